Background: an optimization exercise with open tools, aiming at small area. Do not read the settings as production practice. Where RTL was checked, it was by simulation tests only, not by an equivalence proof against the original. The runs stand in the order in which they began. Some may have run side by side, so a run need not build on the results above it, and the first need not be the original design. The series may have gaps, and a smaller design here may also do less where the tests do not look. For runs 2, 3, 7 to 11 and 13, only the layout was checked, not whether the RTL still works. The flow treats the clock pin as an ideal source, which a real chip does not have.

==> flow/design.v <==
module System_top #(
    parameter  DATA_WIDTH='d8 ,
                DATA_DEPTH='d16,
                PRESCALE_WIDTH='d5,
                NUM_STAGES='d2,
                RATIO_WD='d4
) (
    input wire REF_CLK,
    input wire RST,
    input wire RX_IN,
    output wire TX_OUT
);
localparam [3:0] S_IDLE = 4'd0,    
                 S_WA   = 4'd1,    
                 S_WD   = 4'd2,    
                 S_WR   = 4'd3,    
                 S_RA   = 4'd4,    
                 S_RD   = 4'd5,    
                 S_CA   = 4'd6,    
                 S_CAW  = 4'd7,    
                 S_CB   = 4'd8,    
                 S_CBW  = 4'd9,    
                 S_DF   = 4'd10,   
                 S_AL   = 4'd11,   
                 S_AI   = 4'd12,   
                 S_AS   = 4'd13,   
                 S_TX   = 4'd14;   
reg  [3:0]  state;
reg  [3:0]  slot_cnt;    
reg         clr;         
reg         rx_act;      
reg  [3:0]  cyc;         
reg  [3:0]  bitn;        
reg  [15:0] P;
reg  [3:0]  func;
reg         par;         
reg         second;      
reg         pe, pt;      
reg  [3:0]  r3;          
reg  [15:0] ring0, ring1, ring2, ring3, ring4, ring5, ring6, ring7;
wire [7:0]  T = {ring7[0], ring6[0], ring5[0], ring4[0],
                 ring3[0], ring2[0], ring1[0], ring0[0]};
wire        is2 = (slot_cnt == 4'd2);
wire        is3 = (slot_cnt == 4'd3);
wire [7:0]  rv  = is2 ? 8'h1D : (is3 ? 8'h08 : 8'h00);
wire [3:0]  waddr = (state == S_CAW) ? 4'd0 : ((state == S_CBW) ? 4'd1 : P[3:0]);
wire        wr    = ((state == S_WR) | (state == S_CAW) | (state == S_CBW)) & (slot_cnt == waddr);
wire [7:0]  rin   = clr ? rv : (wr ? P[15:8] : T);
always @(posedge REF_CLK) begin
    ring0 <= {rin[0], ring0[15:1]};
    ring1 <= {rin[1], ring1[15:1]};
    ring2 <= {rin[2], ring2[15:1]};
    ring3 <= {rin[3], ring3[15:1]};
    ring4 <= {rin[4], ring4[15:1]};
    ring5 <= {rin[5], ring5[15:1]};
    ring6 <= {rin[6], ring6[15:1]};
    ring7 <= {rin[7], ring7[15:1]};
end
always @(posedge REF_CLK or negedge RST) begin
    if (!RST) begin
        slot_cnt <= 4'd0;
        clr      <= 1'b1;
    end else begin
        slot_cnt <= slot_cnt + 4'd1;
        if (slot_cnt == 4'd15)
            clr <= 1'b0;
    end
end
always @(posedge REF_CLK) begin
    if (is2) begin
        pe <= T[0];
        pt <= T[1];
    end
    if (is3)
        r3 <= T[3:0];
end
wire        f_mul = (func == 4'd2);
wire        f_div = (func == 4'd3);
wire        f_sub = (func != 4'd0);
wire [7:0]  ax    = f_mul ? P[15:8] : (f_div ? P[14:7] : P[7:0]);
wire [7:0]  ay    = f_mul ? (P[0] ? T : 8'h00) : (f_sub ? ~T : T);
wire        acin  = ~f_mul & f_sub;
wire [8:0]  asum  = {1'b0, ax} + {1'b0, ay} + {8'h00, acin};
wire [7:0]  s     = asum[7:0];
wire        c     = asum[8];
wire        ge    = P[15] | c;                  
wire        eq    = (s == 8'h00);               
wire        gt    = c & ~eq;                    
reg  [15:0] single;
always @(*) begin
    case (func)
        4'd0:    single = {7'b0, c, s};
        4'd1:    single = {{8{~c}}, s};
        4'd4:    single = {8'h00, P[7:0] & T};
        4'd5:    single = {8'h00, P[7:0] | T};
        4'd6:    single = {8'h00, ~(P[7:0] & T)};
        4'd7:    single = {8'h00, ~(P[7:0] | T)};
        4'd9:    single = {15'b0, eq};
        4'd10:   single = {14'b0, gt, 1'b0};
        4'd11:   single = {14'b0, gt, gt};
        4'd12:   single = {9'b0, P[7:1]};
        4'd13:   single = {8'h00, P[6:0], 1'b0};
        4'd14:   single = {9'b0, T[7:1]};
        4'd15:   single = {8'h00, T[6:0], 1'b0};
        default: single = 16'h0000;
    endcase
end
wire        last  = (bitn == 4'd7);
wire [15:0] step  = f_mul ? {c, s, P[7:1]}
                          : {(ge ? s : P[14:7]) & {8{~last}}, P[6:0], ge};
wire        rx_en  = (state <= S_DF);
wire        tx     = (state == S_TX);
wire [3:0]  tc     = tx ? ((r3[3:1] == 3'b000) ? 4'd0 : r3 - 4'd1) : 4'd7;
wire        bend   = (cyc == tc);               
wire        rx_smp = rx_act & (cyc == 4'd4);    
wire        rx_dat = rx_smp & (bitn != 4'd0) & ~bitn[3] | rx_smp & (bitn == 4'd8);
wire        rx_end = rx_smp & ((bitn == 4'd10) | (bitn == 4'd9) & ~pe);
wire        tx_dat = tx & bend & (bitn != 4'd0) & (bitn <= 4'd8);
wire        tx_end = tx & bend & ((bitn == 4'd10) | (bitn == 4'd9) & ~pe);
wire [7:0]  rxb    = P[15:8];                   
wire        rd_hit  = (state == S_RD) & (slot_cnt == P[11:8]);
wire        ai_step = (state == S_AI) & (slot_cnt == {3'b000, ~f_mul});
wire        go_tx   = rd_hit | ai_step & last | (state == S_AS) & (slot_cnt == 4'd1);
assign TX_OUT = ~tx | ((bitn == 4'd0) ? 1'b0 :
                       (bitn <= 4'd8) ? P[0] :
                       ((bitn == 4'd9) & pe) ? par : 1'b1);
always @(posedge REF_CLK or negedge RST) begin
    if (!RST) begin
        state  <= S_IDLE;
        rx_act <= 1'b0;
    end else begin
        if (!rx_act) begin
            if (rx_en & ~RX_IN)
                rx_act <= 1'b1;
        end else if (rx_end)
            rx_act <= 1'b0;
        case (state)
            S_IDLE: if (rx_end) begin
                        if (rxb == 8'hAA)      state <= S_WA;
                        else if (rxb == 8'hBB) state <= S_RA;
                        else if (rxb == 8'hCC) state <= S_CA;
                        else if (rxb == 8'hDD) state <= S_DF;
                    end
            S_WA:   if (rx_end) state <= S_WD;
            S_WD:   if (rx_end) state <= S_WR;
            S_WR:   if (wr) state <= S_IDLE;
            S_RA:   if (rx_end) state <= S_RD;
            S_RD:   if (slot_cnt == P[11:8]) state <= S_TX;
            S_CA:   if (rx_end) state <= S_CAW;
            S_CAW:  if (wr) state <= S_CB;
            S_CB:   if (rx_end) state <= S_CBW;
            S_CBW:  if (wr) state <= S_DF;
            S_DF:   if (rx_end) state <= S_AL;
            S_AL:   if (slot_cnt == {3'b000, f_mul})
                        state <= (f_mul | f_div) ? S_AI : S_AS;
            S_AI:   if (ai_step & last) state <= S_TX;
            S_AS:   if (slot_cnt == 4'd1) state <= S_TX;
            S_TX:   if (tx_end & ~second) state <= S_IDLE;
            default: state <= S_IDLE;
        endcase
    end
end
always @(posedge REF_CLK) begin
    if (go_tx | tx_end) begin
        cyc  <= 4'd0;
        bitn <= 4'd0;
    end else if (rx_act | tx) begin
        if (bend) begin
            cyc  <= 4'd0;
            bitn <= bitn + 4'd1;
        end else
            cyc  <= cyc + 4'd1;
    end else if (ai_step)
        bitn <= bitn + 4'd1;
    else if (state != S_AI) begin
        cyc  <= 4'd1;       
        bitn <= 4'd0;
    end
    if (rx_dat | tx_dat)
        P <= {RX_IN, P[15:1]};
    case (state)
        S_RD: if (slot_cnt == P[11:8]) P[7:0] <= T;
        S_AL: if (slot_cnt == {3'b000, f_mul}) P <= {8'h00, T};
        S_AI: if (ai_step) P <= step;
        S_AS: if (slot_cnt == 4'd1) P <= single;
        default: ;
    endcase
    if (state == S_DF)
        func <= P[11:8];
    if (tx & bend & (bitn == 4'd0))
        par <= pt;
    else if (tx_dat)
        par <= par ^ P[0];
    if (state == S_RD)
        second <= 1'b0;
    else if (state == S_AL)
        second <= 1'b1;
    else if (tx_end)
        second <= 1'b0;
end
endmodule
==> flow/run.sh <==
#!/bin/bash
# synth_recipe.tcl (not shown) runs the flow's synth.tcl, then flattens the netlist and writes it again
# the make line also repeats each setting of config.mk as NAME=value (left out here)
make -C /OpenROAD-flow-scripts/flow DESIGN_CONFIG=/design/flow/config.mk WORK_HOME=/design/flow/orfs CLKGATE_MAP_FILE= SYNTH_SCRIPT=/design/flow/synth_recipe.tcl finish
==> flow/config.mk <==
export PLATFORM = sky130hd
export DESIGN_NAME = System_top
export DESIGN_NICKNAME = System_top
export VERILOG_FILES = /design/flow/design.v
export SDC_FILE = /design/flow/constraint.sdc
export NUM_CORES = 4
export LEC_CHECK = 0
export CAP_MARGIN = 20
export CORE_MARGIN = 2
export CORE_UTILIZATION = 40
export SLEW_MARGIN = 20
==> flow/constraint.sdc <==
create_clock -name core_clock -period 32.0 [get_ports {REF_CLK}]
set_input_delay 6.4000 -clock core_clock [delete_from_list [all_inputs] [get_ports {REF_CLK}]]
set_output_delay 6.4000 -clock core_clock [all_outputs]
set_load 0.01 [all_outputs]
==> results of run 1 <==
-- routing by layer --
layer / global-route usage, % / vias to the layer above
met4: 5.84 / 0
li1: - / 2762
met2: 28.9 / 204
met5: 0 / -
met1: 25.9 / 2816
met3: 5.13 / 19
-- worst paths after layout --
| check | start | endpoint | slack (ns) | cells after the start |
|---|---|---|---|---|
| max in group asynchronous | RST | clr | 25.37 | 1 |
| min in group asynchronous | RST | slot_cnt[0] | 6.29 | 1 |
| worst min-delay path | ring7[2] | ring7[1] | 0.32 | 0 |
| worst min register to register | ring7[2] | ring7[1] | 0.32 | 0 |
| worst max-delay path | state[3] | TX_OUT | 23.02 | 4 |
| worst max register to register | func[1] | P[10] | 26.64 | 14 |
-- logic make-up after synthesis --
kind of cell             count (synthesis)
AO/OA/AOI/OAI                          199
buffers and inverters                   72
multiplexers                            47
adder cells (fa/ha/maj)                 24
XOR/XNOR                                27
flip-flops                             174
AND/OR/NAND/NOR                        241
-- cell usage in the layout (no fill, tap or decap), drive strengths merged, types with 4 or more instances in the layout --
master | synthesis | layout
dfxtp | 153 | 153
or3 | 6 | 6
buf | 13 | 6
a21o | 5 | 5
a211oi | 13 | 13
nand4b | 8 | 8
o211ai | 12 | 12
clkbuf | 36 | 17
nand2b | 13 | 13
or2 | 6 | 6
nor3 | 15 | 15
nand4 | 5 | 5
clkinv | 1 | 7
mux2i | 35 | 35
nand3 | 12 | 12
maj3 | 5 | 5
nor2b | 9 | 9
a21oi | 69 | 69
o31ai | 5 | 5
o221ai | 8 | 8
mux2 | 9 | 9
o22ai | 5 | 5
nand2 | 55 | 55
xor2 | 4 | 4
o21ai | 42 | 42
nor2 | 84 | 84
a31oi | 6 | 6
ha | 17 | 17
and2 | 8 | 8
xnor2 | 23 | 23
a221oi | 5 | 5
dfrtp | 9 | 9
edfxtp | 11 | 11
inv | 22 | 28
-- flip-flops by register name, summed over array words and instances (netlist names) --
| signal | flops |
|---|---|
| rx_act | 1 |
| ring2 | 16 |
| par | 1 |
| pt | 1 |
| bitn | 4 |
| func | 4 |
| second | 1 |
| ring7 | 16 |
| slot_cnt | 4 |
| r3 | 4 |
| ring0 | 16 |
| clr | 1 |
| cyc | 4 |
| ring6 | 16 |
| state | 4 |
| P | 16 |
| ring5 | 16 |
| ring3 | 16 |
| pe | 1 |
| ring1 | 16 |
| ring4 | 16 |
-- stage by stage --
stage          utilization (%)  hold slack, ns  setup slack, ns  cells
6_report                  45.4           0.322            23.02   1005
3_3_place_gp              42.0           0.310            23.52    973
5_1_grt                   45.4           0.333            22.78   1005
2_1_floorplan                -           0.310            24.42    784
3_5_place_dp              42.0           0.312            23.48    973
4_1_cts                   45.4           0.328            23.01   1005
-- worst register-to-register path: cells and delay by family (launching register included) --
kind	cells	cell delay, ns
AOI/OAI and AO/OA	7	2.33
buffers and inverters	2	0.56
DFF	1	0.96
adders and majority gates	2	0.74
and+or+nand+nor	3	0.66
-- area by class of cell --
| type | instances | area share [%] |
|---|---|---|
| repair buffers | 9 | 0.911 |
| flip-flops and latches | 174 | 44.2 |
| inverters | 23 | 1.05 |
| well taps | 229 | 3.48 |
| clock buffers | 17 | 5.16 |
| multi-input cells | 538 | 42.8 |
| clock inverters | 15 | 2.43 |
==> run summary, run 1 <==
final setup vio count: 0
Synth area leaders: dfxtp_1 41%, mux2i_1 4.7%, a21oi_1 4.6%
Routed Antenna Nets: 0
WL met1: 8220 µm
Post-CTS Setup Bufs: 0
Nets: 785
Total Routing Usage GR: 18.8%
# DRC: 0
# diodes: 0
critical path's largest stage delay: 0.64 ns
metal3 WL: 1250 µm
min cycle time layout: 8.98 ns
Post-Synth XOR/XNOR Area: 3.17%
Synth Register Bits: 174
top-count cell post-synth: dfxtp_1
Yosys cell types: 71
Largest delay share family, worst path: simple AND/OR/NAND/NOR gates
Starting DRT DRC Count: 534
post-synth top area share: 41.1%
worst hold-check path type: flop to flop
RSZ-0062 raised after global routing: no
Avg Inst Size Synth: 9.50 µm²
drt pass-1 iters: 5
max cap viols: 0
Synth async-reset ratio: 5.75%
CTS tree: yes
I/O pin count: 4
CTS Sinks: 174
placed cell areas: 7620 µm²
CTS Buf Count: 17
FILL cells: 1723
Final Skew: 0.0117 ns
FF/Latch Area: 3640 µm²
area of the multi-input gates: 3520 µm²
Critical Path Source Type: flop
Buf/Inv on CP: 1
EDFF count, synth: 11
starting density of the core: 41.0%
global-route wire length before repair: 29200 µm
critical path class: flop to primary output
post-synthesis simple-gate area fraction: 16.2%
Post-synth top flop: dfxtp_1
total number of vias: 5801
Chip Width: 140 µm
DP Wirelength: 12500 µm
top cells by count, synth: 153 x dfxtp_1, 84 x nor2_1, 69 x a21oi_1
Mapped Cells: 784
Skew-Pair Late Insertion Delay: 0.43 ns
Synth Area in Compound Gates: 16.9%
fin crit share: 28.1%
clock-pin slew on the worst setup and hold paths: 0.08 ns
Mapped Area: 7450 µm²
CP Capture Type: primary output
arrival time of data at the critical path endpoint: 2.58 ns
Vias/cell: 5.77
Critical-path top delay cell: dfrtp_1
routability cong.: 0.915
Pins Over Slew Limit: 0
CP Max Fanout: 17
DR top layer: met4
CTS root buffer: clkbuf_16
final WL: 18100 µm
largest net degree at the start of global routing: 39
area growth from synthesis to layout: 10.7%
YS warnings: 1
total global routing overflow: 0
Port Buffers: 3
run status: finished clean
setup tns final: 0 ns
hold buffer count at cts: 0
FP Rows: 49
CTS resizes: 0
clk buf depth: 2
synthesized net count: 806
crit-path cells: nand2_1 > nor3b_1 > o21ai_0 > clkdlybuf4s50_1
total core area: 18100 µm²
drt wl/cell: 18.0 µm
area share of fa/ha/maj cells after synthesis: 4.07%
Die Ht: 140 µm
main combinational cell family by area after synthesis: compound AO/OA/AOI/OAI gates
number of global-route vias before repair: 5408
proportion of layout cells with a drive suffix above 1: 7.99%
initial antenna violation count: 0
Die ar.: 19700 µm²
mux share of post-synthesis cell area: 6.97%
Final Hold Vio Count: 0
WL met2: 8330 µm
Worst-Margin Slew: 0.922 ns
CTS H-tree lvls: 4
CP required: 25.60 ns
post-synth top area cell: dfxtp_1
FMAX: 111 MHz
sequential fraction of the synthesis area: 48.9%
Slew HR: 38.5%
post-route cell area: 8240 µm²
Power of run 1 is not shown: the default activity estimate is doubtful for this run.
==> run 2: changes to the inputs <==
--- a/flow/design.v
+++ b/flow/design.v
@@ -23,7 +23,8 @@
                  S_DF   = 4'd10,   
                  S_AL   = 4'd11,   
-                 S_AI   = 4'd12,   
-                 S_AS   = 4'd13,   
-                 S_TX   = 4'd14;   
+                 S_AIM  = 4'd12,   
+                 S_AID  = 4'd13,   
+                 S_AS   = 4'd14,   
+                 S_TX   = 4'd15;   
 reg  [3:0]  state;
 reg  [3:0]  slot_cnt;    
@@ -33,5 +34,4 @@
 reg  [3:0]  bitn;        
 reg  [15:0] P;
-reg  [3:0]  func;
 reg         par;         
 reg         second;      
@@ -43,5 +43,5 @@
 wire        is2 = (slot_cnt == 4'd2);
 wire        is3 = (slot_cnt == 4'd3);
-wire [7:0]  rv  = is2 ? 8'h1D : (is3 ? 8'h08 : 8'h00);
+wire [7:0]  rv  = {3'b000, is2, is2 | is3, is2, 1'b0, is2};
 wire [3:0]  waddr = (state == S_CAW) ? 4'd0 : ((state == S_CBW) ? 4'd1 : P[3:0]);
 wire        wr    = ((state == S_WR) | (state == S_CAW) | (state == S_CBW)) & (slot_cnt == waddr);
@@ -75,10 +75,13 @@
         r3 <= T[3:0];
 end
-wire        f_mul = (func == 4'd2);
-wire        f_div = (func == 4'd3);
-wire        f_sub = (func != 4'd0);
-wire [7:0]  ax    = f_mul ? P[15:8] : (f_div ? P[14:7] : P[7:0]);
-wire [7:0]  ay    = f_mul ? (P[0] ? T : 8'h00) : (f_sub ? ~T : T);
-wire        acin  = ~f_mul & f_sub;
+wire [3:0]  fn    = P[11:8];                    
+wire        fmul  = (fn == 4'd2);
+wire        fdiv  = (fn == 4'd3);
+wire        aim   = (state == S_AIM);
+wire        aid   = (state == S_AID);
+wire        sub   = aid | (fn != 4'd0);
+wire [7:0]  ax    = aim ? P[15:8] : (aid ? P[14:7] : P[7:0]);
+wire [7:0]  ay    = aim ? (P[0] ? T : 8'h00) : (sub ? ~T : T);
+wire        acin  = ~aim & sub;
 wire [8:0]  asum  = {1'b0, ax} + {1'b0, ay} + {8'h00, acin};
 wire [7:0]  s     = asum[7:0];
@@ -89,5 +92,5 @@
 reg  [15:0] single;
 always @(*) begin
-    case (func)
+    case (fn)
         4'd0:    single = {7'b0, c, s};
         4'd1:    single = {{8{~c}}, s};
@@ -107,19 +110,17 @@
 end
 wire        last  = (bitn == 4'd7);
-wire [15:0] step  = f_mul ? {c, s, P[7:1]}
-                          : {(ge ? s : P[14:7]) & {8{~last}}, P[6:0], ge};
-wire        rx_en  = (state <= S_DF);
-wire        tx     = (state == S_TX);
-wire [3:0]  tc     = tx ? ((r3[3:1] == 3'b000) ? 4'd0 : r3 - 4'd1) : 4'd7;
-wire        bend   = (cyc == tc);               
-wire        rx_smp = rx_act & (cyc == 4'd4);    
-wire        rx_dat = rx_smp & (bitn != 4'd0) & ~bitn[3] | rx_smp & (bitn == 4'd8);
-wire        rx_end = rx_smp & ((bitn == 4'd10) | (bitn == 4'd9) & ~pe);
-wire        tx_dat = tx & bend & (bitn != 4'd0) & (bitn <= 4'd8);
-wire        tx_end = tx & bend & ((bitn == 4'd10) | (bitn == 4'd9) & ~pe);
-wire [7:0]  rxb    = P[15:8];                   
+wire        rx_en   = (state <= S_DF);
+wire        tx      = (state == S_TX);
+wire        bend    = (cyc[3:1] == 3'b000);     
+wire        rx_smp  = rx_act & (cyc == 4'd4);   
+wire        rx_dat  = rx_smp & (bitn != 4'd0) & ~bitn[3] | rx_smp & (bitn == 4'd8);
+wire        rx_end  = rx_smp & ((bitn == 4'd10) | (bitn == 4'd9) & ~pe);
+wire        tx_dat  = tx & bend & (bitn != 4'd0) & (bitn <= 4'd8);
+wire        tx_end  = tx & bend & ((bitn == 4'd10) | (bitn == 4'd9) & ~pe);
+wire [7:0]  rxb     = P[15:8];                  
 wire        rd_hit  = (state == S_RD) & (slot_cnt == P[11:8]);
-wire        ai_step = (state == S_AI) & (slot_cnt == {3'b000, ~f_mul});
-wire        go_tx   = rd_hit | ai_step & last | (state == S_AS) & (slot_cnt == 4'd1);
+wire        al_hit  = (state == S_AL) & (slot_cnt == {3'b000, fmul});
+wire        ai_step = aim & (slot_cnt == 4'd0) | aid & (slot_cnt == 4'd1);
+wire        go_tx   = rd_hit | ai_step & last | (state == S_AS);
 assign TX_OUT = ~tx | ((bitn == 4'd0) ? 1'b0 :
                        (bitn <= 4'd8) ? P[0] :
@@ -146,5 +147,5 @@
             S_WR:   if (wr) state <= S_IDLE;
             S_RA:   if (rx_end) state <= S_RD;
-            S_RD:   if (slot_cnt == P[11:8]) state <= S_TX;
+            S_RD:   if (rd_hit) state <= S_TX;
             S_CA:   if (rx_end) state <= S_CAW;
             S_CAW:  if (wr) state <= S_CB;
@@ -152,8 +153,8 @@
             S_CBW:  if (wr) state <= S_DF;
             S_DF:   if (rx_end) state <= S_AL;
-            S_AL:   if (slot_cnt == {3'b000, f_mul})
-                        state <= (f_mul | f_div) ? S_AI : S_AS;
-            S_AI:   if (ai_step & last) state <= S_TX;
-            S_AS:   if (slot_cnt == 4'd1) state <= S_TX;
+            S_AL:   if (al_hit) state <= fmul ? S_AIM : (fdiv ? S_AID : S_AS);
+            S_AIM,
+            S_AID:  if (ai_step & last) state <= S_TX;
+            S_AS:   state <= S_TX;
             S_TX:   if (tx_end & ~second) state <= S_IDLE;
             default: state <= S_IDLE;
@@ -163,29 +164,32 @@
 always @(posedge REF_CLK) begin
     if (go_tx | tx_end) begin
-        cyc  <= 4'd0;
+        cyc  <= r3;
         bitn <= 4'd0;
     end else if (rx_act | tx) begin
         if (bend) begin
-            cyc  <= 4'd0;
+            cyc  <= tx ? r3 : 4'd8;
             bitn <= bitn + 4'd1;
         end else
-            cyc  <= cyc + 4'd1;
+            cyc  <= cyc - 4'd1;
     end else if (ai_step)
         bitn <= bitn + 4'd1;
-    else if (state != S_AI) begin
-        cyc  <= 4'd1;       
+    else if (!aim & !aid) begin
+        cyc  <= 4'd7;       
         bitn <= 4'd0;
     end
     if (rx_dat | tx_dat)
         P <= {RX_IN, P[15:1]};
-    case (state)
-        S_RD: if (slot_cnt == P[11:8]) P[7:0] <= T;
-        S_AL: if (slot_cnt == {3'b000, f_mul}) P <= {8'h00, T};
-        S_AI: if (ai_step) P <= step;
-        S_AS: if (slot_cnt == 4'd1) P <= single;
-        default: ;
-    endcase
-    if (state == S_DF)
-        func <= P[11:8];
+    if (rd_hit)
+        P[7:0] <= T;
+    if (al_hit) begin
+        P[7:0] <= T;
+        if (fmul | fdiv)
+            P[15:8] <= 8'h00;
+    end
+    if (ai_step)
+        P <= aim ? {c, s, P[7:1]}
+                 : {(ge ? s : P[14:7]) & {8{~last}}, P[6:0], ge};
+    if (state == S_AS)
+        P <= single;
     if (tx & bend & (bitn == 4'd0))
         par <= pt;
==> run 2 against run 1 <==
Effect of this change: highest routed layer unchanged; area after synthesis fell by 3.8%; count of clock-buffer cells in the layout rose by 3; still clean; worst hold slack improved by 0.0016 ns; via count fell by 13%; die area fell by 3.7%; cell count fell by 11%.
==> run summary, run 2 <==
Routed Antenna Nets: 0 (unchanged)
CTS Sinks: 170 (-2.3%)
CP Capture Type: primary output
r2r setup slk: 27.08 ns (+0.44 ns)
Vias/cell: 5.61 (-2.7%)
area of the multi-input gates: 3230 µm² (-8.4%)
Chip Width: 138 µm (-1.9%)
CTS H-tree lvls: 4 (unchanged)
starting density of the core: 41.1% (+0.11 points)
Pins Over Slew Limit: 0 (unchanged)
CTS Buf Count: 17 (unchanged)
CTS resizes: 0 (unchanged)
clk buf depth: 2 (unchanged)
Port Buffers: 3 (unchanged)
Total Routing Usage GR: 18.6% (-0.24 points)
Post-CTS Setup Bufs: 0 (unchanged)
YS warnings: 1 (unchanged)
Synth Register Bits: 170 (-2.3%)
setup tns final: 0 ns (unchanged)
total global routing overflow: 0 (unchanged)
# DRC: 0 (unchanged)
area growth from synthesis to layout: 9.79%
Synth area leaders: dfxtp_1 39%, edfxtp_1 8.0%, mux2i_1 6.0%
FMAX: 116 MHz (+4.4%)
run status: finished clean
worst reg2reg startpoint: state[1]
largest net degree at the start of global routing: 40 (+2.6%)
arrival time of data at the critical path endpoint: 2.20 ns (-0.38 ns)
CP required: 25.60 ns (about the same)
initial antenna violation count: 0 (unchanged)
Mapped Area: 7170 µm² (-3.8%)
proportion of layout cells with a drive suffix above 1: 10.8% (+2.9 points)
Die ar.: 19000 µm² (-3.7%)
drt pass-1 iters: 5 (unchanged)
FILL cells: 1605 (-6.8%)
global-route wire length before repair: 26700 µm (-8.5%)
hold_sp: ring7[3]
fin crit share: 26.9% (-1.2 points)
CTS tree: yes
post-synth top area share: 39.4% (-1.7 points)
hold buffer count at cts: 0 (unchanged)
EDFF count, synth: 19 (+8)
min cycle time layout: 8.61 ns (-0.378 ns)
CTS root buffer: clkbuf_16
top-count cell post-synth: dfxtp_1
Final Skew: 0.0263 ns (+0.0147 ns)
Hold Path Cell Cnt: 0 (unchanged)
Yosys cell types: 90 (+27%)
I/O pin count: 4 (unchanged)
Skew-Pair Late Insertion Delay: 0.43 ns (about the same)
post-synth top area cell: dfxtp_1
max cap viols: 0 (unchanged)
RSZ-0062 raised after global routing: no
Starting DRT DRC Count: 456 (-15%)
Avg Inst Size Synth: 10.6 µm² (+12%)
Placed Cells incl. Taps: 866 (-11%)
total number of vias: 5041 (-13%)
Worst R2R End: P[0]
Post-synth top flop: dfxtp_1
DP Wirelength: 11200 µm (-9.8%)
critical path class: flop to primary output
worst hold-check path type: flop to flop
drt wl/cell: 18.5 µm (+2.8%)
Nets: 682 (-13%)
Post-Layout Cell Count: 898 (-11%)
Mapped Cells: 673 (-14%)
Worst-Margin Slew: 0.829 ns (-0.0933 ns)
synthesized net count: 695 (-14%)
commonest non-fill, non-tap cells in the layout: 141 x dfxtp_1, 56 x o21ai_0, 50 x nand2_1
sequential fraction of the synthesis area: 50.9% (+1.9 points)
total core area: 17400 µm² (-4.0%)
Synth async-reset ratio: 5.88% (+0.14 points)
final WL: 16600 µm (-8.2%)
number of global-route vias before repair: 4865 (-10%)
Critical Path Source Type: flop
Setup WS pre-CTS: 23.83 ns (+0.358 ns)
top cells by count, synth: 141 x dfxtp_1, 56 x o21ai_0, 50 x nand2_1
Final Hold Vio Count: 0 (unchanged)
Setup WS post-layout: 23.40 ns (+0.378 ns)
FP Rows: 48 (-2.0%)
CP Max Fanout: 25 (+8)
clock-pin slew on the worst setup and hold paths: 0.07 ns (about the same)
routability cong.: 0.894 (-2.3%)
Slew HR: 44.6% (+6.1 points)
FF/Latch Area: 3640 µm² (unchanged)
# diodes: 0 (unchanged)
Die Ht: 138 µm (-1.9%)
WHS Endpoint: ring7[2]
most common cell after layout, fill and taps aside: dfxtp_1
cells on worst reg2reg path: 15 (+1)
final setup vio count: 0 (unchanged)
[run 2: changes by cell type in the layout (fill, tap and decap cells not counted), moves of 8 or more]
cell      previous run  this run
o21ai_0             37        56
dfxtp_1            153       141
nor2_1              84        31
xnor2_1             23        13
mux2i_1             35        43
a21oi_1             69        22
a211oi_1            13         3
edfxtp_1            11        19
[run 2: critical path, stage by stage (launching register included)]
cell and delay [ns]:
dfrtp_1 0.79, and4_1 0.39, o21ai_0 0.12, clkdlybuf4s50_1 0.49
[run 2: area by class of cell]
class	count	area share (%)
Clock buffer	20	5.82
Clock inverter	12	1.27
Inverter	22	1.05
Multi-Input combinational cell	440	41.0
Sequential cell	170	46.3
Tap cell	225	3.58
Timing Repair Buffer	9	0.954
[run 2: how the worst max path moves through the flow]
stage	start	to
after global placement	state[1]	TX_OUT
final	state[1]	TX_OUT
after global routing	state[1]	TX_OUT
after detailed placement	state[1]	TX_OUT
after floorplan	bitn[0]	TX_OUT
after CTS	state[1]	TX_OUT
[run 2: per-stage QoR]
stage / hold WS, ns / utilization, % / area, µm²
floorplan: 0.310 / - / 7170
global placement: 0.311 / 42.0 / 7310
detailed placement: 0.312 / 42.0 / 7310
CTS: 0.323 / 45.2 / 7870
global route: 0.325 / 45.2 / 7870
finish: 0.324 / 45.2 / 7870
[run 2: logic make-up after synthesis]
group           share of synthesized area (%)
flops                                    50.9
simple gates                             12.7
compound gates                           16.1
buf+inv                                  4.12
mux                                      8.83
fa+ha+maj                                4.50
xor+xnor                                 2.93
[run 2: metal layers]
layer | GRT usage, % | share of wire, %
met5 | 0 | 0
met1 | 24.3 | 44
met4 | 7.99 | 2.5
met2 | 29.5 | 47
met3 | 4.17 | 5.8
Power of run 2 is not shown: the default activity estimate is doubtful for this run.
==> run 3: changes to the inputs <==
--- a/flow/config.mk
+++ b/flow/config.mk
@@ -6,6 +6,8 @@
 export NUM_CORES = 4
 export LEC_CHECK = 0
+export ABC_AREA = 1
 export CAP_MARGIN = 20
 export CORE_MARGIN = 2
-export CORE_UTILIZATION = 40
+export CORE_UTILIZATION = 60
+export CTS_BUF_LIST = sky130_fd_sc_hd__clkbuf_8
 export SLEW_MARGIN = 20
==> run 3 against run 2 <==
Effect of this change: still clean; first-iteration DRC count rose by 81%; non-clock buffer count fell by 6; global-route usage rose by 11 points; wire length rose by 7.5%; area after synthesis fell by 2.1%; design area fell by 4.2%; utilization rose by 21 points.
==> run summary, run 3 <==
run status: finished clean
Skew-Pair Late Insertion Delay: 0.47 ns (+0.04 ns)
Synth Register Bits: 170 (unchanged)
CP Capture Type: primary output
CTS root buffer: clkbuf_8
drt wl/cell: 17.7 µm (-4.1%)
commonest non-fill, non-tap cells in the layout: 162 x nand2_1, 141 x dfxtp_1, 112 x inv_1
arrival time of data at the critical path endpoint: 2.28 ns (+0.08 ns)
hold slack: 0.331 ns (+0.00748 ns)
Nets: 873 (+28%)
clk buf depth: 2 (unchanged)
DP Wirelength: 12700 µm (+13%)
Chip Width: 112 µm (-19%)
Avg Inst Size Synth: 8.28 µm² (-22%)
Setup WS pre-CTS: 23.85 ns (+0.0190 ns)
sequential fraction of the synthesis area: 51.9% (+1.1 points)
global-route wire length before repair: 29000 µm (+8.6%)
Slew HR: 42.3% (-2.3 points)
fin crit share: 27.1% (+0.22 points)
top cells by count, synth: 162 x nand2_1, 141 x dfxtp_1, 112 x inv_1
number of global-route vias before repair: 5563 (+14%)
total number of vias: 5917 (+17%)
post-synth top area share: 40.2% (+0.84 points)
final WL: 17900 µm (+7.5%)
CTS Buf Count: 17 (unchanged)
Worst-Margin Slew: 0.863 ns (+0.0343 ns)
critical path class: flop to primary output
Final Skew: 0.0156 ns (-0.0108 ns)
min cycle time layout: 8.68 ns (+0.0705 ns)
hold buffer count at cts: 0 (unchanged)
total core area: 11400 µm² (-34%)
# DRC: 0 (unchanged)
most common cell after layout, fill and taps aside: nand2_1
Critical Path Source Type: flop
final setup vio count: 0 (unchanged)
setup tns final: 0 ns (unchanged)
Die Ht: 112 µm (-19%)
starting density of the core: 61.5% (+20 points)
CP Max Fanout: 5 (-80%)
initial antenna violation count: 0 (unchanged)
I/O pin count: 4 (unchanged)
Yosys cell types: 47 (-48%)
Final Hold Vio Count: 0 (unchanged)
Vias/cell: 5.88 (+4.7%)
Synth async-reset ratio: 5.88% (unchanged)
largest net degree at the start of global routing: 28 (-30%)
Pins Over Slew Limit: 0 (unchanged)
post-synth top area cell: dfxtp_1
CTS H-tree lvls: 4 (unchanged)
max cap viols: 0 (unchanged)
Port Buffers: 3 (unchanged)
Die ar.: 12600 µm² (-34%)
cells on worst reg2reg path: 20 (+5)
Synth area leaders: dfxtp_1 40%, nand2_1 8.7%, edfxtp_1 8.1%
Post-CTS Setup Bufs: 0 (unchanged)
Setup WS post-layout: 23.32 ns (-0.0705 ns)
area growth from synthesis to layout: 7.36%
Routed Antenna Nets: 0 (unchanged)
routability cong.: 0.961 (+7.4%)
CTS tree: yes
proportion of layout cells with a drive suffix above 1: 6.25% (-4.6 points)
Starting DRT DRC Count: 824 (+81%)
CP required: 25.60 ns (about the same)
Total Routing Usage GR: 29.4% (+11 points)
YS warnings: 1 (unchanged)
top-count cell post-synth: nand2_1
Post-synth top flop: dfxtp_1
Hold Path Cell Cnt: 0 (unchanged)
EDFF count, synth: 19 (unchanged)
clock-pin slew on the worst setup and hold paths: 0.10 ns (+0.03 ns)
synthesized net count: 870 (+25%)
# diodes: 0 (unchanged)
CTS resizes: 0 (unchanged)
RSZ-0062 raised after global routing: no
total global routing overflow: 0 (unchanged)
FP Rows: 39 (-19%)
Mapped Cells: 848 (+26%)
FMAX: 115 MHz (-0.81%)
drt pass-1 iters: 5 (unchanged)
Mapped Area: 7020 µm² (-2.1%)
worst hold-check path type: flop to flop
CTS Sinks: 170 (unchanged)
==> run 3: kinds of logic (layout without fill, tap and decap cells) <==
kind of cell / count (synthesis) / count (layout) / synth area share, %
buf+inv: 134 / 150 / 7.68
compound gates: 194 / 194 / 15.2
simple gates: 322 / 322 / 20.5
flops: 170 / 170 / 51.9
fa+ha+maj: 19 / 19 / 3.60
xor+xnor: 9 / 9 / 1.12
==> run 3: worst paths after layout <==
check | from | end | slack (ns)
max reg2reg | state[0] | P[8] | 27.59
min reg2reg | ring0[12] | ring0[11] | 0.33
min in group asynchronous | RST | state[2] | 6.26
max | bitn[0] | TX_OUT | 23.32
max in group asynchronous | RST | clr | 25.36
min | ring0[12] | ring0[11] | 0.33
==> run 3: layout make-up <==
cell class	instances	area, µm²
fillers	966	3880
flip-flops and latches	170	3640
multi-input cells	544	2830
inverters	115	437
clock buffers	17	234
well taps	143	179
clock inverters	15	176
repair buffers	3	30.0
==> run 3: critical path, cell delays in order (launching register included) <==
cell and delay, ns:
dfxtp_1 0.41, inv_1 0.10, ha_1 0.24, nand2_1 0.09
nand2_1 0.10, inv_1 0.08, o21ai_0 0.07, o21ai_0 0.16
clkdlybuf4s50_1 0.55
==> run 3: through the flow <==
stage                     utilization [%]  instances  area [µm²]
final                                66.0       1007        7530
after global routing                 66.0       1007        7530
after CTS                            66.0       1007        7530
after detailed placement             62.4        975        7120
after global placement               62.4        975        7120
after floorplan                         -        848        7020
==> run 3: layer usage <==
| layer | vias to the layer above | global-route usage (%) | share of wire, % |
|---|---|---|---|
| li1 | 2815 | - | - |
| met2 | 300 | 45.1 | 45 |
| met3 | 51 | 6.64 | 8.7 |
| met5 | - | 0 | 0 |
| met1 | 2751 | 39.9 | 42 |
| met4 | 0 | 14.1 | 3.7 |
Power of run 3 is not shown: the default activity estimate is doubtful for this run.
==> run 4: changes to the inputs <==
--- a/flow/design.v
+++ b/flow/design.v
@@ -34,5 +34,7 @@
 reg  [3:0]  bitn;        
 reg  [15:0] P;
-reg         par;         
+reg         cy;          
+reg         sg;          
+reg         hb;          
 reg         second;      
 reg         pe, pt;      
@@ -80,38 +82,38 @@
 wire        aim   = (state == S_AIM);
 wire        aid   = (state == S_AID);
-wire        sub   = aid | (fn != 4'd0);
-wire [7:0]  ax    = aim ? P[15:8] : (aid ? P[14:7] : P[7:0]);
-wire [7:0]  ay    = aim ? (P[0] ? T : 8'h00) : (sub ? ~T : T);
-wire        acin  = ~aim & sub;
-wire [8:0]  asum  = {1'b0, ax} + {1'b0, ay} + {8'h00, acin};
-wire [7:0]  s     = asum[7:0];
-wire        c     = asum[8];
-wire        ge    = P[15] | c;                  
-wire        eq    = (s == 8'h00);               
-wire        gt    = c & ~eq;                    
-reg  [15:0] single;
-always @(*) begin
-    case (fn)
-        4'd0:    single = {7'b0, c, s};
-        4'd1:    single = {{8{~c}}, s};
-        4'd4:    single = {8'h00, P[7:0] & T};
-        4'd5:    single = {8'h00, P[7:0] | T};
-        4'd6:    single = {8'h00, ~(P[7:0] & T)};
-        4'd7:    single = {8'h00, ~(P[7:0] | T)};
-        4'd9:    single = {15'b0, eq};
-        4'd10:   single = {14'b0, gt, 1'b0};
-        4'd11:   single = {14'b0, gt, gt};
-        4'd12:   single = {9'b0, P[7:1]};
-        4'd13:   single = {8'h00, P[6:0], 1'b0};
-        4'd14:   single = {9'b0, T[7:1]};
-        4'd15:   single = {8'h00, T[6:0], 1'b0};
-        default: single = 16'h0000;
-    endcase
-end
-wire        last  = (bitn == 4'd7);
+wire        as    = (state == S_AS);
+wire        f_cmp = (fn[3:2] == 2'b10);         
+wire        f_sub = (fn == 4'd1) | f_cmp;       
+wire        f_lg  = (fn[3:2] == 2'b01);         
+wire        f_sl  = (fn[3:2] == 2'b11) &  fn[0];    
+wire        f_sr  = (fn[3:2] == 2'b11) & ~fn[0];    
+wire        f_ld1 = fmul | (fn[3:1] == 3'b111);     
+wire        Tb    = T[cyc[2:0]];                
+wire        x     = as ? P[0] : P[8];
+wire        yb    = aim ? (P[0] & Tb) :
+                    aid ? (Tb ^ ~sg) :
+                    ((f_sl ? x : Tb) ^ f_sub);
+wire        fs    = x ^ yb ^ cy;
+wire        fc    = (x & yb) | (x & cy) | (yb & cy);
+wire        lgb   = fn[1] ^ (fn[0] ? (x | Tb) : (x & Tb));
+wire        ins   = (aim | aid) ? fs :
+                    f_lg ? lgb :
+                    (f_sr | (fn == 4'd8)) ? 1'b0 : fs;
+wire        ser   = ~cyc[3] & (aim ? (slot_cnt == 4'd0) : (slot_cnt == 4'd1));
+wire        as_st = as & ser;                   
+wire        as_end = as_st & (f_sr | (cyc[2:0] == 3'b111));
+wire        hi_st = (aim | aid) & ser;          
+wire        m_post = aim & (cyc == 4'd8);       
+wire        d_pre  = aid & (cyc == 4'd15);      
+wire        d_post = aid & (cyc == 4'd8);       
+wire        s8     = hb ^ ~sg ^ cy;             
+wire        last   = (bitn == 4'd7);
+wire        nz    = sg | ins;                   
+wire        gt    = fc & nz;                    
+wire [7:0]  hiv   = (fn == 4'd1) ? {8{~fc}} : {7'b0, (fn == 4'd0) & fc};
 wire        rx_en   = (state <= S_DF);
 wire        tx      = (state == S_TX);
-wire        bend    = (cyc[3:1] == 3'b000);     
-wire        rx_smp  = rx_act & (cyc == 4'd4);   
+wire        bend    = (cyc[3:1] == 3'b111);     
+wire        rx_smp  = rx_act & (cyc == 4'd11);  
 wire        rx_dat  = rx_smp & (bitn != 4'd0) & ~bitn[3] | rx_smp & (bitn == 4'd8);
 wire        rx_end  = rx_smp & ((bitn == 4'd10) | (bitn == 4'd9) & ~pe);
@@ -120,10 +122,11 @@
 wire [7:0]  rxb     = P[15:8];                  
 wire        rd_hit  = (state == S_RD) & (slot_cnt == P[11:8]);
-wire        al_hit  = (state == S_AL) & (slot_cnt == {3'b000, fmul});
-wire        ai_step = aim & (slot_cnt == 4'd0) | aid & (slot_cnt == 4'd1);
-wire        go_tx   = rd_hit | ai_step & last | (state == S_AS);
+wire        al_hit  = (state == S_AL) & (slot_cnt == {3'b000, f_ld1});
+wire        m_done  = m_post & last;
+wire        d_done  = d_post & last;
+wire        go_tx   = rd_hit | m_done | d_done | as_end;
 assign TX_OUT = ~tx | ((bitn == 4'd0) ? 1'b0 :
                        (bitn <= 4'd8) ? P[0] :
-                       ((bitn == 4'd9) & pe) ? par : 1'b1);
+                       ((bitn == 4'd9) & pe) ? cy : 1'b1);
 always @(posedge REF_CLK or negedge RST) begin
     if (!RST) begin
@@ -147,5 +150,4 @@
             S_WR:   if (wr) state <= S_IDLE;
             S_RA:   if (rx_end) state <= S_RD;
-            S_RD:   if (rd_hit) state <= S_TX;
             S_CA:   if (rx_end) state <= S_CAW;
             S_CAW:  if (wr) state <= S_CB;
@@ -154,9 +156,6 @@
             S_DF:   if (rx_end) state <= S_AL;
             S_AL:   if (al_hit) state <= fmul ? S_AIM : (fdiv ? S_AID : S_AS);
-            S_AIM,
-            S_AID:  if (ai_step & last) state <= S_TX;
-            S_AS:   state <= S_TX;
             S_TX:   if (tx_end & ~second) state <= S_IDLE;
-            default: state <= S_IDLE;
+            default: if (go_tx) state <= S_TX;      
         endcase
     end
@@ -164,16 +163,24 @@
 always @(posedge REF_CLK) begin
     if (go_tx | tx_end) begin
-        cyc  <= r3;
+        cyc  <= ~r3;
         bitn <= 4'd0;
     end else if (rx_act | tx) begin
         if (bend) begin
-            cyc  <= tx ? r3 : 4'd8;
+            cyc  <= tx ? ~r3 : 4'd7;
             bitn <= bitn + 4'd1;
         end else
-            cyc  <= cyc - 4'd1;
-    end else if (ai_step)
-        bitn <= bitn + 4'd1;
-    else if (!aim & !aid) begin
-        cyc  <= 4'd7;       
+            cyc  <= cyc + 4'd1;
+    end else if (al_hit) begin
+        cyc  <= {4{fdiv}};
+        bitn <= 4'd0;
+    end else if (aim | aid | as) begin
+        if (ser | d_pre)
+            cyc  <= cyc + 4'd1;
+        if (m_post | d_post) begin
+            cyc  <= {4{aid}};
+            bitn <= bitn + 4'd1;
+        end
+    end else begin
+        cyc  <= 4'd8;       
         bitn <= 4'd0;
     end
@@ -187,13 +194,43 @@
             P[15:8] <= 8'h00;
     end
-    if (ai_step)
-        P <= aim ? {c, s, P[7:1]}
-                 : {(ge ? s : P[14:7]) & {8{~last}}, P[6:0], ge};
-    if (state == S_AS)
-        P <= single;
+    if (hi_st)
+        P[15:8] <= {ins, P[15:9]};
+    if (m_post)
+        P <= {cy, P[15:1]};
+    if (d_pre)
+        P <= {P[14:0], 1'b0};
+    if (d_post) begin
+        P[0] <= ~s8;
+        if (last)
+            P[15:8] <= 8'h00;
+    end
+    if (as_st) begin
+        P[7:0] <= {ins, P[7:1]};
+        if (as_end) begin
+            P[15:8] <= hiv;
+            if (f_cmp)
+                P[7:0] <= {6'b0, fn[1] & gt, fn[0] & (fn[1] ? gt : ~nz)};
+        end
+    end
     if (tx & bend & (bitn == 4'd0))
-        par <= pt;
+        cy <= pt;
     else if (tx_dat)
-        par <= par ^ P[0];
+        cy <= cy ^ P[0];
+    else if (al_hit)
+        cy <= f_sub;
+    else if (as_st | hi_st)
+        cy <= fc;
+    else if (m_post)
+        cy <= 1'b0;
+    else if (d_pre)
+        cy <= ~sg;
+    if (al_hit)
+        sg <= 1'b0;
+    else if (as_st)
+        sg <= nz;
+    else if (d_post)
+        sg <= s8;
+    if (d_pre)
+        hb <= P[15];
     if (state == S_RD)
         second <= 1'b0;
==> run 4 against run 3 <==
Effect of this change: utilization increased by 0.91 points; largest cell class unchanged; wire length decreased by 21%; still clean on timing, DRC and antenna; maximum frequency about the same.
==> run summary, run 4 <==
Post-synth top flop: dfxtp_1
critical path's largest stage delay: 0.48 ns (-0.07 ns)
worst hold-check path type: flop to flop
setup tns final: 0 ns (unchanged)
I/O pin count: 4 (unchanged)
Die ar.: 11300 µm² (-10%)
FP Rows: 37 (-5.1%)
Pins Over Slew Limit: 0 (unchanged)
starting density of the core: 61.2% (-0.29 points)
Worst-Margin Slew: 0.791 ns (-0.0718 ns)
DP Wirelength: 10300 µm (-19%)
Starting DRT DRC Count: 518 (-37%)
CP Max Fanout: 5 (unchanged)
Synth Register Bits: 172 (+1.2%)
sequential fraction of the synthesis area: 59.0% (+7.1 points)
CTS root buffer: clkbuf_8
Die Ht: 106 µm (-5.4%)
Mapped Cells: 684 (-19%)
final setup vio count: 0 (unchanged)
Post-CTS Setup Bufs: 0 (unchanged)
max cap viols: 0 (unchanged)
area of the multi-input gates: 2200 µm² (-22%)
run status: finished clean
Skew-Pair Late Insertion Delay: 0.46 ns (about the same)
Largest delay share family, worst path: buffers and inverters
Chip Width: 106 µm (-5.4%)
Yosys cell types: 45 (-4.3%)
clock-pin slew on the worst setup and hold paths: 0.09 ns (about the same)
Nets: 714 (-18%)
fin crit share: 27.1% (about the same)
# diodes: 0 (unchanged)
Synth async-reset ratio: 5.81% (-0.068 points)
post-route cell area: 6840 µm² (-9.2%)
Total Routing Usage GR: 26.9% (-2.5 points)
Synth area leaders: dfxtp_1 45%, edfxtp_1 9.6%, nand2_1 8.2%
top-count cell post-synth: dfxtp_1
crit-path cells: inv_1 > ha_1 > nand2_1 > nand2_1 > o311ai_0 > nand2_1 > clkdlybuf4s50_1
Port Buffers: 3 (unchanged)
CTS Sinks: 172 (+1.2%)
top cells by count, synth: 142 x dfxtp_1, 136 x nand2_1, 72 x inv_1
total global routing overflow: 0 (unchanged)
initial antenna violation count: 0 (unchanged)
global-route wire length before repair: 22800 µm (-21%)
Avg Inst Size Synth: 9.15 µm² (+11%)
CTS tree: yes
final WL: 14100 µm (-21%)
largest net degree at the start of global routing: 26 (-7.1%)
arrival time of data at the critical path endpoint: 2.28 ns (about the same)
EDFF count, synth: 20 (+1)
Slew HR: 46.8% (+4.6 points)
clk buf depth: 2 (unchanged)
placed cell areas: 6430 µm² (-9.8%)
post-synth top area share: 45.4% (+5.2 points)
FMAX: 115 MHz (about the same)
Mapped Area: 6260 µm² (-11%)
crit-path most repeated cell: nand2_1
Critical Path Source Type: flop
Critical-path top delay cell: clkdlybuf4s50_1
routability cong.: 0.977 (+1.7%)
total core area: 10200 µm² (-10%)
CP Capture Type: primary output
critical path class: flop to primary output
RSZ-0062 raised after global routing: no
drt pass-1 iters: 5 (unchanged)
min cycle time layout: 8.68 ns (+0.00260 ns)
CP required: 25.60 ns (about the same)
CTS Buf Count: 17 (unchanged)
number of global-route vias before repair: 4363 (-22%)
Routed Antenna Nets: 0 (unchanged)
drt wl/cell: 16.6 µm (-6.4%)
Final Skew: 0.0116 ns (-0.00396 ns)
synthesized net count: 699 (-20%)
hold buffer count at cts: 0 (unchanged)
post-synth top area cell: dfxtp_1
Final Hold Vio Count: 0 (unchanged)
area growth from synthesis to layout: 9.36%
FILL cells: 793 (-18%)
CTS H-tree lvls: 4 (unchanged)
Buf/Inv on CP: 2 (-1)
YS warnings: 1 (unchanged)
Vias/cell: 5.56 (-5.3%)
CTS resizes: 0 (unchanged)
proportion of layout cells with a drive suffix above 1: 10.5% (+4.3 points)
total number of vias: 4719 (-20%)
# DRC: 0 (unchanged)
FF/Latch Area: 3690 µm² (+1.4%)
most common cell after layout, fill and taps aside: dfxtp_1
commonest non-fill, non-tap cells in the layout: 142 x dfxtp_1, 136 x nand2_1, 73 x inv_1
==> run 4: kinds of logic after synthesis <==
family / count (synthesis) / share of synthesized area, %
buf+inv: 93 / 5.80
compound gates: 108 / 9.98
flops: 172 / 59.0
xor+xnor: 14 / 1.96
fa+ha+maj: 12 / 2.52
simple gates: 285 / 20.7
==> run 4: layout make-up <==
cell class,instances,area share (%)
Timing Repair Buffer,4,0.548
Clock inverter,13,2.29
Multi-Input combinational cell,419,32.2
Sequential cell,172,54.0
Inverter,85,4.72
Tap cell,136,2.49
Clock buffer,19,3.82
==> run 4: worst register-to-register path, delay by kind of cell (launching register included) <==
kind                       cells  cell delay (ns)
buffers and inverters          2             0.33
AOI/OAI and AO/OA              2             0.32
adders and majority gates      1             0.51
and+or+nand+nor                8             0.90
xor gates and xnor gates       1             0.15
DFF                            1             0.60
==> run 4: path summary, 6_finish.rpt <==
| path | from | to | slack [ns] | cells past startpoint |
|---|---|---|---|---|
| setup / recovery | bitn[1] | TX_OUT | 23.32 | 7 |
| setup reg to reg | P[8] | P[0] | 28.95 | 14 |
| hold reg to reg | ring5[14] | ring5[13] | 0.32 | 0 |
| hold / removal | ring5[14] | ring5[13] | 0.32 | 0 |
| max in group asynchronous | RST | clr | 25.39 | 1 |
| min in group asynchronous | RST | slot_cnt[0] | 6.26 | 1 |
==> run 4: per-layer routing <==
metal  part of all wire (%)  routed length, µm  track usage (%)  vias up
met5                      0                  0                0        -
met2                     43               6100             39.1      228
li1                       -                  -                -     2261
met4                    2.9                412             11.3        0
met3                    9.3               1300             8.03       45
met1                     45               6260             37.5     2185
==> run 4: stage by stage <==
stage | hold WS, ns | utilization, % | setup WS (ns) | instances
floorplan | 0.310 | - | 24.38 | 684
global placement | 0.310 | 62.8 | 23.89 | 816
detailed placement | 0.312 | 62.8 | 23.83 | 816
CTS | 0.325 | 66.9 | 23.32 | 848
global route | 0.333 | 66.9 | 23.16 | 848
finish | 0.324 | 66.9 | 23.32 | 848
Power of run 4 is not shown: the default activity estimate is doubtful for this run.
==> run 5: changes to the inputs <==
--- a/flow/config.mk
+++ b/flow/config.mk
@@ -6,5 +6,4 @@
 export NUM_CORES = 4
 export LEC_CHECK = 0
-export ABC_AREA = 1
 export CAP_MARGIN = 20
 export CORE_MARGIN = 2
==> run 5 against run 4 <==
Effect of this change: flip-flop and latch count is the same; still clean; critical path depth shrank 4; critical path type unchanged; worst hold slack lost 0.0021 ns; synthesized cell count shrank 16%; utilization shrank 1.5 points; count of clock-buffer cells in the layout grew 1; global-route usage grew 0.22 points; design area shrank 1.8%; via count shrank 6.8%; cell count shrank 16%; clock skew shrank 0.0018 ns.
==> run summary, run 5 <==
Worst R2R End: P[1]
# diodes: 0 (unchanged)
Chip Width: 107 µm (+0.41%)
total global routing overflow: 0 (unchanged)
worst reg2reg startpoint: cyc[0]
Mapped Area: 6310 µm² (+0.86%)
top cells by count, synth: 142 x dfxtp_1, 28 x nand2_1, 28 x nor2_1
Synth async-reset ratio: 5.81% (unchanged)
Vias/cell: 6.19 (+11%)
Nets: 578 (-19%)
global-route wire length before repair: 22900 µm (+0.30%)
commonest non-fill, non-tap cells in the layout: 142 x dfxtp_1, 28 x nand2_1, 28 x nor2_1
top-count cell post-synth: dfxtp_1
most common cell after layout, fill and taps aside: dfxtp_1
Skew-Pair Late Insertion Delay: 0.46 ns (about the same)
drt pass-1 iters: 5 (unchanged)
Post-synth top flop: dfxtp_1
setup tns final: 0 ns (unchanged)
CP Capture Type: primary output
Mapped Cells: 576 (-16%)
run status: finished clean
CP required: 25.60 ns (about the same)
Die ar.: 11400 µm² (+0.83%)
r2r setup slk: 28.38 ns (-0.57 ns)
hold_sp: ring7[8]
clock-pin slew on the worst setup and hold paths: 0.09 ns (about the same)
post-synth top area share: 45.0% (-0.39 points)
hold buffer count at cts: 0 (unchanged)
Avg Inst Size Synth: 11.0 µm² (+20%)
total core area: 10300 µm² (+0.45%)
largest net degree at the start of global routing: 28 (+7.7%)
Final Skew: 0.00983 ns (-0.00177 ns)
Starting DRT DRC Count: 475 (-8.3%)
drt wl/cell: 20.2 µm (+22%)
clk buf depth: 2 (unchanged)
CTS resizes: 0 (unchanged)
Yosys cell types: 67 (+49%)
Total Routing Usage GR: 27.1% (+0.22 points)
worst hold-check path type: flop to flop
CTS Buf Count: 17 (unchanged)
CTS Sinks: 172 (unchanged)
Pins Over Slew Limit: 0 (unchanged)
FMAX: 113 MHz (-1.7%)
CP Max Fanout: 27 (+22)
Routed Antenna Nets: 0 (unchanged)
critical path class: flop to primary output
final setup vio count: 0 (unchanged)
Synth area leaders: dfxtp_1 45%, edfxtp_1 9.5%, dfrtp_1 3.6%
CTS root buffer: clkbuf_8
FP Rows: 37 (unchanged)
synthesized net count: 591 (-15%)
Final Hold Vio Count: 0 (unchanged)
min cycle time layout: 8.83 ns (+0.151 ns)
initial antenna violation count: 0 (unchanged)
cells on worst reg2reg path: 10 (-4)
YS warnings: 1 (unchanged)
max cap viols: 0 (unchanged)
Synth Register Bits: 172 (unchanged)
Worst-Margin Slew: 0.946 ns (+0.155 ns)
area growth from synthesis to layout: 6.50%
# DRC: 0 (unchanged)
Slew HR: 36.5% (-10 points)
fin crit share: 27.6% (+0.47 points)
proportion of layout cells with a drive suffix above 1: 7.30% (-3.2 points)
routability cong.: 0.969 (-0.83%)
EDFF count, synth: 20 (unchanged)
WHS Endpoint: ring7[7]
RSZ-0062 raised after global routing: no
DP Wirelength: 10100 µm (-2.7%)
arrival time of data at the critical path endpoint: 2.43 ns (+0.15 ns)
Post-CTS Setup Bufs: 0 (unchanged)
Critical Path Source Type: flop
post-synth top area cell: dfxtp_1
FILL cells: 839 (+5.8%)
total number of vias: 4400 (-6.8%)
Die Ht: 107 µm (+0.41%)
final WL: 14400 µm (+2.2%)
sequential fraction of the synthesis area: 58.5% (-0.50 points)
Port Buffers: 3 (unchanged)
CTS H-tree lvls: 4 (unchanged)
number of global-route vias before repair: 4218 (-3.3%)
I/O pin count: 4 (unchanged)
starting density of the core: 61.4% (+0.25 points)
Hold Path Cell Cnt: 0 (unchanged)
CTS tree: yes
## run 5: cell types whose count changed in the layout (fill, tap and decap cells not counted), sizes merged, moves of 6 or more
cell and delta:
or3 +10, nand2b +8, nor2 -43, xnor2 +12, inv -61, nand3 -26
mux2i +20, nor2b +6, nand2 -117, o21ai -23
## run 5: layout make-up
cell class                 count  area [µm²]  share of cell area (%)
sequential                   172        3690                    55.0
inverter                      21        78.8                    1.17
timing repair buffer           3        30.0                   0.447
multi-input combinational    348        2390                    35.6
tap                          136         170                    2.53
clock buffer                  20         275                    4.09
clock inverter                11        81.3                    1.21
## run 5: how the worst max path moves through the flow
stage | endpoint | start | slack, ns
2_1_floorplan | TX_OUT | bitn[0] | 24.42
3_3_place_gp | TX_OUT | state[1] | 23.75
3_5_place_dp | TX_OUT | state[1] | 23.69
4_1_cts | TX_OUT | state[0] | 23.18
5_1_grt | TX_OUT | state[0] | 23.01
6_report | TX_OUT | state[1] | 23.17
## run 5: cells by family after synthesis
family	Yosys count	synth area share (%)
XOR/XNOR	21	2.91
AO/OA/AOI/OAI	137	14.3
flip-flops	172	58.5
buffers and inverters	56	3.57
adder cells (fa/ha/maj)	12	2.50
AND/OR/NAND/NOR	152	13.6
multiplexers	26	4.66
## run 5: metrics by stage
stage	hold slack (ns)	setup slack (ns)	instance area, µm²	util [%]	std cells
floorplan	0.310	24.42	6310	-	576
global placement	0.311	23.75	6370	61.9	680
detailed placement	0.312	23.69	6370	61.9	680
CTS	0.323	23.18	6720	65.4	711
global route	0.335	23.01	6720	65.4	711
finish	0.322	23.17	6720	65.4	711
## run 5: metal layers
metal | vias up | share of wire (%) | track usage [%]
li1 | 2054 | - | -
met1 | 2103 | 45 | 37.8
met2 | 197 | 44 | 39.4
met3 | 46 | 7.4 | 6.57
met4 | 0 | 3.3 | 13.9
met5 | - | 0 | 0
## run 5: critical path, stage by stage (launching register included)
cell,delay [ns]
dfrtp_1,0.82
and4_1,0.49
o21ai_0,0.16
clkdlybuf4s50_1,0.51
Power of run 5 is not shown: the default activity estimate is doubtful for this run.
==> run 6: changes to the inputs <==
==> flow/flow/run.sh (new file) <==
#!/bin/bash
# Standard ORFS flow; CTS with small clock buffers in small clusters and no dummy loads.
export CTS_ARGS="-sink_clustering_enable -repair_clock_nets -buf_list sky130_fd_sc_hd__clkbuf_4 -sink_clustering_size 6 -sink_clustering_max_diameter 40 -dont_use_dummy_load"
bash standard.sh > standard.log 2>&1
==> flow/standard.sh (new file) <==
#!/bin/bash
# synth_recipe.tcl (not shown) runs the flow's synth.tcl, then flattens the netlist and writes it again
# the make line also repeats each setting of config.mk as NAME=value (left out here)
make -C /OpenROAD-flow-scripts/flow DESIGN_CONFIG=/design/flow/config.mk WORK_HOME=/design/flow/orfs CLKGATE_MAP_FILE= SYNTH_SCRIPT=/design/flow/synth_recipe.tcl "${@:-finish}"
removed: flow/run.sh
==> run 6 against run 5 <==
Effect of this change: still clean; global-route usage shrank 0.50 points; synthesized cell count is the same; area after synthesis is the same; critical path depth is the same; utilization shrank 2.2 points; critical path type unchanged; count of clock-buffer cells in the layout shrank 3; sequential share of layout area grew 1.9 points; flip-flop and latch count is the same; design area shrank 3.4%; worst setup slack lost 0.046 ns.
==> run summary, run 6 <==
Synth async-reset ratio: 5.81% (unchanged)
total global routing overflow: 0 (unchanged)
final WL: 14300 µm (-0.76%)
initial antenna violation count: 0 (unchanged)
CTS resizes: 0 (unchanged)
area growth from synthesis to layout: 2.87%
Nets: 578 (unchanged)
total core area: 10300 µm² (unchanged)
# diodes: 0 (unchanged)
run status: finished clean
EDFF count, synth: 20 (unchanged)
global-route wire length before repair: 22500 µm (-1.5%)
clk buf depth: 2 (unchanged)
post-synth top area share: 45.0% (unchanged)
setup tns final: 0 ns (unchanged)
post-synth top area cell: dfxtp_1
Die Ht: 107 µm (unchanged)
routability cong.: 0.969 (unchanged)
Final Hold Vio Count: 0 (unchanged)
top cells by count, synth: 142 x dfxtp_1, 28 x nand2_1, 28 x nor2_1
Final Skew: 0.0332 ns (+0.0233 ns)
min cycle time layout: 8.87 ns (+0.0460 ns)
YS warnings: 1 (unchanged)
critical path's largest stage delay: 0.81 ns (about the same)
Die ar.: 11400 µm² (unchanged)
top-count cell post-synth: dfxtp_1
CTS tree: yes
Slew HR: 37.7% (+1.2 points)
Starting DRT DRC Count: 538 (+13%)
hold buffer count at cts: 0 (unchanged)
Post-synth top flop: dfxtp_1
CP required: 25.60 ns (about the same)
Critical-path top delay cell: dfrtp_1
Mapped Cells: 576 (unchanged)
drt pass-1 iters: 6 (+1)
max cap viols: 0 (unchanged)
starting density of the core: 61.4% (unchanged)
critical path class: flop to primary output
Total Routing Usage GR: 26.6% (-0.50 points)
number of global-route vias before repair: 4214 (-0.095%)
I/O pin count: 4 (unchanged)
CTS Buf Count: 17 (unchanged)
Synth area leaders: dfxtp_1 45%, edfxtp_1 9.5%, dfrtp_1 3.6%
Hold Path Cell Cnt: 0 (unchanged)
drt wl/cell: 20.5 µm (+1.2%)
Critical Path Source Type: flop
CP Capture Type: primary output
Worst-Margin Slew: 0.929 ns (-0.0173 ns)
cells on worst reg2reg path: 10 (unchanged)
crit-path cells: and4_1 > o21ai_0 > clkdlybuf4s50_1
DP Wirelength: 10100 µm (unchanged)
CP Max Fanout: 27 (unchanged)
synthesized net count: 591 (unchanged)
Port Buffers: 3 (unchanged)
most common cell after layout, fill and taps aside: dfxtp_1
Vias/cell: 6.25 (+1.0%)
total number of vias: 4358 (-0.95%)
Skew-Pair Late Insertion Delay: 0.53 ns (+0.07 ns)
arrival time of data at the critical path endpoint: 2.47 ns (+0.04 ns)
FMAX: 113 MHz (-0.52%)
CTS Sinks: 172 (unchanged)
final setup vio count: 0 (unchanged)
Mapped Area: 6310 µm² (unchanged)
largest net degree at the start of global routing: 28 (unchanged)
Pins Over Slew Limit: 0 (unchanged)
CTS root buffer: clkbuf_4
clock-pin slew on the worst setup and hold paths: 0.12 ns (+0.03 ns)
Chip Width: 107 µm (unchanged)
Routed Antenna Nets: 0 (unchanged)
Yosys cell types: 67 (unchanged)
Synth Register Bits: 172 (unchanged)
FP Rows: 37 (unchanged)
CTS H-tree lvls: 4 (unchanged)
commonest non-fill, non-tap cells in the layout: 142 x dfxtp_1, 28 x nand2_1, 28 x nor2_1
Post-CTS Setup Bufs: 0 (unchanged)
Avg Inst Size Synth: 11.0 µm² (unchanged)
worst hold-check path type: flop to flop
RSZ-0062 raised after global routing: no
sequential fraction of the synthesis area: 58.5% (unchanged)
proportion of layout cells with a drive suffix above 1: 5.17% (-2.1 points)
fin crit share: 27.7% (+0.14 points)
# DRC: 0 (unchanged)
[run 6: cells by family after synthesis]
| logic type | Yosys count | synth area share, % |
|---|---|---|
| multiplexers | 26 | 4.66 |
| AND/OR/NAND/NOR | 152 | 13.6 |
| buffers and inverters | 56 | 3.57 |
| adder cells (fa/ha/maj) | 12 | 2.50 |
| flip-flops | 172 | 58.5 |
| XOR/XNOR | 21 | 2.91 |
| AO/OA/AOI/OAI | 137 | 14.3 |
[run 6: final timing paths]
check                         start       end  slack [ns]
setup / recovery           state[0]    TX_OUT       23.13
setup reg to reg             cyc[0]      P[1]       28.37
hold / removal             ring7[8]  ring7[7]        0.29
max in group asynchronous       RST       clr       25.49
hold reg to reg            ring7[8]  ring7[7]        0.29
min in group asynchronous       RST    rx_act        6.18
[run 6: through the flow]
step,utilization (%),area (µm²),hold slack [ns],setup WS [ns],cells
global placement,61.9,6370,0.311,23.75,680
global route,63.2,6490,0.310,22.91,697
finish,63.2,6490,0.293,23.13,697
CTS,63.2,6490,0.293,23.09,697
floorplan,-,6310,0.310,24.42,576
detailed placement,61.9,6370,0.312,23.69,680
[run 6: area by class of cell]
class | instances | area (µm²)
fillers | 858 | 3780
well taps | 136 | 170
repair buffers | 3 | 30.0
flip-flops and latches | 172 | 3690
inverters | 21 | 78.8
multi-input cells | 348 | 2390
clock buffers | 17 | 128
[run 6: worst max-delay path, delay by kind of cell, from the launching register on]
| kind | cells | cell delay [ns] |
|---|---|---|
| AOI/OAI and AO/OA | 1 | 0.15 |
| DFF | 1 | 0.81 |
| and+or+nand+nor | 1 | 0.49 |
| buffers and inverters | 1 | 0.51 |
[run 6: layer usage]
layer  wire (µm)  up-vias  GRT usage [%]  share of wire [%]
li1            -     2040              -                  -
met1        6400     2067           36.5                 45
met5           0        -              0                  0
met4         482        0           14.7                3.4
met2        6320      207           38.7                 44
met3        1080       44           6.75                7.6
Power of run 6 is not shown: the default activity estimate is doubtful for this run.
==> run 7: changes to the inputs <==
--- a/flow/design.v
+++ b/flow/design.v
@@ -90,5 +90,5 @@
 wire        f_ld1 = fmul | (fn[3:1] == 3'b111);     
 wire        Tb    = T[cyc[2:0]];                
-wire        x     = as ? P[0] : P[8];
+wire        x     = as ? P[0] : (aid ? hb : P[8]);
 wire        yb    = aim ? (P[0] & Tb) :
                     aid ? (Tb ^ ~sg) :
@@ -101,10 +101,10 @@
                     (f_sr | (fn == 4'd8)) ? 1'b0 : fs;
 wire        ser   = ~cyc[3] & (aim ? (slot_cnt == 4'd0) : (slot_cnt == 4'd1));
+wire        post  = (aim | aid) & cyc[3];       
 wire        as_st = as & ser;                   
 wire        as_end = as_st & (f_sr | (cyc[2:0] == 3'b111));
 wire        hi_st = (aim | aid) & ser;          
-wire        m_post = aim & (cyc == 4'd8);       
-wire        d_pre  = aid & (cyc == 4'd15);      
-wire        d_post = aid & (cyc == 4'd8);       
+wire        m_post = aim & post;                
+wire        d_post = aid & post;                
 wire        s8     = hb ^ ~sg ^ cy;             
 wire        last   = (bitn == 4'd7);
@@ -172,11 +172,11 @@
             cyc  <= cyc + 4'd1;
     end else if (al_hit) begin
-        cyc  <= {4{fdiv}};
+        cyc  <= 4'd0;
         bitn <= 4'd0;
     end else if (aim | aid | as) begin
-        if (ser | d_pre)
+        if (ser)
             cyc  <= cyc + 4'd1;
-        if (m_post | d_post) begin
-            cyc  <= {4{aid}};
+        if (post) begin
+            cyc  <= 4'd0;
             bitn <= bitn + 4'd1;
         end
@@ -198,8 +198,6 @@
     if (m_post)
         P <= {cy, P[15:1]};
-    if (d_pre)
-        P <= {P[14:0], 1'b0};
     if (d_post) begin
-        P[0] <= ~s8;
+        P[7:0] <= {P[6:0], ~s8};
         if (last)
             P[15:8] <= 8'h00;
@@ -218,11 +216,11 @@
         cy <= cy ^ P[0];
     else if (al_hit)
-        cy <= f_sub;
+        cy <= f_sub | fdiv;
     else if (as_st | hi_st)
         cy <= fc;
     else if (m_post)
         cy <= 1'b0;
-    else if (d_pre)
-        cy <= ~sg;
+    else if (d_post)
+        cy <= ~s8;
     if (al_hit)
         sg <= 1'b0;
@@ -231,6 +229,10 @@
     else if (d_post)
         sg <= s8;
-    if (d_pre)
-        hb <= P[15];
+    if (al_hit)
+        hb <= T[7];
+    else if (aid & ser)
+        hb <= P[8];
+    else if (d_post)
+        hb <= P[6];
     if (state == S_RD)
         second <= 1'b0;
==> flow/flow/run.sh (replaced) <==
#!/bin/bash
# Standard ORFS flow with CTS told not to add dummy loads.
export CTS_ARGS="-sink_clustering_enable -repair_clock_nets -buf_list sky130_fd_sc_hd__clkbuf_8 -dont_use_dummy_load"
bash standard.sh > standard.log 2>&1
==> run 7 against run 6 <==
Effect of this change: worst setup slack gained 0.20 ns; design area grew 0.77%; die area down 1.4%; utilization increased by 1.1 points; still clean; first-iteration DRC count increased by 3.0%; area after synthesis fell by 1.5%.
==> run summary, run 7 <==
Nets: 558 (-3.5%)
Pins Over Slew Limit: 0 (unchanged)
Yosys cell types: 77 (+15%)
CP required: 25.60 ns (about the same)
max cap viols: 0 (unchanged)
EDFF count, synth: 20 (unchanged)
CTS tree: yes
Port Buffers: 3 (unchanged)
crit-path cells: and4_1 > o21ai_0 > clkdlybuf4s50_1
area share of fa/ha/maj cells after synthesis: 2.33% (-0.16 points)
CTS Buf Count: 17 (unchanged)
clock-pin slew on the worst setup and hold paths: 0.09 ns (-0.03 ns)
final setup vio count: 0 (unchanged)
number of global-route vias before repair: 4017 (-4.7%)
run status: finished clean
worst reg2reg startpoint: state[2]
CTS resizes: 0 (unchanged)
drt wl/cell: 20.3 µm (-0.73%)
synthesized net count: 558 (-5.6%)
fin crit share: 27.1% (-0.64 points)
main combinational cell family by area after synthesis: simple AND/OR/NAND/NOR gates
Die Ht: 106 µm (-0.72%)
# DRC: 0 (unchanged)
Critical-path top delay cell: dfrtp_1
Starting DRT DRC Count: 554 (+3.0%)
most common cell after layout, fill and taps aside: dfxtp_1
top-count cell post-synth: dfxtp_1
Die ar.: 11200 µm² (-1.4%)
CTS Sinks: 172 (unchanged)
FMAX: 115 MHz (+2.4%)
post-synth top area share: 45.7% (+0.68 points)
final WL: 13800 µm (-3.4%)
hold buffer count at cts: 0 (unchanged)
crit path launch: state[1]
Slew HR: 49.6% (+12 points)
Final Hold Vio Count: 0 (unchanged)
Skew-Pair Late Insertion Delay: 0.45 ns (-0.08 ns)
YS warnings: 1 (unchanged)
post-synth top area cell: dfxtp_1
hold slack: 0.309 ns (+0.0164 ns)
end-of-flow core utilization: 64.3% (+1.1 points)
CP Capture Type: primary output
Total Routing Usage GR: 26.2% (-0.47 points)
mux share of post-synthesis cell area: 4.73% (+0.070 points)
Vias/cell: 6.26 (+0.16%)
Largest delay share family, worst path: flip-flops
global-route wire length before repair: 22000 µm (-2.4%)
Routed Antenna Nets: 0 (unchanged)
Worst-Margin Slew: 0.756 ns (-0.173 ns)
critical path class: flop to primary output
post-synthesis simple-gate area fraction: 13.9% (+0.29 points)
total global routing overflow: 0 (unchanged)
largest net degree at the start of global routing: 42 (+50%)
I/O pin count: 4 (unchanged)
CP Max Fanout: 28 (+3.7%)
Mapped Area: 6220 µm² (-1.5%)
FP Rows: 37 (unchanged)
total number of vias: 4246 (-2.6%)
Synth async-reset ratio: 5.81% (unchanged)
# diodes: 0 (unchanged)
setup tns final: 0 ns (unchanged)
Post-Synth XOR/XNOR Area: 2.39% (-0.52 points)
hold_sp: ring4[8]
starting density of the core: 61.1% (-0.36 points)
Final Skew: 0.0227 ns (-0.0105 ns)
Critical Path Source Type: flop
Post-CTS Setup Bufs: 0 (unchanged)
Synth Register Bits: 172 (unchanged)
clk buf depth: 2 (unchanged)
Avg Inst Size Synth: 11.4 µm² (+4.3%)
initial antenna violation count: 1 (+1)
critical path's largest stage delay: 0.82 ns (about the same)
top cells by count, synth: 142 x dfxtp_1, 32 x nor2_1, 30 x nand2_1
Synth Area in Compound Gates: 13.8% (-0.49 points)
DP Wirelength: 9660 µm (-4.0%)
CTS H-tree lvls: 4 (unchanged)
post-route cell area: 6540 µm² (+0.77%)
area of the multi-input gates: 2310 µm² (-3.6%)
min cycle time layout: 8.67 ns (-0.205 ns)
drt pass-1 iters: 8 (+2)
Synth area leaders: dfxtp_1 46%, edfxtp_1 9.7%, dfrtp_1 3.6%
FF/Latch Area: 3690 µm² (unchanged)
commonest non-fill, non-tap cells in the layout: 142 x dfxtp_1, 32 x nor2_1, 30 x nand2_1
CTS root buffer: clkbuf_8
area growth from synthesis to layout: 5.23%
Chip Width: 106 µm (-0.72%)
sequential fraction of the synthesis area: 59.4% (+0.88 points)
Buf/Inv on CP: 1 (unchanged)
Post-synth top flop: dfxtp_1
placed cell areas: 6310 µm² (-0.88%)
proportion of layout cells with a drive suffix above 1: 7.38% (+2.2 points)
total core area: 10200 µm² (-0.90%)
worst hold-check path type: flop to flop
RSZ-0062 raised after global routing: no
arrival time of data at the critical path endpoint: 2.27 ns (-0.20 ns)
routability cong.: 0.899 (-7.2%)
FILL cells: 814 (-5.1%)
Mapped Cells: 544 (-5.6%)
==> run 7: logic make-up after synthesis <==
logic type / after synthesis
DFF: 172
and+or+nand+nor: 152
AOI/OAI and AO/OA: 117
buffers and inverters: 49
muxes: 26
xor gates and xnor gates: 17
adders and majority gates: 11
==> run 7: layout make-up <==
class	instances	area share, %
tap	136	2.60
sequential	172	56.5
timing repair buffer	5	0.688
multi-input combinational	323	35.2
clock buffer	17	3.58
inverter	25	1.43
==> run 7: per-stage QoR <==
step	setup slack [ns]	instances
after floorplan	24.40	544
after CTS	23.32	678
after global routing	23.17	678
after global placement	23.88	661
final	23.33	678
after detailed placement	23.80	661
==> run 7: path summary, 6_finish.rpt <==
| check | to | slack, ns | depth (start not counted) |
|---|---|---|---|
| max | TX_OUT | 23.33 | 3 |
| min | ring4[7] | 0.31 | 0 |
| max reg2reg | P[0] | 28.04 | 11 |
| min reg2reg | ring4[7] | 0.31 | 0 |
| max in group asynchronous | clr | 25.37 | 1 |
| min in group asynchronous | slot_cnt[2] | 6.26 | 1 |
==> run 7: routing by layer <==
layer	GRT usage [%]	share of wire, %
met2	38.3	45
met5	0	0
met4	11.6	3.3
met1	36.0	44
met3	7.79	8.1
Power of run 7 is not shown: the default activity estimate is doubtful for this run.
==> run 8: changes to the inputs <==
--- a/flow/design.v
+++ b/flow/design.v
@@ -64,6 +64,7 @@
         clr      <= 1'b1;
     end else begin
-        slot_cnt <= slot_cnt + 4'd1;
-        if (slot_cnt == 4'd15)
+        slot_cnt <= {slot_cnt[2:0],
+                     slot_cnt[3] ^ slot_cnt[2] ^ (slot_cnt[2:0] == 3'b000)};
+        if (slot_cnt == 4'd8)
             clr <= 1'b0;
     end
==> run 8 against run 7 <==
Effect of this change: still clean; die area increased by 3.2%; highest routed layer unchanged; first-iteration DRC count decreased by 10%; sequential share of layout area decreased by 1.4 points.
==> run summary, run 8 <==
run status: finished clean
synthesized net count: 614 (+10%)
critical path class: flop to primary output
CTS root buffer: clkbuf_8
hold buffer count at cts: 0 (unchanged)
final setup vio count: 0 (unchanged)
top-count cell post-synth: dfxtp_1
Post-Synth XOR/XNOR Area: 2.59% (+0.19 points)
worst hold-check path type: flop to flop
final WL: 14200 µm (+2.7%)
Pins Over Slew Limit: 0 (unchanged)
FMAX: 113 MHz (-2.3%)
post-synthesis simple-gate area fraction: 16.1% (+2.3 points)
Die Ht: 108 µm (+1.6%)
YS warnings: 1 (unchanged)
# DRC: 0 (unchanged)
CP required: 25.60 ns (about the same)
drt pass-1 iters: 5 (-3)
clk buf depth: 2 (unchanged)
Routed Antenna Nets: 0 (unchanged)
Port Buffers: 3 (unchanged)
total global routing overflow: 0 (unchanged)
post-synth top area cell: dfxtp_1
max cap viols: 0 (unchanged)
CTS tree: yes
Worst-Margin Slew: 0.932 ns (+0.177 ns)
CTS Sinks: 172 (unchanged)
DP Wirelength: 9910 µm (+2.6%)
most common cell after layout, fill and taps aside: dfxtp_1
area of the multi-input gates: 2500 µm² (+8.4%)
Yosys cell types: 76 (-1.3%)
Mapped Area: 6430 µm² (+3.4%)
Nets: 602 (+7.9%)
total core area: 10400 µm² (+1.8%)
initial antenna violation count: 0 (-1)
Synth Register Bits: 172 (unchanged)
Die ar.: 11600 µm² (+3.2%)
drt wl/cell: 19.6 µm (-3.9%)
starting density of the core: 62.0% (+0.94 points)
Total Routing Usage GR: 26.4% (+0.25 points)
CTS resizes: 0 (unchanged)
Avg Inst Size Synth: 10.7 µm² (-6.6%)
fin crit share: 27.7% (+0.62 points)
main combinational cell family by area after synthesis: simple AND/OR/NAND/NOR gates
FF/Latch Area: 3690 µm² (unchanged)
Synth area leaders: dfxtp_1 44%, edfxtp_1 9.3%, dfrtp_1 3.5%
RSZ-0062 raised after global routing: no
# diodes: 0 (unchanged)
FP Rows: 37 (unchanged)
global-route wire length before repair: 22600 µm (+2.9%)
total number of vias: 4439 (+4.5%)
sequential fraction of the synthesis area: 57.5% (-1.9 points)
area share of fa/ha/maj cells after synthesis: 1.87% (-0.47 points)
CP Capture Type: primary output
Post-CTS Setup Bufs: 0 (unchanged)
Final Skew: 0.0270 ns (+0.00431 ns)
I/O pin count: 4 (unchanged)
CTS H-tree lvls: 4 (unchanged)
FILL cells: 843 (+3.6%)
Chip Width: 108 µm (+1.6%)
routability cong.: 0.928 (+3.3%)
largest net degree at the start of global routing: 38 (-9.5%)
Starting DRT DRC Count: 498 (-10%)
clock-pin slew on the worst setup and hold paths: 0.08 ns (about the same)
Synth async-reset ratio: 5.81% (unchanged)
commonest non-fill, non-tap cells in the layout: 142 x dfxtp_1, 44 x nand2_1, 44 x nor2_1
Mapped Cells: 602 (+11%)
top cells by count, synth: 142 x dfxtp_1, 44 x nand2_1, 44 x nor2_1
area growth from synthesis to layout: 4.32%
min cycle time layout: 8.87 ns (+0.200 ns)
Vias/cell: 6.13 (-2.1%)
setup tns final: 0 ns (unchanged)
Final Hold Vio Count: 0 (unchanged)
number of global-route vias before repair: 4207 (+4.7%)
Skew-Pair Late Insertion Delay: 0.44 ns (about the same)
Slew HR: 37.9% (-12 points)
Post-synth top flop: dfxtp_1
CTS Buf Count: 17 (unchanged)
post-synth top area share: 44.2% (-1.5 points)
Critical Path Source Type: flop
end-of-flow core utilization: 64.7% (+0.42 points)
proportion of layout cells with a drive suffix above 1: 6.63% (-0.75 points)
EDFF count, synth: 20 (unchanged)
CP Max Fanout: 33 (+18%)
arrival time of data at the critical path endpoint: 2.47 ns (+0.20 ns)
Synth Area in Compound Gates: 14.1% (+0.39 points)
mux share of post-synthesis cell area: 4.15% (-0.58 points)
==> run 8: final timing paths <==
kind / slack (ns) / start / endpoint / cells past startpoint
setup / recovery: 23.13 / state[1] / TX_OUT / 3
min in group asynchronous: 6.30 / RST / slot_cnt[2] / 1
hold / removal: 0.32 / ring5[8] / ring5[7] / 0
max in group asynchronous: 25.33 / RST / rx_act / 1
hold reg to reg: 0.32 / ring5[8] / ring5[7] / 0
setup reg to reg: 27.65 / state[2] / P[7] / 12
==> run 8: cells by family (layout without fill, tap and decap cells) <==
logic type                 Yosys count  after routing
xor gates and xnor gates            19             19
AOI/OAI and AO/OA                  136            136
muxes                               24             24
buffers and inverters               53             39
adders and majority gates            9              9
and+or+nand+nor                    189            189
DFF                                172            172
==> run 8: layer usage <==
| layer | GRT usage (%) | share of wire (%) | vias to the layer above |
|---|---|---|---|
| met2 | 38.8 | 45 | 173 |
| met3 | 5.87 | 6.3 | 33 |
| met5 | 0 | 0 | - |
| met1 | 36.9 | 46 | 2117 |
| li1 | - | - | 2116 |
| met4 | 12.9 | 3.2 | 0 |
==> run 8: stage by stage <==
stage               hold WS, ns  cells  worst slack (ns)  instance area [µm²]
floorplan                 0.310    602             24.42                 6430
global placement          0.310    707             23.70                 6470
detailed placement        0.312    707             23.62                 6470
CTS                       0.314    724             23.15                 6710
global route              0.317    724             22.99                 6710
finish                    0.315    724             23.13                 6710
==> run 8: critical path, stage by stage (launching register included) <==
cell and delay, ns:
dfrtp_1 0.95, and4_1 0.47, o21ai_0 0.13, clkdlybuf4s50_1 0.49
==> run 8: final cells by class <==
| class | instances | area share (%) |
|---|---|---|
| Sequential cell | 172 | 55.1 |
| Multi-Input combinational cell | 377 | 37.3 |
| Clock buffer | 17 | 3.49 |
| Tap cell | 136 | 2.54 |
| Inverter | 17 | 0.951 |
| Timing Repair Buffer | 5 | 0.672 |
Power of run 8 is not shown: the default activity estimate is doubtful for this run.
==> run 9: changes to the inputs <==
--- a/flow/design.v
+++ b/flow/design.v
@@ -11,20 +11,20 @@
     output wire TX_OUT
 );
-localparam [3:0] S_IDLE = 4'd0,    
-                 S_WA   = 4'd1,    
-                 S_WD   = 4'd2,    
-                 S_WR   = 4'd3,    
+localparam [3:0] S_IDLE = 4'd5,    
+                 S_WA   = 4'd7,    
+                 S_WD   = 4'd0,    
+                 S_WR   = 4'd11,    
                  S_RA   = 4'd4,    
-                 S_RD   = 4'd5,    
-                 S_CA   = 4'd6,    
-                 S_CAW  = 4'd7,    
-                 S_CB   = 4'd8,    
-                 S_CBW  = 4'd9,    
-                 S_DF   = 4'd10,   
-                 S_AL   = 4'd11,   
-                 S_AIM  = 4'd12,   
-                 S_AID  = 4'd13,   
+                 S_RD   = 4'd10,    
+                 S_CA   = 4'd8,    
+                 S_CAW  = 4'd13,    
+                 S_CB   = 4'd12,    
+                 S_CBW  = 4'd1,    
+                 S_DF   = 4'd9,   
+                 S_AL   = 4'd15,   
+                 S_AIM  = 4'd2,   
+                 S_AID  = 4'd6,   
                  S_AS   = 4'd14,   
-                 S_TX   = 4'd15;   
+                 S_TX   = 4'd3;   
 reg  [3:0]  state;
 reg  [3:0]  slot_cnt;    
@@ -113,5 +113,7 @@
 wire        gt    = fc & nz;                    
 wire [7:0]  hiv   = (fn == 4'd1) ? {8{~fc}} : {7'b0, (fn == 4'd0) & fc};
-wire        rx_en   = (state <= S_DF);
+wire        rx_en   = (state == S_IDLE) | (state == S_WA) | (state == S_WD) | (state == S_WR) |
+                      (state == S_RA) | (state == S_CA) | (state == S_CAW) | (state == S_CB) |
+                      (state == S_CBW) | (state == S_DF);
 wire        tx      = (state == S_TX);
 wire        bend    = (cyc[3:1] == 3'b111);     
==> run 9 against run 8 <==
Effect of this change: critical path depth unchanged; worst hold slack worse by 0.011 ns; clock skew up 0.013 ns; flip-flop and latch count unchanged; via count down 5.7%; worst setup slack better by 0.20 ns; maximum frequency up 2.3%; first-iteration DRC count down 14%; utilization down 0.16 points; still clean on timing, DRC and antenna; wire length down 5.0%; critical path type unchanged; design area down 1.6%; non-clock buffer count down 2.
==> run summary, run 9 <==
run status: finished clean
Hold Path Cell Cnt: 0 (unchanged)
initial antenna violation count: 1 (+1)
Chip Width: 106 µm (-1.0%)
number of global-route vias before repair: 4127 (-1.9%)
starting density of the core: 61.5% (-0.50 points)
Slew HR: 40.5% (+2.6 points)
total number of vias: 4185 (-5.7%)
post-synth top area cell: dfxtp_1
synthesized net count: 575 (-6.4%)
max cap viols: 0 (unchanged)
hold slack: 0.304 ns (-0.0110 ns)
CP required: 25.60 ns (about the same)
min cycle time layout: 8.67 ns (-0.203 ns)
YS warnings: 1 (unchanged)
CTS H-tree lvls: 4 (unchanged)
Die ar.: 11300 µm² (-2.1%)
Routed Antenna Nets: 0 (unchanged)
Synth area leaders: dfxtp_1 45%, edfxtp_1 9.5%, dfrtp_1 2.8%
CP Capture Type: primary output
top cells by count, synth: 142 x dfxtp_1, 42 x nand2_1, 33 x o21ai_0
CTS Buf Count: 17 (unchanged)
drt wl/cell: 19.4 µm (-0.74%)
Post-synth top flop: dfxtp_1
post-synth top area share: 45.2% (+0.97 points)
Synth async-reset ratio: 5.81% (unchanged)
area growth from synthesis to layout: 4.91%
EDFF count, synth: 20 (unchanged)
cells on worst reg2reg path: 12 (unchanged)
DP Wirelength: 9510 µm (-4.1%)
Mapped Area: 6290 µm² (-2.1%)
Port Buffers: 3 (unchanged)
fin crit share: 27.1% (-0.64 points)
final setup vio count: 0 (unchanged)
end-of-flow core utilization: 64.5% (-0.16 points)
FP Rows: 37 (unchanged)
largest net degree at the start of global routing: 32 (-16%)
Starting DRT DRC Count: 428 (-14%)
top-count cell post-synth: dfxtp_1
RSZ-0062 raised after global routing: no
CTS root buffer: clkbuf_8
arrival time of data at the critical path endpoint: 2.27 ns (-0.20 ns)
CTS resizes: 0 (unchanged)
critical path class: flop to primary output
Critical Path Source Type: flop
global-route wire length before repair: 21900 µm (-3.4%)
hold buffer count at cts: 0 (unchanged)
setup tns final: 0 ns (unchanged)
Avg Inst Size Synth: 11.2 µm² (+4.6%)
Nets: 570 (-5.3%)
CTS Sinks: 172 (unchanged)
total core area: 10200 µm² (-1.3%)
# DRC: 0 (unchanged)
worst hold-check path type: flop to flop
clock-pin slew on the worst setup and hold paths: 0.07 ns (about the same)
Post-CTS Setup Bufs: 0 (unchanged)
Vias/cell: 6.04 (-1.5%)
Mapped Cells: 563 (-6.5%)
final WL: 13500 µm (-5.0%)
sequential fraction of the synthesis area: 58.8% (+1.3 points)
Yosys cell types: 82 (+7.9%)
total global routing overflow: 0 (unchanged)
Total Routing Usage GR: 25.7% (-0.70 points)
Skew-Pair Late Insertion Delay: 0.44 ns (about the same)
Synth Register Bits: 172 (unchanged)
Pins Over Slew Limit: 0 (unchanged)
Worst-Margin Slew: 0.882 ns (-0.0505 ns)
most common cell after layout, fill and taps aside: dfxtp_1
clk buf depth: 2 (unchanged)
routability cong.: 0.939 (+1.1%)
CP Max Fanout: 31 (-6.1%)
commonest non-fill, non-tap cells in the layout: 142 x dfxtp_1, 42 x nand2_1, 33 x o21ai_0
I/O pin count: 4 (unchanged)
Final Skew: 0.0399 ns (+0.0129 ns)
proportion of layout cells with a drive suffix above 1: 9.71% (+3.1 points)
CTS tree: yes
Final Hold Vio Count: 0 (unchanged)
Die Ht: 106 µm (-1.0%)
drt pass-1 iters: 5 (unchanged)
FMAX: 115 MHz (+2.3%)
[run 9: cell count changes after synthesis, moves of 5 or more]
cell      before  now
a211oi_1       7    2
nor3b_1        7    1
nor3_1         5   11
clkbuf_1      15   10
o211ai_1       4    9
nor2_1        44   31
[run 9: final timing paths]
check                         endpoint  startpoint  slack [ns]
max reg2reg                       P[0]    state[3]       27.85
max                             TX_OUT    state[2]       23.33
max in group asynchronous     state[2]         RST       25.33
min in group asynchronous  slot_cnt[1]         RST        6.28
min                           ring3[2]    ring3[3]        0.30
min reg2reg                   ring3[2]    ring3[3]        0.30
[run 9: stage by stage]
step	area, µm²	cells	setup slack, ns
after global placement	6360	675	23.79
final	6600	693	23.33
after floorplan	6290	563	24.37
after global routing	6600	692	23.23
after detailed placement	6360	675	23.77
after CTS	6600	692	23.30
[run 9: cell type report]
| class | instances | area, µm² |
|---|---|---|
| multi-input combinational | 345 | 2390 |
| antenna | 1 | 2.50 |
| timing repair buffer | 3 | 30.0 |
| clock buffer | 17 | 234 |
| fill | 800 | 3630 |
| sequential | 172 | 3700 |
| tap | 136 | 170 |
| inverter | 19 | 71.3 |
[run 9: worst max-delay path: stages (launching register included)]
cell and delay [ns]:
dfstp_2 0.85, and4bb_2 0.35, o21ai_0 0.09, clkdlybuf4s50_1 0.56
[run 9: cell families (layout without fill, tap and decap cells)]
family,count (synthesis),after routing,share of synthesized area [%]
other cells,0,1,0
xor+xnor,19,19,2.65
mux,27,27,5.43
compound gates,121,121,13.2
fa+ha+maj,10,10,2.07
flops,172,172,58.8
simple gates,168,168,14.7
buf+inv,46,39,3.18
[run 9: routing by layer]
layer	vias up	global-route usage, %	routed length, µm
li1	1994	-	-
met1	2000	34.7	6100
met2	161	39.7	6140
met3	30	6.01	830
met4	0	11.5	378
met5	-	0	0
Power of run 9 is not shown: the default activity estimate is doubtful for this run.
==> run 10: changes to the inputs <==
--- a/flow/design.v
+++ b/flow/design.v
@@ -11,20 +11,20 @@
     output wire TX_OUT
 );
-localparam [3:0] S_IDLE = 4'd5,    
-                 S_WA   = 4'd7,    
-                 S_WD   = 4'd0,    
-                 S_WR   = 4'd11,    
-                 S_RA   = 4'd4,    
-                 S_RD   = 4'd10,    
-                 S_CA   = 4'd8,    
+localparam [3:0] S_IDLE = 4'd3,    
+                 S_WA   = 4'd8,    
+                 S_WD   = 4'd2,    
+                 S_WR   = 4'd10,    
+                 S_RA   = 4'd9,    
+                 S_RD   = 4'd15,    
+                 S_CA   = 4'd11,    
                  S_CAW  = 4'd13,    
-                 S_CB   = 4'd12,    
-                 S_CBW  = 4'd1,    
-                 S_DF   = 4'd9,   
-                 S_AL   = 4'd15,   
-                 S_AIM  = 4'd2,   
+                 S_CB   = 4'd1,    
+                 S_CBW  = 4'd12,    
+                 S_DF   = 4'd0,   
+                 S_AL   = 4'd4,   
+                 S_AIM  = 4'd7,   
                  S_AID  = 4'd6,   
-                 S_AS   = 4'd14,   
-                 S_TX   = 4'd3;   
+                 S_AS   = 4'd5,   
+                 S_TX   = 4'd14;   
 reg  [3:0]  state;
 reg  [3:0]  slot_cnt;    
==> run 10 against run 9 <==
Effect of this change: worst setup slack got worse by 0.027 ns; sequential share of layout area is 0.46 points higher; critical path depth unchanged; non-clock buffer count stayed put.
==> run summary, run 10 <==
EDFF count, synth: 20 (unchanged)
# DRC: 0 (unchanged)
Chip Width: 106 µm (-0.35%)
commonest non-fill, non-tap cells in the layout: 142 x dfxtp_1, 35 x nor2_1, 34 x a21oi_1
largest net degree at the start of global routing: 32 (unchanged)
most common cell after layout, fill and taps aside: dfxtp_1
critical path class: flop to primary output
Synth async-reset ratio: 5.81% (unchanged)
total global routing overflow: 0 (unchanged)
CTS Sinks: 172 (unchanged)
proportion of layout cells with a drive suffix above 1: 6.88% (-2.8 points)
Avg Inst Size Synth: 11.2 µm² (+0.15%)
hold slack: 0.312 ns (+0.00788 ns)
worst hold-check path type: flop to flop
Placed Cells incl. Taps: 671 (-0.59%)
arrival time of data at the critical path endpoint: 2.29 ns (+0.02 ns)
top-count cell post-synth: dfxtp_1
Yosys cell types: 77 (-6.1%)
Die Ht: 106 µm (-0.35%)
Starting DRT DRC Count: 475 (+11%)
number of global-route vias before repair: 3880 (-6.0%)
FF/Latch Area: 3700 µm² (unchanged)
sequential fraction of the synthesis area: 59.2% (+0.44 points)
DP Wirelength: 9310 µm (-2.0%)
Routed Antenna Nets: 0 (unchanged)
Synth Register Bits: 172 (unchanged)
RSZ-0062 raised after global routing: no
end-of-flow core utilization: 64.0% (-0.53 points)
Mapped Area: 6240 µm² (-0.74%)
Critical Path Source Type: flop
CP Capture Type: primary output
Slew HR: 42.8% (+2.3 points)
final setup vio count: 0 (unchanged)
area growth from synthesis to layout: 4.83% (about the same)
top cells by count, synth: 142 x dfxtp_1, 35 x nor2_1, 34 x a21oi_1
synthesized net count: 570 (-0.87%)
initial antenna violation count: 0 (-1)
CP required: 25.60 ns (about the same)
FILL cells: 805 (+0.63%)
setup tns final: 0 ns (unchanged)
global-route wire length before repair: 21100 µm (-3.6%)
drt pass-1 iters: 5 (unchanged)
min cycle time layout: 8.69 ns (+0.0271 ns)
CTS resizes: 0 (unchanged)
post-synth top area share: 45.5% (+0.33 points)
total number of vias: 4137 (-1.1%)
drt wl/cell: 19.3 µm (-0.42%)
Worst-Margin Slew: 0.856 ns (-0.0259 ns)
Final Skew: 0.0225 ns (-0.0174 ns)
post-synth top area cell: dfxtp_1
Post-CTS Setup Bufs: 0 (unchanged)
Port Buffers: 3 (unchanged)
Synth area leaders: dfxtp_1 46%, edfxtp_1 9.6%, dfrtp_1 2.8%
CTS Buf Count: 17 (unchanged)
CP Max Fanout: 31 (unchanged)
# diodes: 0 (-1)
Post-Layout Cell Count: 688 (-0.72%)
clk buf depth: 2 (unchanged)
Pins Over Slew Limit: 0 (unchanged)
FMAX: 115 MHz (-0.31%)
CTS H-tree lvls: 4 (unchanged)
run status: finished clean
starting density of the core: 61.0% (-0.45 points)
Skew-Pair Late Insertion Delay: 0.44 ns (about the same)
Die ar.: 11200 µm² (-0.70%)
hold buffer count at cts: 0 (unchanged)
YS warnings: 1 (unchanged)
Final Hold Vio Count: 0 (unchanged)
total core area: 10200 µm² (unchanged)
Mapped Cells: 558 (-0.89%)
max cap viols: 0 (unchanged)
Total Routing Usage GR: 25.3% (-0.44 points)
fin crit share: 27.2% (+0.085 points)
routability cong.: 0.932 (-0.73%)
area of the multi-input gates: 2350 µm² (-1.7%)
r2r setup slk: 28.27 ns (+0.42 ns)
final WL: 13300 µm (-1.1%)
I/O pin count: 4 (unchanged)
Post-synth top flop: dfxtp_1
CTS root buffer: clkbuf_8
clock-pin slew on the worst setup and hold paths: 0.07 ns (about the same)
Nets: 566 (-0.70%)
FP Rows: 37 (unchanged)
Vias/cell: 6.01 (-0.43%)
CTS tree: yes
run 10: layer usage:
layer | GRT usage (%) | wire (µm) | vias up
met2 | 38.2 | 6110 | 161
met3 | 6.81 | 869 | 43
met5 | 0 | 0 | -
met1 | 33.7 | 5840 | 1957
li1 | - | - | 1976
met4 | 12.4 | 476 | 0
run 10: cells by family after synthesis:
group	synth area share, %
compound gates	13.5
xor+xnor	3.03
fa+ha+maj	1.92
buf+inv	3.09
flops	59.2
mux	4.35
simple gates	14.9
run 10: layout make-up:
| type | instances | area share (%) |
|---|---|---|
| sequential | 172 | 56.5 |
| timing repair buffer | 3 | 0.459 |
| clock buffer | 17 | 3.57 |
| inverter | 16 | 0.917 |
| tap | 136 | 2.60 |
| multi-input combinational | 344 | 36.0 |
run 10: path summary, 6_finish.rpt:
path | startpoint | end | depth (start not counted)
max in group asynchronous | RST | state[0] | 1
setup reg to reg | cyc[0] | P[0] | 11
hold / removal | ring1[1] | ring1[0] | 0
setup / recovery | state[0] | TX_OUT | 3
hold reg to reg | ring1[1] | ring1[0] | 0
min in group asynchronous | RST | slot_cnt[1] | 1
run 10: per-stage QoR:
stage               cell area [µm²]  worst slack [ns]
finish                         6550             23.31
global route                   6550             23.19
CTS                            6550             23.29
detailed placement             6310             23.77
global placement               6310             23.80
floorplan                      6240             24.27
run 10: critical path, stage by stage (launching register included):
cell             delay (ns)
dfstp_2                0.86
and4b_1                0.35
o21ai_0                0.11
clkdlybuf4s50_1        0.55
Power of run 10 is not shown: the default activity estimate is doubtful for this run.
==> run 11: changes to the inputs <==
--- a/flow/design.v
+++ b/flow/design.v
@@ -11,20 +11,20 @@
     output wire TX_OUT
 );
-localparam [3:0] S_IDLE = 4'd3,    
-                 S_WA   = 4'd8,    
+localparam [3:0] S_IDLE = 4'd0,    
+                 S_WA   = 4'd1,    
                  S_WD   = 4'd2,    
-                 S_WR   = 4'd10,    
-                 S_RA   = 4'd9,    
-                 S_RD   = 4'd15,    
-                 S_CA   = 4'd11,    
-                 S_CAW  = 4'd13,    
-                 S_CB   = 4'd1,    
-                 S_CBW  = 4'd12,    
-                 S_DF   = 4'd0,   
-                 S_AL   = 4'd4,   
-                 S_AIM  = 4'd7,   
-                 S_AID  = 4'd6,   
-                 S_AS   = 4'd5,   
-                 S_TX   = 4'd14;   
+                 S_WR   = 4'd3,    
+                 S_RA   = 4'd4,    
+                 S_RD   = 4'd5,    
+                 S_CA   = 4'd6,    
+                 S_CAW  = 4'd7,    
+                 S_CB   = 4'd8,    
+                 S_CBW  = 4'd9,    
+                 S_DF   = 4'd10,   
+                 S_AL   = 4'd11,   
+                 S_AIM  = 4'd12,   
+                 S_AID  = 4'd13,   
+                 S_AS   = 4'd14,   
+                 S_TX   = 4'd15;   
 reg  [3:0]  state;
 reg  [3:0]  slot_cnt;    
@@ -64,7 +64,6 @@
         clr      <= 1'b1;
     end else begin
-        slot_cnt <= {slot_cnt[2:0],
-                     slot_cnt[3] ^ slot_cnt[2] ^ (slot_cnt[2:0] == 3'b000)};
-        if (slot_cnt == 4'd8)
+        slot_cnt <= slot_cnt + 4'd1;
+        if (slot_cnt == 4'd15)
             clr <= 1'b0;
     end
@@ -113,7 +112,5 @@
 wire        gt    = fc & nz;                    
 wire [7:0]  hiv   = (fn == 4'd1) ? {8{~fc}} : {7'b0, (fn == 4'd0) & fc};
-wire        rx_en   = (state == S_IDLE) | (state == S_WA) | (state == S_WD) | (state == S_WR) |
-                      (state == S_RA) | (state == S_CA) | (state == S_CAW) | (state == S_CB) |
-                      (state == S_CBW) | (state == S_DF);
+wire        rx_en   = (state <= S_DF);
 wire        tx      = (state == S_TX);
 wire        bend    = (cyc[3:1] == 3'b111);     
==> flow/flow/run.sh (replaced) <==
#!/bin/bash
# Standard ORFS flow with CTS told not to add dummy loads.
export CTS_ARGS="-sink_clustering_enable -repair_clock_nets -buf_list {sky130_fd_sc_hd__clkbuf_4 sky130_fd_sc_hd__clkbuf_8} -dont_use_dummy_load"
bash standard.sh > standard.log 2>&1
==> run 11 against run 10 <==
Effect of this change: maximum frequency grew 0.27%; via count grew 2.6%; count of clock-buffer cells in the layout is the same; area after synthesis shrank 0.42%; design area is essentially flat; critical path type unchanged; cell count shrank 1.5%; largest cell class unchanged; critical path depth is the same; highest routed layer unchanged; first-iteration DRC count grew 17%; wire length grew 3.7%; synthesized cell count shrank 2.5%; clock skew is essentially flat; worst hold slack lost 0.0030 ns.
==> run summary, run 11 <==
met2 usage: 38.3% (+0.14 points)
CTS root buffer: clkbuf_8
top cells by count, synth: 142 x dfxtp_1, 32 x nor2_1, 30 x nand2_1
RSZ-0062 raised after global routing: no
CTS resizes: 0 (unchanged)
main combinational cell family by area after synthesis: simple AND/OR/NAND/NOR gates
proportion of layout cells with a drive suffix above 1: 7.38% (+0.50 points)
fin crit share: 27.1% (-0.073 points)
min cycle time layout: 8.67 ns (-0.0234 ns)
post-synth top area share: 45.7% (+0.19 points)
layer with the highest usage: met2
DP Wirelength: 9660 µm (+3.7%)
arrival time of data at the critical path endpoint: 2.27 ns (-0.02 ns)
sequential fraction of the synthesis area: 59.4% (+0.21 points)
Synth area leaders: dfxtp_1 46%, edfxtp_1 9.7%, dfrtp_1 3.6%
Die ar.: 11200 µm² (-0.40%)
Nets: 558 (-1.4%)
mux share of post-synthesis cell area: 4.73% (+0.38 points)
Avg Inst Size Synth: 11.4 µm² (+2.1%)
top-count cell post-synth: dfxtp_1
global-route wire length before repair: 22000 µm (+4.4%)
crit-path cells: and4_1 > o21ai_0 > clkdlybuf4s50_1
# diodes: 0 (unchanged)
Synth Register Bits: 172 (unchanged)
FMAX: 115 MHz (+0.27%)
post-synth top area cell: dfxtp_1
YS warnings: 1 (unchanged)
Pins Over Slew Limit: 0 (unchanged)
met1 usage: 36.0% (+2.2 points)
starting density of the core: 61.1% (about the same)
Synth async-reset ratio: 5.81% (unchanged)
FP Rows: 37 (unchanged)
run status: finished clean
number of global-route vias before repair: 4017 (+3.5%)
Synth Area in Compound Gates: 13.8% (+0.22 points)
Slew HR: 49.6% (+6.8 points)
post-synthesis simple-gate area fraction: 13.9% (-1.0 points)
FILL cells: 814 (+1.1%)
area share of fa/ha/maj cells after synthesis: 2.33% (+0.41 points)
Port Buffers: 3 (unchanged)
Buf/Inv on CP: 1 (unchanged)
CP Max Fanout: 28 (-9.7%)
Setup WS pre-CTS: 23.80 ns (+0.0292 ns)
met3 Track Usage GR: 7.79% (+0.99 points)
Routed Antenna Nets: 0 (unchanged)
r2r setup slk: 28.04 ns (-0.23 ns)
CTS Sinks: 172 (unchanged)
CTS tree: yes
Critical-path top delay cell: dfrtp_1
Skew-Pair Late Insertion Delay: 0.45 ns (about the same)
Worst-Margin Slew: 0.756 ns (-0.100 ns)
worst hold-check path type: flop to flop
drt pass-1 iters: 8 (+3)
Post-Synth XOR/XNOR Area: 2.39% (-0.63 points)
Critical Path Source Type: flop
CP required: 25.60 ns (about the same)
Setup WS post-layout: 23.33 ns (+0.0234 ns)
CTS Buf Count: 17 (unchanged)
CTS H-tree lvls: 4 (unchanged)
Post-synth top flop: dfxtp_1
total core area: 10200 µm² (-0.45%)
commonest non-fill, non-tap cells in the layout: 142 x dfxtp_1, 32 x nor2_1, 30 x nand2_1
final WL: 13800 µm (+3.7%)
Yosys cell types: 77 (unchanged)
Largest delay share family, worst path: flip-flops
I/O pin count: 4 (unchanged)
clk buf depth: 2 (unchanged)
largest net degree at the start of global routing: 42 (+31%)
routability cong.: 0.899 (-3.6%)
critical path class: flop to primary output
Vias/cell: 6.26 (+4.1%)
critical path's largest stage delay: 0.82 ns (-0.04 ns)
hold buffer count at cts: 0 (unchanged)
total number of vias: 4246 (+2.6%)
most common cell after layout, fill and taps aside: dfxtp_1
setup tns final: 0 ns (unchanged)
initial antenna violation count: 1 (+1)
Total Routing Usage GR: 26.2% (+0.89 points)
post-route cell area: 6540 µm² (about the same)
Final Skew: 0.0227 ns (+0.000201 ns)
EDFF count, synth: 20 (unchanged)
CP Capture Type: primary output
synthesized net count: 558 (-2.1%)
clock-pin slew on the worst setup and hold paths: 0.09 ns (+0.02 ns)
drt wl/cell: 20.3 µm (+5.2%)
Die Ht: 106 µm (-0.20%)
final setup vio count: 0 (unchanged)
area growth from synthesis to layout: 5.23%
max cap viols: 0 (unchanged)
Post-CTS Setup Bufs: 0 (unchanged)
placed cell areas: 6310 µm² (about the same)
Final Hold Vio Count: 0 (unchanged)
end-of-flow core utilization: 64.3% (+0.27 points)
Starting DRT DRC Count: 554 (+17%)
Chip Width: 106 µm (-0.20%)
Mapped Area: 6220 µm² (-0.42%)
Mapped Cells: 544 (-2.5%)
# DRC: 0 (unchanged)
total global routing overflow: 0 (unchanged)
[run 11: final cells by class]
class	count	area [µm²]	area share [%]
Inverter	25	93.8	1.43
Tap cell	136	170	2.60
Sequential cell	172	3690	56.5
Multi-Input combinational cell	323	2310	35.2
Clock buffer	17	234	3.58
Timing Repair Buffer	5	45.0	0.688
[run 11: worst register-to-register path: stages (launching register included)]
cell	delay [ns]
dfrtp_1	0.78
and2_1	0.37
a21oi_1	0.11
a221oi_1	0.50
a31o_2	0.23
a21oi_1	0.07
a21oi_1	0.20
fa_1	0.50
a32oi_1	0.24
o2111ai_1	0.19
a32o_1	0.25
a211o_1	0.29
[run 11: cell families (layout without fill, tap and decap cells)]
kind of cell,count (synthesis),after routing
DFF,172,172
and+or+nand+nor,152,152
AOI/OAI and AO/OA,117,117
buffers and inverters,49,47
muxes,26,26
xor gates and xnor gates,17,17
adders and majority gates,11,11
[run 11: worst paths after layout]
path / startpoint / end / depth (start not counted)
min: ring4[8] / ring4[7] / 0
max in group asynchronous: RST / clr / 1
min reg2reg: ring4[8] / ring4[7] / 0
max: state[1] / TX_OUT / 3
max reg2reg: state[2] / P[0] / 11
min in group asynchronous: RST / slot_cnt[2] / 1
[run 11: layer usage]
metal | vias to the layer above | wire (µm)
li1 | 1973 | -
met1 | 2021 | 6050
met2 | 209 | 6160
met3 | 43 | 1120
met4 | 0 | 460
met5 | - | 0
[run 11: through the flow]
stage	hold WS (ns)	std cells
finish	0.309	678
global route	0.311	678
CTS	0.309	678
detailed placement	0.312	661
global placement	0.310	661
floorplan	0.310	544
Power of run 11 is not shown: the default activity estimate is doubtful for this run.
==> run 12: changes to the inputs <==
--- a/flow/design.v
+++ b/flow/design.v
@@ -11,20 +11,20 @@
     output wire TX_OUT
 );
-localparam [3:0] S_IDLE = 4'd0,    
-                 S_WA   = 4'd1,    
-                 S_WD   = 4'd2,    
-                 S_WR   = 4'd3,    
-                 S_RA   = 4'd4,    
-                 S_RD   = 4'd5,    
-                 S_CA   = 4'd6,    
-                 S_CAW  = 4'd7,    
+localparam [3:0] S_IDLE = 4'd4,    
+                 S_WA   = 4'd7,    
+                 S_WD   = 4'd3,    
+                 S_WR   = 4'd15,    
+                 S_RA   = 4'd10,    
+                 S_RD   = 4'd6,    
+                 S_CA   = 4'd12,    
+                 S_CAW  = 4'd11,    
                  S_CB   = 4'd8,    
                  S_CBW  = 4'd9,    
-                 S_DF   = 4'd10,   
-                 S_AL   = 4'd11,   
-                 S_AIM  = 4'd12,   
-                 S_AID  = 4'd13,   
-                 S_AS   = 4'd14,   
-                 S_TX   = 4'd15;   
+                 S_DF   = 4'd2,   
+                 S_AL   = 4'd14,   
+                 S_AIM  = 4'd13,   
+                 S_AID  = 4'd5,   
+                 S_AS   = 4'd0,   
+                 S_TX   = 4'd1;   
 reg  [3:0]  state;
 reg  [3:0]  slot_cnt;    
@@ -64,6 +64,7 @@
         clr      <= 1'b1;
     end else begin
-        slot_cnt <= slot_cnt + 4'd1;
-        if (slot_cnt == 4'd15)
+        slot_cnt <= {slot_cnt[2:0],
+                     slot_cnt[3] ^ slot_cnt[2] ^ (slot_cnt[2:0] == 3'b000)};
+        if (slot_cnt == 4'd8)
             clr <= 1'b0;
     end
@@ -112,5 +113,7 @@
 wire        gt    = fc & nz;                    
 wire [7:0]  hiv   = (fn == 4'd1) ? {8{~fc}} : {7'b0, (fn == 4'd0) & fc};
-wire        rx_en   = (state <= S_DF);
+wire        rx_en   = (state == S_IDLE) | (state == S_WA) | (state == S_WD) | (state == S_WR) |
+                      (state == S_RA) | (state == S_CA) | (state == S_CAW) | (state == S_CB) |
+                      (state == S_CBW) | (state == S_DF);
 wire        tx      = (state == S_TX);
 wire        bend    = (cyc[3:1] == 3'b111);     
==> flow/flow/run.sh (replaced) <==
#!/bin/bash
# Standard ORFS flow with CTS told not to add dummy loads.
export CTS_ARGS="-sink_clustering_enable -repair_clock_nets -buf_list sky130_fd_sc_hd__clkbuf_8 -dont_use_dummy_load"
bash standard.sh > standard.log 2>&1
==> run 12 against run 11 <==
Effect of this change: synthesized cell count down 3.3%; critical path depth unchanged; design area down 3.3%; clock skew up 0.0069 ns; first-iteration DRC count down 37%; cell count down 3.2%; via count down 7.4%; wire length down 10%; largest cell class unchanged.
==> run summary, run 12 <==
run status: finished clean
Yosys cell types: 71 (-7.8%)
Critical Path Source Type: flop
worst reg2reg startpoint: state[3]
Synth Area in Compound Gates: 12.3% (-1.5 points)
hold_sp: ring1[14]
Final Hold Vio Count: 0 (unchanged)
Synth async-reset ratio: 5.81% (unchanged)
crit path launch: state[3]
post-synth top area share: 47.4% (+1.7 points)
CTS Sinks: 172 (unchanged)
Placed Cells incl. Taps: 639 (-3.3%)
WL met1: 5390 µm (-11%)
setup tns final: 0 ns (unchanged)
# DRC: 0 (unchanged)
Mapped Cells: 526 (-3.3%)
CTS resizes: 0 (unchanged)
Mapped Area: 6000 µm² (-3.5%)
top cells by count, synth: 142 x dfxtp_1, 34 x nor2_1, 32 x nand2_1
Die Ht: 104 µm (-1.7%)
critical path class: flop to primary output
Worst-Margin Slew: 0.940 ns (+0.185 ns)
largest net degree at the start of global routing: 32 (-24%)
Synth Register Bits: 172 (unchanged)
CTS tree: yes
DR top layer: met5
top-count cell post-synth: dfxtp_1
area growth from synthesis to layout: 5.46%
CP Max Fanout: 31 (+11%)
Starting DRT DRC Count: 350 (-37%)
CP required: 25.60 ns (about the same)
min cycle time layout: 9.04 ns (+0.368 ns)
final setup vio count: 0 (unchanged)
Chip Width: 104 µm (-1.7%)
max cap viols: 0 (unchanged)
drt wl/cell: 18.8 µm (-7.3%)
CTS H-tree lvls: 4 (unchanged)
Port Buffers: 3 (unchanged)
YS warnings: 1 (unchanged)
Post-Synth XOR/XNOR Area: 2.77% (+0.38 points)
global-route wire length before repair: 20100 µm (-8.8%)
total core area: 9730 µm² (-4.5%)
Vias/cell: 6.00 (-4.3%)
Die ar.: 10800 µm² (-3.4%)
post-synth top area cell: dfxtp_1
FMAX: 111 MHz (-4.1%)
Avg Inst Size Synth: 11.4 µm² (-0.22%)
clock-pin slew on the worst setup and hold paths: 0.08 ns (about the same)
sequential fraction of the synthesis area: 61.6% (+2.2 points)
starting density of the core: 61.7% (+0.61 points)
clk buf depth: 2 (unchanged)
Skew-Pair Late Insertion Delay: 0.43 ns (-0.02 ns)
# diodes: 0 (unchanged)
FP Rows: 36 (-2.7%)
CTS root buffer: clkbuf_8
synthesized net count: 538 (-3.6%)
number of global-route vias before repair: 3786 (-5.8%)
hold buffer count at cts: 0 (unchanged)
WL met2: 5570 µm (-9.7%)
hold slack: 0.306 ns (-0.00310 ns)
most common cell after layout, fill and taps aside: dfxtp_1
routability cong.: 0.893 (-0.67%)
metal3 WL: 959 µm (-14%)
placed cell areas: 6090 µm² (-3.4%)
total global routing overflow: 0 (unchanged)
Synth area leaders: dfxtp_1 47%, edfxtp_1 10%, dfrtp_1 3.3%
Slew HR: 37.3% (-12 points)
EDFF count, synth: 20 (unchanged)
final WL: 12400 µm (-10%)
CTS Buf Count: 17 (unchanged)
arrival time of data at the critical path endpoint: 2.64 ns (+0.37 ns)
commonest non-fill, non-tap cells in the layout: 142 x dfxtp_1, 34 x nor2_1, 32 x nand2_1
I/O pin count: 4 (unchanged)
Total Routing Usage GR: 24.1% (-2.0 points)
main combinational cell family by area after synthesis: simple AND/OR/NAND/NOR gates
drt pass-1 iters: 7 (-1)
initial antenna violation count: 1 (unchanged)
total number of vias: 3933 (-7.4%)
Nets: 537 (-3.8%)
CP Capture Type: primary output
DP Wirelength: 8620 µm (-11%)
Final Skew: 0.0296 ns (+0.00690 ns)
Post-CTS Setup Bufs: 0 (unchanged)
mux share of post-synthesis cell area: 4.67% (-0.057 points)
Routed Antenna Nets: 0 (unchanged)
area share of fa/ha/maj cells after synthesis: 2.00% (-0.33 points)
Post-synth top flop: dfxtp_1
Pins Over Slew Limit: 0 (unchanged)
Post-Layout Cell Count: 656 (-3.2%)
proportion of layout cells with a drive suffix above 1: 7.27% (-0.11 points)
post-synthesis simple-gate area fraction: 13.5% (-0.37 points)
RSZ-0062 raised after global routing: no
post-route cell area: 6330 µm² (-3.3%)
fin crit share: 28.2% (+1.2 points)
worst hold-check path type: flop to flop
## run 12: cell types whose count changed in the layout (fill, tap and decap cells not counted), moves of 5 or more
cell / before / now
xor2_1: 4 / 13
inv_1: 25 / 17
o21bai_1: 0 / 7
xnor2_1: 13 / 6
o2111ai_1: 6 / 0
a21oi_1: 25 / 30
nand2b_1: 2 / 7
## run 12: cells by family (layout without fill, tap and decap cells)
family | count (synthesis) | count (layout)
xor+xnor | 19 | 19
compound gates | 109 | 109
flops | 172 | 172
buf+inv | 43 | 40
simple gates | 150 | 150
fa+ha+maj | 9 | 9
mux | 24 | 24
## run 12: worst max-delay path, stage by stage, from the launching register on
cell and delay [ns]:
dfrtp_1 0.73, nor4b_2 0.76, o21ai_0 0.20, clkdlybuf4s50_1 0.52
## run 12: layer usage
layer,track usage (%),up-vias
li1,-,1860
met1,32.7,1862
met2,35.3,172
met3,6.20,37
met4,13.5,2
met5,0,-
## run 12: area by class of cell
cell class / count / area (µm²)
fillers: 753 / 3400
multi-input cells: 311 / 2120
flip-flops and latches: 172 / 3700
clock buffers: 17 / 234
well taps: 133 / 166
repair buffers: 5 / 45.0
inverters: 18 / 67.6
## run 12: path summary, 6_finish.rpt
| check | endpoint | slack [ns] | cells after the start |
|---|---|---|---|
| worst max-delay path | TX_OUT | 22.96 | 3 |
| worst min-delay path | ring1[13] | 0.31 | 0 |
| worst max register to register | P[0] | 28.01 | 13 |
| worst min register to register | ring1[13] | 0.31 | 0 |
| max in group asynchronous | state[2] | 25.33 | 1 |
| min in group asynchronous | slot_cnt[2] | 6.29 | 1 |
## run 12: metrics by stage
stage          util, %  setup WS [ns]
2_1_floorplan        -          24.40
3_3_place_gp      62.6          23.49
3_5_place_dp      62.6          23.45
4_1_cts           65.0          22.98
5_1_grt           65.0          22.76
6_report          65.0          22.96
Power of run 12 is not shown: the default activity estimate is doubtful for this run.
==> run 13: changes to the inputs <==
--- a/flow/design.v
+++ b/flow/design.v
@@ -12,19 +12,19 @@
 );
 localparam [3:0] S_IDLE = 4'd4,    
-                 S_WA   = 4'd7,    
-                 S_WD   = 4'd3,    
-                 S_WR   = 4'd15,    
-                 S_RA   = 4'd10,    
-                 S_RD   = 4'd6,    
-                 S_CA   = 4'd12,    
-                 S_CAW  = 4'd11,    
-                 S_CB   = 4'd8,    
-                 S_CBW  = 4'd9,    
-                 S_DF   = 4'd2,   
-                 S_AL   = 4'd14,   
-                 S_AIM  = 4'd13,   
-                 S_AID  = 4'd5,   
-                 S_AS   = 4'd0,   
-                 S_TX   = 4'd1;   
+                 S_WA   = 4'd11,    
+                 S_WD   = 4'd13,    
+                 S_WR   = 4'd8,    
+                 S_RA   = 4'd9,    
+                 S_RD   = 4'd10,    
+                 S_CA   = 4'd0,    
+                 S_CAW  = 4'd7,    
+                 S_CB   = 4'd6,    
+                 S_CBW  = 4'd3,    
+                 S_DF   = 4'd12,   
+                 S_AL   = 4'd5,   
+                 S_AIM  = 4'd14,   
+                 S_AID  = 4'd1,   
+                 S_AS   = 4'd2,   
+                 S_TX   = 4'd15;   
 reg  [3:0]  state;
 reg  [3:0]  slot_cnt;    
@@ -91,5 +91,8 @@
 wire        f_ld1 = fmul | (fn[3:1] == 3'b111);     
 wire        Tb    = T[cyc[2:0]];                
-wire        x     = as ? P[0] : (aid ? hb : P[8]);
+wire        first = (bitn == 4'd0);
+wire        last   = (bitn == 4'd7);
+wire        hi8   = P[8] & ~first;              
+wire        x     = as ? P[0] : (aid ? hb : hi8);
 wire        yb    = aim ? (P[0] & Tb) :
                     aid ? (Tb ^ ~sg) :
@@ -98,5 +101,6 @@
 wire        fc    = (x & yb) | (x & cy) | (yb & cy);
 wire        lgb   = fn[1] ^ (fn[0] ? (x | Tb) : (x & Tb));
-wire        ins   = (aim | aid) ? fs :
+wire        ins   = aim ? fs :
+                    aid ? fs & ~last :          
                     f_lg ? lgb :
                     (f_sr | (fn == 4'd8)) ? 1'b0 : fs;
@@ -109,5 +113,4 @@
 wire        d_post = aid & post;                
 wire        s8     = hb ^ ~sg ^ cy;             
-wire        last   = (bitn == 4'd7);
 wire        nz    = sg | ins;                   
 wire        gt    = fc & nz;                    
@@ -194,6 +197,4 @@
     if (al_hit) begin
         P[7:0] <= T;
-        if (fmul | fdiv)
-            P[15:8] <= 8'h00;
     end
     if (hi_st)
@@ -203,6 +204,4 @@
     if (d_post) begin
         P[7:0] <= {P[6:0], ~s8};
-        if (last)
-            P[15:8] <= 8'h00;
     end
     if (as_st) begin
@@ -235,5 +234,5 @@
         hb <= T[7];
     else if (aid & ser)
-        hb <= P[8];
+        hb <= hi8;
     else if (d_post)
         hb <= P[6];
--- a/flow/config.mk
+++ b/flow/config.mk
@@ -6,4 +6,5 @@
 export NUM_CORES = 4
 export LEC_CHECK = 0
+export ABC_AREA = 1
 export CAP_MARGIN = 20
 export CORE_MARGIN = 2
==> run 13 against run 12 <==
Effect of this change: still clean on timing, DRC and antenna; wire length rose by 3.5%; first-iteration DRC count rose by 22%; critical path depth rose by 4; count of clock-buffer cells in the layout did not move; worst hold slack improved by 0.0068 ns; utilization rose by 0.71 points; synthesized cell count rose by 23%; critical endpoint unchanged; largest cell class unchanged.
==> run summary, run 13 <==
run status: finished clean
global-route wire length before repair: 21600 µm (+7.7%)
cells on worst reg2reg path: 21 (+8)
Post-synth top flop: dfxtp_1
Hold Path Cell Cnt: 0 (unchanged)
Critical-path top delay cell: clkdlybuf4s50_1
proportion of layout cells with a drive suffix above 1: 7.50% (+0.24 points)
Die Ht: 104 µm (+0.40%)
FMAX: 114 MHz (+3.3%)
Post-CTS Setup Bufs: 0 (unchanged)
Skew-Pair Late Insertion Delay: 0.45 ns (+0.02 ns)
YS warnings: 1 (unchanged)
arrival time of data at the critical path endpoint: 2.35 ns (-0.29 ns)
worst hold-check path type: flop to flop
top cells by count, synth: 142 x dfxtp_1, 110 x nand2_1, 68 x nor2_1
FP Rows: 36 (unchanged)
Worst R2R End: P[0]
number of global-route vias before repair: 4251 (+12%)
starting density of the core: 61.9% (+0.23 points)
CP Max Fanout: 5 (-84%)
CP required: 25.60 ns (about the same)
top-count cell post-synth: dfxtp_1
most common cell after layout, fill and taps aside: dfxtp_1
final WL: 12800 µm (+3.5%)
Mapped Area: 6050 µm² (+0.83%)
CTS resizes: 0 (unchanged)
Starting DRT DRC Count: 426 (+22%)
CP Capture Type: primary output
post-synth top area cell: dfxtp_1
commonest non-fill, non-tap cells in the layout: 142 x dfxtp_1, 110 x nand2_1, 68 x nor2_1
setup tns final: 0 ns (unchanged)
CTS tree: yes
Synth Register Bits: 172 (unchanged)
post-synth top area share: 47.0% (-0.39 points)
Nets: 667 (+24%)
# DRC: 0 (unchanged)
Mapped Cells: 645 (+23%)
hold buffer count at cts: 0 (unchanged)
largest net degree at the start of global routing: 18 (-44%)
crit-path cells: inv_1 > ha_1 > a21oi_1 > inv_1 > o311ai_0 > nand2_1 > clkdlybuf4s50_1
r2r setup slk: 28.30 ns (+0.29 ns)
Synth area leaders: dfxtp_1 47%, edfxtp_1 9.9%, nand2_1 6.8%
area growth from synthesis to layout: 6.23%
Yosys cell types: 46 (-35%)
CTS Buf Count: 17 (unchanged)
CTS H-tree lvls: 4 (unchanged)
post-route cell area: 6430 µm² (+1.6%)
Avg Inst Size Synth: 9.38 µm² (-18%)
Critical Path Source Type: flop
hold_sp: ring2[7]
Final Hold Vio Count: 0 (unchanged)
I/O pin count: 4 (unchanged)
critical path class: flop to primary output
Vias/cell: 5.54 (-7.6%)
Worst-Margin Slew: 0.626 ns (-0.315 ns)
crit-path most repeated cell: inv_1
total global routing overflow: 0 (unchanged)
CTS Sinks: 172 (unchanged)
EDFF count, synth: 20 (unchanged)
clock-pin slew on the worst setup and hold paths: 0.08 ns (about the same)
Routed Antenna Nets: 0 (unchanged)
Port Buffers: 3 (unchanged)
fin crit share: 27.4% (-0.89 points)
clk buf depth: 2 (unchanged)
total number of vias: 4355 (+11%)
synthesized net count: 657 (+22%)
sequential fraction of the synthesis area: 61.1% (-0.51 points)
DP Wirelength: 9400 µm (+9.1%)
Total Routing Usage GR: 25.6% (+1.5 points)
Slew HR: 58.1% (+21 points)
drt pass-1 iters: 5 (-2)
min cycle time layout: 8.75 ns (-0.285 ns)
max cap viols: 0 (unchanged)
RSZ-0062 raised after global routing: no
# diodes: 0 (unchanged)
Final Skew: 0.0282 ns (-0.00142 ns)
total core area: 9770 µm² (+0.46%)
WHS Endpoint: ring2[6]
Pins Over Slew Limit: 0 (unchanged)
drt wl/cell: 16.3 µm (-14%)
CTS root buffer: clkbuf_8
final setup vio count: 0 (unchanged)
initial antenna violation count: 0 (-1)
Synth async-reset ratio: 5.81% (unchanged)
Chip Width: 104 µm (+0.40%)
Die ar.: 10900 µm² (+0.80%)
placed cell areas: 6190 µm² (+1.6%)
routability cong.: 0.975 (+9.2%)
worst reg2reg startpoint: state[0]
critical path's largest stage delay: 0.48 ns (-0.28 ns)
-- run 13: cell count changes after synthesis, sizes merged, moves of 7 or more --
cell,before,now
o21ai,25,58
nand2b,7,0
nand2,32,115
nor2b,7,0
buf,15,5
nand3,15,26
mux2i,19,0
nor2,34,75
inv,18,75
a21oi,31,39
-- run 13: per-layer routing --
layer  track usage (%)  wire [µm]  part of all wire [%]
met2              38.0       5610                    44
met3              5.70        964                   7.5
met5                 0          0                     0
met1              35.4       5770                    45
met4              13.1        451                   3.5
-- run 13: worst max path at each step --
| stage | start | cells past startpoint | slack, ns | endpoint |
|---|---|---|---|---|
| 4_1_cts | bitn[0] | 7 | 23.17 | TX_OUT |
| 6_report | bitn[0] | 7 | 23.25 | TX_OUT |
| 3_5_place_dp | bitn[0] | 7 | 23.65 | TX_OUT |
| 2_1_floorplan | bitn[0] | 6 | 24.29 | TX_OUT |
| 5_1_grt | bitn[0] | 7 | 23.08 | TX_OUT |
| 3_3_place_gp | bitn[0] | 7 | 23.69 | TX_OUT |
-- run 13: through the flow --
step           hold slack, ns  util, %  cells  setup slack, ns
2_1_floorplan           0.310        -    645            24.29
3_3_place_gp            0.310     63.4    769            23.69
3_5_place_dp            0.312     63.4    769            23.65
4_1_cts                 0.320     65.7    786            23.17
5_1_grt                 0.319     65.7    786            23.08
6_report                0.313     65.7    786            23.25
-- run 13: area by class of cell --
class                           instances  area [µm²]
Sequential cell                       172        3700
Fill cell                             808        3350
Multi-Input combinational cell        386        2020
Inverter                               75         282
Clock buffer                           17         234
Tap cell                              133         166
Timing Repair Buffer                    3        30.0
-- run 13: logic make-up (layout without fill, tap and decap cells) --
logic type / Yosys count / in the layout / share of synthesized area [%]
xor+xnor: 13 / 13 / 2.01
simple gates: 238 / 238 / 17.7
buf+inv: 87 / 95 / 5.54
flops: 172 / 172 / 61.1
fa+ha+maj: 9 / 9 / 1.99
compound gates: 126 / 126 / 11.7
-- run 13: worst max-delay path: cells and delay by family, from the launching register on --
| family | cells | cell delay (ns) |
|---|---|---|
| buffers and inverters | 3 | 0.68 |
| AOI/OAI and AO/OA | 2 | 0.51 |
| DFF | 1 | 0.40 |
| adders and majority gates | 1 | 0.24 |
| and+or+nand+nor | 1 | 0.08 |
Power of run 13 is not shown: the default activity estimate is doubtful for this run.
==> run 14: changes to the inputs <==
--- a/flow/design.v
+++ b/flow/design.v
@@ -11,20 +11,20 @@
     output wire TX_OUT
 );
-localparam [3:0] S_IDLE = 4'd4,    
-                 S_WA   = 4'd11,    
-                 S_WD   = 4'd13,    
-                 S_WR   = 4'd8,    
-                 S_RA   = 4'd9,    
-                 S_RD   = 4'd10,    
-                 S_CA   = 4'd0,    
-                 S_CAW  = 4'd7,    
-                 S_CB   = 4'd6,    
-                 S_CBW  = 4'd3,    
-                 S_DF   = 4'd12,   
-                 S_AL   = 4'd5,   
-                 S_AIM  = 4'd14,   
-                 S_AID  = 4'd1,   
-                 S_AS   = 4'd2,   
-                 S_TX   = 4'd15;   
+localparam [3:0] S_IDLE = 4'd15,    
+                 S_WA   = 4'd14,    
+                 S_WD   = 4'd10,    
+                 S_WR   = 4'd5,    
+                 S_RA   = 4'd13,    
+                 S_RD   = 4'd1,    
+                 S_CA   = 4'd11,    
+                 S_CAW  = 4'd6,    
+                 S_CB   = 4'd3,    
+                 S_CBW  = 4'd7,    
+                 S_DF   = 4'd9,   
+                 S_AL   = 4'd8,   
+                 S_AIM  = 4'd2,   
+                 S_AID  = 4'd0,   
+                 S_AS   = 4'd12,   
+                 S_TX   = 4'd4;   
 reg  [3:0]  state;
 reg  [3:0]  slot_cnt;    
@@ -122,8 +122,8 @@
 wire        bend    = (cyc[3:1] == 3'b111);     
 wire        rx_smp  = rx_act & (cyc == 4'd11);  
-wire        rx_dat  = rx_smp & (bitn != 4'd0) & ~bitn[3] | rx_smp & (bitn == 4'd8);
-wire        rx_end  = rx_smp & ((bitn == 4'd10) | (bitn == 4'd9) & ~pe);
-wire        tx_dat  = tx & bend & (bitn != 4'd0) & (bitn <= 4'd8);
-wire        tx_end  = tx & bend & ((bitn == 4'd10) | (bitn == 4'd9) & ~pe);
+wire        rx_dat  = rx_smp & bitn[3];
+wire        rx_end  = rx_smp & ((bitn == 4'd1) | (bitn == 4'd0) & ~pe);
+wire        tx_dat  = tx & bend & bitn[3];
+wire        tx_end  = tx & bend & ((bitn == 4'd1) | (bitn == 4'd0) & ~pe);
 wire [7:0]  rxb     = P[15:8];                  
 wire        rd_hit  = (state == S_RD) & (slot_cnt == P[11:8]);
@@ -132,7 +132,7 @@
 wire        d_done  = d_post & last;
 wire        go_tx   = rd_hit | m_done | d_done | as_end;
-assign TX_OUT = ~tx | ((bitn == 4'd0) ? 1'b0 :
-                       (bitn <= 4'd8) ? P[0] :
-                       ((bitn == 4'd9) & pe) ? cy : 1'b1);
+assign TX_OUT = ~tx | (bitn[3] ? P[0] :
+                       (bitn == 4'd7) ? 1'b0 :
+                       ((bitn == 4'd0) & pe) ? cy : 1'b1);
 always @(posedge REF_CLK or negedge RST) begin
     if (!RST) begin
@@ -170,5 +170,5 @@
     if (go_tx | tx_end) begin
         cyc  <= ~r3;
-        bitn <= 4'd0;
+        bitn <= 4'd7;
     end else if (rx_act | tx) begin
         if (bend) begin
@@ -189,5 +189,5 @@
     end else begin
         cyc  <= 4'd8;       
-        bitn <= 4'd0;
+        bitn <= 4'd7;
     end
     if (rx_dat | tx_dat)
@@ -213,5 +213,5 @@
         end
     end
-    if (tx & bend & (bitn == 4'd0))
+    if (tx & bend & (bitn == 4'd7))
         cy <= pt;
     else if (tx_dat)
==> run 14 against run 13 <==
Effect of this change: critical path type unchanged; via count down 1.7%; worst hold slack worse by 0.017 ns; non-clock buffer count unchanged; utilization down 0.47 points; still clean; synthesized cell count down 2.3%; design area down 1.6%.
==> run summary, run 14 <==
Post-CTS Setup Bufs: 0 (unchanged)
hold slack: 0.296 ns (-0.0174 ns)
most common cell after layout, fill and taps aside: dfxtp_1
clk buf depth: 2 (unchanged)
# DRC: 0 (unchanged)
hold buffer count at cts: 0 (unchanged)
Critical Path Source Type: flop
crit path launch: state[2]
Die ar.: 10700 µm² (-1.5%)
CTS resizes: 0 (unchanged)
total core area: 9680 µm² (-0.92%)
Critical-path top delay cell: dfstp_2
top cells by count, synth: 142 x dfxtp_1, 119 x nand2_1, 61 x o21ai_0
RSZ-0062 raised after global routing: no
# diodes: 0 (unchanged)
initial antenna violation count: 0 (unchanged)
CTS Sinks: 172 (unchanged)
Die Ht: 104 µm (-0.76%)
FF/Latch Area: 3700 µm² (+0.10%)
CP required: 25.60 ns (about the same)
Nets: 652 (-2.2%)
Total Routing Usage GR: 25.2% (-0.41 points)
post-route cell area: 6320 µm² (-1.6%)
placed cell areas: 6090 µm² (-1.7%)
DP Wirelength: 9370 µm (-0.38%)
EDFF count, synth: 20 (unchanged)
final setup vio count: 0 (unchanged)
Yosys cell types: 45 (-2.2%)
min cycle time layout: 8.58 ns (-0.172 ns)
FMAX: 117 MHz (+2.0%)
Final Hold Vio Count: 0 (unchanged)
Synth Register Bits: 172 (unchanged)
worst reg2reg startpoint: state[3]
CTS H-tree lvls: 4 (unchanged)
area growth from synthesis to layout: 6.16% (about the same)
fin crit share: 26.8% (-0.54 points)
final WL: 12800 µm (+0.20%)
FILL cells: 791 (-2.1%)
Synth async-reset ratio: 5.81% (unchanged)
routability cong.: 1.01 (+3.9%)
area of the multi-input gates: 1940 µm² (-3.8%)
Final Skew: 0.0337 ns (+0.00552 ns)
Routed Antenna Nets: 0 (unchanged)
CTS Buf Count: 17 (unchanged)
drt wl/cell: 16.6 µm (+2.0%)
Chip Width: 104 µm (-0.76%)
arrival time of data at the critical path endpoint: 2.18 ns (-0.17 ns)
run status: finished clean
largest net degree at the start of global routing: 19 (+1)
YS warnings: 1 (unchanged)
CP Capture Point: TX_OUT
number of global-route vias before repair: 4094 (-3.7%)
Slew HR: 59.9% (+1.7 points)
sequential fraction of the synthesis area: 62.1% (+1.0 points)
CTS root buffer: clkbuf_8
Post-synth top flop: dfxtp_1
Avg Inst Size Synth: 9.45 µm² (+0.77%)
CTS tree: yes
proportion of layout cells with a drive suffix above 1: 8.92% (+1.4 points)
Mapped Area: 5950 µm² (-1.6%)
CP Capture Type: primary output
Setup WS post-layout: 23.42 ns (+0.172 ns)
worst hold-check path type: flop to flop
Pins Over Slew Limit: 0 (unchanged)
setup tns final: 0 ns (unchanged)
critical path's largest stage delay: 0.61 ns (+0.13 ns)
Worst-Margin Slew: 0.600 ns (-0.0253 ns)
CP Max Fanout: 9 (+4)
commonest non-fill, non-tap cells in the layout: 142 x dfxtp_1, 119 x nand2_1, 61 x o21ai_0
total global routing overflow: 0 (unchanged)
total number of vias: 4281 (-1.7%)
FP Rows: 36 (unchanged)
critical path class: flop to primary output
Mapped Cells: 630 (-2.3%)
Starting DRT DRC Count: 323 (-24%)
Vias/cell: 5.55 (about the same)
post-synth top area share: 47.7% (+0.75 points)
clock-pin slew on the worst setup and hold paths: 0.09 ns (about the same)
synthesized net count: 641 (-2.4%)
Skew-Pair Late Insertion Delay: 0.45 ns (about the same)
drt pass-1 iters: 5 (unchanged)
max cap viols: 0 (unchanged)
crit-path cells: inv_2 > nor2_4 > nand2_1 > a31oi_1 > o21ai_0 > clkdlybuf4s50_1
I/O pin count: 4 (unchanged)
post-synth top area cell: dfxtp_1
Hold Path Cell Cnt: 0 (unchanged)
r2r setup slk: 28.51 ns (+0.21 ns)
global-route wire length before repair: 20900 µm (-3.4%)
Worst R2R End: P[1]
Synth area leaders: dfxtp_1 48%, edfxtp_1 10%, nand2_1 7.5%
top-count cell post-synth: dfxtp_1
Setup WS pre-CTS: 23.86 ns (+0.213 ns)
starting density of the core: 61.5% (-0.41 points)
Port Buffers: 3 (unchanged)
cells on worst reg2reg path: 22 (+4.8%)
## run 14: logic make-up after synthesis
kind of cell | count (synthesis) | share of synthesized area, %
AOI/OAI and AO/OA | 135 | 12.8
and+or+nand+nor | 229 | 16.7
DFF | 172 | 62.1
adders and majority gates | 8 | 1.81
buffers and inverters | 77 | 5.25
xor gates and xnor gates | 9 | 1.32
## run 14: layout make-up
| type | count | area share (%) |
|---|---|---|
| Sequential cell | 172 | 58.5 |
| Multi-Input combinational cell | 381 | 30.7 |
| Inverter | 66 | 3.94 |
| Clock buffer | 17 | 3.70 |
| Tap cell | 133 | 2.63 |
| Timing Repair Buffer | 3 | 0.475 |
## run 14: worst max-delay path, delay by kind of cell, from the launching register on
family / cells / cell delay, ns
compound gates: 2 / 0.28
buf+inv: 2 / 0.57
flops: 1 / 0.61
simple gates: 2 / 0.30
## run 14: through the flow
stage,util [%],instances
floorplan,-,630
global placement,62.9,755
detailed placement,62.9,755
CTS,65.3,772
global route,65.3,772
finish,65.3,772
## run 14: layer usage
layer | vias up | global-route usage (%) | routed length [µm]
met5 | - | 0 | 0
met4 | 0 | 10.4 | 310
met3 | 23 | 6.92 | 754
met2 | 131 | 39.6 | 6030
met1 | 2036 | 33.2 | 5720
li1 | 2091 | - | -
## run 14: worst min-delay path by stage
stage	start	end	slack [ns]
floorplan	ring0[1]	ring0[0]	0.31
global placement	ring5[7]	ring5[6]	0.31
detailed placement	ring0[3]	ring0[2]	0.31
CTS	ring5[13]	ring5[12]	0.30
global route	ring5[13]	ring5[12]	0.30
finish	ring5[13]	ring5[12]	0.30
Power of run 14 is not shown: the default activity estimate is doubtful for this run.
==> run 15: changes to the inputs <==
==> flow/flow/run.sh (replaced) <==
#!/bin/bash
# Standard ORFS flow, except: CTS builds the tree from clkbuf_4 without dummy
# loads, and before routing flow/fix_clk.tcl upsizes to clkbuf_8 the clock
# buffers whose flip-flops would see a slow clock edge.
set -e
export CTS_ARGS="-sink_clustering_enable -repair_clock_nets -buf_list sky130_fd_sc_hd__clkbuf_4 -dont_use_dummy_load"
bash standard.sh cts > standard_cts.log 2>&1
openroad -no_init -exit flow/fix_clk.tcl > fix_clk.log 2>&1
bash standard.sh finish > standard.log 2>&1
==> flow/flow/fix_clk.tcl (new file) <==
# Upsize clock buffers (clkbuf_4 -> clkbuf_8) whose loads would see a slow
# clock edge, then legalize the placement. Runs on the CTS result.
set R orfs/results/sky130hd/System_top/base
set P $::env(FLOW_HOME)/platforms/sky130hd
read_liberty $P/lib/sky130_fd_sc_hd__tt_025C_1v80.lib
read_db $R/4_cts.odb
read_sdc $R/4_cts.sdc
source $P/setRC.tcl
proc load_slew {inst} {
  set p [get_pins -of_objects $inst -filter "direction==output"]
  set mx 0
  foreach q [get_pins -of_objects [get_nets -of_objects $p] -filter "direction==input"] {
    set s [get_property $q slew_max]
    if {$s > $mx} { set mx $s }
  }
  return $mx
}
for {set it 0} {$it < 24} {incr it} {
  estimate_parasitics -placement
  set worst ""
  set wslew 0
  foreach inst [get_cells *] {
    if {[get_property $inst ref_name] != "sky130_fd_sc_hd__clkbuf_4"} { continue }
    set s [load_slew $inst]
    if {$s > $wslew} { set wslew $s; set worst $inst }
  }
  puts "iteration $it: worst [get_full_name $worst] $wslew"
  if {$wslew <= 0.105} { break }
  replace_cell $worst sky130_fd_sc_hd__clkbuf_8
}
detailed_placement
check_placement
estimate_parasitics -placement
foreach inst [get_cells *] {
  if {[string match *clkbuf* [get_property $inst ref_name]]} {
    puts "final [get_full_name $inst] [get_property $inst ref_name] [load_slew $inst]"
  }
}
write_db $R/4_cts.odb
==> run 15 against run 14 <==
Effect of this change: still clean; sequential share of layout area is 0.41 points higher; area after synthesis did not move; via count up 0.42%; flip-flop and latch count did not move; worst hold slack better by 0.0098 ns.
==> run summary, run 15 <==
FMAX: 116 MHz (-0.25%)
most common cell after layout, fill and taps aside: dfxtp_1
Pins Over Slew Limit: 0 (unchanged)
Yosys cell types: 45 (unchanged)
Critical Path Source Type: flop
CTS H-tree lvls: 4 (unchanged)
Final Skew: 0.0306 ns (-0.00302 ns)
I/O pin count: 4 (unchanged)
hold slack: 0.305 ns (+0.00981 ns)
Port Buffers: 3 (unchanged)
Buf/Inv on CP: 2 (unchanged)
drt pass-1 iters: 5 (unchanged)
Post-Layout Cell Count: 772 (unchanged)
worst reg2reg startpoint: state[3]
routability cong.: 1.01 (unchanged)
cells on worst reg2reg path: 22 (unchanged)
critical path class: flop to primary output
Largest delay share family, worst path: flip-flops
# diodes: 0 (unchanged)
EDFF count, synth: 20 (unchanged)
worst hold-check path type: flop to flop
Vias/cell: 5.57 (+0.42%)
commonest non-fill, non-tap cells in the layout: 142 x dfxtp_1, 119 x nand2_1, 61 x o21ai_0
DP Wirelength: 9370 µm (unchanged)
max cap viols: 0 (unchanged)
crit-path cells: inv_2 > nor2_4 > nand2_1 > a31oi_1 > o21ai_0 > clkdlybuf4s50_1
post-synth top area cell: dfxtp_1
Setup WS post-layout: 23.40 ns (-0.0216 ns)
CTS resizes: 0 (unchanged)
synthesized net count: 641 (unchanged)
Setup WS pre-CTS: 23.86 ns (unchanged)
Synth async-reset ratio: 5.81% (unchanged)
CP required: 25.60 ns (about the same)
arrival time of data at the critical path endpoint: 2.20 ns (+0.02 ns)
# DRC: 0 (unchanged)
proportion of layout cells with a drive suffix above 1: 8.92% (unchanged)
Die ar.: 10700 µm² (unchanged)
Avg Inst Size Synth: 9.45 µm² (unchanged)
CP Capture Type: primary output
number of global-route vias before repair: 4040 (-1.3%)
total core area: 9680 µm² (unchanged)
Post-CTS Setup Bufs: 0 (unchanged)
top-count cell post-synth: dfxtp_1
Routed Antenna Nets: 0 (unchanged)
fin crit share: 26.9% (+0.068 points)
Synth area leaders: dfxtp_1 48%, edfxtp_1 10%, nand2_1 7.5%
clock-pin slew on the worst setup and hold paths: 0.09 ns (about the same)
crit path launch: state[2]
Mapped Cells: 630 (unchanged)
total global routing overflow: 0 (unchanged)
final WL: 12600 µm (-1.5%)
Critical-path top delay cell: dfstp_2
Post-synth top flop: dfxtp_1
CP Depth: 6 (unchanged)
Skew-Pair Late Insertion Delay: 0.44 ns (about the same)
Mapped Area: 5950 µm² (unchanged)
setup tns final: 0 ns (unchanged)
Total Routing Usage GR: 24.9% (-0.33 points)
hold buffer count at cts: 0 (unchanged)
area growth from synthesis to layout: 5.42%
global-route wire length before repair: 20600 µm (-1.4%)
FILL cells: 806 (+1.9%)
CTS root buffer: clkbuf_4
CTS Sinks: 172 (unchanged)
CTS Buf Count: 17 (unchanged)
Chip Width: 104 µm (unchanged)
initial antenna violation count: 0 (unchanged)
top cells by count, synth: 142 x dfxtp_1, 119 x nand2_1, 61 x o21ai_0
starting density of the core: 61.5% (unchanged)
run status: finished clean
largest net degree at the start of global routing: 19 (unchanged)
FP Rows: 36 (unchanged)
clk buf depth: 2 (unchanged)
Worst R2R End: P[1]
final setup vio count: 0 (unchanged)
Nets: 652 (unchanged)
Final Hold Vio Count: 0 (unchanged)
total number of vias: 4299 (+0.42%)
critical path's largest stage delay: 0.62 ns (about the same)
Die Ht: 104 µm (unchanged)
r2r setup slk: 28.45 ns (-0.06 ns)
CTS tree: yes
Placed Cells incl. Taps: 755 (unchanged)
Worst-Margin Slew: 0.594 ns (-0.00684 ns)
post-synth top area share: 47.7% (unchanged)
YS warnings: 1 (unchanged)
CP Capture Point: TX_OUT
Starting DRT DRC Count: 366 (+13%)
RSZ-0062 raised after global routing: no
sequential fraction of the synthesis area: 62.1% (unchanged)
Synth Register Bits: 172 (unchanged)
drt wl/cell: 16.4 µm (-1.5%)
Slew HR: 60.3% (+0.46 points)
min cycle time layout: 8.60 ns (+0.0216 ns)
CP Max Fanout: 9 (unchanged)
## run 15: cell counts after synthesis
No cell type changed its count.
## run 15: cells by family after synthesis
group	after synthesis	share of synthesized area, %
AOI/OAI and AO/OA	135	12.8
xor gates and xnor gates	9	1.32
adders and majority gates	8	1.81
buffers and inverters	77	5.25
DFF	172	62.1
and+or+nand+nor	229	16.7
## run 15: per-layer routing
| layer | up-vias | GRT usage (%) | wire (µm) |
|---|---|---|---|
| met5 | - | 0 | 0 |
| met3 | 23 | 7.30 | 804 |
| met4 | 0 | 10.1 | 323 |
| li1 | 2095 | - | - |
| met1 | 2021 | 32.9 | 5570 |
| met2 | 160 | 38.7 | 5940 |
## run 15: per-stage QoR
stage	util, %	instance area (µm²)
global route	64.8	6280
floorplan	-	5950
finish	64.8	6280
CTS	64.2	6210
detailed placement	62.9	6090
global placement	62.9	6090
## run 15: how the worst min path moves through the flow
stage | slack [ns] | endpoint | startpoint | cells after the start
after floorplan | 0.31 | ring0[0] | ring0[1] | 0
after global placement | 0.31 | ring5[6] | ring5[7] | 0
after detailed placement | 0.31 | ring0[2] | ring0[3] | 0
after CTS | 0.28 | ring5[12] | ring5[13] | 0
after global routing | 0.31 | ring5[1] | ring5[2] | 0
final | 0.31 | ring7[10] | ring7[11] | 0
## run 15: worst reg2reg max path, cell delays in order (launching register included)
cell	delay, ns
dfstp_2	0.64
nand2_1	0.11
nor2_1	0.24
inv_2	0.11
nand3_1	0.10
nand2_1	0.07
inv_1	0.09
nand2_1	0.05
o21ai_0	0.09
nand2_1	0.08
nand2_1	0.06
o22ai_1	0.08
nand2_1	0.07
o31ai_1	0.08
fa_1	0.58
o21ai_0	0.10
a311oi_1	0.23
nor2_1	0.07
nand2_1	0.07
nand2_1	0.12
nand2_1	0.09
nand2_1	0.07
o21ai_1	0.17
## run 15: area by class of cell
cell class,count,area (µm²),share of cell area (%)
Timing Repair Buffer,3,30.0,0.478
Tap cell,133,166,2.65
Sequential cell,172,3700,58.9
Inverter,66,249,3.97
Multi-Input combinational cell,381,1940,30.9
Clock buffer,17,190,3.03
Power of run 15 is not shown: the default activity estimate is doubtful for this run.
==> run 16: changes to the inputs <==
--- a/flow/flow/fix_clk.tcl
+++ b/flow/flow/fix_clk.tcl
@@ -26,5 +26,5 @@
   }
   puts "iteration $it: worst [get_full_name $worst] $wslew"
-  if {$wslew <= 0.105} { break }
+  if {$wslew <= 0.115} { break }
   replace_cell $worst sky130_fd_sc_hd__clkbuf_8
 }
==> run 16 against run 15 <==
Effect of this change: still clean on timing, DRC and antenna; maximum frequency increased by 0.17%; global-route usage did not move; flip-flop and latch count did not move; wire length grew 0.29%; sequential share of layout area is 0.24 points higher; critical path depth unchanged; via count down 0.70%; worst hold slack lost 0.0042 ns; clock skew rose by 0.0017 ns; count of clock-buffer cells in the layout did not move; first-iteration DRC count is 8.2% lower.
==> run summary, run 16 <==
run status: finished clean
cells on worst reg2reg path: 23 (+4.5%)
Chip Width: 104 µm (unchanged)
# diodes: 0 (unchanged)
EDFF count, synth: 20 (unchanged)
worst hold-check path type: flop to flop
area of the multi-input gates: 1940 µm² (unchanged)
hold buffer count at cts: 0 (unchanged)
CP Max Fanout: 9 (unchanged)
arrival time of data at the critical path endpoint: 2.19 ns (about the same)
number of global-route vias before repair: 4040 (unchanged)
FP Rows: 36 (unchanged)
Mapped Cells: 630 (unchanged)
FILL cells: 807 (+0.12%)
FF/Latch Area: 3700 µm² (unchanged)
global-route wire length before repair: 20600 µm (unchanged)
min cycle time layout: 8.59 ns (-0.0142 ns)
Post-CTS Setup Bufs: 0 (unchanged)
total core area: 9680 µm² (unchanged)
clk buf depth: 2 (unchanged)
sequential fraction of the synthesis area: 62.1% (unchanged)
# DRC: 0 (unchanged)
final WL: 12700 µm (+0.29%)
total global routing overflow: 0 (unchanged)
post-synth top area cell: dfxtp_1
largest net degree at the start of global routing: 19 (unchanged)
Synth async-reset ratio: 5.81% (unchanged)
hold_sp: ring3[2]
Die ar.: 10700 µm² (unchanged)
YS warnings: 1 (unchanged)
total number of vias: 4269 (-0.70%)
Skew-Pair Late Insertion Delay: 0.43 ns (about the same)
DP Wirelength: 9370 µm (unchanged)
Post-synth top flop: dfxtp_1
CTS resizes: 0 (unchanged)
clock-pin slew on the worst setup and hold paths: 0.11 ns (+0.02 ns)
Synth Register Bits: 172 (unchanged)
Starting DRT DRC Count: 336 (-8.2%)
most common cell after layout, fill and taps aside: dfxtp_1
CTS tree: yes
drt wl/cell: 16.4 µm (+0.29%)
commonest non-fill, non-tap cells in the layout: 142 x dfxtp_1, 119 x nand2_1, 61 x o21ai_0
Worst-Margin Slew: 0.583 ns (-0.0104 ns)
critical path class: flop to primary output
Setup WS pre-CTS: 23.86 ns (unchanged)
Final Hold Vio Count: 0 (unchanged)
Placed Cells incl. Taps: 755 (unchanged)
setup tns final: 0 ns (unchanged)
Worst R2R End: P[0]
Critical Path Source Type: flop
final setup vio count: 0 (unchanged)
CP required: 25.60 ns (about the same)
Vias/cell: 5.53 (-0.70%)
Hold Path Cell Cnt: 0 (unchanged)
Port Buffers: 3 (unchanged)
top cells by count, synth: 142 x dfxtp_1, 119 x nand2_1, 61 x o21ai_0
top-count cell post-synth: dfxtp_1
synthesized net count: 641 (unchanged)
max cap viols: 0 (unchanged)
Final Skew: 0.0323 ns (+0.00169 ns)
Pins Over Slew Limit: 0 (unchanged)
post-synth top area share: 47.7% (unchanged)
area growth from synthesis to layout: 5.00%
Synth area leaders: dfxtp_1 48%, edfxtp_1 10%, nand2_1 7.5%
Total Routing Usage GR: 24.9% (unchanged)
drt pass-1 iters: 4 (-1)
I/O pin count: 4 (unchanged)
Yosys cell types: 45 (unchanged)
Slew HR: 61.0% (+0.70 points)
fin crit share: 26.8% (-0.044 points)
routability cong.: 1.01 (unchanged)
worst reg2reg startpoint: state[3]
Nets: 652 (unchanged)
starting density of the core: 61.5% (unchanged)
r2r setup slk: 28.47 ns (+0.02 ns)
CP Capture Type: primary output
FMAX: 116 MHz (+0.17%)
initial antenna violation count: 0 (unchanged)
Die Ht: 104 µm (unchanged)
CTS Sinks: 172 (unchanged)
CTS H-tree lvls: 4 (unchanged)
CTS Buf Count: 17 (unchanged)
Mapped Area: 5950 µm² (unchanged)
Routed Antenna Nets: 0 (unchanged)
RSZ-0062 raised after global routing: no
CTS root buffer: clkbuf_4
Avg Inst Size Synth: 9.45 µm² (unchanged)
WHS Endpoint: ring3[1]
Setup WS post-layout: 23.41 ns (+0.0142 ns)
proportion of layout cells with a drive suffix above 1: 8.92% (unchanged)
Post-Layout Cell Count: 772 (unchanged)
[run 16: cell counts after synthesis]
Identical to the previous run, type by type.
[run 16: layer usage]
metal,up-vias,share of wire [%],track usage [%],routed length [µm]
met3,21,6.1,7.30,775
met2,137,47,38.7,5910
met1,2009,45,32.9,5680
met5,-,0,0,0
met4,0,2.4,10.1,303
li1,2102,-,-,-
[run 16: layout make-up]
class                           instances  share of cell area [%]
Tap cell                              133                    2.66
Multi-Input combinational cell        381                    31.1
Timing Repair Buffer                    3                   0.480
Inverter                               66                    3.98
Sequential cell                       172                    59.2
Clock buffer                           17                    2.64
[run 16: logic make-up after synthesis]
kind of cell	synth area share (%)
and+or+nand+nor	16.7
DFF	62.1
adders and majority gates	1.81
xor gates and xnor gates	1.32
buffers and inverters	5.25
AOI/OAI and AO/OA	12.8
[run 16: worst max path at each step]
stage,start,endpoint,slack (ns),cells after the start
finish,state[2],TX_OUT,23.41,6
global route,state[2],TX_OUT,23.25,6
CTS,state[2],TX_OUT,23.28,6
detailed placement,state[2],TX_OUT,23.86,6
global placement,state[2],TX_OUT,23.91,6
floorplan,state[2],TX_OUT,24.38,6
[run 16: critical path: stages, from the launching register on]
cell and delay [ns]:
dfstp_2 0.62, inv_2 0.09, nor2_4 0.14, nand2_1 0.16, a31oi_1 0.19, o21ai_0 0.10
clkdlybuf4s50_1 0.48
[run 16: metrics by stage]
stage / instance area, µm² / utilization, % / hold WS (ns)
final: 6250 / 64.6 / 0.301
after CTS: 6210 / 64.2 / 0.279
after global routing: 6250 / 64.6 / 0.298
after floorplan: 5950 / - / 0.310
after global placement: 6090 / 62.9 / 0.310
after detailed placement: 6090 / 62.9 / 0.312
Power of run 16 is not shown: the default activity estimate is doubtful for this run.
==> run 17: changes to the inputs <==
==> flow/flow/run.sh (replaced) <==
#!/bin/bash
# ORFS flow with three changes:
#  - synthesis is the standard flow's, except that ABC maps the logic with flow/area.abc
#    (an area-oriented script; flip-flops are mapped before ABC, unchanged);
#  - CTS builds the tree from clkbuf_4 without dummy loads;
#  - before routing, flow/fix_clk.tcl upsizes to clkbuf_8 the clock buffers
#    whose flip-flops would see a slow clock edge.
set -e
W=$(pwd)
export MY_ABC_SCRIPT=$W/flow/area.abc
export CTS_ARGS="-sink_clustering_enable -repair_clock_nets -buf_list sky130_fd_sc_hd__clkbuf_4 -dont_use_dummy_load"
S="SYNTH_SCRIPT=$W/flow/mysynth.tcl"
bash standard.sh synth "$S" > standard_synth.log 2>&1
bash standard.sh cts "$S" > standard_cts.log 2>&1
openroad -no_init -exit flow/fix_clk.tcl > fix_clk.log 2>&1
bash standard.sh finish "$S" > standard.log 2>&1
==> flow/flow/area.abc (new file) <==
strash
&get -n
&fraig -x
&put
scorr
dc2
strash
&get -n
&dch -f
&nf -R 1000
&put
strash
&get -n
&dch -f
&nf -R 1000
&put
topo
dnsize
==> flow/flow/mysynth.tcl (new file) <==
# The standard flow's synthesis script, with ABC run on a script of our own (MY_ABC_SCRIPT)
proc synth {args} { yosys synth -nofsm -noshare {*}$args }
proc fix_abc_args {n1 n2 op} {
  upvar #0 abc_args a
  set i [lsearch -exact $a -script]
  if {$i >= 0 && [lindex $a [expr {$i + 1}]] ne $::env(MY_ABC_SCRIPT)} {
    set a [lreplace $a [expr {$i + 1}] [expr {$i + 1}] $::env(MY_ABC_SCRIPT)]
  }
}
trace add variable ::abc_args write fix_abc_args
source $::env(SCRIPTS_DIR)/synth.tcl
# left out here: clear keep_hierarchy, flatten, clean up, hide names made inside functions, write 1_2_yosys.v
==> run 17 against run 16 <==
Effect of this change: critical endpoint unchanged; critical path depth decreased by 2; highest routed layer unchanged; worst hold slack better by 0.0012 ns; flip-flop and latch count stayed put.
==> run summary, run 17 <==
Synth area leaders: dfxtp_1 51%, edfxtp_1 11%, o21ai_0 4.1%
run status: finished clean
EDFF count, synth: 20 (unchanged)
CTS H-tree lvls: 4 (unchanged)
Worst R2R End: P[0]
CP Capture Point: TX_OUT
post-synth top area share: 50.7% (+3.0 points)
post-synth top area cell: dfxtp_1
worst hold-check path type: flop to flop
CTS Buf Count: 17 (unchanged)
sequential fraction of the synthesis area: 66.0% (+3.9 points)
CP required: 25.60 ns (about the same)
FILL cells: 733 (-9.2%)
Critical Path Source Type: flop
clock-pin slew on the worst setup and hold paths: 0.10 ns (about the same)
CTS tree: yes
CP Max Fanout: 12 (+3)
Post-synth top flop: dfxtp_1
Mapped Cells: 491 (-22%)
global-route wire length before repair: 18100 µm (-12%)
Worst-Margin Slew: 0.884 ns (+0.301 ns)
total core area: 9150 µm² (-5.5%)
proportion of layout cells with a drive suffix above 1: 4.70% (-4.2 points)
Port Buffers: 3 (unchanged)
drt pass-1 iters: 6 (+2)
worst reg2reg startpoint: state[1]
area growth from synthesis to layout: 5.96%
Yosys cell types: 48 (+6.7%)
YS warnings: 1 (unchanged)
initial antenna violation count: 0 (unchanged)
final setup vio count: 0 (unchanged)
crit path launch: state[2]
Pins Over Slew Limit: 0 (unchanged)
Routed Antenna Nets: 0 (unchanged)
top cells by count, synth: 142 x dfxtp_1, 48 x nor2_1, 46 x o21ai_0
total number of vias: 3796 (-11%)
starting density of the core: 61.2% (-0.24 points)
drt wl/cell: 18.0 µm (+9.6%)
r2r setup slk: 27.64 ns (-0.83 ns)
CTS root buffer: clkbuf_4
Skew-Pair Late Insertion Delay: 0.42 ns (about the same)
Final Skew: 0.0377 ns (+0.00537 ns)
# diodes: 0 (unchanged)
placed cell areas: 5770 µm² (-5.1%)
Slew HR: 40.6% (-20 points)
synthesized net count: 502 (-22%)
Nets: 524 (-20%)
hold buffer count at cts: 0 (unchanged)
number of global-route vias before repair: 3465 (-14%)
routability cong.: 0.946 (-6.7%)
fin crit share: 26.9% (+0.073 points)
max cap viols: 0 (unchanged)
DP Wirelength: 7810 µm (-17%)
largest net degree at the start of global routing: 21 (+2)
most common cell after layout, fill and taps aside: dfxtp_1
Total Routing Usage GR: 23.7% (-1.2 points)
Vias/cell: 6.10 (+10%)
Synth async-reset ratio: 5.81% (unchanged)
Synth Register Bits: 172 (unchanged)
cells on worst reg2reg path: 14 (-39%)
top-count cell post-synth: dfxtp_1
setup tns final: 0 ns (unchanged)
clk buf depth: 2 (unchanged)
CTS resizes: 0 (unchanged)
CP Capture Type: primary output
CTS Sinks: 172 (unchanged)
Final Hold Vio Count: 0 (unchanged)
Die Ht: 101 µm (-2.9%)
min cycle time layout: 8.61 ns (+0.0232 ns)
RSZ-0062 raised after global routing: no
commonest non-fill, non-tap cells in the layout: 142 x dfxtp_1, 48 x nor2_1, 46 x o21ai_0
# DRC: 0 (unchanged)
Hold Path Cell Cnt: 0 (unchanged)
Avg Inst Size Synth: 11.4 µm² (+21%)
total global routing overflow: 0 (unchanged)
FP Rows: 35 (-2.8%)
Chip Width: 101 µm (-2.9%)
arrival time of data at the critical path endpoint: 2.21 ns (+0.02 ns)
critical path class: flop to primary output
I/O pin count: 4 (unchanged)
FMAX: 116 MHz (-0.27%)
Mapped Area: 5610 µm² (-5.9%)
Post-CTS Setup Bufs: 0 (unchanged)
Die ar.: 10100 µm² (-5.6%)
post-route cell area: 5940 µm² (-5.0%)
Starting DRT DRC Count: 420 (+25%)
final WL: 11200 µm (-12%)
## run 17: cell types whose count changed after synthesis, sizes merged, moves of 10 or more
cell	previous run	this run
nand2	122	35
mux2i	0	11
clkinv	1	11
inv	65	0
o21ai	77	46
nor2	61	48
nand3	30	20
## run 17: logic make-up (layout without fill, tap and decap cells)
group / count (synthesis) / after routing / share of synthesized area, %
flip-flops: 172 / 172 / 66.0
multiplexers: 18 / 18 / 3.77
AND/OR/NAND/NOR: 153 / 153 / 13.0
XOR/XNOR: 17 / 17 / 2.66
buffers and inverters: 11 / 31 / 0.737
adder cells (fa/ha/maj): 9 / 9 / 2.10
AO/OA/AOI/OAI: 111 / 111 / 11.7
## run 17: final cells by class
cell class	count	area, µm²	share of cell area [%]
Sequential cell	172	3700	62.3
Tap cell	111	139	2.34
Inverter	11	41.3	0.695
Multi-Input combinational cell	308	1860	31.4
Clock buffer	17	165	2.78
Timing Repair Buffer	3	30.0	0.506
## run 17: worst min path at each step
stage              start  slack (ns)        end
3_3_place_gp    ring1[9]        0.31   ring1[8]
2_1_floorplan   ring0[1]        0.31   ring0[0]
5_1_grt        ring6[13]        0.30  ring6[12]
6_report       ring6[13]        0.30  ring6[12]
3_5_place_dp    ring5[4]        0.31   ring5[3]
4_1_cts         ring3[5]        0.28   ring3[4]
## run 17: per-stage QoR
step / util, % / std cells / setup slack (ns) / hold slack, ns
2_1_floorplan: - / 491 / 24.42 / 0.310
5_1_grt: 64.9 / 622 / 23.24 / 0.300
3_3_place_gp: 63.1 / 605 / 23.88 / 0.310
4_1_cts: 64.5 / 622 / 23.28 / 0.280
3_5_place_dp: 63.1 / 605 / 23.80 / 0.312
6_report: 64.9 / 622 / 23.39 / 0.302
## run 17: worst max-delay path: stages (launching register included)
cell,delay (ns)
dfstp_2,0.64
nand2b_1,0.15
nor3_1,0.38
o21ai_0,0.15
clkdlybuf4s50_1,0.50
## run 17: layer usage
layer | vias up | GRT usage, % | share of wire (%)
li1 | 1797 | - | -
met1 | 1786 | 32.5 | 43
met2 | 191 | 35.2 | 46
met3 | 22 | 7.42 | 8.8
met4 | 0 | 9.59 | 2.2
met5 | - | 0 | 0
Power of run 17 is not shown: the default activity estimate is doubtful for this run.
==> run 18: changes to the inputs <==
==> flow/flow/area.abc (replaced) <==
strash
&get -n
&fraig -x
&put
scorr
dc2
strash
&get -n
&deepsyn -T 30
&put
strash
&get -n
&dch -f
&nf -R 1000
&put
topo
dnsize
--- a/flow/flow/fix_clk.tcl
+++ b/flow/flow/fix_clk.tcl
@@ -26,5 +26,5 @@
   }
   puts "iteration $it: worst [get_full_name $worst] $wslew"
-  if {$wslew <= 0.115} { break }
+  if {$wslew <= 0.110} { break }
   replace_cell $worst sky130_fd_sc_hd__clkbuf_8
 }
==> run 18 against run 17 <==
Effect of this change: maximum frequency increased by 0.28%; cell count decreased by 5.6%; still clean; first-iteration DRC count decreased by 29%; critical path type unchanged; critical endpoint unchanged.
==> run summary, run 18 <==
run status: finished clean
most common cell after layout, fill and taps aside: dfxtp_1
Nets: 492 (-6.1%)
synthesized net count: 468 (-6.8%)
final setup vio count: 0 (unchanged)
Port Buffers: 3 (unchanged)
fin crit share: 26.8% (-0.076 points)
hold_sp: ring4[13]
# diodes: 0 (unchanged)
worst reg2reg startpoint: state[1]
critical path class: flop to primary output
area growth from synthesis to layout: 6.47%
Die ar.: 9830 µm² (-3.0%)
total number of vias: 3544 (-6.6%)
WHS Endpoint: ring4[12]
Mapped Cells: 457 (-6.9%)
cells on worst reg2reg path: 13 (-1)
post-synth top area cell: dfxtp_1
RSZ-0062 raised after global routing: no
CP required: 25.60 ns (about the same)
sequential fraction of the synthesis area: 68.1% (+2.1 points)
Starting DRT DRC Count: 297 (-29%)
final WL: 11000 µm (-2.2%)
Final Skew: 0.0337 ns (-0.00404 ns)
FMAX: 116 MHz (+0.28%)
CTS Buf Count: 17 (unchanged)
hold buffer count at cts: 0 (unchanged)
# DRC: 0 (unchanged)
Synth area leaders: dfxtp_1 52%, edfxtp_1 11%, nand2_1 3.5%
Yosys cell types: 55 (+15%)
Vias/cell: 6.04 (-1.1%)
placed cell areas: 5610 µm² (-2.8%)
max cap viols: 0 (unchanged)
crit path launch: state[2]
Post-synth top flop: dfxtp_1
Worst-Margin Slew: 0.833 ns (-0.0518 ns)
starting density of the core: 62.0% (+0.75 points)
Pins Over Slew Limit: 0 (unchanged)
largest net degree at the start of global routing: 28 (+33%)
CP Max Fanout: 12 (unchanged)
worst hold-check path type: flop to flop
total global routing overflow: 0 (unchanged)
Total Routing Usage GR: 24.3% (+0.56 points)
clock-pin slew on the worst setup and hold paths: 0.10 ns (about the same)
CTS tree: yes
top cells by count, synth: 142 x dfxtp_1, 50 x nand2_1, 31 x nor2_1
drt wl/cell: 18.7 µm (+3.7%)
FP Rows: 34 (-2.9%)
number of global-route vias before repair: 3504 (+1.1%)
Setup WS pre-CTS: 23.84 ns (+0.0330 ns)
Final Hold Vio Count: 0 (unchanged)
Mapped Area: 5430 µm² (-3.1%)
min cycle time layout: 8.59 ns (-0.0243 ns)
arrival time of data at the critical path endpoint: 2.19 ns (-0.02 ns)
setup tns final: 0 ns (unchanged)
Routed Antenna Nets: 0 (unchanged)
Die Ht: 99.2 µm (-1.5%)
initial antenna violation count: 0 (unchanged)
Hold Path Cell Cnt: 0 (unchanged)
total core area: 8760 µm² (-4.3%)
commonest non-fill, non-tap cells in the layout: 142 x dfxtp_1, 50 x nand2_1, 31 x nor2_1
post-synth top area share: 52.3% (+1.6 points)
CTS resizes: 0 (unchanged)
Avg Inst Size Synth: 11.9 µm² (+4.1%)
EDFF count, synth: 20 (unchanged)
drt pass-1 iters: 5 (-1)
YS warnings: 1 (unchanged)
DP Wirelength: 7780 µm (-0.46%)
I/O pin count: 4 (unchanged)
proportion of layout cells with a drive suffix above 1: 5.22% (+0.52 points)
clk buf depth: 2 (unchanged)
routability cong.: 0.989 (+4.6%)
global-route wire length before repair: 18200 µm (+0.42%)
Synth Register Bits: 172 (unchanged)
Setup WS post-layout: 23.41 ns (+0.0243 ns)
Chip Width: 99.2 µm (-1.5%)
Worst R2R End: P[0]
Critical Path Source Type: flop
Slew HR: 43.1% (+2.5 points)
Post-CTS Setup Bufs: 0 (unchanged)
CTS Sinks: 172 (unchanged)
post-route cell area: 5780 µm² (-2.6%)
r2r setup slk: 27.97 ns (+0.33 ns)
CTS H-tree lvls: 4 (unchanged)
CP Capture Type: primary output
top-count cell post-synth: dfxtp_1
CTS root buffer: clkbuf_4
Skew-Pair Late Insertion Delay: 0.41 ns (about the same)
Synth async-reset ratio: 5.81% (unchanged)
## run 18: cell count changes after synthesis, moves of 4 or more
cell / previous run / this run
and3_1: 8 / 1
mux2i_1: 11 / 4
a31oi_1: 5 / 0
nand2_1: 35 / 50
nor2b_1: 2 / 9
nor3_1: 9 / 16
a22o_1: 0 / 4
o21ai_0: 46 / 16
nor2_1: 48 / 31
and2_0: 1 / 7
mux2_1: 5 / 1
a21oi_1: 28 / 13
## run 18: kinds of logic (layout without fill, tap and decap cells)
| kind of cell | count (synthesis) | count (layout) | share of synthesized area (%) |
|---|---|---|---|
| buf+inv | 13 | 35 | 0.898 |
| compound gates | 82 | 82 | 10.8 |
| fa+ha+maj | 8 | 8 | 1.98 |
| simple gates | 158 | 158 | 14.0 |
| mux | 6 | 6 | 1.36 |
| flops | 172 | 172 | 68.1 |
| xor+xnor | 18 | 18 | 2.90 |
## run 18: how the worst max path moves through the flow
stage                   to  slack [ns]  depth (start not counted)
finish              TX_OUT       23.41                          4
global route        TX_OUT       23.25                          4
CTS                 TX_OUT       23.25                          4
detailed placement  TX_OUT       23.84                          4
global placement    TX_OUT       23.91                          4
floorplan           TX_OUT       24.53                          3
## run 18: through the flow
| stage | cells | hold slack, ns | utilization (%) |
|---|---|---|---|
| 6_report | 587 | 0.313 | 66.0 |
| 2_1_floorplan | 457 | 0.310 | - |
| 4_1_cts | 587 | 0.281 | 65.5 |
| 3_5_place_dp | 570 | 0.312 | 64.0 |
| 3_3_place_gp | 570 | 0.310 | 64.0 |
| 5_1_grt | 587 | 0.315 | 66.0 |
## run 18: worst max-delay path, cell delays in order, from the launching register on
cell	delay (ns)
dfstp_2	0.64
nand2b_1	0.14
nor3_1	0.38
nand3_1	0.14
clkdlybuf4s50_1	0.51
## run 18: cell type report
cell class                 instances  area [µm²]
clock buffer                      17         171
fill                             666        2980
inverter                          13        48.8
multi-input combinational        272        1680
sequential                       172        3700
tap                              108         135
timing repair buffer               5        45.0
## run 18: layer usage
layer / routed length (µm) / up-vias / global-route usage (%) / share of wire, %
met4: 105 / 0 / 8.85 / 0.96
met1: 4900 / 1735 / 34.6 / 45
met3: 700 / 12 / 5.83 / 6.4
met2: 5240 / 136 / 36.7 / 48
met5: 0 / - / 0 / 0
li1: - / 1661 / - / -
Power of run 18 is not shown: the default activity estimate is doubtful for this run.
==> run 19: changes to the inputs <==
--- a/flow/design.v
+++ b/flow/design.v
@@ -11,20 +11,19 @@
     output wire TX_OUT
 );
-localparam [3:0] S_IDLE = 4'd15,    
-                 S_WA   = 4'd14,    
-                 S_WD   = 4'd10,    
-                 S_WR   = 4'd5,    
-                 S_RA   = 4'd13,    
-                 S_RD   = 4'd1,    
-                 S_CA   = 4'd11,    
-                 S_CAW  = 4'd6,    
-                 S_CB   = 4'd3,    
-                 S_CBW  = 4'd7,    
-                 S_DF   = 4'd9,   
-                 S_AL   = 4'd8,   
-                 S_AIM  = 4'd2,   
-                 S_AID  = 4'd0,   
-                 S_AS   = 4'd12,   
-                 S_TX   = 4'd4;   
+localparam [3:0] S_IDLE = 4'd4,    
+                 S_WA   = 4'd7,    
+                 S_WD   = 4'd3,    
+                 S_WR   = 4'd15,    
+                 S_RA   = 4'd10,    
+                 S_RD   = 4'd6,    
+                 S_CA   = 4'd12,    
+                 S_CB   = 4'd8,    
+                 S_DFB  = 4'd9,    
+                 S_DF   = 4'd2,   
+                 S_AL   = 4'd14,   
+                 S_AIM  = 4'd13,   
+                 S_AID  = 4'd5,   
+                 S_AS   = 4'd0,   
+                 S_TX   = 4'd1;   
 reg  [3:0]  state;
 reg  [3:0]  slot_cnt;    
@@ -46,6 +45,7 @@
 wire        is3 = (slot_cnt == 4'd3);
 wire [7:0]  rv  = {3'b000, is2, is2 | is3, is2, 1'b0, is2};
-wire [3:0]  waddr = (state == S_CAW) ? 4'd0 : ((state == S_CBW) ? 4'd1 : P[3:0]);
-wire        wr    = ((state == S_WR) | (state == S_CAW) | (state == S_CBW)) & (slot_cnt == waddr);
+wire [3:0]  waddr = (state == S_CB) ? 4'd0 : ((state == S_DFB) ? 4'd1 : P[3:0]);
+wire        wr    = ((state == S_WR) | ((state == S_CB) | (state == S_DFB)) & (bitn == 4'd7)) &
+                    (slot_cnt == waddr);
 wire [7:0]  rin   = clr ? rv : (wr ? P[15:8] : T);
 always @(posedge REF_CLK) begin
@@ -117,6 +117,6 @@
 wire [7:0]  hiv   = (fn == 4'd1) ? {8{~fc}} : {7'b0, (fn == 4'd0) & fc};
 wire        rx_en   = (state == S_IDLE) | (state == S_WA) | (state == S_WD) | (state == S_WR) |
-                      (state == S_RA) | (state == S_CA) | (state == S_CAW) | (state == S_CB) |
-                      (state == S_CBW) | (state == S_DF);
+                      (state == S_RA) | (state == S_CA) | (state == S_CB) | (state == S_DFB) |
+                      (state == S_DF);
 wire        tx      = (state == S_TX);
 wire        bend    = (cyc[3:1] == 3'b111);     
@@ -156,8 +156,7 @@
             S_WR:   if (wr) state <= S_IDLE;
             S_RA:   if (rx_end) state <= S_RD;
-            S_CA:   if (rx_end) state <= S_CAW;
-            S_CAW:  if (wr) state <= S_CB;
-            S_CB:   if (rx_end) state <= S_CBW;
-            S_CBW:  if (wr) state <= S_DF;
+            S_CA:   if (rx_end) state <= S_CB;
+            S_CB:   if (rx_end) state <= S_DFB;
+            S_DFB,
             S_DF:   if (rx_end) state <= S_AL;
             S_AL:   if (al_hit) state <= fmul ? S_AIM : (fdiv ? S_AID : S_AS);
--- a/flow/flow/area.abc
+++ b/flow/flow/area.abc
@@ -14,4 +14,9 @@
 &nf -R 1000
 &put
+strash
+&get -n
+&dch -f
+&nf -R 1000
+&put
 topo
 dnsize
==> run 19 against run 18 <==
Effect of this change: die area decreased by 0.75%; worst setup slack got worse by 0.12 ns; global-route usage decreased by 0.20 points; design area decreased by 0.89%; synthesized cell count increased by 4.2%; cell count increased by 2.9%; critical path depth decreased by 1; area after synthesis decreased by 0.78%; non-clock buffer count decreased by 2; via count increased by 1.2%; critical path type unchanged.
==> run summary, run 19 <==
commonest non-fill, non-tap cells in the layout: 142 x dfxtp_1, 67 x nand2_1, 35 x nor2_1, 35 x a21oi_1, 23 x o21ai_0
top-count cell post-synth: dfxtp_1
# diodes: 0 (unchanged)
Mapped Cells: 476 (+4.2%)
global-route wire length before repair: 17900 µm (-1.3%)
initial antenna violation count: 0 (unchanged)
Post-synth top flop: dfxtp_1
crit-path cells: nor3_1 > o211ai_1 > clkdlybuf4s50_1
Buf/Inv on CP: 1 (unchanged)
FP Rows: 34 (unchanged)
Slew HR: 31.9% (-11 points)
hold buffer count at cts: 0 (unchanged)
DP Wirelength: 7600 µm (-2.3%)
Yosys cell types: 46 (-16%)
clock-pin slew on the worst setup and hold paths: 0.09 ns (about the same)
post-synth top area cell: dfxtp_1
post-synth top area share: 52.7% (+0.41 points)
number of global-route vias before repair: 3434 (-2.0%)
# DRC: 0 (unchanged)
CTS Sinks: 172 (unchanged)
Synth Register Bits: 172 (unchanged)
met1 usage: 34.0% (-0.58 points)
CTS resizes: 0 (unchanged)
Vias/cell: 5.94 (-1.7%)
FILL cells: 678 (+1.8%)
EDFF count, synth: 20 (unchanged)
drt pass-1 iters: 5 (unchanged)
clk buf depth: 2 (unchanged)
sequential fraction of the synthesis area: 68.6% (+0.47 points)
CP required: 25.60 ns (about the same)
Avg Inst Size Synth: 11.3 µm² (-4.7%)
Routed Antenna Nets: 0 (unchanged)
critical path's largest stage delay: 0.63 ns (about the same)
CTS tree: yes
FF/Latch Area: 3700 µm² (-0.10%)
Pins Over Slew Limit: 0 (unchanged)
Port Buffers: 3 (unchanged)
CTS H-tree lvls: 4 (unchanged)
layer with the highest usage: met2
YS warnings: 1 (unchanged)
RSZ-0062 raised after global routing: no
critical path class: flop to primary output
Starting DRT DRC Count: 333 (+12%)
worst hold-check path type: flop to flop
met3 Track Usage GR: 4.26% (-1.6 points)
drt wl/cell: 18.4 µm (-1.3%)
CTS root buffer: clkbuf_4
total number of vias: 3585 (+1.2%)
Post-CTS Setup Bufs: 0 (unchanged)
Die ar.: 9760 µm² (-0.75%)
area of the multi-input gates: 1660 µm² (-1.6%)
FMAX: 115 MHz (-1.4%)
Synth async-reset ratio: 5.81% (unchanged)
synthesized net count: 487 (+4.1%)
Largest delay share family, worst path: simple AND/OR/NAND/NOR gates
final WL: 11100 µm (+1.6%)
run status: finished clean
Worst-Margin Slew: 1.02 ns (+0.189 ns)
arrival time of data at the critical path endpoint: 2.31 ns (+0.12 ns)
Synth area leaders: dfxtp_1 53%, edfxtp_1 11%, nand2_1 4.7%
Critical Path Source Type: flop
starting density of the core: 61.8% (-0.19 points)
Chip Width: 98.8 µm (-0.38%)
Die Ht: 98.8 µm (-0.38%)
total core area: 8720 µm² (-0.49%)
CP Capture Type: primary output
top cells by count, synth: 142 x dfxtp_1, 67 x nand2_1, 35 x a21oi_1, 35 x nor2_1, 23 x o21ai_0
I/O pin count: 4 (unchanged)
Final Skew: 0.0276 ns (-0.00609 ns)
fin crit share: 27.2% (+0.38 points)
min cycle time layout: 8.71 ns (+0.122 ns)
Skew-Pair Late Insertion Delay: 0.40 ns (about the same)
setup tns final: 0 ns (unchanged)
r2r setup slk: 28.53 ns (+0.56 ns)
max cap viols: 0 (unchanged)
CTS Buf Count: 17 (unchanged)
area growth from synthesis to layout: 6.36%
total global routing overflow: 0 (unchanged)
CP Max Fanout: 17 (+5)
Final Hold Vio Count: 0 (unchanged)
most common cell after layout, fill and taps aside: dfxtp_1
Mapped Area: 5390 µm² (-0.78%)
Critical-path top delay cell: nor3_1
largest net degree at the start of global routing: 22 (-21%)
routability cong.: 1.00 (+1.0%)
Total Routing Usage GR: 24.1% (-0.20 points)
met2 usage: 37.8% (+1.1 points)
Nets: 509 (+3.5%)
proportion of layout cells with a drive suffix above 1: 3.83% (-1.4 points)
final setup vio count: 0 (unchanged)
[run 19: final timing paths]
check / startpoint / endpoint / cells past startpoint
worst max-delay path: state[3] / TX_OUT / 3
max in group asynchronous: RST / state[2] / 1
worst min register to register: ring7[9] / ring7[8] / 0
worst max register to register: state[0] / P[0] / 14
min in group asynchronous: RST / slot_cnt[1] / 1
worst min-delay path: ring7[9] / ring7[8] / 0
[run 19: cell families after synthesis]
| group | count (synthesis) | share of synthesized area, % |
|---|---|---|
| and+or+nand+nor | 167 | 14.2 |
| DFF | 172 | 68.6 |
| AOI/OAI and AO/OA | 100 | 11.4 |
| xor gates and xnor gates | 16 | 2.60 |
| adders and majority gates | 8 | 2.00 |
| buffers and inverters | 10 | 0.696 |
| muxes | 3 | 0.580 |
[run 19: area by class of cell]
class	count	share of cell area, %
inverters	10	0.655
clock buffers	17	3.10
repair buffers	3	0.524
well taps	108	2.36
flip-flops and latches	172	64.5
multi-input cells	294	28.9
[run 19: per-stage QoR]
stage	hold slack, ns	std cells	setup slack [ns]	utilization, %	area, µm²
after global placement	0.310	587	23.87	63.7	5560
final	0.305	604	23.29	65.7	5730
after CTS	0.298	604	23.19	65.2	5680
after floorplan	0.310	476	24.50	-	5390
after global routing	0.301	604	23.17	65.7	5730
after detailed placement	0.312	587	23.78	63.7	5560
[run 19: layer usage]
| metal | routed length, µm | up-vias | share of wire (%) |
|---|---|---|---|
| met2 | 5230 | 154 | 47 |
| met4 | 153 | 0 | 1.4 |
| met1 | 5020 | 1695 | 45 |
| li1 | - | 1715 | - |
| met5 | 0 | - | 0 |
| met3 | 713 | 21 | 6.4 |
Power of run 19 is not shown: the default activity estimate is doubtful for this run.
==> run 20: changes to the inputs <==
--- a/flow/config.mk
+++ b/flow/config.mk
@@ -9,5 +9,5 @@
 export CAP_MARGIN = 20
 export CORE_MARGIN = 2
-export CORE_UTILIZATION = 60
+export CORE_UTILIZATION = 50
 export CTS_BUF_LIST = sky130_fd_sc_hd__clkbuf_8
 export SLEW_MARGIN = 20
==> run 20 against run 19 <==
Effect of this change: global-route usage is 3.2 points lower; wire length decreased by 2.0%; maximum frequency grew 0.95%; register-to-register slack got worse by 0.06 ns; via count decreased by 1.5%; worst setup slack gained 0.082 ns; sequential share of layout area shrank 0.34 points; die area increased by 19%; critical path depth is the same; utilization shrank 10 points; first-iteration DRC count is 4.8% higher; critical path type unchanged; critical endpoint unchanged.
==> run summary, run 20 <==
post-synth top area share: 52.7% (unchanged)
Die ar.: 11600 µm² (+19%)
met2 usage: 31.1% (-6.7 points)
EDFF count, synth: 20 (unchanged)
mux share of post-synthesis cell area: 0.580% (unchanged)
post-synth top area cell: dfxtp_1
CTS tree: yes
CTS resizes: 0 (unchanged)
arrival time of data at the critical path endpoint: 2.23 ns (-0.08 ns)
clk buf depth: 2 (unchanged)
Worst-Margin Slew: 0.889 ns (-0.132 ns)
Final Skew: 0.0351 ns (+0.00748 ns)
CTS H-tree lvls: 4 (unchanged)
most common cell after layout, fill and taps aside: dfxtp_1
Hold Path Cell Cnt: 0 (unchanged)
CP required: 25.60 ns (about the same)
sequential fraction of the synthesis area: 68.6% (unchanged)
initial antenna violation count: 0 (unchanged)
Nets: 510 (+0.20%)
met1 usage: 28.6% (-5.4 points)
main combinational cell family by area after synthesis: simple AND/OR/NAND/NOR gates
Post-Synth XOR/XNOR Area: 2.60% (unchanged)
WHS Endpoint: ring1[3]
Starting DRT DRC Count: 349 (+4.8%)
Skew-Pair Late Insertion Delay: 0.42 ns (+0.02 ns)
top-count cell post-synth: dfxtp_1
layer with the highest usage: met2
I/O pin count: 4 (unchanged)
synthesized net count: 487 (unchanged)
FMAX: 116 MHz (+0.95%)
CTS root buffer: clkbuf_4
RSZ-0062 raised after global routing: no
run status: finished clean
Synth Area in Compound Gates: 11.4% (unchanged)
met3 Track Usage GR: 5.39% (+1.1 points)
# diodes: 0 (unchanged)
r2r setup slk: 28.47 ns (-0.06 ns)
Die Ht: 108 µm (+9.2%)
FF/Latch Area: 3700 µm² (unchanged)
final WL: 10900 µm (-2.0%)
Vias/cell: 5.58 (-6.0%)
number of global-route vias before repair: 3476 (+1.2%)
Pins Over Slew Limit: 0 (unchanged)
Post-CTS Setup Bufs: 0 (unchanged)
routability cong.: 0.866 (-13%)
Synth Register Bits: 172 (unchanged)
worst hold-check path type: flop to flop
critical path class: flop to primary output
Synth area leaders: dfxtp_1 53%, edfxtp_1 11%, nand2_1 4.7%
total number of vias: 3531 (-1.5%)
top cells by count, synth: 142 x dfxtp_1, 67 x nand2_1, 35 x a21oi_1, 35 x nor2_1, 23 x o21ai_0
CP Capture Type: primary output
proportion of layout cells with a drive suffix above 1: 4.02% (+0.19 points)
clock-pin slew on the worst setup and hold paths: 0.11 ns (+0.02 ns)
area growth from synthesis to layout: 6.92%
# DRC: 0 (unchanged)
FP Rows: 37 (+8.8%)
hold_sp: ring1[4]
Yosys cell types: 46 (unchanged)
Final Hold Vio Count: 0 (unchanged)
CTS Sinks: 172 (unchanged)
drt pass-1 iters: 5 (unchanged)
YS warnings: 1 (unchanged)
starting density of the core: 51.7% (-10 points)
area share of fa/ha/maj cells after synthesis: 2.00% (unchanged)
FILL cells: 934 (+38%)
Slew HR: 40.3% (+8.4 points)
max cap viols: 0 (unchanged)
Routed Antenna Nets: 0 (unchanged)
Mapped Area: 5390 µm² (unchanged)
min cycle time layout: 8.63 ns (-0.0816 ns)
Avg Inst Size Synth: 11.3 µm² (unchanged)
total global routing overflow: 0 (unchanged)
CP Max Fanout: 17 (unchanged)
Port Buffers: 3 (unchanged)
Setup WS pre-CTS: 23.83 ns (+0.0452 ns)
Critical Path Source Type: flop
Post-synth top flop: dfxtp_1
Total Routing Usage GR: 20.9% (-3.2 points)
setup tns final: 0 ns (unchanged)
final setup vio count: 0 (unchanged)
global-route wire length before repair: 18000 µm (+0.57%)
DP Wirelength: 7640 µm (+0.54%)
Setup WS post-layout: 23.37 ns (+0.0816 ns)
Synth async-reset ratio: 5.81% (unchanged)
Chip Width: 108 µm (+9.2%)
cells on worst reg2reg path: 14 (unchanged)
post-synthesis simple-gate area fraction: 14.2% (unchanged)
hold slack: 0.291 ns (-0.0146 ns)
drt wl/cell: 17.2 µm (-6.5%)
hold buffer count at cts: 0 (unchanged)
worst reg2reg startpoint: state[0]
CTS Buf Count: 17 (unchanged)
area of the multi-input gates: 1660 µm² (unchanged)
total core area: 10400 µm² (+19%)
largest net degree at the start of global routing: 19 (-14%)
commonest non-fill, non-tap cells in the layout: 142 x dfxtp_1, 67 x nand2_1, 35 x nor2_1, 35 x a21oi_1, 23 x o21ai_0
fin crit share: 27.0% (-0.26 points)
Worst R2R End: P[0]
Mapped Cells: 476 (unchanged)
==> run 20: cell types whose count changed in the layout (fill, tap and decap cells not counted) <==
cell / delta
buf_4: +1
clkbuf_8: -2
clkbuf_4: +2
==> run 20: metrics by stage <==
step	utilization, %	std cells	area, µm²
CTS	55.0	633	5730
detailed placement	53.7	616	5600
global placement	53.7	616	5600
finish	55.3	633	5760
floorplan	-	476	5390
global route	55.3	633	5760
==> run 20: layout make-up <==
| class | count | area share [%] |
|---|---|---|
| inverter | 10 | 0.651 |
| sequential | 172 | 64.1 |
| multi-input combinational | 294 | 28.7 |
| tap | 136 | 2.95 |
| clock buffer | 17 | 2.87 |
| timing repair buffer | 4 | 0.651 |
==> run 20: metal layers <==
layer / vias to the layer above / part of all wire (%) / wire length, µm
li1: 1717 / - / -
met3: 13 / 4.0 / 433
met1: 1733 / 49 / 5320
met4: 0 / 1.7 / 182
met5: - / 0 / 0
met2: 68 / 46 / 4970
==> run 20: worst max-delay path by stage <==
stage | startpoint | endpoint | slack [ns]
detailed placement | state[3] | TX_OUT | 23.83
floorplan | state[1] | TX_OUT | 24.50
global placement | state[3] | TX_OUT | 23.88
global route | state[1] | TX_OUT | 23.14
finish | state[3] | TX_OUT | 23.37
CTS | state[3] | TX_OUT | 23.19
==> run 20: worst max-delay path: stages (launching register included) <==
cell,delay [ns]
dfrtp_1,0.58
nor3_1,0.55
o211ai_1,0.18
clkdlybuf4s50_1,0.52
==> run 20: kinds of logic (layout without fill, tap and decap cells) <==
| kind of cell | after synthesis | after routing |
|---|---|---|
| flops | 172 | 172 |
| fa+ha+maj | 8 | 8 |
| simple gates | 167 | 167 |
| compound gates | 100 | 100 |
| buf+inv | 10 | 31 |
| xor+xnor | 16 | 16 |
| mux | 3 | 3 |
Power of run 20 is not shown: the default activity estimate is doubtful for this run.
==> run 21: changes to the inputs <==
--- a/flow/config.mk
+++ b/flow/config.mk
@@ -9,5 +9,5 @@
 export CAP_MARGIN = 20
 export CORE_MARGIN = 2
-export CORE_UTILIZATION = 50
+export CORE_UTILIZATION = 70
 export CTS_BUF_LIST = sky130_fd_sc_hd__clkbuf_8
 export SLEW_MARGIN = 20
==> run 21 against run 20 <==
Effect of this change: clock skew decreased by 0.0094 ns; sequential share of layout area increased by 0.53 points; area after synthesis unchanged; wire length increased by 9.1%; maximum frequency about the same; worst hold slack improved by 0.022 ns; die area decreased by 28%; highest routed layer unchanged.
==> run summary, run 21 <==
run status: finished clean
Worst-Margin Slew: 1.16 ns (+0.269 ns)
most common cell after layout, fill and taps aside: dfxtp_1
Synth area leaders: dfxtp_1 53%, edfxtp_1 11%, nand2_1 4.7%
metal3 WL: 1160 µm (+170%)
Critical-path top delay cell: dfrtp_1
Critical Path Source Type: flop
post-route cell area: 5720 µm² (-0.83%)
Mapped Area: 5390 µm² (unchanged)
crit-path cells: nor3_1 > o211ai_1 > clkdlybuf4s50_1
synthesized net count: 487 (unchanged)
Pins Over Slew Limit: 0 (unchanged)
setup tns final: 0 ns (unchanged)
CTS Sinks: 172 (unchanged)
arrival time of data at the critical path endpoint: 2.23 ns (about the same)
clk buf depth: 2 (unchanged)
CP required: 25.60 ns (about the same)
total global routing overflow: 0 (unchanged)
FP Rows: 31 (-16%)
Die Ht: 91.8 µm (-15%)
FMAX: 116 MHz (about the same)
CP Max Fanout: 17 (unchanged)
YS warnings: 1 (unchanged)
total core area: 7370 µm² (-29%)
I/O pin count: 4 (unchanged)
RSZ-0062 raised after global routing: no
Skew-Pair Late Insertion Delay: 0.42 ns (about the same)
CTS Buf Count: 17 (unchanged)
WL met1: 4730 µm (-11%)
Slew HR: 22.8% (-17 points)
placed cell areas: 5540 µm² (-0.96%)
number of global-route vias before repair: 3615 (+4.0%)
routability cong.: 0.936 (+8.1%)
post-synth top area share: 52.7% (unchanged)
hold buffer count at cts: 0 (unchanged)
Yosys cell types: 46 (unchanged)
largest net degree at the start of global routing: 19 (unchanged)
CP Capture Type: primary output
# DRC: 0 (unchanged)
Final Skew: 0.0256 ns (-0.00944 ns)
CTS root buffer: clkbuf_4
clock-pin slew on the worst setup and hold paths: 0.09 ns (-0.02 ns)
sequential fraction of the synthesis area: 68.6% (unchanged)
Vias/cell: 6.44 (+16%)
Total Routing Usage GR: 30.0% (+9.1 points)
worst hold-check path type: flop to flop
global-route wire length before repair: 18800 µm (+4.3%)
Chip Width: 91.8 µm (-15%)
CTS H-tree lvls: 4 (unchanged)
initial antenna violation count: 0 (unchanged)
Post-CTS Setup Bufs: 0 (unchanged)
Final Hold Vio Count: 0 (unchanged)
# diodes: 0 (unchanged)
Routed Antenna Nets: 0 (unchanged)
DR top layer: met4
Starting DRT DRC Count: 487 (+40%)
commonest non-fill, non-tap cells in the layout: 142 x dfxtp_1, 67 x nand2_1, 35 x nor2_1, 35 x a21oi_1, 23 x o21ai_0
fin crit share: 27.0% (about the same)
Avg Inst Size Synth: 11.3 µm² (unchanged)
drt pass-1 iters: 7 (+2)
Synth async-reset ratio: 5.81% (unchanged)
final setup vio count: 0 (unchanged)
final WL: 11900 µm (+9.1%)
Synth Register Bits: 172 (unchanged)
max cap viols: 0 (unchanged)
Mapped Cells: 476 (unchanged)
CTS tree: yes
post-synth top area cell: dfxtp_1
starting density of the core: 73.1% (+21 points)
total number of vias: 3834 (+8.6%)
WL met2: 5450 µm (+9.7%)
hold slack: 0.313 ns (+0.0223 ns)
CTS resizes: 0 (unchanged)
Post-synth top flop: dfxtp_1
critical path's largest stage delay: 0.59 ns (about the same)
proportion of layout cells with a drive suffix above 1: 3.83% (-0.19 points)
Port Buffers: 3 (unchanged)
area growth from synthesis to layout: 6.04%
top-count cell post-synth: dfxtp_1
drt wl/cell: 20.0 µm (+16%)
EDFF count, synth: 20 (unchanged)
top cells by count, synth: 142 x dfxtp_1, 67 x nand2_1, 35 x a21oi_1, 35 x nor2_1, 23 x o21ai_0
Nets: 509 (-0.20%)
Die ar.: 8420 µm² (-28%)
critical path class: flop to primary output
min cycle time layout: 8.63 ns (+0.000600 ns)
DP Wirelength: 8320 µm (+8.9%)
[run 21: cell counts after synthesis]
No cell type changed its count.
[run 21: area by class of cell]
type / instances / area [µm²]
fillers: 457 / 1650
flip-flops and latches: 172 / 3700
clock buffers: 17 / 171
well taps: 99 / 124
multi-input cells: 294 / 1660
inverters: 10 / 37.5
repair buffers: 3 / 30.0
[run 21: cell families (layout without fill, tap and decap cells)]
family	Yosys count	in the layout	synth area share, %
AND/OR/NAND/NOR	167	167	14.2
multiplexers	3	3	0.580
buffers and inverters	10	30	0.696
AO/OA/AOI/OAI	100	100	11.4
XOR/XNOR	16	16	2.60
flip-flops	172	172	68.6
adder cells (fa/ha/maj)	8	8	2.00
[run 21: routing by layer]
layer	GRT usage, %	vias up
li1	-	1715
met1	39.8	1799
met2	44.4	263
met3	8.46	57
met4	17.5	0
met5	0	-
[run 21: worst paths after layout]
check	from	end	slack (ns)	cells after the start
hold / removal	ring6[5]	ring6[4]	0.31	0
min in group asynchronous	RST	slot_cnt[1]	6.30	1
setup reg to reg	state[0]	P[9]	28.35	11
hold reg to reg	ring6[5]	ring6[4]	0.31	0
setup / recovery	state[3]	TX_OUT	23.37	3
max in group asynchronous	RST	state[2]	25.37	1
[run 21: critical path, delay by kind of cell, from the launching register on]
kind | cells | cell delay (ns)
flops | 1 | 0.59
simple gates | 1 | 0.55
buf+inv | 1 | 0.52
compound gates | 1 | 0.17
[run 21: through the flow]
stage,worst slack [ns],util (%),std cells
floorplan,24.50,-,476
global placement,23.88,75.2,578
detailed placement,23.82,75.2,578
CTS,23.21,77.0,595
global route,23.25,77.6,595
finish,23.37,77.6,595
Power of run 21 is not shown: the default activity estimate is doubtful for this run.
==> run 22: changes to the inputs <==
--- a/flow/flow/run.sh
+++ b/flow/flow/run.sh
@@ -9,5 +9,5 @@
 W=$(pwd)
 export MY_ABC_SCRIPT=$W/flow/area.abc
-export CTS_ARGS="-sink_clustering_enable -repair_clock_nets -buf_list sky130_fd_sc_hd__clkbuf_4 -dont_use_dummy_load"
+export CTS_ARGS="-sink_clustering_enable -repair_clock_nets -buf_list sky130_fd_sc_hd__clkbuf_4 -sink_clustering_size 10 -sink_clustering_max_diameter 50 -dont_use_dummy_load"
 S="SYNTH_SCRIPT=$W/flow/mysynth.tcl"
 bash standard.sh synth "$S" > standard_synth.log 2>&1
--- a/flow/config.mk
+++ b/flow/config.mk
@@ -9,5 +9,5 @@
 export CAP_MARGIN = 20
 export CORE_MARGIN = 2
-export CORE_UTILIZATION = 70
+export CORE_UTILIZATION = 60
 export CTS_BUF_LIST = sky130_fd_sc_hd__clkbuf_8
 export SLEW_MARGIN = 20
==> run 22 against run 21 <==
Effect of this change: still clean on timing, DRC and antenna; global-route usage shrank 5.9 points; die area grew 16%; worst hold slack lost 0.0077 ns; design area grew 0.31%; register-to-register slack gained 0.18 ns; non-clock buffer count is the same; utilization shrank 12 points; sequential share of layout area shrank 0.20 points; maximum frequency shrank 0.93%; wire length shrank 6.5%; clock skew grew 0.0020 ns; worst setup slack lost 0.081 ns; highest routed layer unchanged.
==> run summary, run 22 <==
clk buf depth: 2 (unchanged)
Post-synth top flop: dfxtp_1
CTS Buf Count: 17 (unchanged)
total global routing overflow: 0 (unchanged)
Total Routing Usage GR: 24.1% (-5.9 points)
Worst R2R End: P[0]
arrival time of data at the critical path endpoint: 2.31 ns (+0.08 ns)
Setup WS post-layout: 23.29 ns (-0.0810 ns)
met2 usage: 37.8% (-6.5 points)
largest net degree at the start of global routing: 22 (+3)
FF/Latch Area: 3700 µm² (unchanged)
global-route wire length before repair: 17900 µm (-4.7%)
Placed Cells incl. Taps: 587 (+1.6%)
Vias/cell: 5.94 (-7.9%)
YS warnings: 1 (unchanged)
Synth area leaders: dfxtp_1 53%, edfxtp_1 11%, nand2_1 4.7%
area growth from synthesis to layout: 6.36%
Nets: 509 (unchanged)
top-count cell post-synth: dfxtp_1
CTS resizes: 0 (unchanged)
Yosys cell types: 46 (unchanged)
Post-Layout Cell Count: 604 (+1.5%)
Synth async-reset ratio: 5.81% (unchanged)
Die ar.: 9760 µm² (+16%)
Worst-Margin Slew: 1.02 ns (-0.137 ns)
final setup vio count: 0 (unchanged)
FILL cells: 678 (+48%)
Mapped Cells: 476 (unchanged)
CP required: 25.60 ns (about the same)
fin crit share: 27.2% (+0.25 points)
Final Hold Vio Count: 0 (unchanged)
worst reg2reg startpoint: state[0]
Die Ht: 98.8 µm (+7.7%)
post-synth top area share: 52.7% (unchanged)
proportion of layout cells with a drive suffix above 1: 3.83% (unchanged)
Starting DRT DRC Count: 333 (-32%)
r2r setup slk: 28.53 ns (+0.18 ns)
setup tns final: 0 ns (unchanged)
hold slack: 0.305 ns (-0.00767 ns)
Critical Path Source Type: flop
crit-path cells: nor3_1 > o211ai_1 > clkdlybuf4s50_1
I/O pin count: 4 (unchanged)
FMAX: 115 MHz (-0.93%)
total core area: 8720 µm² (+18%)
Mapped Area: 5390 µm² (unchanged)
most common cell after layout, fill and taps aside: dfxtp_1
Skew-Pair Late Insertion Delay: 0.40 ns (-0.02 ns)
Chip Width: 98.8 µm (+7.7%)
drt pass-1 iters: 5 (-2)
Hold Path Cell Cnt: 0 (unchanged)
routability cong.: 1.00 (+6.8%)
critical path class: flop to primary output
critical path's largest stage delay: 0.63 ns (+0.04 ns)
area of the multi-input gates: 1660 µm² (unchanged)
CTS root buffer: clkbuf_4
worst hold-check path type: flop to flop
met1 usage: 34.0% (-5.8 points)
Routed Antenna Nets: 0 (unchanged)
total number of vias: 3585 (-6.5%)
synthesized net count: 487 (unchanged)
starting density of the core: 61.8% (-11 points)
post-synth top area cell: dfxtp_1
Critical-path top delay cell: nor3_1
met3 Track Usage GR: 4.26% (-4.2 points)
top cells by count, synth: 142 x dfxtp_1, 67 x nand2_1, 35 x a21oi_1, 35 x nor2_1, 23 x o21ai_0
CP Max Fanout: 17 (unchanged)
CTS H-tree lvls: 4 (unchanged)
Slew HR: 31.9% (+9.1 points)
hold_sp: ring7[9]
EDFF count, synth: 20 (unchanged)
CP Capture Type: primary output
sequential fraction of the synthesis area: 68.6% (unchanged)
initial antenna violation count: 0 (unchanged)
# diodes: 0 (unchanged)
Pins Over Slew Limit: 0 (unchanged)
number of global-route vias before repair: 3434 (-5.0%)
FP Rows: 34 (+9.7%)
final WL: 11100 µm (-6.5%)
run status: finished clean
hold buffer count at cts: 0 (unchanged)
CTS tree: yes
Port Buffers: 3 (unchanged)
RSZ-0062 raised after global routing: no
clock-pin slew on the worst setup and hold paths: 0.09 ns (about the same)
max cap viols: 0 (unchanged)
min cycle time layout: 8.71 ns (+0.0810 ns)
CTS Sinks: 172 (unchanged)
DP Wirelength: 7600 µm (-8.7%)
Post-CTS Setup Bufs: 0 (unchanged)
Avg Inst Size Synth: 11.3 µm² (unchanged)
Setup WS pre-CTS: 23.78 ns (-0.0406 ns)
layer with the highest usage: met2
crit path launch: state[3]
drt wl/cell: 18.4 µm (-7.9%)
WHS Endpoint: ring7[8]
Synth Register Bits: 172 (unchanged)
# DRC: 0 (unchanged)
Final Skew: 0.0276 ns (+0.00195 ns)
cells on worst reg2reg path: 14 (+3)
commonest non-fill, non-tap cells in the layout: 142 x dfxtp_1, 67 x nand2_1, 35 x nor2_1, 35 x a21oi_1, 23 x o21ai_0
==> run 22: cell counts after synthesis <==
No cell type changed its count.
==> run 22: worst max-delay path by stage <==
stage | endpoint | slack (ns) | cells after the start
global route | TX_OUT | 23.17 | 3
finish | TX_OUT | 23.29 | 3
global placement | TX_OUT | 23.87 | 3
floorplan | TX_OUT | 24.50 | 2
CTS | TX_OUT | 23.19 | 3
detailed placement | TX_OUT | 23.78 | 3
==> run 22: per-layer routing <==
metal | part of all wire [%] | vias to the layer above | wire length (µm)
met5 | 0 | - | 0
met4 | 1.4 | 0 | 153
met3 | 6.4 | 21 | 713
met2 | 47 | 154 | 5230
met1 | 45 | 1695 | 5020
li1 | - | 1715 | -
==> run 22: logic make-up (layout without fill, tap and decap cells) <==
| logic type | after synthesis | in the layout | synth area share (%) |
|---|---|---|---|
| flops | 172 | 172 | 68.6 |
| simple gates | 167 | 167 | 14.2 |
| compound gates | 100 | 100 | 11.4 |
| xor+xnor | 16 | 16 | 2.60 |
| buf+inv | 10 | 30 | 0.696 |
| fa+ha+maj | 8 | 8 | 2.00 |
| mux | 3 | 3 | 0.580 |
==> run 22: layout make-up <==
| cell class | instances | area share [%] |
|---|---|---|
| Sequential cell | 172 | 64.5 |
| Multi-Input combinational cell | 294 | 28.9 |
| Clock buffer | 17 | 3.10 |
| Tap cell | 108 | 2.36 |
| Inverter | 10 | 0.655 |
| Timing Repair Buffer | 3 | 0.524 |
==> run 22: critical path, delay by kind of cell, from the launching register on <==
family | cells | cell delay, ns
compound gates | 1 | 0.19
buf+inv | 1 | 0.52
flops | 1 | 0.58
simple gates | 1 | 0.63
==> run 22: through the flow <==
step	util, %	area, µm²
after CTS	65.2	5680
final	65.7	5730
after floorplan	-	5390
after global placement	63.7	5560
after detailed placement	63.7	5560
after global routing	65.7	5730
Power of run 22 is not shown: the default activity estimate is doubtful for this run.
==> run 23: changes to the inputs <==
--- a/flow/design.v
+++ b/flow/design.v
@@ -11,19 +11,19 @@
     output wire TX_OUT
 );
-localparam [3:0] S_IDLE = 4'd4,    
-                 S_WA   = 4'd7,    
-                 S_WD   = 4'd3,    
-                 S_WR   = 4'd15,    
-                 S_RA   = 4'd10,    
-                 S_RD   = 4'd6,    
+localparam [3:0] S_IDLE = 4'd6,    
+                 S_WA   = 4'd10,    
+                 S_WD   = 4'd13,    
+                 S_WR   = 4'd3,    
+                 S_RA   = 4'd2,    
+                 S_RD   = 4'd8,    
                  S_CA   = 4'd12,    
-                 S_CB   = 4'd8,    
-                 S_DFB  = 4'd9,    
-                 S_DF   = 4'd2,   
+                 S_CB   = 4'd5,    
+                 S_DFB  = 4'd7,    
+                 S_DF   = 4'd4,   
                  S_AL   = 4'd14,   
-                 S_AIM  = 4'd13,   
-                 S_AID  = 4'd5,   
-                 S_AS   = 4'd0,   
-                 S_TX   = 4'd1;   
+                 S_AIM  = 4'd9,   
+                 S_AID  = 4'd0,   
+                 S_AS   = 4'd11,   
+                 S_TX   = 4'd15;   
 reg  [3:0]  state;
 reg  [3:0]  slot_cnt;    
@@ -36,5 +36,4 @@
 reg         sg;          
 reg         hb;          
-reg         second;      
 reg         pe, pt;      
 reg  [3:0]  r3;          
@@ -161,5 +160,5 @@
             S_DF:   if (rx_end) state <= S_AL;
             S_AL:   if (al_hit) state <= fmul ? S_AIM : (fdiv ? S_AID : S_AS);
-            S_TX:   if (tx_end & ~second) state <= S_IDLE;
+            S_TX:   if (tx_end & ~sg) state <= S_IDLE;
             default: if (go_tx) state <= S_TX;      
         endcase
@@ -224,5 +223,7 @@
     else if (d_post)
         cy <= ~s8;
-    if (al_hit)
+    if (go_tx)
+        sg <= (state != S_RD);
+    else if (tx_end | al_hit)
         sg <= 1'b0;
     else if (as_st)
@@ -236,10 +237,4 @@
     else if (d_post)
         hb <= P[6];
-    if (state == S_RD)
-        second <= 1'b0;
-    else if (state == S_AL)
-        second <= 1'b1;
-    else if (tx_end)
-        second <= 1'b0;
 end
 endmodule
--- a/flow/flow/run.sh
+++ b/flow/flow/run.sh
@@ -9,5 +9,5 @@
 W=$(pwd)
 export MY_ABC_SCRIPT=$W/flow/area.abc
-export CTS_ARGS="-sink_clustering_enable -repair_clock_nets -buf_list sky130_fd_sc_hd__clkbuf_4 -sink_clustering_size 10 -sink_clustering_max_diameter 50 -dont_use_dummy_load"
+export CTS_ARGS="-sink_clustering_enable -repair_clock_nets -buf_list sky130_fd_sc_hd__clkbuf_4 -dont_use_dummy_load"
 S="SYNTH_SCRIPT=$W/flow/mysynth.tcl"
 bash standard.sh synth "$S" > standard_synth.log 2>&1
==> run 23 against run 22 <==
Effect of this change: critical path depth grew 4; cell count decreased by 1.8%; worst hold slack got worse by 0.0042 ns; via count did not move; register-to-register slack worse by 0.85 ns; die area down 0.31%; first-iteration DRC count rose by 34%; synthesized cell count is 2.3% lower; area after synthesis fell by 0.32%; still clean; non-clock buffer count unchanged.
==> run summary, run 23 <==
post-synth top area cell: dfxtp_1
CTS root buffer: clkbuf_4
FP Rows: 34 (unchanged)
top-count cell post-synth: dfxtp_1
hold buffer count at cts: 0 (unchanged)
Placed Cells incl. Taps: 576 (-1.9%)
Mapped Area: 5370 µm² (-0.32%)
Final Hold Vio Count: 0 (unchanged)
Yosys cell types: 44 (-4.3%)
Chip Width: 98.6 µm (-0.16%)
Synth Register Bits: 171 (-0.58%)
CTS H-tree lvls: 4 (unchanged)
RSZ-0062 raised after global routing: no
Post-CTS Setup Bufs: 0 (unchanged)
run status: finished clean
Nets: 498 (-2.2%)
most common cell after layout, fill and taps aside: dfxtp_1
clk buf depth: 2 (unchanged)
Slew HR: 39.2% (+7.3 points)
Final Skew: 0.0346 ns (+0.00698 ns)
Worst-Margin Slew: 0.909 ns (-0.112 ns)
clock-pin slew on the worst setup and hold paths: 0.09 ns (about the same)
Routed Antenna Nets: 0 (unchanged)
Critical Path Source Type: flop
sequential fraction of the synthesis area: 68.6% (about the same)
CTS Sinks: 171 (-0.58%)
Port Buffers: 3 (unchanged)
routability cong.: 0.997 (-0.28%)
Critical-path top delay cell: clkdlybuf4s50_1
drt pass-1 iters: 7 (+2)
EDFF count, synth: 21 (+5.0%)
max cap viols: 0 (unchanged)
placed cell areas: 5540 µm² (-0.20%)
initial antenna violation count: 0 (unchanged)
post-synth top area share: 52.2% (-0.57 points)
setup tns final: 0 ns (unchanged)
Synth async-reset ratio: 5.85% (+0.034 points)
total number of vias: 3585 (unchanged)
# diodes: 0 (unchanged)
crit-path cells: clkinv_1 > ha_1 > nand2_1 > nor2_1 > a221oi_1 > or2_0 > clkdlybuf4s50_1
starting density of the core: 61.6% (-0.20 points)
FMAX: 116 MHz (+0.82%)
Starting DRT DRC Count: 446 (+34%)
fin crit share: 27.0% (-0.22 points)
CP required: 25.60 ns (about the same)
Avg Inst Size Synth: 11.6 µm² (+2.0%)
post-route cell area: 5720 µm² (-0.20%)
arrival time of data at the critical path endpoint: 2.24 ns (-0.07 ns)
YS warnings: 1 (unchanged)
CTS resizes: 0 (unchanged)
total core area: 8720 µm² (unchanged)
CP Capture Type: primary output
Total Routing Usage GR: 25.2% (+1.1 points)
Post-Layout Cell Count: 593 (-1.8%)
commonest non-fill, non-tap cells in the layout: 140 x dfxtp_1, 47 x nor2_1, 44 x nand2_1
Mapped Cells: 465 (-2.3%)
Vias/cell: 6.05 (+1.9%)
I/O pin count: 4 (unchanged)
worst hold-check path type: flop to flop
# DRC: 0 (unchanged)
CP Max Fanout: 5 (-12)
Pins Over Slew Limit: 0 (unchanged)
CTS Buf Count: 17 (unchanged)
area growth from synthesis to layout: 6.50%
global-route wire length before repair: 18500 µm (+3.2%)
final setup vio count: 0 (unchanged)
Die ar.: 9730 µm² (-0.31%)
synthesized net count: 476 (-2.3%)
Die Ht: 98.6 µm (-0.16%)
proportion of layout cells with a drive suffix above 1: 4.74% (+0.91 points)
r2r setup slk: 27.68 ns (-0.85 ns)
min cycle time layout: 8.64 ns (-0.0710 ns)
Post-synth top flop: dfxtp_1
largest net degree at the start of global routing: 20 (-9.1%)
number of global-route vias before repair: 3500 (+1.9%)
Skew-Pair Late Insertion Delay: 0.42 ns (+0.02 ns)
Synth area leaders: dfxtp_1 52%, edfxtp_1 12%, nor2_1 3.3%
final WL: 11700 µm (+4.8%)
total global routing overflow: 0 (unchanged)
critical path's largest stage delay: 0.53 ns (-0.10 ns)
drt wl/cell: 19.7 µm (+6.7%)
DP Wirelength: 8190 µm (+7.7%)
top cells by count, synth: 140 x dfxtp_1, 47 x nor2_1, 44 x nand2_1
critical path class: flop to primary output
CTS tree: yes
[run 23: cell count changes after synthesis, sizes merged, moves of 4 or more]
cell,before,now
nor2,35,47
a22oi,9,4
o21ai,23,30
and2,1,7
nor3,11,7
nand4,6,2
xor2,5,10
xnor2,11,4
o31ai,4,0
o22ai,4,8
nand2,67,44
[run 23: worst paths after layout]
check / start / end / cells after the start
max reg2reg: state[0] / P[1] / 13
min in group asynchronous: RST / state[0] / 1
min reg2reg: ring5[5] / ring5[4] / 0
min: ring5[5] / ring5[4] / 0
max in group asynchronous: RST / state[2] / 1
max: bitn[0] / TX_OUT / 7
[run 23: kinds of logic (layout without fill, tap and decap cells)]
logic type	count (synthesis)	after routing	share of synthesized area (%)
adder cells (fa/ha/maj)	8	8	2.00
AND/OR/NAND/NOR	154	154	13.2
buffers and inverters	9	29	0.629
flip-flops	171	171	68.6
AO/OA/AOI/OAI	103	103	11.7
XOR/XNOR	14	14	2.28
multiplexers	6	6	1.58
[run 23: critical path: cells and delay by family, from the launching register on]
family	cells	cell delay (ns)
flops	1	0.44
simple gates	3	0.28
fa+ha+maj	1	0.23
buf+inv	2	0.63
compound gates	1	0.27
[run 23: cell type report]
cell class / instances / area, µm²
Sequential cell: 171 / 3690
Tap cell: 108 / 135
Clock buffer: 17 / 178
Timing Repair Buffer: 3 / 30.0
Fill cell: 671 / 3000
Inverter: 9 / 33.8
Multi-Input combinational cell: 285 / 1660
[run 23: metal layers]
metal / wire length, µm / vias up / GRT usage (%)
met5: 0 / - / 0
met4: 298 / 0 / 10.2
met3: 1040 / 37 / 8.09
met2: 5370 / 190 / 38.5
met1: 4940 / 1678 / 33.7
li1: - / 1680 / -
[run 23: stage by stage]
| stage | hold WS [ns] | setup slack, ns | util (%) |
|---|---|---|---|
| 4_1_cts | 0.290 | 23.24 | 65.0 |
| 5_1_grt | 0.299 | 23.20 | 65.6 |
| 2_1_floorplan | 0.310 | 24.39 | - |
| 3_3_place_gp | 0.309 | 23.83 | 63.5 |
| 6_report | 0.301 | 23.36 | 65.6 |
| 3_5_place_dp | 0.312 | 23.77 | 63.6 |
Power of run 23 is not shown: the default activity estimate is doubtful for this run.
==> run 24: changes to the inputs <==
--- a/flow/flow/fix_clk.tcl
+++ b/flow/flow/fix_clk.tcl
@@ -26,5 +26,5 @@
   }
   puts "iteration $it: worst [get_full_name $worst] $wslew"
-  if {$wslew <= 0.110} { break }
+  if {$wslew <= 0.118} { break }
   replace_cell $worst sky130_fd_sc_hd__clkbuf_8
 }
==> run 24 against run 23 <==
Effect of this change: global-route usage about the same; clock skew decreased by 0.0052 ns; area after synthesis unchanged; sequential share of layout area increased by 0.21 points; critical path depth unchanged; non-clock buffer count unchanged; flip-flop and latch count unchanged; maximum frequency increased by 0.11%; design area decreased by 0.33%; via count increased by 0.22%.
==> run summary, run 24 <==
synthesized net count: 476 (unchanged)
commonest non-fill, non-tap cells in the layout: 140 x dfxtp_1, 47 x nor2_1, 44 x nand2_1
worst hold-check path type: flop to flop
I/O pin count: 4 (unchanged)
Setup WS pre-CTS: 23.77 ns (unchanged)
area growth from synthesis to layout: 6.15%
crit path launch: bitn[0]
Setup WS post-layout: 23.37 ns (+0.00980 ns)
Worst-Margin Slew: 0.926 ns (+0.0171 ns)
Die Ht: 98.6 µm (unchanged)
Post-synth top flop: dfxtp_1
Port Buffers: 3 (unchanged)
min cycle time layout: 8.63 ns (-0.00980 ns)
FP Rows: 34 (unchanged)
Avg Inst Size Synth: 11.6 µm² (unchanged)
Critical Path Source Type: flop
critical path's largest stage delay: 0.53 ns (about the same)
sequential fraction of the synthesis area: 68.6% (unchanged)
max cap viols: 0 (unchanged)
Chip Width: 98.6 µm (unchanged)
YS warnings: 1 (unchanged)
RSZ-0062 raised after global routing: no
Pins Over Slew Limit: 0 (unchanged)
CTS Buf Count: 17 (unchanged)
CTS H-tree lvls: 4 (unchanged)
CTS tree: yes
fin crit share: 27.0% (-0.031 points)
top cells by count, synth: 140 x dfxtp_1, 47 x nor2_1, 44 x nand2_1
Skew-Pair Late Insertion Delay: 0.41 ns (about the same)
number of global-route vias before repair: 3497 (-0.086%)
clk buf depth: 2 (unchanged)
largest net degree at the start of global routing: 20 (unchanged)
Critical-path top delay cell: clkdlybuf4s50_1
# DRC: 0 (unchanged)
hold_sp: ring4[5]
most common cell after layout, fill and taps aside: dfxtp_1
drt pass-1 iters: 6 (-1)
Final Skew: 0.0294 ns (-0.00519 ns)
post-synth top area cell: dfxtp_1
EDFF count, synth: 21 (unchanged)
FMAX: 116 MHz (+0.11%)
Synth async-reset ratio: 5.85% (unchanged)
total core area: 8720 µm² (unchanged)
total number of vias: 3593 (+0.22%)
Slew HR: 38.0% (-1.1 points)
Mapped Cells: 465 (unchanged)
Nets: 498 (unchanged)
CP Max Fanout: 5 (unchanged)
initial antenna violation count: 0 (unchanged)
crit-path cells: clkinv_1 > ha_1 > nand2_1 > nor2_1 > a221oi_1 > or2_0 > clkdlybuf4s50_1
total global routing overflow: 0 (unchanged)
hold buffer count at cts: 0 (unchanged)
Synth area leaders: dfxtp_1 52%, edfxtp_1 12%, nor2_1 3.3%
arrival time of data at the critical path endpoint: 2.23 ns (about the same)
routability cong.: 0.997 (unchanged)
CP Capture Type: primary output
top-count cell post-synth: dfxtp_1
drt wl/cell: 19.6 µm (-0.34%)
setup tns final: 0 ns (unchanged)
critical path class: flop to primary output
CTS root buffer: clkbuf_4
global-route wire length before repair: 18500 µm (unchanged)
post-synth top area share: 52.2% (unchanged)
starting density of the core: 61.6% (unchanged)
Synth Register Bits: 171 (unchanged)
Starting DRT DRC Count: 517 (+16%)
Routed Antenna Nets: 0 (unchanged)
worst reg2reg startpoint: state[3]
CP required: 25.60 ns (about the same)
proportion of layout cells with a drive suffix above 1: 4.74% (unchanged)
# diodes: 0 (unchanged)
run status: finished clean
clock-pin slew on the worst setup and hold paths: 0.11 ns (+0.02 ns)
DP Wirelength: 8190 µm (unchanged)
CTS Sinks: 171 (unchanged)
Mapped Area: 5370 µm² (unchanged)
Final Hold Vio Count: 0 (unchanged)
Die ar.: 9730 µm² (unchanged)
Total Routing Usage GR: 25.2% (-0.046 points)
Post-CTS Setup Bufs: 0 (unchanged)
Vias/cell: 6.06 (+0.22%)
Yosys cell types: 44 (unchanged)
CTS resizes: 0 (unchanged)
final WL: 11600 µm (-0.34%)
final setup vio count: 0 (unchanged)
-- run 24: cell counts after synthesis --
No cell type changed its count.
-- run 24: through the flow --
stage	hold slack, ns	std cells	cell area [µm²]	util (%)
2_1_floorplan	0.310	465	5370	-
3_3_place_gp	0.309	576	5540	63.5
3_5_place_dp	0.312	576	5540	63.6
4_1_cts	0.290	593	5670	65.0
5_1_grt	0.309	593	5700	65.4
6_report	0.307	593	5700	65.4
-- run 24: layer usage --
layer  vias to the layer above  track usage, %  share of wire, %
li1                       1688               -                 -
met1                      1687            33.7                42
met2                       195            38.5                47
met3                        23            7.87               9.6
met4                         0            10.2               2.1
met5                         -               0                 0
-- run 24: kinds of logic (layout without fill, tap and decap cells) --
group | Yosys count | after routing | share of synthesized area [%]
AO/OA/AOI/OAI | 103 | 103 | 11.7
XOR/XNOR | 14 | 14 | 2.28
adder cells (fa/ha/maj) | 8 | 8 | 2.00
buffers and inverters | 9 | 29 | 0.629
flip-flops | 171 | 171 | 68.6
multiplexers | 6 | 6 | 1.58
AND/OR/NAND/NOR | 154 | 154 | 13.2
-- run 24: path summary, 6_finish.rpt --
| check | endpoint | slack (ns) | cells past startpoint |
|---|---|---|---|
| max in group asynchronous | state[2] | 25.34 | 1 |
| worst max register to register | P[1] | 27.76 | 13 |
| worst max-delay path | TX_OUT | 23.37 | 7 |
| worst min register to register | ring4[4] | 0.31 | 0 |
| min in group asynchronous | state[3] | 6.30 | 1 |
| worst min-delay path | ring4[4] | 0.31 | 0 |
-- run 24: critical path, delay by kind of cell (launching register included) --
| family | cells | cell delay, ns |
|---|---|---|
| DFF | 1 | 0.44 |
| adders and majority gates | 1 | 0.23 |
| AOI/OAI and AO/OA | 1 | 0.27 |
| buffers and inverters | 2 | 0.63 |
| and+or+nand+nor | 3 | 0.29 |
-- run 24: final cells by class --
cell class,count,area (µm²)
clock buffers,17,159
well taps,108,135
repair buffers,3,30.0
inverters,9,33.8
multi-input cells,285,1660
flip-flops and latches,171,3690
fillers,673,3020
Power of run 24 is not shown: the default activity estimate is doubtful for this run.

re-timing with driven ports:
How much do the figures lean on ideal ports? The routed layouts below were timed once more, with nothing changed but the port constraints.
Step 1, drivers: a clkbuf_16 drives REF_CLK and a buf_2 each remaining input, both assumed.
Step 2 moves the port delays by t, midway between the first and last clock arrival at a register: inputs arrive t later, outputs are due t later. That takes back most of the time a late clock gives input paths.
Three values: ideal, step 1, step 2; two values: the first two.
| run | t (ns) | setup slack, ns | cell pins on the clock port's net |
|---|---|---|---|
| run 1 | 0.469 | 23.017 / 22.972 / 23.441 | 1 |
| run 2 | 0.463 | 23.395 / 23.354 / 23.816 | 1 |
| run 3 | 0.495 | 23.324 / 23.289 / 23.785 | 1 |
| run 4 | 0.488 | 23.322 / 23.289 / 23.777 | 1 |
| run 5 | 0.484 | 23.171 / 23.137 / 23.621 | 1 |
| run 6 | 0.554 | 23.125 / 23.093 / 23.647 | 1 |
| run 7 | 0.478 | 23.330 / 23.293 / 23.771 | 1 |
| run 8 | 0.466 | 23.130 / 23.095 / 23.560 | 1 |
| run 9 | 0.453 | 23.334 / 23.299 / 23.752 | 1 |
| run 10 | 0.465 | 23.306 / 23.272 / 23.737 | 1 |
| run 11 | 0.478 | 23.330 / 23.293 / 23.771 | 1 |
| run 12 | 0.452 | 22.962 / 22.930 / 23.382 | 1 |
| run 13 | 0.465 | 23.246 / 23.215 / 23.680 | 1 |
| run 14 | 0.468 | 23.419 / 23.385 / 23.853 | 1 |
| run 15 | 0.457 | 23.397 / 23.363 / 23.819 | 1 |
| run 16 | 0.449 | 23.411 / 23.377 / 23.826 | 1 |
| run 17 | 0.439 | 23.388 / 23.354 / 23.792 | 1 |
| run 18 | 0.425 | 23.412 / 23.380 / 23.805 | 1 |
| run 19 | 0.421 | 23.290 / 23.260 / 23.681 | 1 |
| run 20 | 0.434 | 23.372 / 23.338 / 23.772 | 1 |
| run 21 | 0.438 | 23.371 / 23.338 / 23.776 | 1 |
| run 22 | 0.421 | 23.290 / 23.260 / 23.681 | 1 |
| run 23 | 0.430 | 23.361 / 23.329 / 23.760 | 1 |
| run 24 | 0.426 | 23.371 / 23.339 / 23.766 | 1 |
After both steps every run listed still meets setup and hold.
